Source: an optimization exercise on an open RTL-to-GDS flow (aim: small area). Production flows keep margins and buffers that such runs may drop.
RTL that was checked went through simulation tests only; none was proved equivalent to the original.
Runs are listed by start time; runs that overlapped did not see each other's results, and the first one shown may already differ from the original design.
Some runs may be left out. An edit can pass the tests and still lose a function that they never use.
No functional check of the RTL was part of run 1.
No activity file was given, so power comes from the tool's default toggle rates.

[config.mk]
export PLATFORM = sky130hd
export DESIGN_NAME = c7bifu
export DESIGN_NICKNAME = c7bifu
export VERILOG_FILES = /design/flow/design.v
export SDC_FILE = /design/flow/constraint.sdc
export NUM_CORES = 4
export LEC_CHECK = 0
export CAP_MARGIN = 20
export CORE_MARGIN = 2
export CORE_UTILIZATION = 40
export SLEW_MARGIN = 20
[constraint.sdc]
create_clock -name core_clock -period 12.0 [get_ports {clk}]
set_input_delay 2.4000 -clock core_clock [delete_from_list [all_inputs] [get_ports {clk}]]
set_output_delay 2.4000 -clock core_clock [all_outputs]
set_load 0.01 [all_outputs]
[design.v]
module dffe_ns (din, en, clk, q);
   parameter SIZE = 1;
   input  [SIZE-1:0] din;
   input             en;
   input             clk;
   output [SIZE-1:0] q;
   reg    [SIZE-1:0] q;
   always @(posedge clk)
      q[SIZE-1:0] <= en ? din[SIZE-1:0] : q[SIZE-1:0];
endmodule
module dffrl_ns (din, clk, rst_l, q);
   parameter SIZE = 1;
   input  [SIZE-1:0] din;
   input             clk;
   input             rst_l;
   output [SIZE-1:0] q;
   reg    [SIZE-1:0] q;
   always @(posedge clk)
      q[SIZE-1:0] <= rst_l ? din[SIZE-1:0] : {SIZE{1'b0}};
endmodule
module dffrle_ns (din, rst_l, en, clk, q);
   parameter SIZE = 1;
   input  [SIZE-1:0] din;
   input             en;
   input             clk;
   input             rst_l;
   output [SIZE-1:0] q;
   reg    [SIZE-1:0] q;
   always @(posedge clk)
      q[SIZE-1:0] <= rst_l ? (en ? din[SIZE-1:0] : q[SIZE-1:0]) : {SIZE{1'b0}};
endmodule
module c7bifu_fcl (
   input              clk,
   input              resetn,
   output             ifu_icu_req_ic1,
   input              icu_ifu_ack_ic1,
   input              icu_ifu_data_valid_ic2,
   input              exu_ifu_except,
   input              exu_ifu_branch,
   input              exu_ifu_ertn,
   input              exu_ifu_stall,
   output             pf_addr_sel_init,
   output             pf_addr_sel_old,
   output             pf_addr_sel_inc,
   output             pf_addr_sel_brn,
   output             pf_addr_sel_isr,
   output             pf_addr_sel_ert,
   output             pf_addr_en,
   output             icu_data_vld,
   output             stall,
   output             flush,
   input              iq_full
);
   wire addr_stall;
   wire data_stall;
   wire stall_pf;
   wire stall_f;
   wire icu_req;
   wire icu_req_in;
   wire icu_req_q;
   wire d_stall_in;
   wire d_stall_q;
   wire except;
   wire branch;
   wire ertn;
   wire data_cancel_in;
   wire data_cancel_q;
   wire data_cancel_en;
   wire resetn_sync_q;
   assign flush = except | branch | ertn;
   assign addr_stall = icu_req_q; 
   assign stall_pf = addr_stall | stall_f | iq_full;
   assign stall_f = data_stall & ~flush;
   assign icu_req = (( ~icu_req_q & ~d_stall_q) | flush)
		    & ~iq_full
		    ;  
   assign icu_req_in = (~icu_ifu_ack_ic1) & (icu_req | icu_req_q);
   dffrl_ns #(1) icu_req_reg (
      .din (icu_req_in),
      .clk (clk),
      .rst_l (resetn),
      .q   (icu_req_q));
   assign ifu_icu_req_ic1 = icu_req_q;
   assign d_stall_in = (d_stall_q & ~icu_ifu_data_valid_ic2) | icu_ifu_ack_ic1;
   dffrl_ns #(1) d_stall_reg (
      .din (d_stall_in),
      .clk (clk),
      .rst_l (resetn),
      .q   (d_stall_q));
   assign data_stall = d_stall_q;
   assign except = exu_ifu_except;
   assign branch = exu_ifu_branch;
   assign ertn = exu_ifu_ertn;
   assign pf_addr_sel_init = ~resetn_sync_q;
   assign pf_addr_sel_old = stall_pf & ~pf_addr_sel_init & ~pf_addr_sel_brn & ~pf_addr_sel_isr & ~pf_addr_sel_ert;
   assign pf_addr_sel_inc = ~stall_pf & ~flush & ~pf_addr_sel_init;
   assign pf_addr_sel_brn = branch;
   assign pf_addr_sel_isr = except;
   assign pf_addr_sel_ert = ertn;
   assign pf_addr_en = ~stall_pf | flush;
   assign data_cancel_in = (data_stall & flush) & ~icu_ifu_data_valid_ic2;
   assign data_cancel_en = flush | icu_ifu_data_valid_ic2;
   assign icu_data_vld = icu_ifu_data_valid_ic2 & ~data_cancel_q;
   assign stall = exu_ifu_stall;
   dffrl_ns #(1) reset_sync_reg (
      .din (1'b1),
      .clk (clk),
      .rst_l (resetn),
      .q   (resetn_sync_q));
   dffrle_ns #(1) data_cancel_reg (
      .din (data_cancel_in),
      .clk (clk),
      .rst_l (resetn),
      .en (data_cancel_en),
      .q   (data_cancel_q));
endmodule
module c7bifu_iq (
    input              clk,
    input              resetn,
    input  [31:0]      data_addr,
    input  [63:0]      data,
    input              data_vld,
    input  [31:0]      start_addr,
    input              stall,
    input              flush,
    output             iq_full,
    output [31:0]      inst_addr,
    output [31:0]      inst,
    output             inst_vld
);
parameter DEPTH_BYTES = 128;
parameter DEPTH_WORDS = 4;
parameter WORD_BYTES = 4;
localparam PTR_WIDTH = 2;   
localparam COUNTER_WIDTH = PTR_WIDTH + 1;   
reg [31:0] queue_addr [0:DEPTH_WORDS-1];
reg [31:0] queue_data [0:DEPTH_WORDS-1];
reg [PTR_WIDTH:0] wr_ptr;      
reg [PTR_WIDTH:0] rd_ptr;      
reg [PTR_WIDTH:0] entry_count;
reg skip_first_half;
reg [31:0] expected_addr;
wire wr_en;
wire rd_en;
wire queue_full;
wire queue_empty;
wire [PTR_WIDTH-1:0] wr_ptr_idx;
wire [PTR_WIDTH-1:0] rd_ptr_idx;
always @(posedge clk or negedge resetn) begin
    if (!resetn) begin
        skip_first_half <= 1'b0;
        expected_addr <= 32'b0;
    end else if (flush) begin
        skip_first_half <= start_addr[2];
        expected_addr <= {start_addr[31:3], 3'b000};
    end else if (wr_en && skip_first_half && (data_addr == expected_addr)) begin
        skip_first_half <= 1'b0;
    end
end
wire [PTR_WIDTH:0] free_slots;
assign free_slots = DEPTH_WORDS - entry_count;
assign queue_full = (free_slots < 2);
assign queue_empty = (entry_count == 0);
assign iq_full = queue_full;
assign wr_en = data_vld && !queue_full;
assign rd_en = !stall && !queue_empty && !flush;
always @(posedge clk or negedge resetn) begin
    if (!resetn) begin
        entry_count <= {(PTR_WIDTH+1){1'b0}};
    end else if (flush) begin
        entry_count <= {(PTR_WIDTH+1){1'b0}};
    end else begin
        case ({wr_en, rd_en})
            2'b01:   entry_count <= entry_count - 1'b1;
            2'b10:   begin
                if (skip_first_half && (data_addr == expected_addr)) begin
                    entry_count <= entry_count + 1'b1;
                end else begin
                    entry_count <= entry_count + 2'b10;
                end
            end
            2'b11:   begin
                if (skip_first_half && (data_addr == expected_addr)) begin
                    entry_count <= entry_count;   
                end else begin
                    entry_count <= entry_count + 1'b1;   
                end
            end
            default: entry_count <= entry_count;
        endcase
    end
end
assign wr_ptr_idx = wr_ptr[PTR_WIDTH-1:0];
assign rd_ptr_idx = rd_ptr[PTR_WIDTH-1:0];
always @(posedge clk or negedge resetn) begin
    if (!resetn) begin
        wr_ptr <= {(PTR_WIDTH+1){1'b0}};
        rd_ptr <= {(PTR_WIDTH+1){1'b0}};
    end else if (flush) begin
        wr_ptr <= {(PTR_WIDTH+1){1'b0}};
        rd_ptr <= {(PTR_WIDTH+1){1'b0}};
    end else begin
        if (wr_en) begin
            if (skip_first_half && (data_addr == expected_addr)) begin
                wr_ptr <= wr_ptr + 1'b1;
            end else begin
                wr_ptr <= wr_ptr + 2'b10;   
            end
        end
        if (rd_en) begin
            rd_ptr <= rd_ptr + 1'b1;
        end
    end
end
integer i;
always @(posedge clk or negedge resetn) begin
    if (!resetn) begin
        for (i = 0; i < DEPTH_WORDS; i = i + 1) begin
            queue_addr[i] <= 32'b0;
            queue_data[i] <= 32'b0;
        end
    end else if (flush) begin
        for (i = 0; i < DEPTH_WORDS; i = i + 1) begin
            queue_addr[i] <= 32'b0;
            queue_data[i] <= 32'b0;
        end
    end else if (wr_en) begin
        if (skip_first_half && (data_addr == expected_addr)) begin
            queue_addr[wr_ptr_idx] <= expected_addr + 32'h4;
            queue_data[wr_ptr_idx] <= data[63:32];
        end else begin
            queue_addr[wr_ptr_idx] <= data_addr;
            queue_data[wr_ptr_idx] <= data[31:0];
            if (DEPTH_WORDS == 4) begin
                case (wr_ptr_idx)
                    2'b00: begin
                        queue_addr[2'b01] <= data_addr + 32'h4;
                        queue_data[2'b01] <= data[63:32];
                    end
                    2'b01: begin
                        queue_addr[2'b10] <= data_addr + 32'h4;
                        queue_data[2'b10] <= data[63:32];
                    end
                    2'b10: begin
                        queue_addr[2'b11] <= data_addr + 32'h4;
                        queue_data[2'b11] <= data[63:32];
                    end
                    2'b11: begin
                        queue_addr[2'b00] <= data_addr + 32'h4;
                        queue_data[2'b00] <= data[63:32];
                    end
                endcase
            end else begin
                queue_addr[(wr_ptr_idx + 1) % DEPTH_WORDS] <= data_addr + 32'h4;
                queue_data[(wr_ptr_idx + 1) % DEPTH_WORDS] <= data[63:32];
            end
        end
    end
end
reg [31:0] inst_addr_reg;
reg [31:0] inst_reg;
reg inst_vld_reg;
always @(posedge clk or negedge resetn) begin
    if (!resetn) begin
        inst_addr_reg <= 32'b0;
        inst_reg <= 32'b0;
        inst_vld_reg <= 1'b0;
    end else if (flush) begin
        inst_addr_reg <= 32'b0;
        inst_reg <= 32'b0;
        inst_vld_reg <= 1'b0;
    end else begin
        if (rd_en) begin
            inst_addr_reg <= queue_addr[rd_ptr_idx];
            inst_reg <= queue_data[rd_ptr_idx];
            inst_vld_reg <= 1'b1;
        end else begin
            inst_vld_reg <= 1'b0;
        end
    end
end
assign inst_addr = inst_addr_reg;
assign inst = inst_reg;
assign inst_vld = inst_vld_reg;
endmodule
module c7bifu_imd(
   input  [31:0]                        inst,
   input  [60-1:0]  op,
   output [31:0]                        imm_shifted,
   output [31:0]                  alu_c,
   output [31:0]                  br_offs
   );
   wire [ 4:0] port0_i5  = inst[14:10];
   wire [ 5:0] port0_i6  = inst[15:10];
   wire [11:0] port0_i12 = inst[21:10];
   wire [13:0] port0_i14 = inst[23:10];
   wire [15:0] port0_i16 = inst[25:10];
   wire [19:0] port0_i20 = inst[24: 5];
   wire [31:0] port0_i5_u  = {27'b0,port0_i5};
   wire [31:0] port0_i6_u  = {26'b0,port0_i6};
   wire [31:0] port0_i12_u = {20'b0,port0_i12};
   wire [31:0] port0_i12_s = {{20{port0_i12[11]}},port0_i12};
   wire [31:0] port0_i14_s = {{18{port0_i14[13]}},port0_i14};
   wire [31:0] port0_i16_s = {{16{port0_i16[15]}},port0_i16};
   wire [31:0] port0_i20_s = {{12{port0_i20[19]}},port0_i20};
   wire [31:0] port0_i5_i = op[6] ? port0_i6_u : port0_i5_u;
   wire [31:0] port0_i12_i = op[12] ? port0_i12_u : port0_i12_s;
   wire [31:0] port0_imm = op[8 ] ? port0_i5_i  :
	       op[9] ? port0_i12_i :
	       op[39] ? port0_i14_s :
	       op[10] ? port0_i16_s :
	       op[11] ? port0_i20_s :
	       32'b0;
   assign imm_shifted = op[38:36] == 3'b001  ? {port0_imm[29:0], 2'b0} :
				  op[38:36] == 3'b010 ? {port0_imm[19:0],12'b0} :
				  op[38:36] == 3'b011 ? {port0_imm[15:0],16'b0} :
				  op[38:36] == 3'b100 ? {port0_imm[13:0],18'b0} :
				  port0_imm; 
   assign alu_c = (op[33:28] == 6'd6 || op[33:28] == 6'd7) ? {31'd0,!op[12]} :
			(op[22] || op[33:28] == 6'd1) ? {29'd0,inst[17:15]} :
			(op[33:28] == 6'd9 || op[33:28] == 6'd10) ? {20'd0,inst[21:10]} :
			(op[33:28] == 6'd21) ? port0_imm :
			port0_imm;
   wire [15:0] port0_offset16 = inst[25:10];
   wire [20:0] port0_offset21 = {inst[4:0],inst[25:10]};
   wire [25:0] port0_offset26 = {inst[9:0],inst[25:10]};
   wire [31:0] port0_offset = op[20    ] ? {{14{port0_offset16[15]}},port0_offset16,2'b0} :
	                      op[7] ? {{ 4{port0_offset26[25]}},port0_offset26,2'b0} :
	                                                          {{ 9{port0_offset21[20]}},port0_offset21,2'b0} ;
   assign br_offs = port0_offset;
endmodule  
module decoder (
    input  [31:0] inst,
    output [60-1:0] res
);
wire [5:0] op_func = inst[31:26];
wire [4:0] op_rd   = inst[ 4: 0];
wire [4:0] op_rj   = inst[ 9: 5];
wire [4:0] op_rk   = inst[14:10];
wire [4:0] op_sa   = inst[19:15];
wire [5:0] op_def  = inst[25:20];
wire op_clo_w      = op_func == 6'b000000 && op_def == 6'b000000 && op_sa == 5'b00000 && op_rk == 5'b00100;
wire op_clz_w      = op_func == 6'b000000 && op_def == 6'b000000 && op_sa == 5'b00000 && op_rk == 5'b00101;
wire op_cto_w      = op_func == 6'b000000 && op_def == 6'b000000 && op_sa == 5'b00000 && op_rk == 5'b00110;
wire op_ctz_w      = op_func == 6'b000000 && op_def == 6'b000000 && op_sa == 5'b00000 && op_rk == 5'b00111;
wire op_clo_d      = op_func == 6'b000000 && op_def == 6'b000000 && op_sa == 5'b00000 && op_rk == 5'b01000;
wire op_clz_d      = op_func == 6'b000000 && op_def == 6'b000000 && op_sa == 5'b00000 && op_rk == 5'b01001;
wire op_cto_d      = op_func == 6'b000000 && op_def == 6'b000000 && op_sa == 5'b00000 && op_rk == 5'b01010;
wire op_ctz_d      = op_func == 6'b000000 && op_def == 6'b000000 && op_sa == 5'b00000 && op_rk == 5'b01011;
wire op_revb_2h    = op_func == 6'b000000 && op_def == 6'b000000 && op_sa == 5'b00000 && op_rk == 5'b01100;
wire op_revb_4h    = op_func == 6'b000000 && op_def == 6'b000000 && op_sa == 5'b00000 && op_rk == 5'b01101;
wire op_revb_2w    = op_func == 6'b000000 && op_def == 6'b000000 && op_sa == 5'b00000 && op_rk == 5'b01110;
wire op_revb_d     = op_func == 6'b000000 && op_def == 6'b000000 && op_sa == 5'b00000 && op_rk == 5'b01111;
wire op_revh_2w    = op_func == 6'b000000 && op_def == 6'b000000 && op_sa == 5'b00000 && op_rk == 5'b10000;
wire op_revh_d     = op_func == 6'b000000 && op_def == 6'b000000 && op_sa == 5'b00000 && op_rk == 5'b10001;
wire op_bitrev_4b  = op_func == 6'b000000 && op_def == 6'b000000 && op_sa == 5'b00000 && op_rk == 5'b10010;
wire op_bitrev_8b  = op_func == 6'b000000 && op_def == 6'b000000 && op_sa == 5'b00000 && op_rk == 5'b10011;
wire op_bitrev_w   = op_func == 6'b000000 && op_def == 6'b000000 && op_sa == 5'b00000 && op_rk == 5'b10100;
wire op_bitrev_d   = op_func == 6'b000000 && op_def == 6'b000000 && op_sa == 5'b00000 && op_rk == 5'b10101;
wire op_ext_w_h    = op_func == 6'b000000 && op_def == 6'b000000 && op_sa == 5'b00000 && op_rk == 5'b10110;
wire op_ext_w_b    = op_func == 6'b000000 && op_def == 6'b000000 && op_sa == 5'b00000 && op_rk == 5'b10111;
wire op_rdtimel_w  = op_func == 6'b000000 && op_def == 6'b000000 && op_sa == 5'b00000 && op_rk == 5'b11000;
wire op_rdtimeh_w  = op_func == 6'b000000 && op_def == 6'b000000 && op_sa == 5'b00000 && op_rk == 5'b11001;
wire op_rdtime_d   = op_func == 6'b000000 && op_def == 6'b000000 && op_sa == 5'b00000 && op_rk == 5'b11010;
wire op_cpucfg     = op_func == 6'b000000 && op_def == 6'b000000 && op_sa == 5'b00000 && op_rk == 5'b11011;
wire op_asrtle_d   = op_func == 6'b000000 && op_def == 6'b000000 && op_sa == 5'b00010                       && op_rd == 5'b00000;
wire op_asrtgt_d   = op_func == 6'b000000 && op_def == 6'b000000 && op_sa == 5'b00011                       && op_rd == 5'b00000;
wire op_alsl_w     = op_func == 6'b000000 && op_def == 6'b000000 && op_sa[4:2] == 3'b010;
wire op_alsl_wu    = op_func == 6'b000000 && op_def == 6'b000000 && op_sa[4:2] == 3'b011;
wire op_bytepick_w = op_func == 6'b000000 && op_def == 6'b000000 && op_sa[4:2] == 3'b100;
wire op_bytepick_d = op_func == 6'b000000 && op_def == 6'b000000 && op_sa[4:3] == 2'b11;
wire op_add_w      = op_func == 6'b000000 && op_def == 6'b000001 && op_sa == 5'b00000;
wire op_add_d      = op_func == 6'b000000 && op_def == 6'b000001 && op_sa == 5'b00001;
wire op_sub_w      = op_func == 6'b000000 && op_def == 6'b000001 && op_sa == 5'b00010;
wire op_sub_d      = op_func == 6'b000000 && op_def == 6'b000001 && op_sa == 5'b00011;
wire op_slt        = op_func == 6'b000000 && op_def == 6'b000001 && op_sa == 5'b00100;
wire op_sltu       = op_func == 6'b000000 && op_def == 6'b000001 && op_sa == 5'b00101;
wire op_maskeqz    = op_func == 6'b000000 && op_def == 6'b000001 && op_sa == 5'b00110;
wire op_masknez    = op_func == 6'b000000 && op_def == 6'b000001 && op_sa == 5'b00111;
wire op_nor        = op_func == 6'b000000 && op_def == 6'b000001 && op_sa == 5'b01000;
wire op_and        = op_func == 6'b000000 && op_def == 6'b000001 && op_sa == 5'b01001;
wire op_or         = op_func == 6'b000000 && op_def == 6'b000001 && op_sa == 5'b01010;
wire op_xor        = op_func == 6'b000000 && op_def == 6'b000001 && op_sa == 5'b01011;
wire op_orn        = op_func == 6'b000000 && op_def == 6'b000001 && op_sa == 5'b01100;
wire op_andn       = op_func == 6'b000000 && op_def == 6'b000001 && op_sa == 5'b01101;
wire op_sll_w      = op_func == 6'b000000 && op_def == 6'b000001 && op_sa == 5'b01110;
wire op_srl_w      = op_func == 6'b000000 && op_def == 6'b000001 && op_sa == 5'b01111;
wire op_sra_w      = op_func == 6'b000000 && op_def == 6'b000001 && op_sa == 5'b10000;
wire op_sll_d      = op_func == 6'b000000 && op_def == 6'b000001 && op_sa == 5'b10001;
wire op_srl_d      = op_func == 6'b000000 && op_def == 6'b000001 && op_sa == 5'b10010;
wire op_sra_d      = op_func == 6'b000000 && op_def == 6'b000001 && op_sa == 5'b10011;
wire op_rotr_w     = op_func == 6'b000000 && op_def == 6'b000001 && op_sa == 5'b10110;
wire op_rotr_d     = op_func == 6'b000000 && op_def == 6'b000001 && op_sa == 5'b10111;
wire op_mul_w      = op_func == 6'b000000 && op_def == 6'b000001 && op_sa == 5'b11000;
wire op_mulh_w     = op_func == 6'b000000 && op_def == 6'b000001 && op_sa == 5'b11001;
wire op_mulh_wu    = op_func == 6'b000000 && op_def == 6'b000001 && op_sa == 5'b11010;
wire op_mul_d      = op_func == 6'b000000 && op_def == 6'b000001 && op_sa == 5'b11011;
wire op_mulh_d     = op_func == 6'b000000 && op_def == 6'b000001 && op_sa == 5'b11100;
wire op_mulh_du    = op_func == 6'b000000 && op_def == 6'b000001 && op_sa == 5'b11101;
wire op_mulw_d_w   = op_func == 6'b000000 && op_def == 6'b000001 && op_sa == 5'b11110;
wire op_mulw_d_wu  = op_func == 6'b000000 && op_def == 6'b000001 && op_sa == 5'b11111;
wire op_div_w      = op_func == 6'b000000 && op_def == 6'b000010 && op_sa == 5'b00000;
wire op_mod_w      = op_func == 6'b000000 && op_def == 6'b000010 && op_sa == 5'b00001;
wire op_div_wu     = op_func == 6'b000000 && op_def == 6'b000010 && op_sa == 5'b00010;
wire op_mod_wu     = op_func == 6'b000000 && op_def == 6'b000010 && op_sa == 5'b00011;
wire op_div_d      = op_func == 6'b000000 && op_def == 6'b000010 && op_sa == 5'b00100;
wire op_mod_d      = op_func == 6'b000000 && op_def == 6'b000010 && op_sa == 5'b00101;
wire op_div_du     = op_func == 6'b000000 && op_def == 6'b000010 && op_sa == 5'b00110;
wire op_mod_du     = op_func == 6'b000000 && op_def == 6'b000010 && op_sa == 5'b00111;
wire op_crc_w_b_w  = op_func == 6'b000000 && op_def == 6'b000010 && op_sa == 5'b01000;
wire op_crc_w_h_w  = op_func == 6'b000000 && op_def == 6'b000010 && op_sa == 5'b01001;
wire op_crc_w_w_w  = op_func == 6'b000000 && op_def == 6'b000010 && op_sa == 5'b01010;
wire op_crc_w_d_w  = op_func == 6'b000000 && op_def == 6'b000010 && op_sa == 5'b01011;
wire op_crcc_w_b_w = op_func == 6'b000000 && op_def == 6'b000010 && op_sa == 5'b01100;
wire op_crcc_w_h_w = op_func == 6'b000000 && op_def == 6'b000010 && op_sa == 5'b01101;
wire op_crcc_w_w_w = op_func == 6'b000000 && op_def == 6'b000010 && op_sa == 5'b01110;
wire op_crcc_w_d_w = op_func == 6'b000000 && op_def == 6'b000010 && op_sa == 5'b01111;
wire op_break      = op_func == 6'b000000 && op_def == 6'b000010 && op_sa == 5'b10100;
wire op_syscall    = op_func == 6'b000000 && op_def == 6'b000010 && op_sa == 5'b10110;
wire op_alsl_d     = op_func == 6'b000000 && op_def == 6'b000010 && op_sa[4:2] == 3'b110;
wire op_slli_w     = op_func == 6'b000000 && op_def == 6'b000100 && op_sa == 5'b00001;
wire op_slli_d     = op_func == 6'b000000 && op_def == 6'b000100 && op_sa[4:1] == 4'b0001;
wire op_srli_w     = op_func == 6'b000000 && op_def == 6'b000100 && op_sa == 5'b01001;
wire op_srli_d     = op_func == 6'b000000 && op_def == 6'b000100 && op_sa[4:1] == 4'b0101;
wire op_srai_w     = op_func == 6'b000000 && op_def == 6'b000100 && op_sa == 5'b10001;
wire op_srai_d     = op_func == 6'b000000 && op_def == 6'b000100 && op_sa[4:1] == 4'b1001;
wire op_rotri_w    = op_func == 6'b000000 && op_def == 6'b000100 && op_sa == 5'b11001;
wire op_rotri_d    = op_func == 6'b000000 && op_def == 6'b000100 && op_sa[4:1] == 4'b1101;
wire op_bstrins_w  = op_func == 6'b000000 && op_def[5:1] == 5'b00011 && op_sa[0] == 1'b0;
wire op_bstrpick_w = op_func == 6'b000000 && op_def[5:1] == 5'b00011 && op_sa[0] == 1'b1;
wire op_bstrins_d  = op_func == 6'b000000 && op_def[5:2] == 4'b0010;
wire op_bstrpick_d = op_func == 6'b000000 && op_def[5:2] == 4'b0011;
wire op_slti       = op_func == 6'b000000 && op_def[5:2] == 4'b1000;
wire op_sltui      = op_func == 6'b000000 && op_def[5:2] == 4'b1001;
wire op_addi_w     = op_func == 6'b000000 && op_def[5:2] == 4'b1010;
wire op_addi_d     = op_func == 6'b000000 && op_def[5:2] == 4'b1011;
wire op_lu52i_d    = op_func == 6'b000000 && op_def[5:2] == 4'b1100;
wire op_andi       = op_func == 6'b000000 && op_def[5:2] == 4'b1101;
wire op_ori        = op_func == 6'b000000 && op_def[5:2] == 4'b1110;
wire op_xori       = op_func == 6'b000000 && op_def[5:2] == 4'b1111;
wire op_addu16i_d  = op_func == 6'b000100;
wire op_lu12i_w    = op_func == 6'b000101 && op_def[5] == 1'b0;
wire op_lu32i_d    = op_func == 6'b000101 && op_def[5] == 1'b1;
wire op_pcaddi     = op_func == 6'b000110 && op_def[5] == 1'b0;
wire op_pcalau12i  = op_func == 6'b000110 && op_def[5] == 1'b1;
wire op_pcaddu12i  = op_func == 6'b000111 && op_def[5] == 1'b0;
wire op_pcaddu18i  = op_func == 6'b000111 && op_def[5] == 1'b1;
wire op_csrrd      = op_func == 6'b000001 && op_def[5:4] == 2'b00                                           && op_rj == 5'b00000;
wire op_csrwr      = op_func == 6'b000001 && op_def[5:4] == 2'b00                                           && op_rj == 5'b00001;
wire op_csrxchg    = op_func == 6'b000001 && op_def[5:4] == 2'b00                                           && (op_rj != 5'b00001 && op_rj != 5'b00000);
wire op_cache      = op_func == 6'b000001 && op_def[5:2] == 4'b1000;
wire op_iocsrrd_b  = op_func == 6'b000001 && op_def == 6'b100100 && op_sa == 5'b10000 && op_rk == 5'b00000;
wire op_iocsrrd_h  = op_func == 6'b000001 && op_def == 6'b100100 && op_sa == 5'b10000 && op_rk == 5'b00001;
wire op_iocsrrd_w  = op_func == 6'b000001 && op_def == 6'b100100 && op_sa == 5'b10000 && op_rk == 5'b00010;
wire op_iocsrrd_d  = op_func == 6'b000001 && op_def == 6'b100100 && op_sa == 5'b10000 && op_rk == 5'b00011;
wire op_iocsrwr_b  = op_func == 6'b000001 && op_def == 6'b100100 && op_sa == 5'b10000 && op_rk == 5'b00100;
wire op_iocsrwr_h  = op_func == 6'b000001 && op_def == 6'b100100 && op_sa == 5'b10000 && op_rk == 5'b00101;
wire op_iocsrwr_w  = op_func == 6'b000001 && op_def == 6'b100100 && op_sa == 5'b10000 && op_rk == 5'b00110;
wire op_iocsrwr_d  = op_func == 6'b000001 && op_def == 6'b100100 && op_sa == 5'b10000 && op_rk == 5'b00111;
wire op_tlbinv     = op_func == 6'b000001 && op_def == 6'b100100 && op_sa == 5'b10000 && op_rk == 5'b01000 && op_rj == 5'b00000 && op_rd == 5'b00000;
wire op_gtlbinv    = op_func == 6'b000001 && op_def == 6'b100100 && op_sa == 5'b10000 && op_rk == 5'b01000 && op_rj == 5'b00000 && op_rd == 5'b00001;
wire op_tlbflush   = op_func == 6'b000001 && op_def == 6'b100100 && op_sa == 5'b10000 && op_rk == 5'b01001 && op_rj == 5'b00000 && op_rd == 5'b00000;
wire op_gtlbflush  = op_func == 6'b000001 && op_def == 6'b100100 && op_sa == 5'b10000 && op_rk == 5'b01001 && op_rj == 5'b00000 && op_rd == 5'b00001;
wire op_tlbp       = op_func == 6'b000001 && op_def == 6'b100100 && op_sa == 5'b10000 && op_rk == 5'b01010 && op_rj == 5'b00000 && op_rd == 5'b00000;
wire op_gtlbp      = op_func == 6'b000001 && op_def == 6'b100100 && op_sa == 5'b10000 && op_rk == 5'b01010 && op_rj == 5'b00000 && op_rd == 5'b00001;
wire op_tlbr       = op_func == 6'b000001 && op_def == 6'b100100 && op_sa == 5'b10000 && op_rk == 5'b01011 && op_rj == 5'b00000 && op_rd == 5'b00000;
wire op_gtlbr      = op_func == 6'b000001 && op_def == 6'b100100 && op_sa == 5'b10000 && op_rk == 5'b01011 && op_rj == 5'b00000 && op_rd == 5'b00001;
wire op_tlbwi      = op_func == 6'b000001 && op_def == 6'b100100 && op_sa == 5'b10000 && op_rk == 5'b01100 && op_rj == 5'b00000 && op_rd == 5'b00000;
wire op_gtlbwi     = op_func == 6'b000001 && op_def == 6'b100100 && op_sa == 5'b10000 && op_rk == 5'b01100 && op_rj == 5'b00000 && op_rd == 5'b00001;
wire op_tlbwr      = op_func == 6'b000001 && op_def == 6'b100100 && op_sa == 5'b10000 && op_rk == 5'b01101 && op_rj == 5'b00000 && op_rd == 5'b00000;
wire op_gtlbwr     = op_func == 6'b000001 && op_def == 6'b100100 && op_sa == 5'b10000 && op_rk == 5'b01101 && op_rj == 5'b00000 && op_rd == 5'b00001;
wire op_eret       = op_func == 6'b000001 && op_def == 6'b100100 && op_sa == 5'b10000 && op_rk == 5'b01110 && op_rj == 5'b00000 && op_rd == 5'b00000;
wire op_wait       = op_func == 6'b000001 && op_def == 6'b100100 && op_sa == 5'b10001;
wire op_invtlb     = op_func == 6'b000001 && op_def == 6'b100100 && op_sa == 5'b10011;
wire op_ll_w        = op_func == 6'b001000 && op_def[5:4] == 2'b00;
wire op_sc_w        = op_func == 6'b001000 && op_def[5:4] == 2'b01;
wire op_ll_d        = op_func == 6'b001000 && op_def[5:4] == 2'b10;
wire op_sc_d        = op_func == 6'b001000 && op_def[5:4] == 2'b11;
wire op_ldptr_w     = op_func == 6'b001001 && op_def[5:4] == 2'b00;
wire op_stptr_w     = op_func == 6'b001001 && op_def[5:4] == 2'b01;
wire op_ldptr_d     = op_func == 6'b001001 && op_def[5:4] == 2'b10;
wire op_stptr_d     = op_func == 6'b001001 && op_def[5:4] == 2'b11;
wire op_ld_b        = op_func == 6'b001010 && op_def[5:2] == 4'b0000;
wire op_ld_h        = op_func == 6'b001010 && op_def[5:2] == 4'b0001;
wire op_ld_w        = op_func == 6'b001010 && op_def[5:2] == 4'b0010;
wire op_ld_d        = op_func == 6'b001010 && op_def[5:2] == 4'b0011;
wire op_st_b        = op_func == 6'b001010 && op_def[5:2] == 4'b0100;
wire op_st_h        = op_func == 6'b001010 && op_def[5:2] == 4'b0101;
wire op_st_w        = op_func == 6'b001010 && op_def[5:2] == 4'b0110;
wire op_st_d        = op_func == 6'b001010 && op_def[5:2] == 4'b0111;
wire op_ld_bu       = op_func == 6'b001010 && op_def[5:2] == 4'b1000;
wire op_ld_hu       = op_func == 6'b001010 && op_def[5:2] == 4'b1001;
wire op_ld_wu       = op_func == 6'b001010 && op_def[5:2] == 4'b1010;
wire op_preld       = op_func == 6'b001010 && op_def[5:2] == 4'b1011;
wire op_ldx_b       = op_func == 6'b001110 && op_def == 6'b000000 && op_sa == 5'b00000;
wire op_ldx_h       = op_func == 6'b001110 && op_def == 6'b000000 && op_sa == 5'b01000;
wire op_ldx_w       = op_func == 6'b001110 && op_def == 6'b000000 && op_sa == 5'b10000;
wire op_ldx_d       = op_func == 6'b001110 && op_def == 6'b000000 && op_sa == 5'b11000;
wire op_stx_b       = op_func == 6'b001110 && op_def == 6'b000001 && op_sa == 5'b00000;
wire op_stx_h       = op_func == 6'b001110 && op_def == 6'b000001 && op_sa == 5'b01000;
wire op_stx_w       = op_func == 6'b001110 && op_def == 6'b000001 && op_sa == 5'b10000;
wire op_stx_d       = op_func == 6'b001110 && op_def == 6'b000001 && op_sa == 5'b11000;
wire op_ldx_bu      = op_func == 6'b001110 && op_def == 6'b000010 && op_sa == 5'b00000;
wire op_ldx_hu      = op_func == 6'b001110 && op_def == 6'b000010 && op_sa == 5'b01000;
wire op_ldx_wu      = op_func == 6'b001110 && op_def == 6'b000010 && op_sa == 5'b10000;
wire op_preldx      = op_func == 6'b001110 && op_def == 6'b000010 && op_sa == 5'b11000;
wire op_amswap_w    = op_func == 6'b001110 && op_def == 6'b000110 && op_sa == 5'b00000;
wire op_amswap_d    = op_func == 6'b001110 && op_def == 6'b000110 && op_sa == 5'b00001;
wire op_amadd_w     = op_func == 6'b001110 && op_def == 6'b000110 && op_sa == 5'b00010;
wire op_amadd_d     = op_func == 6'b001110 && op_def == 6'b000110 && op_sa == 5'b00011;
wire op_amand_w     = op_func == 6'b001110 && op_def == 6'b000110 && op_sa == 5'b00100;
wire op_amand_d     = op_func == 6'b001110 && op_def == 6'b000110 && op_sa == 5'b00101;
wire op_amor_w      = op_func == 6'b001110 && op_def == 6'b000110 && op_sa == 5'b00110;
wire op_amor_d      = op_func == 6'b001110 && op_def == 6'b000110 && op_sa == 5'b00111;
wire op_amxor_w     = op_func == 6'b001110 && op_def == 6'b000110 && op_sa == 5'b01000;
wire op_amxor_d     = op_func == 6'b001110 && op_def == 6'b000110 && op_sa == 5'b01001;
wire op_ammax_w     = op_func == 6'b001110 && op_def == 6'b000110 && op_sa == 5'b01010;
wire op_ammax_d     = op_func == 6'b001110 && op_def == 6'b000110 && op_sa == 5'b01011;
wire op_ammin_w     = op_func == 6'b001110 && op_def == 6'b000110 && op_sa == 5'b01100;
wire op_ammin_d     = op_func == 6'b001110 && op_def == 6'b000110 && op_sa == 5'b01101;
wire op_ammax_wu    = op_func == 6'b001110 && op_def == 6'b000110 && op_sa == 5'b01110;
wire op_ammax_du    = op_func == 6'b001110 && op_def == 6'b000110 && op_sa == 5'b01111;
wire op_ammin_wu    = op_func == 6'b001110 && op_def == 6'b000110 && op_sa == 5'b10000;
wire op_ammin_du    = op_func == 6'b001110 && op_def == 6'b000110 && op_sa == 5'b10001;
wire op_amswap_db_w = op_func == 6'b001110 && op_def == 6'b000110 && op_sa == 5'b10010;
wire op_amswap_db_d = op_func == 6'b001110 && op_def == 6'b000110 && op_sa == 5'b10011;
wire op_amadd_db_w  = op_func == 6'b001110 && op_def == 6'b000110 && op_sa == 5'b10100;
wire op_amadd_db_d  = op_func == 6'b001110 && op_def == 6'b000110 && op_sa == 5'b10101;
wire op_amand_db_w  = op_func == 6'b001110 && op_def == 6'b000110 && op_sa == 5'b10110;
wire op_amand_db_d  = op_func == 6'b001110 && op_def == 6'b000110 && op_sa == 5'b10111;
wire op_amor_db_w   = op_func == 6'b001110 && op_def == 6'b000110 && op_sa == 5'b11000;
wire op_amor_db_d   = op_func == 6'b001110 && op_def == 6'b000110 && op_sa == 5'b11001;
wire op_amxor_db_w  = op_func == 6'b001110 && op_def == 6'b000110 && op_sa == 5'b11010;
wire op_amxor_db_d  = op_func == 6'b001110 && op_def == 6'b000110 && op_sa == 5'b11011;
wire op_ammax_db_w  = op_func == 6'b001110 && op_def == 6'b000110 && op_sa == 5'b11100;
wire op_ammax_db_d  = op_func == 6'b001110 && op_def == 6'b000110 && op_sa == 5'b11101;
wire op_ammin_db_w  = op_func == 6'b001110 && op_def == 6'b000110 && op_sa == 5'b11110;
wire op_ammin_db_d  = op_func == 6'b001110 && op_def == 6'b000110 && op_sa == 5'b11111;
wire op_ammax_db_wu = op_func == 6'b001110 && op_def == 6'b000111 && op_sa == 5'b00000;
wire op_ammax_db_du = op_func == 6'b001110 && op_def == 6'b000111 && op_sa == 5'b00001;
wire op_ammin_db_wu = op_func == 6'b001110 && op_def == 6'b000111 && op_sa == 5'b00010;
wire op_ammin_db_du = op_func == 6'b001110 && op_def == 6'b000111 && op_sa == 5'b00011;
wire op_dbar        = op_func == 6'b001110 && op_def == 6'b000111 && op_sa == 5'b00100;
wire op_ibar        = op_func == 6'b001110 && op_def == 6'b000111 && op_sa == 5'b00101;
wire op_ldgt_b      = op_func == 6'b001110 && op_def == 6'b000111 && op_sa == 5'b10000;
wire op_ldgt_h      = op_func == 6'b001110 && op_def == 6'b000111 && op_sa == 5'b10001;
wire op_ldgt_w      = op_func == 6'b001110 && op_def == 6'b000111 && op_sa == 5'b10010;
wire op_ldgt_d      = op_func == 6'b001110 && op_def == 6'b000111 && op_sa == 5'b10011;
wire op_ldle_b      = op_func == 6'b001110 && op_def == 6'b000111 && op_sa == 5'b10100;
wire op_ldle_h      = op_func == 6'b001110 && op_def == 6'b000111 && op_sa == 5'b10101;
wire op_ldle_w      = op_func == 6'b001110 && op_def == 6'b000111 && op_sa == 5'b10110;
wire op_ldle_d      = op_func == 6'b001110 && op_def == 6'b000111 && op_sa == 5'b10111;
wire op_stgt_b      = op_func == 6'b001110 && op_def == 6'b000111 && op_sa == 5'b11000;
wire op_stgt_h      = op_func == 6'b001110 && op_def == 6'b000111 && op_sa == 5'b11001;
wire op_stgt_w      = op_func == 6'b001110 && op_def == 6'b000111 && op_sa == 5'b11010;
wire op_stgt_d      = op_func == 6'b001110 && op_def == 6'b000111 && op_sa == 5'b11011;
wire op_stle_b      = op_func == 6'b001110 && op_def == 6'b000111 && op_sa == 5'b11100;
wire op_stle_h      = op_func == 6'b001110 && op_def == 6'b000111 && op_sa == 5'b11101;
wire op_stle_w      = op_func == 6'b001110 && op_def == 6'b000111 && op_sa == 5'b11110;
wire op_stle_d      = op_func == 6'b001110 && op_def == 6'b000111 && op_sa == 5'b11111;
wire op_beqz       = op_func == 6'b010000;
wire op_bnez       = op_func == 6'b010001;
wire op_bceqz      = op_func == 6'b010010 && op_rj[4:3] == 2'b00;
wire op_bcnez      = op_func == 6'b010010 && op_rj[4:3] == 2'b01;
wire op_jiscr0     = op_func == 6'b010010 && op_rj == 5'b10000;
wire op_jiscr1     = op_func == 6'b010010 && op_rj == 5'b11000;
wire op_jirl       = op_func == 6'b010011;
wire op_b          = op_func == 6'b010100;
wire op_bl         = op_func == 6'b010101;
wire op_beq        = op_func == 6'b010110;
wire op_bne        = op_func == 6'b010111;
wire op_blt        = op_func == 6'b011000;
wire op_bge        = op_func == 6'b011001;
wire op_bltu       = op_func == 6'b011010;
wire op_bgeu       = op_func == 6'b011011;
wire op_fld_s      = op_func == 6'b001010 && op_def[5:2] == 4'b1100;
wire op_fst_s      = op_func == 6'b001010 && op_def[5:2] == 4'b1101;
wire op_fld_d      = op_func == 6'b001010 && op_def[5:2] == 4'b1110;
wire op_fst_d      = op_func == 6'b001010 && op_def[5:2] == 4'b1111;
wire op_fadd_s       = op_func == 6'b000000 && op_def == 6'b010000 && op_sa == 5'b00001;
wire op_fadd_d       = op_func == 6'b000000 && op_def == 6'b010000 && op_sa == 5'b00010;
wire op_fsub_s       = op_func == 6'b000000 && op_def == 6'b010000 && op_sa == 5'b00101;
wire op_fsub_d       = op_func == 6'b000000 && op_def == 6'b010000 && op_sa == 5'b00110;
wire op_fmul_s       = op_func == 6'b000000 && op_def == 6'b010000 && op_sa == 5'b01001;
wire op_fmul_d       = op_func == 6'b000000 && op_def == 6'b010000 && op_sa == 5'b01010;
wire op_fdiv_s       = op_func == 6'b000000 && op_def == 6'b010000 && op_sa == 5'b01101;
wire op_fdiv_d       = op_func == 6'b000000 && op_def == 6'b010000 && op_sa == 5'b01110;
wire op_fmax_s       = op_func == 6'b000000 && op_def == 6'b010000 && op_sa == 5'b10001;
wire op_fmax_d       = op_func == 6'b000000 && op_def == 6'b010000 && op_sa == 5'b10010;
wire op_fmin_s       = op_func == 6'b000000 && op_def == 6'b010000 && op_sa == 5'b10101;
wire op_fmin_d       = op_func == 6'b000000 && op_def == 6'b010000 && op_sa == 5'b10110;
wire op_fmaxa_s      = op_func == 6'b000000 && op_def == 6'b010000 && op_sa == 5'b11001;
wire op_fmaxa_d      = op_func == 6'b000000 && op_def == 6'b010000 && op_sa == 5'b11010;
wire op_fmina_s      = op_func == 6'b000000 && op_def == 6'b010000 && op_sa == 5'b11101;
wire op_fmina_d      = op_func == 6'b000000 && op_def == 6'b010000 && op_sa == 5'b11110;
wire op_fscaleb_s    = op_func == 6'b000000 && op_def == 6'b010001 && op_sa == 5'b00001;
wire op_fscaleb_d    = op_func == 6'b000000 && op_def == 6'b010001 && op_sa == 5'b00010;
wire op_fcopysign_s  = op_func == 6'b000000 && op_def == 6'b010001 && op_sa == 5'b00101;
wire op_fcopysign_d  = op_func == 6'b000000 && op_def == 6'b010001 && op_sa == 5'b00110;
wire op_fabs_s       = op_func == 6'b000000 && op_def == 6'b010001 && op_sa == 5'b01000 && op_rk == 5'b00001;
wire op_fabs_d       = op_func == 6'b000000 && op_def == 6'b010001 && op_sa == 5'b01000 && op_rk == 5'b00010;
wire op_neg_s        = op_func == 6'b000000 && op_def == 6'b010001 && op_sa == 5'b01000 && op_rk == 5'b00101;
wire op_neg_d        = op_func == 6'b000000 && op_def == 6'b010001 && op_sa == 5'b01000 && op_rk == 5'b00110;
wire op_flogb_s      = op_func == 6'b000000 && op_def == 6'b010001 && op_sa == 5'b01000 && op_rk == 5'b01001;
wire op_flogb_d      = op_func == 6'b000000 && op_def == 6'b010001 && op_sa == 5'b01000 && op_rk == 5'b01010;
wire op_fclass_s     = op_func == 6'b000000 && op_def == 6'b010001 && op_sa == 5'b01000 && op_rk == 5'b01101;
wire op_fclass_d     = op_func == 6'b000000 && op_def == 6'b010001 && op_sa == 5'b01000 && op_rk == 5'b01110;
wire op_fsqrt_s      = op_func == 6'b000000 && op_def == 6'b010001 && op_sa == 5'b01000 && op_rk == 5'b10001;
wire op_fsqrt_d      = op_func == 6'b000000 && op_def == 6'b010001 && op_sa == 5'b01000 && op_rk == 5'b10010;
wire op_frecip_s     = op_func == 6'b000000 && op_def == 6'b010001 && op_sa == 5'b01000 && op_rk == 5'b10101;
wire op_frecip_d     = op_func == 6'b000000 && op_def == 6'b010001 && op_sa == 5'b01000 && op_rk == 5'b10110;
wire op_frsqrt_s     = op_func == 6'b000000 && op_def == 6'b010001 && op_sa == 5'b01000 && op_rk == 5'b11001;
wire op_frsqrt_d     = op_func == 6'b000000 && op_def == 6'b010001 && op_sa == 5'b01000 && op_rk == 5'b11010;
wire op_fmov_s       = op_func == 6'b000000 && op_def == 6'b010001 && op_sa == 5'b01001 && op_rk == 5'b00101;
wire op_fmov_d       = op_func == 6'b000000 && op_def == 6'b010001 && op_sa == 5'b01001 && op_rk == 5'b00110;
wire op_movgr2fr_w   = op_func == 6'b000000 && op_def == 6'b010001 && op_sa == 5'b01001 && op_rk == 5'b01001;
wire op_movgr2fr_d   = op_func == 6'b000000 && op_def == 6'b010001 && op_sa == 5'b01001 && op_rk == 5'b01010;
wire op_movgr2frh_w  = op_func == 6'b000000 && op_def == 6'b010001 && op_sa == 5'b01001 && op_rk == 5'b01011;
wire op_movfr2gr_s   = op_func == 6'b000000 && op_def == 6'b010001 && op_sa == 5'b01001 && op_rk == 5'b01101;
wire op_movfr2gr_d   = op_func == 6'b000000 && op_def == 6'b010001 && op_sa == 5'b01001 && op_rk == 5'b01110;
wire op_movfrh2gr_s  = op_func == 6'b000000 && op_def == 6'b010001 && op_sa == 5'b01001 && op_rk == 5'b01111;
wire op_movgr2fcsr   = op_func == 6'b000000 && op_def == 6'b010001 && op_sa == 5'b01001 && op_rk == 5'b10000;
wire op_movfcsr2gr   = op_func == 6'b000000 && op_def == 6'b010001 && op_sa == 5'b01001 && op_rk == 5'b10010;
wire op_movfr2cf     = op_func == 6'b000000 && op_def == 6'b010001 && op_sa == 5'b01001 && op_rk == 5'b10100 && op_rd[4:3] == 2'b0;
wire op_movcf2fr     = op_func == 6'b000000 && op_def == 6'b010001 && op_sa == 5'b01001 && op_rk == 5'b10101 && op_rj[4:3] == 2'b0;
wire op_movgr2cf     = op_func == 6'b000000 && op_def == 6'b010001 && op_sa == 5'b01001 && op_rk == 5'b10110 && op_rd[4:3] == 2'b0;
wire op_movcf2gr     = op_func == 6'b000000 && op_def == 6'b010001 && op_sa == 5'b01001 && op_rk == 5'b10111 && op_rj[4:3] == 2'b0;
wire op_fcvt_s_d     = op_func == 6'b000000 && op_def == 6'b010001 && op_sa == 5'b10010 && op_rk == 5'b00110;
wire op_fcvt_d_s     = op_func == 6'b000000 && op_def == 6'b010001 && op_sa == 5'b10010 && op_rk == 5'b01001;
wire op_ftintrm_w_s  = op_func == 6'b000000 && op_def == 6'b010001 && op_sa == 5'b10100 && op_rk == 5'b00001;
wire op_ftintrm_w_d  = op_func == 6'b000000 && op_def == 6'b010001 && op_sa == 5'b10100 && op_rk == 5'b00010;
wire op_ftintrp_w_s  = op_func == 6'b000000 && op_def == 6'b010001 && op_sa == 5'b10100 && op_rk == 5'b10001;
wire op_ftintrp_w_d  = op_func == 6'b000000 && op_def == 6'b010001 && op_sa == 5'b10100 && op_rk == 5'b10010;
wire op_ftintrz_w_s  = op_func == 6'b000000 && op_def == 6'b010001 && op_sa == 5'b10101 && op_rk == 5'b00001;
wire op_ftintrz_w_d  = op_func == 6'b000000 && op_def == 6'b010001 && op_sa == 5'b10101 && op_rk == 5'b00010;
wire op_ftintrne_w_s = op_func == 6'b000000 && op_def == 6'b010001 && op_sa == 5'b10101 && op_rk == 5'b10001;
wire op_ftintrne_w_d = op_func == 6'b000000 && op_def == 6'b010001 && op_sa == 5'b10101 && op_rk == 5'b10010;
wire op_ftint_w_s    = op_func == 6'b000000 && op_def == 6'b010001 && op_sa == 5'b10110 && op_rk == 5'b00001;
wire op_ftint_w_d    = op_func == 6'b000000 && op_def == 6'b010001 && op_sa == 5'b10110 && op_rk == 5'b00010;
wire op_ffint_s_w    = op_func == 6'b000000 && op_def == 6'b010001 && op_sa == 5'b11010 && op_rk == 5'b00100;
wire op_ffint_d_w    = op_func == 6'b000000 && op_def == 6'b010001 && op_sa == 5'b11010 && op_rk == 5'b01000;
wire op_frint_s      = op_func == 6'b000000 && op_def == 6'b010001 && op_sa == 5'b11100 && op_rk == 5'b10001;
wire op_frint_d      = op_func == 6'b000000 && op_def == 6'b010001 && op_sa == 5'b11100 && op_rk == 5'b10010;
wire op_fmadd_s     = op_func == 6'b000010 && op_def == 6'b000001;
wire op_fmadd_d     = op_func == 6'b000010 && op_def == 6'b000010;
wire op_fmsub_s     = op_func == 6'b000010 && op_def == 6'b000101;
wire op_fmsub_d     = op_func == 6'b000010 && op_def == 6'b000110;
wire op_fnmadd_s    = op_func == 6'b000010 && op_def == 6'b001001;
wire op_fnmadd_d    = op_func == 6'b000010 && op_def == 6'b001010;
wire op_fnmsub_s    = op_func == 6'b000010 && op_def == 6'b001101;
wire op_fnmsub_d    = op_func == 6'b000010 && op_def == 6'b001110;
wire op_fcmp_cond_s = op_func == 6'b000011 && op_def == 6'b000001 && op_rd[4:3] == 2'b00;
wire op_fcmp_cond_d = op_func == 6'b000011 && op_def == 6'b000010 && op_rd[4:3] == 2'b00;
wire op_fsel        = op_func == 6'b000011 && op_def == 6'b010000 && op_sa[4:3] == 2'b00;
wire rd2rj = op_lu32i_d;
wire gr_wen = op_clo_w || op_clz_w || op_cto_w || op_ctz_w  || op_clo_d  || op_clz_d || op_cto_d || op_ctz_d || op_revb_2h || op_revb_4h || op_revb_2w || op_revb_d || 
              op_revh_2w || op_revh_d || op_bitrev_4b || op_bitrev_8b || op_bitrev_w || op_bitrev_d || op_ext_w_h || op_ext_w_b || op_rdtimel_w || op_rdtimeh_w || 
              op_rdtime_d || op_cpucfg || op_asrtle_d || op_asrtgt_d || op_alsl_w || op_alsl_wu || op_bytepick_w || op_bytepick_d || op_add_w || op_add_d || op_sub_w || 
              op_sub_d || op_slt || op_sltu || op_maskeqz || op_masknez  || op_nor || op_and || op_or || op_xor || op_orn || op_andn || op_sll_w || op_srl_w || op_sra_w || 
              op_sll_d || op_srl_d || op_sra_d || op_rotr_w || op_rotr_d || op_mul_w || op_mulh_w  || op_mulh_wu || op_mul_d || op_mulh_d || op_mulh_du || op_mulw_d_w || 
              op_mulw_d_wu || op_div_w || op_mod_w || op_div_wu || op_mod_wu || op_div_d || op_mod_d || op_div_du || op_mod_du || op_crc_w_b_w || op_crc_w_h_w || 
              op_crc_w_w_w || op_crc_w_d_w || op_crcc_w_b_w || op_crcc_w_h_w || op_crcc_w_w_w || op_crcc_w_d_w || op_crcc_w_d_w || 
              op_alsl_d || op_slli_w || op_slli_d || op_srli_w || op_srli_d || op_srai_w || op_srai_d || op_rotri_w || op_rotri_d || op_bstrins_w || op_bstrpick_w || 
              op_bstrins_d || op_bstrpick_d ||  
              op_slti || op_sltui || op_addi_w || op_addi_d || op_lu52i_d || op_andi || op_ori || op_xori ||  
              op_addu16i_d || op_lu12i_w || op_lu32i_d || op_pcaddi || op_pcalau12i || op_pcaddu12i || op_pcaddu18i ||  
              op_csrrd || op_csrxchg || op_csrwr || 
              op_ll_w || op_ll_d || op_ldptr_d || op_ldptr_w || op_ld_b || op_ld_h || op_ld_w || op_ld_d || op_ld_bu || op_ld_hu || op_ld_wu || op_ldx_b || op_ldx_h || 
              op_ldx_w || op_ldx_d || op_ldx_bu || op_ldx_hu || op_ldx_wu || op_sc_w || op_sc_d || 
              op_ldgt_b || op_ldgt_h || op_ldgt_w || op_ldgt_d || op_ldle_b || op_ldle_h || op_ldle_w || op_ldle_d ||  
              op_iocsrrd_b || op_iocsrrd_h || op_iocsrrd_w || op_iocsrrd_d ||  
              op_jirl || op_bl ||  
              op_movfr2gr_s || op_movfr2gr_d || op_movfrh2gr_s || op_movfcsr2gr || op_movcf2gr;  
wire rj_read = op_clo_w || op_clz_w || op_cto_w || op_ctz_w  || op_clo_d  || op_clz_d || op_cto_d || op_ctz_d || op_revb_2h || op_revb_4h || op_revb_2w || op_revb_d || 
              op_revh_2w || op_revh_d || op_bitrev_4b || op_bitrev_8b || op_bitrev_w || op_bitrev_d || op_ext_w_h || op_ext_w_b || op_rdtimel_w || op_rdtimeh_w || 
              op_rdtime_d || op_cpucfg || op_asrtle_d || op_asrtgt_d || op_alsl_w || op_alsl_wu || op_bytepick_w || op_bytepick_d || op_add_w || op_add_d || op_sub_w || 
              op_sub_d || op_slt || op_sltu || op_maskeqz || op_masknez  || op_nor || op_and || op_or || op_xor || op_orn || op_andn || op_sll_w || op_srl_w || op_sra_w || 
              op_sll_d || op_srl_d || op_sra_d || op_rotr_w || op_rotr_d || op_mul_w || op_mulh_w  || op_mulh_wu || op_mul_d || op_mulh_d || op_mulh_du || op_mulw_d_w || 
              op_mulw_d_wu || op_div_w || op_mod_w || op_div_wu || op_mod_wu || op_div_d || op_mod_d || op_div_du || op_mod_du || op_crc_w_b_w || op_crc_w_h_w || 
              op_crc_w_w_w || op_crc_w_d_w || op_crcc_w_b_w || op_crcc_w_h_w || op_crcc_w_w_w || op_crcc_w_d_w || op_crcc_w_d_w ||
              op_alsl_d || op_slli_w || op_slli_d || op_srli_w || op_srli_d || op_srai_w || op_srai_d || op_rotri_w || op_rotri_d || op_bstrins_w || op_bstrpick_w || 
              op_bstrins_d || op_bstrpick_d ||  
              op_slti || op_sltui || op_addi_w || op_addi_d || op_lu52i_d || op_andi || op_ori || op_xori ||  
              op_addu16i_d ||  
              rd2rj ||
              op_csrxchg ||
              op_invtlb || op_cache ||
              op_ll_w || op_sc_w || op_ll_d || op_sc_d || op_ldptr_w || op_stptr_w || op_ldptr_d || op_stptr_d || op_ld_b || op_ld_h || op_ld_w || op_ld_d || op_st_b || 
              op_st_h || op_st_w || op_st_d || op_ld_bu || op_ld_hu || op_ld_wu || op_preld || op_ldx_b || op_ldx_h || op_ldx_w || op_ldx_d || op_stx_b || op_stx_h || op_stx_w || op_stx_d || 
              op_ldx_bu || op_ldx_hu || op_ldx_wu || op_preldx || op_amswap_w || op_amswap_d || op_amadd_w || op_amadd_d || op_amand_w || op_amand_d || op_amor_w ||
              op_amor_d || op_amxor_w || op_amxor_d || op_ammax_w || op_ammax_d || op_ammin_w || op_ammin_d || op_ammax_wu || op_ammax_du || op_ammin_wu || op_ammin_du || 
              op_amswap_db_w || op_amswap_db_d || op_amadd_db_w || op_amadd_db_d || op_amand_db_w || op_amand_db_d || op_amor_db_w || op_amor_db_d || op_amxor_db_w || 
              op_amxor_db_d || op_ammax_db_w || op_ammax_db_d || op_ammin_db_w || op_ammin_db_d || op_ammax_db_wu || op_ammax_db_du || op_ammin_db_wu || op_ammin_db_du || 
              op_ldgt_b || op_ldgt_h || op_ldgt_w || op_ldgt_d || op_ldle_b || op_ldle_h || op_ldle_w || op_ldle_d || op_stgt_b || op_stgt_h || 
              op_stgt_w || op_stgt_d || op_stle_b || op_stle_h || op_stle_w || op_stle_d ||  
              op_iocsrrd_b || op_iocsrrd_h || op_iocsrrd_w || op_iocsrrd_w || op_iocsrwr_b || op_iocsrwr_h || op_iocsrwr_w || op_iocsrwr_d ||  
              op_beqz || op_bnez || op_jirl || op_beq || op_bne || op_blt || op_bge || op_bltu || op_bgeu ||  
              op_movgr2fr_w || op_movgr2fr_d || op_movgr2frh_w || op_movgr2fcsr || op_movgr2cf;
wire rk_read = op_asrtle_d || op_asrtgt_d || op_alsl_w || op_alsl_wu || op_bytepick_w || op_bytepick_d || op_add_w || op_add_d || op_sub_w || 
              op_sub_d || op_slt || op_sltu || op_maskeqz || op_masknez  || op_nor || op_and || op_or || op_xor || op_orn || op_andn || op_sll_w || op_srl_w || op_sra_w || 
              op_sll_d || op_srl_d || op_sra_d || op_rotr_w || op_rotr_d || op_mul_w || op_mulh_w  || op_mulh_wu || op_mul_d || op_mulh_d || op_mulh_du || op_mulw_d_w || 
              op_mulw_d_wu || op_div_w || op_mod_w || op_div_wu || op_mod_wu || op_div_d || op_mod_d || op_div_du || op_mod_du || op_crc_w_b_w || op_crc_w_h_w || 
              op_crc_w_w_w || op_crc_w_d_w || op_crcc_w_b_w || op_crcc_w_h_w || op_crcc_w_w_w || op_crcc_w_d_w || op_crcc_w_d_w || op_alsl_d || 
              op_ldx_b || op_ldx_h || op_ldx_w || op_ldx_d || op_ldx_bu || op_ldx_hu || op_ldx_wu || op_stx_b || op_stx_h || op_stx_w || op_stx_d ||
              op_ldgt_b || op_ldgt_h || op_ldgt_w || op_ldgt_d || op_ldle_b || op_ldle_h || op_ldle_w || op_ldle_d || 
              op_stgt_b || op_stgt_h || op_stgt_w || op_stgt_d || op_stle_b || op_stle_h || op_stle_w || op_stle_d ||
              op_preldx || op_invtlb ||
              op_amswap_w || op_amswap_d || op_amadd_w || op_amadd_d || op_amand_w || op_amand_d || op_amor_w || op_amor_d || 
              op_amxor_w || op_amxor_d || op_ammax_w || op_ammax_d || op_ammin_w || op_ammin_d || op_ammax_wu || op_ammax_du || 
              op_ammin_wu || op_ammin_du || op_amswap_db_w || op_amswap_db_d || op_amadd_db_w || op_amadd_db_d || op_amand_db_w || 
              op_amand_db_d || op_amor_db_w || op_amor_db_d || op_amxor_db_w || op_amxor_db_d || op_ammax_db_w || op_ammax_db_d || 
              op_ammin_db_w || op_ammin_db_d || op_ammax_db_wu || op_ammax_db_du || op_ammin_db_wu || op_ammin_db_du; 
wire rd_write = op_clo_w || op_clz_w || op_cto_w || op_ctz_w  || op_clo_d  || op_clz_d || op_cto_d || op_ctz_d || op_revb_2h || op_revb_4h || op_revb_2w || op_revb_d || 
              op_revh_2w || op_revh_d || op_bitrev_4b || op_bitrev_8b || op_bitrev_w || op_bitrev_d || op_ext_w_h || op_ext_w_b || op_rdtimel_w || op_rdtimeh_w || 
              op_rdtime_d || op_cpucfg || op_alsl_w || op_alsl_wu || op_bytepick_w || op_bytepick_d || op_add_w || op_add_d || op_sub_w || 
              op_sub_d || op_slt || op_sltu || op_maskeqz || op_masknez  || op_nor || op_and || op_or || op_xor || op_orn || op_andn || op_sll_w || op_srl_w || op_sra_w || 
              op_sll_d || op_srl_d || op_sra_d || op_rotr_w || op_rotr_d || op_mul_w || op_mulh_w  || op_mulh_wu || op_mul_d || op_mulh_d || op_mulh_du || op_mulw_d_w || 
              op_mulw_d_wu || op_div_w || op_mod_w || op_div_wu || op_mod_wu || op_div_d || op_mod_d || op_div_du || op_mod_du || op_crc_w_b_w || op_crc_w_h_w || 
              op_crc_w_w_w || op_crc_w_d_w || op_crcc_w_b_w || op_crcc_w_h_w || op_crcc_w_w_w || op_crcc_w_d_w || op_crcc_w_d_w ||
              op_alsl_d || op_slli_w || op_slli_d || op_srli_w || op_srli_d || op_srai_w || op_srai_d || op_rotri_w || op_rotri_d || op_bstrins_w || op_bstrpick_w || 
              op_bstrins_d || op_bstrpick_d ||  
              op_csrxchg || op_csrwr ||
              op_slti || op_sltui || op_addi_w || op_addi_d || op_lu52i_d || op_andi || op_ori || op_xori ||  
              op_addu16i_d || op_lu12i_w || op_lu32i_d || op_pcaddi || op_pcalau12i || op_pcaddu12i || op_pcaddu18i ||  
              op_ll_w || op_sc_w || op_ll_d || op_sc_d || op_ldptr_w || op_stptr_w || op_ldptr_d || op_stptr_d || op_ld_b || op_ld_h || op_ld_w || op_ld_d || 
              op_ld_bu || op_ld_hu || op_ld_wu || op_ldx_b || op_ldx_h || op_ldx_w || op_ldx_d ||
              op_ldx_bu || op_ldx_hu || op_ldx_wu || op_amswap_w || op_amswap_d || op_amadd_w || op_amadd_d || op_amand_w || op_amand_d || op_amor_w ||
              op_amor_d || op_amxor_w || op_amxor_d || op_ammax_w || op_ammax_d || op_ammin_w || op_ammin_d || op_ammax_wu || op_ammax_du || op_ammin_wu || op_ammin_du || 
              op_amswap_db_w || op_amswap_db_d || op_amadd_db_w || op_amadd_db_d || op_amand_db_w || op_amand_db_d || op_amor_db_w || op_amor_db_d || op_amxor_db_w || 
              op_amxor_db_d || op_ammax_db_w || op_ammax_db_d || op_ammin_db_w || op_ammin_db_d || op_ammax_db_wu || op_ammax_db_du || op_ammin_db_wu || op_ammin_db_du || 
              op_ldgt_b || op_ldgt_h || op_ldgt_w || op_ldgt_d || op_ldle_b || op_ldle_h || op_ldle_w || op_ldle_d || op_stgt_b || op_stgt_h || 
              op_stgt_w || op_stgt_d || op_stle_b || op_stle_h || op_stle_w || op_stle_d ||  
              op_iocsrrd_b || op_iocsrrd_h || op_iocsrrd_w || op_iocsrrd_w ||  
              op_movfr2gr_s || op_movfr2gr_d || op_movfrh2gr_s || op_movfcsr2gr || op_movcf2gr;  
  wire mul_related = op_mul_d || op_mul_w || op_mulh_d || op_mulh_du || op_mulh_w || op_mulh_wu || op_mulw_d_w || op_mulw_d_w || op_mulw_d_wu;
  wire div_related = op_div_d || op_div_du || op_div_w || op_div_wu || op_mod_d || op_mod_du || op_mod_w || op_mod_wu;
  wire high_target = op_mulh_d || op_mulh_du || op_mulh_w || op_mulh_wu || op_div_d || op_div_du || op_div_w || op_div_wu ||  
                     op_b || op_bl ||  
                     op_cto_d || op_cto_w || op_ctz_d || op_ctz_w ||  
                     op_rdtimeh_w;
  wire double_word =  op_clo_d || op_clz_d || op_cto_d || op_ctz_d || op_revb_d || op_revh_d || op_bitrev_d || op_rdtime_d || 
                      op_asrtle_d || op_asrtgt_d || op_bytepick_d ||op_add_d || op_sub_d || op_sll_d || op_srl_d || op_sra_d || 
                      op_rotr_d || op_mul_d || op_mulh_d || op_mulh_du || op_mulw_d_w || op_mulw_d_wu || op_div_d || op_div_du || 
                      op_mod_d || op_mod_du || op_alsl_d || op_slli_d || op_srli_d || op_srai_d || op_rotri_d || op_bstrins_d ||
                      op_bstrpick_d || op_revb_4h || op_bitrev_8b ||  
                      op_addi_d || op_lu52i_d ||  
                      op_addu16i_d || op_lu32i_d || op_pcaddu18i || op_pcalau12i || op_pcaddu12i || op_pcaddi ||  
                      op_ll_d || op_sc_d || op_ldptr_d || op_stptr_d || op_ld_d || op_st_d || op_ldx_d || op_stx_d || op_amswap_d || 
                      op_iocsrrd_d || op_iocsrwr_d ||
                      op_rdtime_d; 
  wire rd_read = op_jirl || op_beq || op_bne || op_blt || op_bge || op_bltu || op_bgeu ||
                op_bstrins_d || op_bstrins_w ||
                op_csrxchg || op_csrwr ||
                op_sc_w || op_sc_d || op_stptr_w || op_stptr_d || op_st_b || op_st_h || op_st_w || op_st_d || op_stx_b || op_stx_h || op_stx_w || op_stx_d || 
                op_amswap_w || op_amswap_d || op_amadd_w || op_amadd_d || op_amand_w || op_amand_d || op_amor_w ||
                op_amor_d || op_amxor_w || op_amxor_d || op_ammax_w || op_ammax_d || op_ammin_w || op_ammin_d || op_ammax_wu || op_ammax_du || op_ammin_wu || op_ammin_du || 
                op_amswap_db_w || op_amswap_db_d || op_amadd_db_w || op_amadd_db_d || op_amand_db_w || op_amand_db_d || op_amor_db_w || op_amor_db_d || op_amxor_db_w || 
                op_amxor_db_d || op_ammax_db_w || op_ammax_db_d || op_ammin_db_w || op_ammin_db_d || op_ammax_db_wu || op_ammax_db_du || op_ammin_db_wu || op_ammin_db_du || 
                op_ldgt_b || op_ldgt_h || op_ldgt_w || op_ldgt_d || op_ldle_b || op_ldle_h || op_ldle_w || op_ldle_d || op_stgt_b || op_stgt_h || 
                op_stgt_w || op_stgt_d || op_stle_b || op_stle_h || op_stle_w || op_stle_d ||  
                op_iocsrwr_b || op_iocsrwr_h || op_iocsrwr_w || op_iocsrwr_d;
  wire i5 = op_slli_w || op_srli_w || op_srai_w || op_rotri_w || op_slli_d || op_srli_d || op_srai_d || op_rotri_d;
  wire i12 = op_slti || op_sltui || op_addi_w || op_addi_d || op_lu52i_d || op_andi || op_ori || op_xori ||  
             op_ld_b || op_ld_h || op_ld_w || op_ld_d || op_st_b || op_st_h || op_st_w || op_st_d || op_ld_bu || op_ld_hu || 
             op_ld_wu || op_preld || op_cache ||  
             op_fld_d || op_fst_d ;
  wire i14 = op_ll_w || op_sc_w || op_ll_d || op_sc_d || op_ldptr_w || op_stptr_w || op_ldptr_d || op_stptr_d;
  wire i16 = op_addu16i_d;
  wire i20 = op_lu12i_w || op_lu32i_d || op_pcaddi || op_pcalau12i || op_pcaddu12i || op_pcaddu18i;
  wire lui = op_lu12i_w; 
  wire unsign = op_mulh_du || op_mulh_wu || op_mulw_d_wu || op_div_du || op_div_wu || op_mod_du || op_mod_wu || 
                op_slli_w || op_slli_d || op_srli_w || op_srli_d || op_srai_w || op_srai_d || op_rotri_w || op_rotri_d ||  
                op_andi || op_ori || op_xori || op_clz_d || op_clz_w || op_ctz_d || op_ctz_w || 
                op_bltu || op_bgeu;  
  wire lsu_related =op_ll_w || op_sc_w || op_ll_d || op_sc_d || op_ldptr_w || op_stptr_w || op_ldptr_d || op_stptr_d || op_ld_b || op_ld_h || op_ld_w || op_ld_d || op_st_b || 
                    op_st_h || op_st_w || op_st_d || op_ld_bu || op_ld_hu || op_ld_wu || op_preld || op_ldx_h || op_ldx_w || op_ldx_d || op_ldx_b || op_stx_b || op_stx_h || op_stx_w || op_stx_d || 
                    op_ldx_bu || op_ldx_hu || op_ldx_wu || op_preldx || op_amswap_w || op_amswap_d || op_amadd_w || op_amadd_d || op_amand_w || op_amand_d || op_amor_w ||
                    op_amor_d || op_amxor_w || op_amxor_d || op_ammax_w || op_ammax_d || op_ammin_w || op_ammin_d || op_ammax_wu || op_ammax_du || op_ammin_wu || op_ammin_du || 
                    op_amswap_db_w || op_amswap_db_d || op_amadd_db_w || op_amadd_db_d || op_amand_db_w || op_amand_db_d || op_amor_db_w || op_amor_db_d || op_amxor_db_w || 
                    op_amxor_db_d || op_ammax_db_w || op_ammax_db_d || op_ammin_db_w || op_ammin_db_d || op_ammax_db_wu || op_ammax_db_du || op_ammin_db_wu || op_ammin_db_du || 
                    op_dbar || op_ibar || op_ldgt_b || op_ldgt_h || op_ldgt_w || op_ldgt_d || op_ldle_b || op_ldle_h || op_ldle_w || op_ldle_d || op_stgt_b || op_stgt_h || 
                    op_stgt_w || op_stgt_d || op_stle_b || op_stle_h || op_stle_w || op_stle_d ||  
                    op_iocsrrd_b || op_iocsrrd_h || op_iocsrrd_w || op_iocsrrd_w || op_iocsrwr_b || op_iocsrwr_h || op_iocsrwr_w || op_iocsrwr_d ||  
                    op_fld_d || op_fst_d || 
                    op_invtlb ||  
                    op_cache ;  
  wire bru_related = op_beqz || op_bnez || op_bceqz || op_bcnez || op_jiscr0 || op_jiscr1 || op_jirl || op_b || op_bl || op_beq || op_bne || op_blt || op_bge ||
                     op_bltu || op_bgeu;
  wire csr_related = op_csrrd || op_csrwr || op_csrxchg || op_cpucfg || op_rdtime_d || op_rdtimeh_w || op_rdtimel_w;
  wire csr_write = op_csrwr || op_csrxchg;
  wire csr_read = op_csrrd || csr_write;
  wire csr_xchg = op_csrxchg;
  wire cache_related = op_cache;
  wire tlb_related = op_tlbflush  || op_tlbinv  || op_tlbp  || op_tlbr  || op_tlbwi  || op_tlbwr ||
                     op_gtlbflush || op_gtlbinv || op_gtlbp || op_gtlbr || op_gtlbwi || op_gtlbwr||
                     op_invtlb;
  wire pc_related = op_pcaddi || op_pcaddu12i || op_pcaddu18i || op_pcalau12i;
  wire lsu_st = op_sc_w || op_sc_d || op_stptr_w || op_stptr_d || op_st_b || op_st_h || op_st_w || op_st_d || op_stx_b || op_stx_h || op_stx_w || op_stx_d || 
                op_stgt_b || op_stgt_h || op_stgt_w || op_stgt_d || op_stle_b || op_stle_h || op_stle_w || op_stle_d || 
                op_iocsrwr_b || op_iocsrwr_h || op_iocsrwr_w || op_iocsrwr_d || 
                op_amswap_w || op_amswap_d || op_amadd_w || op_amadd_d || op_amand_w || op_amand_d || op_amor_w || op_amor_d || 
                op_amxor_w || op_amxor_d || op_ammax_w || op_ammax_d || op_ammin_w || op_ammin_d || op_ammax_wu || op_ammax_du || 
                op_ammin_wu || op_ammin_du || op_amswap_db_w || op_amswap_db_d || op_amadd_db_w || op_amadd_db_d || op_amand_db_w || 
                op_amand_db_d || op_amor_db_w || op_amor_db_d || op_amxor_db_w || op_amxor_db_d || op_ammax_db_w || op_ammax_db_d || 
                op_ammin_db_w || op_ammin_db_d || op_ammax_db_wu || op_ammax_db_du || op_ammin_db_wu || op_ammin_db_du;
  wire [7-1:0] lsu_code = op_ld_b                 ? 7'd24      :
                                       op_ld_h                 ? 7'd27      :
                                       (op_ld_w || op_ldptr_w) ? 7'd29      :
                                       (op_ld_d || op_ldptr_d) ? 7'd26      :
                                       op_st_b                 ? 7'd49      :
                                       op_st_h                 ? 7'd51      :
                                       (op_st_w || op_stptr_w) ? 7'd52      :
                                       (op_st_d || op_stptr_d) ? 7'd50      :
                                       op_stx_b                ? 7'd45     :
                                       op_stx_h                ? 7'd47     :
                                       op_stx_w                ? 7'd48     :
                                       op_stx_d                ? 7'd46     :
                                       op_ld_bu                ? 7'd25     :
                                       op_ld_hu                ? 7'd28     :
                                       op_ld_wu                ? 7'd30     :
                                       op_ldx_bu               ? 7'd18    :
                                       op_ldx_hu               ? 7'd21    :
                                       op_ldx_wu               ? 7'd23    :
                                       op_ldx_b                ? 7'd17     :
                                       op_ldx_h                ? 7'd20     :
                                       op_ldx_w                ? 7'd22     :
                                       op_ldx_d                ? 7'd19     :
                                       op_ldgt_b               ? 7'd9    :
                                       op_ldgt_h               ? 7'd11    :
                                       op_ldgt_w               ? 7'd12    :
                                       op_ldgt_d               ? 7'd10    :
                                       op_ldle_b               ? 7'd13    :
                                       op_ldle_h               ? 7'd15    :
                                       op_ldle_w               ? 7'd16    :
                                       op_ldle_d               ? 7'd14    :
                                       op_stgt_b               ? 7'd37    :
                                       op_stgt_h               ? 7'd39    :
                                       op_stgt_w               ? 7'd40    :
                                       op_stgt_d               ? 7'd38    :
                                       op_stle_b               ? 7'd41    :
                                       op_stle_h               ? 7'd43    :
                                       op_stle_w               ? 7'd44    :
                                       op_stle_d               ? 7'd42    :
                                       op_preld                ? 7'd33     :
                                       op_preldx               ? 7'd34    :
                                       op_iocsrrd_b            ? 7'd1 :
                                       op_iocsrrd_h            ? 7'd3 :
                                       op_iocsrrd_w            ? 7'd4 :
                                       op_iocsrrd_w            ? 7'd2 :
                                       op_iocsrwr_b            ? 7'd5 :
                                       op_iocsrwr_h            ? 7'd7 :
                                       op_iocsrwr_w            ? 7'd8 :
                                       op_iocsrwr_d            ? 7'd6 :
                                       op_ll_w                 ? 7'd32      :
                                       op_ll_d                 ? 7'd31      :
                                       op_sc_w                 ? 7'd36      :
                                       op_sc_d                 ? 7'd35      :
                                                                 7'd0      ;
  wire [4-1:0] mdu_code = op_mul_w     ? 4'b0000     :
                                             op_mulh_w    ? 4'b0001    :
                                             op_mulh_wu   ? 4'b0010   :
                                             op_mul_d     ? 4'b0011     :
                                             op_mulh_d    ? 4'b0100    :
                                             op_mulh_du   ? 4'b0101   :
                                             op_mulw_d_w  ? 4'b0110  :
                                             op_mulw_d_wu ? 4'b0111 :
                                             op_div_w     ? 4'b1000     :
                                             op_mod_w     ? 4'b1001     :
                                             op_div_wu    ? 4'b1010    :
                                             op_mod_wu    ? 4'b1011    :
                                             op_div_d     ? 4'b1100     :
                                             op_mod_d     ? 4'b1101     :
                                             op_div_du    ? 4'b1110    :
                                                            4'b1111    ;
  wire [6-1:0] alu_code = (op_add_w || op_add_d || op_addi_w || op_addi_d || op_addu16i_d || op_pcaddi || 
                                            op_pcaddu12i || op_pcaddu18i) ? 6'd0 :
                                            op_pcalau12i ? 6'd19 :
                                            (op_sub_w || op_sub_d) ? 6'd31 :
                                            (op_and || op_andi) ? 6'd2 :
                                            (op_andn) ? 6'd3 :
                                            (op_orn) ? 6'd18 :
                                            (op_or || op_ori) ? 6'd17 :
                                            (op_xor || op_xori) ? 6'd33 :
                                            (op_nor) ? 6'd16 :
                                            (op_slt || op_slti) ? 6'd27 :
                                            (op_sltu || op_sltui) ? 6'd28 :
                                            (op_sll_w || op_sll_d || op_slli_d || op_slli_w) ? 6'd26 :
                                            (op_srl_w || op_srl_d || op_srli_d || op_srli_w) ? 6'd30 :
                                            (op_sra_w || op_sra_d || op_srai_d || op_srai_w) ? 6'd29 :
                                            (op_rotr_w || op_rotr_d || op_rotri_w || op_rotri_d) ? 6'd21 :
                                            (op_clo_w || op_clz_w ||op_clo_d || op_clz_d) ? 6'd6 :
                                            (op_bitrev_4b || op_bitrev_8b) ? 6'd5 :
                                            (op_bitrev_w || op_bitrev_d) ? 6'd4 :
                                            (op_bstrpick_w || op_bstrpick_d) ? 6'd9 :
                                            (op_bstrins_w || op_bstrins_d) ? 6'd10 :
                                            op_ext_w_b ? 6'd22 :
                                            op_ext_w_h ? 6'd23 :
                                            (op_revb_2h || op_revb_4h) ? 6'd32 :
                                            (op_revb_2w || op_revb_d) ? 6'd20 :
                                            (op_maskeqz) ? 6'd25 :
                                            (op_masknez) ? 6'd24 :
                                            (op_alsl_w || op_alsl_d) ? 6'd11 :
                                            (op_alsl_wu) ? 6'd12 :
                                            (op_bytepick_w || op_bytepick_d) ? 6'd1 :
                                            (op_cto_w || op_ctz_w || op_cto_d || op_ctz_d) ? 6'd7 :
                                            (op_revh_d || op_revh_2w) ? 6'd8 :
                                            op_lu52i_d ? 6'd15 :
                                            op_lu12i_w ? 6'd13 :
                                            6'd14;  
wire [4-1:0] bru_code = (op_beqz || op_bceqz) ? 4'd3 :
                                           (op_bnez || op_bcnez) ? 4'd10 :
                                           (op_blt) ? 4'd7 :
                                           (op_bge) ? 4'd4 :
                                           (op_jirl || op_jiscr0 || op_jiscr1) ? 4'd6 :
                                           (op_beq) ? 4'd2 :
                                           (op_bne) ? 4'd9 :
                                           (op_bltu)? 4'd8:
                                           (op_bgeu)? 4'd5:
                                           (op_bl  )? 4'd1 :
                                           4'd0;
wire [4-1:0] tlb_code = op_tlbflush  ? 4'b0000  :
                                           op_tlbinv    ? 4'b0001    :
                                           op_tlbp      ? 4'b0010      :
                                           op_tlbr      ? 4'b0011      :
                                           op_tlbwi     ? 4'b0100     :
                                           op_tlbwr     ? 4'b0101     :
                                           op_gtlbflush ? 4'b0110 :
                                           op_gtlbinv   ? 4'b0111   :
                                           op_gtlbp     ? 4'b1000     :
                                           op_gtlbr     ? 4'b1001     :
                                           op_gtlbwi    ? 4'b1010    :
                                           op_gtlbwr    ? 4'b1011    :
                                           op_invtlb    ? 4'b1100    :
                                                          4'b0;
wire sa = op_alsl_d || op_bytepick_d || op_bytepick_w || op_alsl_w || op_alsl_wu;
wire msbd = op_bstrins_w || op_bstrpick_d || op_bstrins_d || op_bstrpick_w;
wire cpucfg = op_cpucfg;
wire syscall = op_syscall;
wire eret = op_eret;
wire rdtime = op_rdtimel_w || op_rdtimeh_w || op_rdtime_d;
wire [2:0] imm_shift =  (op_pcaddi || op_ll_d || op_ll_w || op_sc_d || op_sc_w || op_ldptr_d || 
                         op_ldptr_w || op_stptr_d || op_stptr_w || bru_related) ? 3'b001 :
                        (op_lu12i_w || op_pcaddu12i || op_pcalau12i) ? 3'b010 :
                        (op_addu16i_d) ? 3'b011 :
                        (op_pcaddu18i) ? 3'b100 :
                        (op_lu32i_d)   ? 3'b101 :
                        (op_lu52i_d)   ? 3'b110 :
                                         3'b000  ;
wire triple_read = op_stx_b || op_stx_d || op_stx_h || op_stx_w || op_stgt_b || op_stgt_h || op_stgt_w || op_stgt_d || op_stle_b || op_stle_h || op_stle_w || op_stle_d;
wire double_read = op_preldx || op_ldx_b || op_ldx_h || op_ldx_w || op_ldx_d || op_ldx_bu || op_ldx_hu || op_ldx_wu || op_ldgt_b || op_ldgt_h || op_ldgt_w || op_ldgt_d || op_ldle_b || op_ldle_h || op_ldle_w || op_ldle_d ||
                   op_amswap_w || op_amswap_d || op_amadd_w || op_amadd_d || op_amand_w || op_amand_d || op_amor_w ||
                   op_amor_d || op_amxor_w || op_amxor_d || op_ammax_w || op_ammax_d || op_ammin_w || op_ammin_d || op_ammax_wu || op_ammax_du || op_ammin_wu || op_ammin_du || 
                   op_amswap_db_w || op_amswap_db_d || op_amadd_db_w || op_amadd_db_d || op_amand_db_w || op_amand_db_d || op_amor_db_w || op_amor_db_d || op_amxor_db_w || 
                   op_amxor_db_d || op_ammax_db_w || op_ammax_db_d || op_ammin_db_w || op_ammin_db_d || op_ammax_db_wu || op_ammax_db_du || op_ammin_db_wu || op_ammin_db_du;
wire float    = op_fmadd_s || op_fmadd_d || op_fmsub_s || op_fld_d || op_fst_d || 
                op_fadd_s || op_fadd_d || op_fsub_s || 
                op_movgr2fr_w || op_movgr2fr_d || op_movgr2frh_w || op_movfr2gr_s || op_movfr2gr_d || op_movfrh2gr_s || op_movgr2fcsr || op_movfcsr2gr ||
                op_movfr2cf || op_movcf2fr || op_movgr2cf ||  
                op_bceqz || op_bcnez; 
wire fr_wen   = op_fmadd_s || op_fmadd_d || op_fmsub_s || op_fld_d ||
                op_fadd_s || op_fadd_d || op_fsub_s ||  
                op_movgr2fr_w || op_movgr2fr_d || op_movgr2frh_w || op_movcf2fr;
wire fk_read  = op_fadd_s || op_fadd_d || op_fsub_s;
wire fj_read  = op_fadd_s || op_fadd_d || op_fsub_s || op_movfr2gr_s || op_movfr2gr_d || op_movfrh2gr_s || op_movfr2cf;
wire fd_write = op_fadd_s || op_fadd_d || op_fsub_s || op_movgr2fr_w || op_movgr2fr_d || op_movgr2frh_w || op_movcf2fr;
wire ff_exchange = op_movgr2fr_w || op_movgr2fr_d || op_movgr2frh_w || op_movfr2gr_s || op_movfr2gr_d || op_movfrh2gr_s;
wire valid = op_rdtimel_w || op_rdtimeh_w || op_add_w     || op_sub_w   || op_slt    || op_sltu    || op_nor    || op_and     || op_or      || op_xor     || 
             op_sll_w     || op_srl_w     || op_sra_w     || op_mul_w   || op_mulh_w || op_mulh_wu || op_div_w  || op_mod_w   || op_div_wu  || op_mod_wu  ||
             op_break     || op_syscall   || op_slli_w    || op_srli_w  || op_srai_w || 
             op_fadd_s       || op_fadd_d       || op_fsub_s     || op_fsub_d      || op_fmul_s      || op_fmul_d      || op_fdiv_s      || op_fdiv_d      || op_fmax_s      || 
             op_fmax_d       || op_fmin_s       || op_fmin_d     || op_fmaxa_s     || op_fmaxa_d     || op_fmina_s     || op_fmina_d     || op_fscaleb_s   || op_fscaleb_d   || 
             op_fcopysign_s  || op_fcopysign_d  || op_fabs_s     || op_fabs_d      || op_neg_s       || op_neg_d       || op_flogb_s     || op_flogb_d     || op_fclass_s    ||
             op_fclass_d     || op_fsqrt_s      || op_fsqrt_d    || op_frecip_s    || op_frecip_d    || op_frsqrt_s    || op_frsqrt_d    || op_fmov_s      || op_fmov_d      ||
             op_movgr2fr_w   || op_movgr2frh_w  || op_movfr2gr_s || op_movfrh2gr_s || op_movgr2fcsr  || op_movfcsr2gr  || op_movfr2cf    || op_movcf2fr    || op_movgr2cf    ||
             op_movcf2gr     || op_fcvt_s_d     || op_fcvt_d_s   || op_ftintrm_w_s || op_ftintrm_w_d || op_ftintrp_w_s || op_ftintrp_w_d || op_ftintrz_w_s || op_ftintrz_w_d ||
             op_ftintrne_w_s || op_ftintrne_w_d || op_ftint_w_s  || op_ftint_w_d   || op_ffint_s_w   || op_ffint_d_w   || op_frint_s     || op_frint_d     || 
             op_slti || op_sltui || op_addi_w || op_andi  || op_ori  || op_xori || op_csrrd  || op_csrwr   || op_csrxchg || op_cache   || 
             op_tlbp || op_tlbr  || op_tlbwi  || op_tlbwr || op_eret || op_wait || op_tlbinv || op_invtlb  ||
             op_fmadd_s     || op_fmadd_d     || op_fmsub_s || op_fmsub_d || op_fnmadd_s || op_fnmadd_d || op_fnmsub_s || op_fnmsub_d ||
             op_fcmp_cond_s || op_fcmp_cond_d || op_fsel    ||
             op_lu12i_w || op_pcaddu12i || op_ll_w  || op_sc_w  || op_ld_b  || op_ld_h  || op_ld_w  || op_st_b  || op_st_h  ||
             op_st_w    || op_ld_bu     || op_ld_wu || op_ld_hu || op_preld || op_fld_s || op_fst_s || op_fld_d || op_fst_d ||
             op_dbar    || op_ibar      || op_bceqz || op_bcnez || op_jirl  || op_b     || op_bl    || op_beq   || op_bne   ||
             op_blt     || op_bge       || op_bltu  || op_bgeu  || op_bnez  || op_beqz ;
assign res[0        ] = gr_wen;
assign res[1       ] = rj_read;
assign res[2       ] = rk_read;
assign res[3      ] = rd_write || fd_write;
assign res[4   ] = mul_related;
assign res[5   ] = div_related;
assign res[6   ] = double_word;
assign res[7   ] = high_target;
assign res[8            ] = i5;
assign res[9           ] = i12;
assign res[39           ] = i14;
assign res[10           ] = i16;
assign res[11           ] = i20;
assign res[12        ] = unsign;
assign res[13   ] = lsu_related;
assign res[14   ] = bru_related;
assign res[15   ] = csr_related;
assign res[16     ] = csr_write;
assign res[17 ] = cache_related;
assign res[18   ] = tlb_related;
assign res[19    ] = pc_related;
assign res[20       ] = rd_read;
assign res[21        ] = lsu_st;
assign res[22            ] = sa;
assign res[23          ] = msbd;
assign res[25         ] = op_break;
assign res[24        ] = cpucfg;
assign res[26       ] = syscall;
assign res[27          ] = eret;
assign res[34:28       ] = (mul_related || div_related) ? {3'b0,mdu_code} :
                                     (lsu_related && !op_invtlb ) ?       lsu_code  :
                                     bru_related                  ? {3'b0,bru_code} :
                                     tlb_related                  ? {3'b0,tlb_code} :
                                                                    {1'b0,alu_code} ;
assign res[35           ] = lui;
assign res[38:36     ] = imm_shift;
assign res[56         ] = rd2rj;
assign res[40      ] = csr_read;
assign res[41      ] = csr_xchg;
assign res[42   ] = triple_read;
assign res[43   ] = double_read;
assign res[54          ] = op_dbar ||
                                     op_amswap_db_w || op_amswap_db_d || op_amadd_db_w || op_amadd_db_d || op_amand_db_w || op_amand_db_d || op_amor_db_w || op_amor_db_d || op_amxor_db_w || 
                                     op_amxor_db_d || op_ammax_db_w || op_ammax_db_d || op_ammin_db_w || op_ammin_db_d || op_ammax_db_wu || op_ammax_db_du || op_ammin_db_wu || op_ammin_db_du;
assign res[55          ] = op_ibar;
assign res[44         ] = float;
assign res[45        ] = fr_wen;
assign res[46       ] = fj_read;
assign res[47       ] = fk_read;
assign res[48       ] = 1'b0; 
assign res[50:49   ] = {1'b0,ff_exchange};
assign res[53:51     ] = 3'b0;  
assign res[57           ] = !valid || (op_invtlb && ((op_rd != 5'h0) && (op_rd != 5'h1) && (op_rd != 5'h2) && (op_rd != 5'h3) && (op_rd != 5'h4) && (op_rd != 5'h5) && (op_rd != 5'h6)));
assign res[58        ] = rdtime;
assign res[59          ] = op_wait;
endmodule
module c7bifu_dec (
   input              clk,
   input              resetn,
   input              stall,
   input              flush,
   input              inst_vld_f,
   input  [31:0]      inst_addr_f,
   input  [31:0]      inst_f,
   output             ifu_exu_vld_d,
   output [31:0]      ifu_exu_pc_d,
   output [4:0]       ifu_exu_rs1_d,
   output [4:0]       ifu_exu_rs2_d,
   output [4:0]       ifu_exu_rd_d,
   output             ifu_exu_wen_d,
   output [31:0]      ifu_exu_imm_shifted_d,
   output             ifu_exu_alu_vld_d,
   output [5:0]       ifu_exu_alu_op_d,
   output             ifu_exu_alu_a_pc_d,
   output [31:0]      ifu_exu_alu_c_d,
   output             ifu_exu_alu_double_word_d,
   output             ifu_exu_alu_b_imm_d,
   output             ifu_exu_lsu_vld_d,
   output [6:0]       ifu_exu_lsu_op_d,
   output             ifu_exu_lsu_double_read_d,
   output             ifu_exu_bru_vld_d,
   output [3:0]       ifu_exu_bru_op_d,
   output [31:0]      ifu_exu_bru_offset_d,
   output             ifu_exu_mul_vld_d,
   output             ifu_exu_mul_signed_d,
   output             ifu_exu_mul_double_d,
   output             ifu_exu_mul_hi_d,
   output             ifu_exu_mul_short_d,
   output             ifu_exu_csr_vld_d,
   output [13:0]      ifu_exu_csr_raddr_d,
   output             ifu_exu_csr_xchg_d,
   output             ifu_exu_csr_wen_d,
   output [13:0]      ifu_exu_csr_waddr_d,
   output             ifu_exu_ertn_vld_d,
   output             dec_exc_vld_d,
   output [5:0]       dec_exc_code_d
);
   wire [31:0] inst_d;
   wire        inst_vld_d;
   wire [60-1:0] op_d;
   wire [31:0] alu_c_d;
   wire [31:0] imm_shifted_d;
   wire [31:0] br_offs_d;
   decoder u_decoder(
      .inst                            (inst_d),
      .res                             (op_d)
   );
   c7bifu_imd u_imd(
      .inst                            (inst_d),
      .op                              (op_d),
      .imm_shifted                     (imm_shifted_d),
      .alu_c                           (alu_c_d),
      .br_offs                         (br_offs_d)
      );
   assign dec_exc_vld_d = (op_d[26] | op_d[25 ] | op_d[57]) & ifu_exu_vld_d;  
   assign dec_exc_code_d =  
                           op_d[26] ? 6'h0b :
                           op_d[25  ] ? 6'h0c :
                           op_d[57    ] ? 6'h0d :
                                              6'd0;
   wire alu_dispatch_d = ~op_d[13] && ~op_d[14] && ~op_d[4] && ~op_d[5] && ~op_d[15]
                         && ~op_d[27] && ~op_d[26] && ~op_d[25] && ~op_d[57];
   wire lsu_dispatch_d = op_d[13];
   wire bru_dispatch_d = op_d[14];
   wire mul_dispatch_d = op_d[4];
   wire none_dispatch_d = (op_d[15] || op_d[18] || op_d[17]);
   wire ertn_dispatch_d = op_d[27];
   assign ifu_exu_rs1_d = op_d[56  ] ? inst_d[ 4: 0] : inst_d[ 9: 5];
   assign ifu_exu_rs2_d = op_d[20] ? inst_d[ 4: 0] : inst_d[14:10];
   assign ifu_exu_wen_d = op_d[0];
   assign ifu_exu_rd_d = (op_d[14] && (op_d[31:28] == 4'd1)) ? 5'd1 : inst_d[ 4: 0];
   assign ifu_exu_imm_shifted_d = imm_shifted_d;
   assign ifu_exu_alu_vld_d = alu_dispatch_d & ifu_exu_vld_d;
   assign ifu_exu_alu_op_d = op_d[33:28];  
   assign ifu_exu_alu_a_pc_d = op_d[19];
   assign ifu_exu_alu_c_d = alu_c_d;
   assign ifu_exu_alu_double_word_d = op_d[6];
   assign ifu_exu_alu_b_imm_d = (op_d[8] || op_d[9] || op_d[10] || op_d[11]) & alu_dispatch_d;
   assign ifu_exu_lsu_vld_d = lsu_dispatch_d & ifu_exu_vld_d; 
   assign ifu_exu_lsu_op_d = op_d[34:28];
   assign ifu_exu_lsu_double_read_d = op_d[43] & lsu_dispatch_d;
   assign ifu_exu_bru_vld_d = bru_dispatch_d & ifu_exu_vld_d;
   assign ifu_exu_bru_op_d = op_d[31:28];
   assign ifu_exu_bru_offset_d = br_offs_d;
   assign ifu_exu_mul_vld_d = mul_dispatch_d & ifu_exu_vld_d;
   wire [4-1:0] mul_op_d = op_d[31:28];
   assign ifu_exu_mul_signed_d = mul_op_d == 4'b0000    ||
                                 mul_op_d == 4'b0001   ||
                                 mul_op_d == 4'b0011    ||
                                 mul_op_d == 4'b0100   ||
                                 mul_op_d == 4'b0110 ;
   assign ifu_exu_mul_double_d = mul_op_d == 4'b0011    ||
                                 mul_op_d == 4'b0100   ||
                                 mul_op_d == 4'b0101  ;
   assign ifu_exu_mul_hi_d     = mul_op_d == 4'b0001   ||
                                 mul_op_d == 4'b0010  ||
                                 mul_op_d == 4'b0100   ||
                                 mul_op_d == 4'b0101  ;
   assign ifu_exu_mul_short_d  = mul_op_d == 4'b0000    ||
                                 mul_op_d == 4'b0001   ||
                                 mul_op_d == 4'b0010  ;
   assign ifu_exu_csr_vld_d = none_dispatch_d & ifu_exu_vld_d;
   assign ifu_exu_csr_raddr_d = inst_d[23:10];
   assign ifu_exu_csr_xchg_d = op_d[41];
   assign ifu_exu_csr_wen_d = (op_d[41] | op_d[16]) & ifu_exu_csr_vld_d;
   assign ifu_exu_csr_waddr_d = inst_d[23:10];
   assign ifu_exu_ertn_vld_d = ertn_dispatch_d & ifu_exu_vld_d;
   wire reg_en = ~stall | flush;
   dffe_ns #(32) ifu_exu_pc_reg (
      .din   (inst_addr_f & {32{~flush}}),
      .en    (reg_en),
      .clk   (clk),
      .q     (ifu_exu_pc_d)
   );
   dffe_ns #(32) inst_reg (
      .din   (inst_f & {32{~flush}}),
      .en    (reg_en),
      .clk   (clk),
      .q     (inst_d)
   );
   dffrle_ns #(1) inst_vld_reg (
      .din   (inst_vld_f & ~flush),
      .rst_l (resetn),
      .en    (reg_en),
      .clk   (clk),
      .q     (inst_vld_d)
   );
   assign ifu_exu_vld_d = inst_vld_d && ~stall;
endmodule
module c7bifu (
   input              clk,
   input              resetn,
   output [31:0]      ifu_icu_addr_ic1,
   output             ifu_icu_req_ic1,
   input              icu_ifu_ack_ic1,
   input              icu_ifu_data_valid_ic2,
   input  [63:0]      icu_ifu_data_ic2,
   input              exu_ifu_except,
   input  [31:0]      exu_ifu_isr_addr,
   input              exu_ifu_branch,
   input  [31:0]      exu_ifu_brn_addr,
   input              exu_ifu_ertn,
   input  [31:0]      exu_ifu_ert_addr,
   input              exu_ifu_stall,
   output             ifu_exu_vld_d,
   output [31:0]      ifu_exu_pc_d,
   output [4:0]       ifu_exu_rs1_d,
   output [4:0]       ifu_exu_rs2_d,
   output [4:0]       ifu_exu_rd_d,
   output             ifu_exu_wen_d,
   output [31:0]      ifu_exu_imm_shifted_d,
   output             ifu_exu_alu_vld_d,
   output [5:0]       ifu_exu_alu_op_d,  
   output             ifu_exu_alu_a_pc_d, 
   output [31:0]      ifu_exu_alu_c_d,
   output             ifu_exu_alu_double_word_d,
   output             ifu_exu_alu_b_imm_d,
   output             ifu_exu_lsu_vld_d,
   output [6:0]       ifu_exu_lsu_op_d,  
   output             ifu_exu_lsu_double_read_d,
   output             ifu_exu_bru_vld_d,
   output [3:0]       ifu_exu_bru_op_d,  
   output [31:0]      ifu_exu_bru_offset_d,
   output             ifu_exu_mul_vld_d,
   output             ifu_exu_mul_signed_d,
   output             ifu_exu_mul_double_d,
   output             ifu_exu_mul_hi_d,
   output             ifu_exu_mul_short_d,
   output             ifu_exu_csr_vld_d,
   output [13:0]      ifu_exu_csr_raddr_d,  
   output             ifu_exu_csr_xchg_d,
   output             ifu_exu_csr_wen_d,
   output [13:0]      ifu_exu_csr_waddr_d,  
   output             ifu_exu_ertn_vld_d,
   output             ifu_exu_exc_vld_d,
   output [5:0]       ifu_exu_exc_code_d
);
   wire [31:0] pf_addr_in;
   wire [31:0] pf_addr_q;
   wire [31:0] pf_addr_inc;
   wire pf_addr_sel_init;
   wire pf_addr_sel_old;
   wire pf_addr_sel_inc;
   wire pf_addr_sel_brn;
   wire pf_addr_sel_isr;
   wire pf_addr_sel_ert;
   wire pf_addr_en;
   wire icu_data_vld;
   wire [31:0] inst_addr_f;
   wire [31:0] inst_f;
   wire        inst_vld_f;
   wire stall;
   wire stall_iq;
   wire stall_dec;
   wire flush;
   wire iq_full;
   wire dec_exc_vld_d;
   wire [5:0] dec_exc_code_d;
   assign stall_dec = stall;
   assign stall_iq = stall | ifu_exu_csr_vld_d | ifu_exu_lsu_vld_d; 
   c7bifu_fcl u_fcl (
      .clk                             (clk),
      .resetn                          (resetn),
      .ifu_icu_req_ic1                 (ifu_icu_req_ic1),
      .icu_ifu_ack_ic1                 (icu_ifu_ack_ic1),
      .icu_ifu_data_valid_ic2          (icu_ifu_data_valid_ic2),
      .exu_ifu_except                  (exu_ifu_except),
      .exu_ifu_branch                  (exu_ifu_branch),
      .exu_ifu_ertn                    (exu_ifu_ertn),
      .exu_ifu_stall                   (exu_ifu_stall),
      .pf_addr_sel_init                (pf_addr_sel_init),
      .pf_addr_sel_old                 (pf_addr_sel_old),
      .pf_addr_sel_inc                 (pf_addr_sel_inc),
      .pf_addr_sel_brn                 (pf_addr_sel_brn),
      .pf_addr_sel_isr                 (pf_addr_sel_isr),
      .pf_addr_sel_ert                 (pf_addr_sel_ert),
      .pf_addr_en                      (pf_addr_en),
      .icu_data_vld                    (icu_data_vld),
      .stall                           (stall),
      .flush                           (flush),
      .iq_full                         (iq_full)
   );
   assign pf_addr_inc = pf_addr_q + 4'h8;
   assign pf_addr_in = {32{pf_addr_sel_init}} & 32'h1c000000     |
                       {32{pf_addr_sel_old}}  & pf_addr_q        |
                       {32{pf_addr_sel_inc}}  & pf_addr_inc      |      
                       {32{pf_addr_sel_brn}}  & exu_ifu_brn_addr |
                       {32{pf_addr_sel_isr}}  & exu_ifu_isr_addr |
                       {32{pf_addr_sel_ert}}  & exu_ifu_ert_addr;		      
   assign ifu_icu_addr_ic1 = pf_addr_in;
   c7bifu_iq u_iq (
      .clk                             (clk),
      .resetn                          (resetn),
      .data_addr                       ({ifu_icu_addr_ic1[31:3], 3'b0}),
      .data                            (icu_ifu_data_ic2),
      .data_vld                        (icu_data_vld),
      .start_addr                      (ifu_icu_addr_ic1),
      .stall                           (stall_iq),
      .flush                           (flush),
      .iq_full                         (iq_full),
      .inst_addr                       (inst_addr_f),
      .inst                            (inst_f),
      .inst_vld                        (inst_vld_f)
   );
   c7bifu_dec u_dec (
      .clk                             (clk),
      .resetn                          (resetn),
      .stall                           (stall_dec),
      .flush                           (flush),
      .inst_vld_f                      (inst_vld_f),
      .inst_addr_f                     (inst_addr_f),
      .inst_f                          (inst_f),
      .ifu_exu_vld_d                   (ifu_exu_vld_d),
      .ifu_exu_pc_d                    (ifu_exu_pc_d),
      .ifu_exu_rs1_d                   (ifu_exu_rs1_d),
      .ifu_exu_rs2_d                   (ifu_exu_rs2_d),
      .ifu_exu_rd_d                    (ifu_exu_rd_d),
      .ifu_exu_wen_d                   (ifu_exu_wen_d),
      .ifu_exu_imm_shifted_d           (ifu_exu_imm_shifted_d),
      .ifu_exu_alu_vld_d               (ifu_exu_alu_vld_d),
      .ifu_exu_alu_op_d                (ifu_exu_alu_op_d),
      .ifu_exu_alu_a_pc_d              (ifu_exu_alu_a_pc_d),
      .ifu_exu_alu_c_d                 (ifu_exu_alu_c_d),
      .ifu_exu_alu_double_word_d       (ifu_exu_alu_double_word_d),
      .ifu_exu_alu_b_imm_d             (ifu_exu_alu_b_imm_d),
      .ifu_exu_lsu_vld_d               (ifu_exu_lsu_vld_d),
      .ifu_exu_lsu_op_d                (ifu_exu_lsu_op_d),
      .ifu_exu_lsu_double_read_d       (ifu_exu_lsu_double_read_d),
      .ifu_exu_bru_vld_d               (ifu_exu_bru_vld_d),
      .ifu_exu_bru_op_d                (ifu_exu_bru_op_d),
      .ifu_exu_bru_offset_d            (ifu_exu_bru_offset_d),
      .ifu_exu_mul_vld_d               (ifu_exu_mul_vld_d),
      .ifu_exu_mul_signed_d            (ifu_exu_mul_signed_d),
      .ifu_exu_mul_double_d            (ifu_exu_mul_double_d),
      .ifu_exu_mul_hi_d                (ifu_exu_mul_hi_d),
      .ifu_exu_mul_short_d             (ifu_exu_mul_short_d),
      .ifu_exu_csr_vld_d               (ifu_exu_csr_vld_d),
      .ifu_exu_csr_raddr_d             (ifu_exu_csr_raddr_d),
      .ifu_exu_csr_xchg_d              (ifu_exu_csr_xchg_d),
      .ifu_exu_csr_wen_d               (ifu_exu_csr_wen_d),
      .ifu_exu_csr_waddr_d             (ifu_exu_csr_waddr_d),
      .ifu_exu_ertn_vld_d              (ifu_exu_ertn_vld_d),
      .dec_exc_vld_d                   (dec_exc_vld_d),
      .dec_exc_code_d                  (dec_exc_code_d)
   );
   assign ifu_exu_exc_vld_d = dec_exc_vld_d;  
   assign ifu_exu_exc_code_d = dec_exc_code_d;
   dffe_ns #(32) pf_addr_reg (
      .din (pf_addr_in),
      .en  (pf_addr_en),
      .clk (clk),
      .q   (pf_addr_q));
endmodule
[run.sh]
#!/bin/bash
# synth_recipe.tcl (not shown) runs the flow's synth.tcl, then flattens the netlist and writes it again
# the make line also repeats each setting of config.mk as NAME=value (left out here)
make -C /OpenROAD-flow-scripts/flow DESIGN_CONFIG=/design/flow/config.mk WORK_HOME=/design/flow/orfs CLKGATE_MAP_FILE= SYNTH_SCRIPT=/design/flow/synth_recipe.tcl finish
==> impl_metrics.prom, run 1 <==
# TYPE chip_impl_metric gauge
chip_impl_info{name="outcome",value="timing/DRC/antenna clean"} 1
chip_impl_info{name="rr_endpoint",value="u_iq.queue_data[3][24]"} 1
chip_impl_metric{name="cts_made_buffers",unit=""} 50
chip_impl_metric{name="critPathRequiredTime",unit="ns"} 9.60
chip_impl_metric{name="worst_clock_skew",unit="ns"} 0.0279
chip_impl_metric{name="r2r_setup_slack",unit="ns"} 5.26
chip_impl_info{name="setup.worst_path.class",value="reg -> out"} 1
chip_impl_info{name="most_numerous_cell_in_the_yosys_netlist",value="sky130_fd_sc_hd__nand2_1"} 1
chip_impl_info{name="root_buffer",value="sky130_fd_sc_hd__clkbuf_16"} 1
chip_impl_metric{name="worst-path-max-fanout",unit=""} 42
chip_impl_info{name="registers.top_by_ff_count",value="u_iq.queue_data"} 1
chip_impl_info{name="largest_registers",value="u_iq.queue_data: 128 flops, u_iq.queue_addr: 120 flops"} 1
chip_impl_metric{name="placeableCoreArea",unit="um2"} 67400
chip_impl_metric{name="syn_inst",unit=""} 3121
chip_impl_metric{name="clkTransAtPathRegs",unit="ns"} 0.06
chip_impl_metric{name="seq_power_share",unit=""} 0.433
chip_impl_metric{name="total_global_route_track_usage",unit=""} 0.330
chip_impl_metric{name="die_x",unit="um"} 265
chip_impl_metric{name="dpl.hpwl",unit="um"} 82500
chip_impl_metric{name="drt_iter0_markers",unit=""} 3018
chip_impl_metric{name="final-max-slew-violation-count",unit=""} 0
chip_impl_metric{name="grt-ovfl-total",unit=""} 0
chip_impl_metric{name="setup_tns",unit="ns"} 0
chip_impl_metric{name="grt_antenna_before_repair",unit=""} 3
chip_impl_metric{name="power_per_cell_area",unit="nW/um2"} 113
chip_impl_metric{name="regArea",unit="um2"} 11600
chip_impl_metric{name="yosysWarningCount",unit=""} 6
chip_impl_metric{name="die_area",unit="um2"} 70500
chip_impl_info{name="worst_hold_path.endpoint",value="u_iq.queue_addr[3][21]"} 1
chip_impl_metric{name="netlist_area",unit="um2"} 27300
chip_impl_metric{name="average_wire_length_per_cell_after_detail_routing",unit="um"} 28.2
chip_impl_metric{name="detail_route.drc_violations",unit=""} 0
chip_impl_metric{name="areaGrowthSynthToFinish",unit="%"} 21.8
chip_impl_metric{name="hold_buffers",unit=""} 0
chip_impl_metric{name="global_placement_routability_congestion",unit=""} 1.05
chip_impl_metric{name="route.final.wire_length",unit="um"} 119000
chip_impl_metric{name="number_of_synthesized_flops_with_an_enable_pin",unit=""} 94
chip_impl_metric{name="final-setup-viol-count",unit=""} 0
chip_impl_metric{name="layout-drive-gt1-share",unit=""} 0.0682
chip_impl_metric{name="row_count",unit=""} 95
chip_impl_metric{name="max-cap-violations",unit=""} 0
chip_impl_metric{name="drt_first_pass_iters",unit=""} 9
chip_impl_metric{name="filler_cell_count",unit=""} 6333
chip_impl_metric{name="largest_reg_flops",unit=""} 128
chip_impl_metric{name="port-buffer-count",unit=""} 406
chip_impl_metric{name="mean_syn_cell_area",unit="um2"} 8.76
chip_impl_metric{name="worst_skew_pair.late_latency",unit="ns"} 0.61
chip_impl_info{name="timing.hold.worst.class",value="reg -> reg"} 1
chip_impl_metric{name="synth-seq-area-share",unit=""} 0.425
chip_impl_metric{name="initial_utilization",unit=""} 0.406
chip_impl_metric{name="clock_sink_count",unit=""} 447
chip_impl_metric{name="ys_seq_elements",unit=""} 447
chip_impl_metric{name="vias",unit=""} 26900
chip_impl_metric{name="avgViaCountPerCell",unit=""} 6.37
chip_impl_metric{name="first_global_vias",unit=""} 26100
chip_impl_metric{name="min_delay_path_depth",unit=""} 1
chip_impl_metric{name="finalCriticalPeriod",unit="ns"} 8.81
chip_impl_metric{name="timing.final.crit_share",unit=""} 0.734
chip_impl_metric{name="post_layout_nets",unit=""} 3497
chip_impl_metric{name="internal-power",unit="mW"} 2.72
chip_impl_info{name="synth_top_area_cell",value="sky130_fd_sc_hd__dfrtp_1"} 1
chip_impl_metric{name="switchingPower",unit="mW"} 1.04
chip_impl_info{name="hold_path_startpoint",value="u_iq.queue_addr[3][21]"} 1
chip_impl_metric{name="netlist-cell-type-count",unit=""} 96
chip_impl_metric{name="grt_start_max_net_pins",unit=""} 194
chip_impl_info{name="crit-reg2reg-launch",value="u_iq.entry_count[1]"} 1
chip_impl_metric{name="grt_first_pass_wirelength",unit="um"} 176000
chip_impl_info{name="end_kind",value="output port"} 1
chip_impl_metric{name="die-height",unit="um"} 265
chip_impl_metric{name="power.share.clock",unit=""} 0.415
chip_impl_info{name="ys.flop_type",value="sky130_fd_sc_hd__dfrtp_1"} 1
chip_impl_metric{name="timing_worst_slew_pin_value",unit="ns"} 1.11
chip_impl_metric{name="portion_of_synthesized_cell_area_occupied_by_the_leading_cell_type",unit=""} 0.319
chip_impl_metric{name="io_pins",unit=""} 414
chip_impl_metric{name="ant_nets",unit=""} 0
chip_impl_metric{name="post-cts-setup-buffer-count",unit=""} 0
chip_impl_info{name="setup.worst_path.start_class",value="flip-flop"} 1
chip_impl_metric{name="p_leak",unit="nW"} 13.5
chip_impl_metric{name="synthArstFlopShare",unit=""} 0.779
chip_impl_metric{name="total_power",unit="mW"} 3.76
chip_impl_metric{name="crit_arrival",unit="ns"} 6.41
chip_impl_metric{name="power.combinational.fraction",unit=""} 0.152
chip_impl_metric{name="cts_htree_levels",unit=""} 2
chip_impl_metric{name="clock_path_buffers",unit=""} 3
chip_impl_metric{name="timing.fmax",unit="MHz"} 114
chip_impl_metric{name="post_cts_resized",unit=""} 0
chip_impl_metric{name="ff2ff_path_depth",unit=""} 15
chip_impl_metric{name="swShare",unit=""} 0.276
chip_impl_info{name="cts_tree",value="yes"} 1
chip_impl_info{name="synth.top_cells.by_count",value="436 x sky130_fd_sc_hd__nand2_1, 348 x sky130_fd_sc_hd__dfrtp_1, 263 x sky130_fd_sc_hd__o21ai_0"} 1
chip_impl_metric{name="vdd_ir_drop_max",unit="mV"} 0.0920
chip_impl_metric{name="max-slew-margin-rel",unit=""} 0.256
chip_impl_metric{name="final_hold_violation_count",unit=""} 0
chip_impl_metric{name="combined_area_of_the_multi_input_logic_cells",unit="um2"} 14100
chip_impl_info{name="netlist_top_cells_area",value="sky130_fd_sc_hd__dfrtp_1 32%, sky130_fd_sc_hd__edfxtp_1 10%, sky130_fd_sc_hd__nand2_1 6.0%"} 1
chip_impl_info{name="unrepaired_setup_endpoints_after_global_routing",value="false"} 1
chip_impl_metric{name="antenna_cells",unit=""} 0
## power by group through the flow
stage | registers (mW) | logic (mW) | clock network (mW)
final | 1.63 | 0.572 | 1.56
after global routing | 1.63 | 0.612 | 1.65
after CTS | 1.63 | 0.567 | 1.59
after detailed placement | 1.66 | 0.564 | 0
after global placement | 1.65 | 0.561 | 0
after floorplan | 1.64 | 0.281 | 0
## critical path, stage by stage (launching register included)
cell and delay (ns):
sky130_fd_sc_hd__edfxtp_1 0.34, sky130_fd_sc_hd__buf_4 0.42, sky130_fd_sc_hd__nor4bb_1 0.88, sky130_fd_sc_hd__nand4_1 0.33, sky130_fd_sc_hd__nor4_1 0.39, sky130_fd_sc_hd__buf_4 0.23, sky130_fd_sc_hd__nand2_1 0.15, sky130_fd_sc_hd__a211o_1 0.31
sky130_fd_sc_hd__o21ai_0 0.31, sky130_fd_sc_hd__nor4_1 0.18, sky130_fd_sc_hd__a21oi_1 0.29, sky130_fd_sc_hd__o21ai_0 0.38, sky130_fd_sc_hd__a2111oi_0 0.90, sky130_fd_sc_hd__clkdlybuf4s50_1 0.69
## final cells by class
type | instances | share of cell area
timing repair buffer | 477 | 0.139
multi-input combinational | 2297 | 0.424
tap | 873 | 0.0328
clock inverter | 22 | 0.00714
sequential | 447 | 0.349
inverter | 42 | 0.00474
clock buffer | 71 | 0.0430
## layout by cell type (no fill, tap or decap), types with 40 or more instances in the layout
cell type,count
sky130_fd_sc_hd__buf_4,68
sky130_fd_sc_hd__and2_1,149
sky130_fd_sc_hd__o21ai_0,263
sky130_fd_sc_hd__nand4_1,40
sky130_fd_sc_hd__nor3_1,62
sky130_fd_sc_hd__dfrtp_1,348
sky130_fd_sc_hd__a222oi_1,84
sky130_fd_sc_hd__a22o_1,54
sky130_fd_sc_hd__a221o_1,69
sky130_fd_sc_hd__clkdlybuf4s50_1,405
sky130_fd_sc_hd__clkbuf_16,51
sky130_fd_sc_hd__nand2_1,435
sky130_fd_sc_hd__edfxtp_1,94
sky130_fd_sc_hd__a21oi_1,230
sky130_fd_sc_hd__inv_1,41
sky130_fd_sc_hd__nor2_1,171
sky130_fd_sc_hd__nand3_1,98
sky130_fd_sc_hd__mux2i_1,73
## through the flow
stage	hold slack, ns	utilization	worst slack (ns)	std cells	cell area [um2]
after detailed placement	0.473	0.469	3.58	4135	31600
after CTS	0.494	0.494	3.15	4228	33300
after global placement	0.468	0.469	3.61	4135	31600
after global routing	0.501	0.494	3.06	4229	33300
after floorplan	0.455	-	4.89	3127	27400
final	0.493	0.494	3.19	4229	33300
## layer usage
| layer | vias up | routed length [um] | track usage | share of wire |
|---|---|---|---|---|
| li1 | 11900 | - | - | - |
| met1 | 13400 | 51400 | 0.463 | 0.43 |
| met2 | 1498 | 53900 | 0.517 | 0.45 |
| met3 | 198 | 9940 | 0.0571 | 0.083 |
| met4 | 6 | 3840 | 0.106 | 0.032 |
| met5 | - | 46 | 0 | 0.00039 |
## how the worst max path moves through the flow
stage / start / to / slack, ns
detailed placement: exu_ifu_except / u_iq.queue_data[3][0] / 3.58
CTS: u_dec.inst_reg.q[19] / ifu_exu_imm_shifted_d[30] / 3.15
global placement: exu_ifu_branch / u_iq.queue_data[3][22] / 3.61
finish: u_dec.inst_reg.q[25] / ifu_exu_alu_b_imm_d / 3.19
global route: u_dec.inst_reg.q[25] / ifu_exu_alu_b_imm_d / 3.06
floorplan: u_iq.entry_count[1] / ifu_icu_addr_ic1[28] / 4.89
## logic make-up (layout without fill, tap and decap cells)
family,after synthesis,in the layout,synth area share
AOI/OAI and AO/OA,952,952,0.237
xor gates and xnor gates,45,45,0.0144
buffers and inverters,383,612,0.0665
and+or+nand+nor,1184,1184,0.214
muxes,94,94,0.0354
DFF,447,447,0.425
adders and majority gates,15,15,0.00677
other,1,7,0.000137
==> inputs of run 2 (changes only) <==
--- a/design.v
+++ b/design.v
@@ -1,288 +1,3 @@
-module dffe_ns (din, en, clk, q);
-   parameter SIZE = 1;
-   input  [SIZE-1:0] din;
-   input             en;
-   input             clk;
-   output [SIZE-1:0] q;
-   reg    [SIZE-1:0] q;
-   always @(posedge clk)
-      q[SIZE-1:0] <= en ? din[SIZE-1:0] : q[SIZE-1:0];
-endmodule
-module dffrl_ns (din, clk, rst_l, q);
-   parameter SIZE = 1;
-   input  [SIZE-1:0] din;
-   input             clk;
-   input             rst_l;
-   output [SIZE-1:0] q;
-   reg    [SIZE-1:0] q;
-   always @(posedge clk)
-      q[SIZE-1:0] <= rst_l ? din[SIZE-1:0] : {SIZE{1'b0}};
-endmodule
-module dffrle_ns (din, rst_l, en, clk, q);
-   parameter SIZE = 1;
-   input  [SIZE-1:0] din;
-   input             en;
-   input             clk;
-   input             rst_l;
-   output [SIZE-1:0] q;
-   reg    [SIZE-1:0] q;
-   always @(posedge clk)
-      q[SIZE-1:0] <= rst_l ? (en ? din[SIZE-1:0] : q[SIZE-1:0]) : {SIZE{1'b0}};
-endmodule
-module c7bifu_fcl (
-   input              clk,
-   input              resetn,
-   output             ifu_icu_req_ic1,
-   input              icu_ifu_ack_ic1,
-   input              icu_ifu_data_valid_ic2,
-   input              exu_ifu_except,
-   input              exu_ifu_branch,
-   input              exu_ifu_ertn,
-   input              exu_ifu_stall,
-   output             pf_addr_sel_init,
-   output             pf_addr_sel_old,
-   output             pf_addr_sel_inc,
-   output             pf_addr_sel_brn,
-   output             pf_addr_sel_isr,
-   output             pf_addr_sel_ert,
-   output             pf_addr_en,
-   output             icu_data_vld,
-   output             stall,
-   output             flush,
-   input              iq_full
-);
-   wire addr_stall;
-   wire data_stall;
-   wire stall_pf;
-   wire stall_f;
-   wire icu_req;
-   wire icu_req_in;
-   wire icu_req_q;
-   wire d_stall_in;
-   wire d_stall_q;
-   wire except;
-   wire branch;
-   wire ertn;
-   wire data_cancel_in;
-   wire data_cancel_q;
-   wire data_cancel_en;
-   wire resetn_sync_q;
-   assign flush = except | branch | ertn;
-   assign addr_stall = icu_req_q; 
-   assign stall_pf = addr_stall | stall_f | iq_full;
-   assign stall_f = data_stall & ~flush;
-   assign icu_req = (( ~icu_req_q & ~d_stall_q) | flush)
-		    & ~iq_full
-		    ;  
-   assign icu_req_in = (~icu_ifu_ack_ic1) & (icu_req | icu_req_q);
-   dffrl_ns #(1) icu_req_reg (
-      .din (icu_req_in),
-      .clk (clk),
-      .rst_l (resetn),
-      .q   (icu_req_q));
-   assign ifu_icu_req_ic1 = icu_req_q;
-   assign d_stall_in = (d_stall_q & ~icu_ifu_data_valid_ic2) | icu_ifu_ack_ic1;
-   dffrl_ns #(1) d_stall_reg (
-      .din (d_stall_in),
-      .clk (clk),
-      .rst_l (resetn),
-      .q   (d_stall_q));
-   assign data_stall = d_stall_q;
-   assign except = exu_ifu_except;
-   assign branch = exu_ifu_branch;
-   assign ertn = exu_ifu_ertn;
-   assign pf_addr_sel_init = ~resetn_sync_q;
-   assign pf_addr_sel_old = stall_pf & ~pf_addr_sel_init & ~pf_addr_sel_brn & ~pf_addr_sel_isr & ~pf_addr_sel_ert;
-   assign pf_addr_sel_inc = ~stall_pf & ~flush & ~pf_addr_sel_init;
-   assign pf_addr_sel_brn = branch;
-   assign pf_addr_sel_isr = except;
-   assign pf_addr_sel_ert = ertn;
-   assign pf_addr_en = ~stall_pf | flush;
-   assign data_cancel_in = (data_stall & flush) & ~icu_ifu_data_valid_ic2;
-   assign data_cancel_en = flush | icu_ifu_data_valid_ic2;
-   assign icu_data_vld = icu_ifu_data_valid_ic2 & ~data_cancel_q;
-   assign stall = exu_ifu_stall;
-   dffrl_ns #(1) reset_sync_reg (
-      .din (1'b1),
-      .clk (clk),
-      .rst_l (resetn),
-      .q   (resetn_sync_q));
-   dffrle_ns #(1) data_cancel_reg (
-      .din (data_cancel_in),
-      .clk (clk),
-      .rst_l (resetn),
-      .en (data_cancel_en),
-      .q   (data_cancel_q));
-endmodule
-module c7bifu_iq (
-    input              clk,
-    input              resetn,
-    input  [31:0]      data_addr,
-    input  [63:0]      data,
-    input              data_vld,
-    input  [31:0]      start_addr,
-    input              stall,
-    input              flush,
-    output             iq_full,
-    output [31:0]      inst_addr,
-    output [31:0]      inst,
-    output             inst_vld
-);
-parameter DEPTH_BYTES = 128;
-parameter DEPTH_WORDS = 4;
-parameter WORD_BYTES = 4;
-localparam PTR_WIDTH = 2;   
-localparam COUNTER_WIDTH = PTR_WIDTH + 1;   
-reg [31:0] queue_addr [0:DEPTH_WORDS-1];
-reg [31:0] queue_data [0:DEPTH_WORDS-1];
-reg [PTR_WIDTH:0] wr_ptr;      
-reg [PTR_WIDTH:0] rd_ptr;      
-reg [PTR_WIDTH:0] entry_count;
-reg skip_first_half;
-reg [31:0] expected_addr;
-wire wr_en;
-wire rd_en;
-wire queue_full;
-wire queue_empty;
-wire [PTR_WIDTH-1:0] wr_ptr_idx;
-wire [PTR_WIDTH-1:0] rd_ptr_idx;
-always @(posedge clk or negedge resetn) begin
-    if (!resetn) begin
-        skip_first_half <= 1'b0;
-        expected_addr <= 32'b0;
-    end else if (flush) begin
-        skip_first_half <= start_addr[2];
-        expected_addr <= {start_addr[31:3], 3'b000};
-    end else if (wr_en && skip_first_half && (data_addr == expected_addr)) begin
-        skip_first_half <= 1'b0;
-    end
-end
-wire [PTR_WIDTH:0] free_slots;
-assign free_slots = DEPTH_WORDS - entry_count;
-assign queue_full = (free_slots < 2);
-assign queue_empty = (entry_count == 0);
-assign iq_full = queue_full;
-assign wr_en = data_vld && !queue_full;
-assign rd_en = !stall && !queue_empty && !flush;
-always @(posedge clk or negedge resetn) begin
-    if (!resetn) begin
-        entry_count <= {(PTR_WIDTH+1){1'b0}};
-    end else if (flush) begin
-        entry_count <= {(PTR_WIDTH+1){1'b0}};
-    end else begin
-        case ({wr_en, rd_en})
-            2'b01:   entry_count <= entry_count - 1'b1;
-            2'b10:   begin
-                if (skip_first_half && (data_addr == expected_addr)) begin
-                    entry_count <= entry_count + 1'b1;
-                end else begin
-                    entry_count <= entry_count + 2'b10;
-                end
-            end
-            2'b11:   begin
-                if (skip_first_half && (data_addr == expected_addr)) begin
-                    entry_count <= entry_count;   
-                end else begin
-                    entry_count <= entry_count + 1'b1;   
-                end
-            end
-            default: entry_count <= entry_count;
-        endcase
-    end
-end
-assign wr_ptr_idx = wr_ptr[PTR_WIDTH-1:0];
-assign rd_ptr_idx = rd_ptr[PTR_WIDTH-1:0];
-always @(posedge clk or negedge resetn) begin
-    if (!resetn) begin
-        wr_ptr <= {(PTR_WIDTH+1){1'b0}};
-        rd_ptr <= {(PTR_WIDTH+1){1'b0}};
-    end else if (flush) begin
-        wr_ptr <= {(PTR_WIDTH+1){1'b0}};
-        rd_ptr <= {(PTR_WIDTH+1){1'b0}};
-    end else begin
-        if (wr_en) begin
-            if (skip_first_half && (data_addr == expected_addr)) begin
-                wr_ptr <= wr_ptr + 1'b1;
-            end else begin
-                wr_ptr <= wr_ptr + 2'b10;   
-            end
-        end
-        if (rd_en) begin
-            rd_ptr <= rd_ptr + 1'b1;
-        end
-    end
-end
-integer i;
-always @(posedge clk or negedge resetn) begin
-    if (!resetn) begin
-        for (i = 0; i < DEPTH_WORDS; i = i + 1) begin
-            queue_addr[i] <= 32'b0;
-            queue_data[i] <= 32'b0;
-        end
-    end else if (flush) begin
-        for (i = 0; i < DEPTH_WORDS; i = i + 1) begin
-            queue_addr[i] <= 32'b0;
-            queue_data[i] <= 32'b0;
-        end
-    end else if (wr_en) begin
-        if (skip_first_half && (data_addr == expected_addr)) begin
-            queue_addr[wr_ptr_idx] <= expected_addr + 32'h4;
-            queue_data[wr_ptr_idx] <= data[63:32];
-        end else begin
-            queue_addr[wr_ptr_idx] <= data_addr;
-            queue_data[wr_ptr_idx] <= data[31:0];
-            if (DEPTH_WORDS == 4) begin
-                case (wr_ptr_idx)
-                    2'b00: begin
-                        queue_addr[2'b01] <= data_addr + 32'h4;
-                        queue_data[2'b01] <= data[63:32];
-                    end
-                    2'b01: begin
-                        queue_addr[2'b10] <= data_addr + 32'h4;
-                        queue_data[2'b10] <= data[63:32];
-                    end
-                    2'b10: begin
-                        queue_addr[2'b11] <= data_addr + 32'h4;
-                        queue_data[2'b11] <= data[63:32];
-                    end
-                    2'b11: begin
-                        queue_addr[2'b00] <= data_addr + 32'h4;
-                        queue_data[2'b00] <= data[63:32];
-                    end
-                endcase
-            end else begin
-                queue_addr[(wr_ptr_idx + 1) % DEPTH_WORDS] <= data_addr + 32'h4;
-                queue_data[(wr_ptr_idx + 1) % DEPTH_WORDS] <= data[63:32];
-            end
-        end
-    end
-end
-reg [31:0] inst_addr_reg;
-reg [31:0] inst_reg;
-reg inst_vld_reg;
-always @(posedge clk or negedge resetn) begin
-    if (!resetn) begin
-        inst_addr_reg <= 32'b0;
-        inst_reg <= 32'b0;
-        inst_vld_reg <= 1'b0;
-    end else if (flush) begin
-        inst_addr_reg <= 32'b0;
-        inst_reg <= 32'b0;
-        inst_vld_reg <= 1'b0;
-    end else begin
-        if (rd_en) begin
-            inst_addr_reg <= queue_addr[rd_ptr_idx];
-            inst_reg <= queue_data[rd_ptr_idx];
-            inst_vld_reg <= 1'b1;
-        end else begin
-            inst_vld_reg <= 1'b0;
-        end
-    end
-end
-assign inst_addr = inst_addr_reg;
-assign inst = inst_reg;
-assign inst_vld = inst_vld_reg;
-endmodule
 module c7bifu_imd(
    input  [31:0]                        inst,
    input  [60-1:0]  op,
@@ -1039,15 +754,10 @@
 assign res[59          ] = op_wait;
 endmodule
 module c7bifu_dec (
-   input              clk,
-   input              resetn,
    input              stall,
-   input              flush,
-   input              inst_vld_f,
-   input  [31:0]      inst_addr_f,
-   input  [31:0]      inst_f,
+   input              inst_vld_d,
+   input  [31:0]      inst_d,
    output             ifu_exu_vld_d,
-   output [31:0]      ifu_exu_pc_d,
    output [4:0]       ifu_exu_rs1_d,
    output [4:0]       ifu_exu_rs2_d,
    output [4:0]       ifu_exu_rd_d,
@@ -1079,8 +789,6 @@
    output             dec_exc_vld_d,
    output [5:0]       dec_exc_code_d
 );
-   wire [31:0] inst_d;
-   wire        inst_vld_d;
    wire [60-1:0] op_d;
    wire [31:0] alu_c_d;
    wire [31:0] imm_shifted_d;
@@ -1149,26 +857,6 @@
    assign ifu_exu_csr_wen_d = (op_d[41] | op_d[16]) & ifu_exu_csr_vld_d;
    assign ifu_exu_csr_waddr_d = inst_d[23:10];
    assign ifu_exu_ertn_vld_d = ertn_dispatch_d & ifu_exu_vld_d;
-   wire reg_en = ~stall | flush;
-   dffe_ns #(32) ifu_exu_pc_reg (
-      .din   (inst_addr_f & {32{~flush}}),
-      .en    (reg_en),
-      .clk   (clk),
-      .q     (ifu_exu_pc_d)
-   );
-   dffe_ns #(32) inst_reg (
-      .din   (inst_f & {32{~flush}}),
-      .en    (reg_en),
-      .clk   (clk),
-      .q     (inst_d)
-   );
-   dffrle_ns #(1) inst_vld_reg (
-      .din   (inst_vld_f & ~flush),
-      .rst_l (resetn),
-      .en    (reg_en),
-      .clk   (clk),
-      .q     (inst_vld_d)
-   );
    assign ifu_exu_vld_d = inst_vld_d && ~stall;
 endmodule
 module c7bifu (
@@ -1219,83 +907,119 @@
    output             ifu_exu_exc_vld_d,
    output [5:0]       ifu_exu_exc_code_d
 );
-   wire [31:0] pf_addr_in;
-   wire [31:0] pf_addr_q;
-   wire [31:0] pf_addr_inc;
-   wire pf_addr_sel_init;
-   wire pf_addr_sel_old;
-   wire pf_addr_sel_inc;
-   wire pf_addr_sel_brn;
-   wire pf_addr_sel_isr;
-   wire pf_addr_sel_ert;
-   wire pf_addr_en;
-   wire icu_data_vld;
-   wire [31:0] inst_addr_f;
-   wire [31:0] inst_f;
-   wire        inst_vld_f;
-   wire stall;
-   wire stall_iq;
-   wire stall_dec;
-   wire flush;
+   wire flush = exu_ifu_except | exu_ifu_branch | exu_ifu_ertn;
+   wire stall = exu_ifu_stall;
+   reg  req_q;          
+   reg  d_stall_q;      
+   reg  cancel_q;       
+   reg  rsync_q;        
    wire iq_full;
-   wire dec_exc_vld_d;
+   wire init     = ~rsync_q;
+   wire stall_pf = req_q | (d_stall_q & ~flush) | iq_full;
+   wire pf_inc   = ~stall_pf & ~flush & ~init;
+   wire icu_req  = ((~req_q & ~d_stall_q) | flush) & ~iq_full;
+   always @(posedge clk) begin
+      if (!resetn) begin
+         req_q     <= 1'b0;
+         d_stall_q <= 1'b0;
+         cancel_q  <= 1'b0;
+         rsync_q   <= 1'b0;
+      end else begin
+         req_q     <= ~icu_ifu_ack_ic1 & (icu_req | req_q);
+         d_stall_q <= (d_stall_q & ~icu_ifu_data_valid_ic2) | icu_ifu_ack_ic1;
+         if (icu_ifu_data_valid_ic2)
+            cancel_q <= 1'b0;
+         else if (flush)
+            cancel_q <= d_stall_q;
+         rsync_q   <= 1'b1;
+      end
+   end
+   assign ifu_icu_req_ic1 = req_q;
+   reg  [31:2] pf_q;
+   wire [31:2] tgt = {30{exu_ifu_branch}} & exu_ifu_brn_addr[31:2] |
+                     {30{exu_ifu_except}} & exu_ifu_isr_addr[31:2] |
+                     {30{exu_ifu_ertn}}   & exu_ifu_ert_addr[31:2];
+   wire [31:3] pf_q_inc = pf_q[31:3] + 29'd1;
+   wire [31:2] pf_in = init     ? (30'h07000000 | tgt) :
+                       flush    ? tgt :
+                       stall_pf ? pf_q : {pf_q_inc, pf_q[2]};
+   always @(posedge clk)
+      pf_q <= pf_in;
+   assign ifu_icu_addr_ic1 = {pf_in, 2'b00};
+   wire data_vld = icu_ifu_data_valid_ic2 & ~cancel_q;
+   reg  [1:0]  wr_q;        
+   reg  [2:0]  rd_q;        
+   reg         skip_q;      
+   reg         fv_q;        
+   reg  [63:0] blk0, blk1;
+   reg  [1:0]  age0, age1;
+   wire [2:0] count = {wr_q, 1'b0} - rd_q;
+   assign iq_full   = (count > 3'd2);
+   wire iq_empty    = (count == 3'd0);
+   wire stall_iq;
+   wire wr_en   = data_vld & ~iq_full;
+   wire rd_en   = ~stall_iq & ~iq_empty & ~flush;
+   wire skip_wr = wr_en & skip_q & stall_pf;
+   always @(posedge clk or negedge resetn) begin
+      if (!resetn) begin
+         wr_q   <= 2'b0;
+         rd_q   <= 3'b0;
+         skip_q <= 1'b0;
+         fv_q   <= 1'b0;
+      end else if (flush) begin
+         wr_q   <= 2'b0;
+         rd_q   <= 3'b0;
+         skip_q <= pf_in[2];
+         fv_q   <= 1'b0;
+      end else begin
+         if (wr_en)
+            wr_q <= wr_q + 2'd1;
+         if (rd_en | skip_wr)
+            rd_q <= rd_q + 3'd1;
+         if (~stall_pf | wr_en)
+            skip_q <= 1'b0;
+         fv_q <= rd_en;
+      end
+   end
+   always @(posedge clk) begin
+      if (wr_en & ~wr_q[0]) blk0 <= icu_ifu_data_ic2;
+      if (wr_en &  wr_q[0]) blk1 <= icu_ifu_data_ic2;
+      age0 <= (wr_en & ~wr_q[0]) ? 2'd0 : age0 + {1'b0, pf_inc};
+      age1 <= (wr_en &  wr_q[0]) ? 2'd0 : age1 + {1'b0, pf_inc};
+   end
+   wire [1:0]  fp     = rd_q[1:0] - 2'd1;
+   wire [63:0] f_blk  = fp[1] ? blk1 : blk0;
+   wire [31:0] f_inst = fp[0] ? f_blk[63:32] : f_blk[31:0];
+   wire [1:0]  f_age  = fp[1] ? age1 : age0;
+   reg  [31:0] inst_d;
+   reg         half_d;
+   reg  [1:0]  age_d;
+   reg         vld_d;
+   wire        reg_en = ~stall | flush;
+   always @(posedge clk) begin
+      if (!resetn)
+         vld_d <= 1'b0;
+      else if (reg_en)
+         vld_d <= fv_q & ~flush;
+   end
+   always @(posedge clk) begin
+      if (reg_en) begin
+         inst_d <= f_inst;
+         half_d <= fp[0];
+         age_d  <= f_age + {1'b0, pf_inc};
+      end else begin
+         age_d  <= age_d + {1'b0, pf_inc};
+      end
+   end
+   assign ifu_exu_pc_d = {pf_q[31:3] - {27'd0, age_d}, half_d, 2'b00};
+   assign stall_iq = stall | ifu_exu_csr_vld_d | ifu_exu_lsu_vld_d;
+   wire       dec_exc_vld_d;
    wire [5:0] dec_exc_code_d;
-   assign stall_dec = stall;
-   assign stall_iq = stall | ifu_exu_csr_vld_d | ifu_exu_lsu_vld_d; 
-   c7bifu_fcl u_fcl (
-      .clk                             (clk),
-      .resetn                          (resetn),
-      .ifu_icu_req_ic1                 (ifu_icu_req_ic1),
-      .icu_ifu_ack_ic1                 (icu_ifu_ack_ic1),
-      .icu_ifu_data_valid_ic2          (icu_ifu_data_valid_ic2),
-      .exu_ifu_except                  (exu_ifu_except),
-      .exu_ifu_branch                  (exu_ifu_branch),
-      .exu_ifu_ertn                    (exu_ifu_ertn),
-      .exu_ifu_stall                   (exu_ifu_stall),
-      .pf_addr_sel_init                (pf_addr_sel_init),
-      .pf_addr_sel_old                 (pf_addr_sel_old),
-      .pf_addr_sel_inc                 (pf_addr_sel_inc),
-      .pf_addr_sel_brn                 (pf_addr_sel_brn),
-      .pf_addr_sel_isr                 (pf_addr_sel_isr),
-      .pf_addr_sel_ert                 (pf_addr_sel_ert),
-      .pf_addr_en                      (pf_addr_en),
-      .icu_data_vld                    (icu_data_vld),
-      .stall                           (stall),
-      .flush                           (flush),
-      .iq_full                         (iq_full)
-   );
-   assign pf_addr_inc = pf_addr_q + 4'h8;
-   assign pf_addr_in = {32{pf_addr_sel_init}} & 32'h1c000000     |
-                       {32{pf_addr_sel_old}}  & pf_addr_q        |
-                       {32{pf_addr_sel_inc}}  & pf_addr_inc      |      
-                       {32{pf_addr_sel_brn}}  & exu_ifu_brn_addr |
-                       {32{pf_addr_sel_isr}}  & exu_ifu_isr_addr |
-                       {32{pf_addr_sel_ert}}  & exu_ifu_ert_addr;		      
-   assign ifu_icu_addr_ic1 = pf_addr_in;
-   c7bifu_iq u_iq (
-      .clk                             (clk),
-      .resetn                          (resetn),
-      .data_addr                       ({ifu_icu_addr_ic1[31:3], 3'b0}),
-      .data                            (icu_ifu_data_ic2),
-      .data_vld                        (icu_data_vld),
-      .start_addr                      (ifu_icu_addr_ic1),
-      .stall                           (stall_iq),
-      .flush                           (flush),
-      .iq_full                         (iq_full),
-      .inst_addr                       (inst_addr_f),
-      .inst                            (inst_f),
-      .inst_vld                        (inst_vld_f)
-   );
    c7bifu_dec u_dec (
-      .clk                             (clk),
-      .resetn                          (resetn),
-      .stall                           (stall_dec),
-      .flush                           (flush),
-      .inst_vld_f                      (inst_vld_f),
-      .inst_addr_f                     (inst_addr_f),
-      .inst_f                          (inst_f),
+      .stall                           (stall),
+      .inst_vld_d                      (vld_d),
+      .inst_d                          (inst_d),
       .ifu_exu_vld_d                   (ifu_exu_vld_d),
-      .ifu_exu_pc_d                    (ifu_exu_pc_d),
       .ifu_exu_rs1_d                   (ifu_exu_rs1_d),
       .ifu_exu_rs2_d                   (ifu_exu_rs2_d),
       .ifu_exu_rd_d                    (ifu_exu_rd_d),
@@ -1327,11 +1051,6 @@
       .dec_exc_vld_d                   (dec_exc_vld_d),
       .dec_exc_code_d                  (dec_exc_code_d)
    );
-   assign ifu_exu_exc_vld_d = dec_exc_vld_d;  
+   assign ifu_exu_exc_vld_d = dec_exc_vld_d;
    assign ifu_exu_exc_code_d = dec_exc_code_d;
-   dffe_ns #(32) pf_addr_reg (
-      .din (pf_addr_in),
-      .en  (pf_addr_en),
-      .clk (clk),
-      .q   (pf_addr_q));
 endmodule
==> impl_metrics.prom, run 2 <==
# TYPE chip_impl_metric gauge
chip_impl_metric{name="drt_iter0_markers",unit=""} 1861
chip_impl_info{name="ys.flop_type",value="sky130_fd_sc_hd__edfxtp_1"} 1
chip_impl_metric{name="avgViaCountPerCell",unit=""} 6.30
chip_impl_metric{name="syn_inst",unit=""} 1579
chip_impl_metric{name="post_cts_resized",unit=""} 0
chip_impl_metric{name="filler_cell_count",unit=""} 3332
chip_impl_metric{name="worst-path-max-fanout",unit=""} 33
chip_impl_metric{name="global_route.usage.met1",unit=""} 0.440
chip_impl_metric{name="final_core_utilization",unit=""} 0.537
chip_impl_metric{name="die_area",unit="um2"} 38000
chip_impl_metric{name="detail_route.drc_violations",unit=""} 0
chip_impl_metric{name="max-cap-violations",unit=""} 0
chip_impl_metric{name="crit_arrival",unit="ns"} 6.69
chip_impl_info{name="outcome",value="timing/DRC/antenna clean"} 1
chip_impl_metric{name="worst_clock_skew",unit="ns"} 0.0277
chip_impl_metric{name="die-height",unit="um"} 195
chip_impl_metric{name="dpl.hpwl",unit="um"} 46600
chip_impl_metric{name="route.final.wire_length",unit="um"} 62800
chip_impl_metric{name="seq_power_share",unit=""} 0.433
chip_impl_metric{name="grt_util_met3",unit=""} 0.0724
chip_impl_metric{name="io_pins",unit=""} 414
chip_impl_metric{name="timing.final.crit_share",unit=""} 0.757
chip_impl_metric{name="p_leak",unit="nW"} 6.63
chip_impl_metric{name="portion_of_synthesized_cell_area_occupied_by_the_leading_cell_type",unit=""} 0.331
chip_impl_metric{name="final-max-slew-violation-count",unit=""} 0
chip_impl_metric{name="cts_htree_levels",unit=""} 1
chip_impl_metric{name="power.combinational.fraction",unit=""} 0.206
chip_impl_metric{name="yosysWarningCount",unit=""} 1
chip_impl_metric{name="placeableCoreArea",unit="um2"} 35700
chip_impl_info{name="synth.top_cells.by_count",value="161 x sky130_fd_sc_hd__edfxtp_1, 144 x sky130_fd_sc_hd__nor2_1, 110 x sky130_fd_sc_hd__nand2_1"} 1
chip_impl_metric{name="total_power",unit="mW"} 1.99
chip_impl_metric{name="areaGrowthSynthToFinish",unit="%"} 31.5
chip_impl_metric{name="grt_first_pass_wirelength",unit="um"} 92500
chip_impl_info{name="most_numerous_cell_in_the_yosys_netlist",value="sky130_fd_sc_hd__edfxtp_1"} 1
chip_impl_metric{name="first_global_vias",unit=""} 14100
chip_impl_info{name="end_kind",value="output port"} 1
chip_impl_metric{name="clock_path_buffers",unit=""} 3
chip_impl_metric{name="switchingPower",unit="mW"} 0.531
chip_impl_metric{name="drt_first_pass_iters",unit=""} 10
chip_impl_metric{name="vias",unit=""} 14600
chip_impl_metric{name="mean_syn_cell_area",unit="um2"} 9.24
chip_impl_info{name="synth_top_area_cell",value="sky130_fd_sc_hd__edfxtp_1"} 1
chip_impl_metric{name="netlist-cell-type-count",unit=""} 93
chip_impl_info{name="layout.cells.most_common_list",value="398 x sky130_fd_sc_hd__clkdlybuf4s50_1, 161 x sky130_fd_sc_hd__edfxtp_1, 143 x sky130_fd_sc_hd__nor2_1"} 1
chip_impl_info{name="setup.worst_path.class",value="in -> out"} 1
chip_impl_metric{name="global_placement_routability_congestion",unit=""} 1.06
chip_impl_metric{name="power_per_cell_area",unit="nW/um2"} 104
chip_impl_metric{name="setup_tns",unit="ns"} 0
chip_impl_metric{name="post-cts-setup-buffer-count",unit=""} 0
chip_impl_metric{name="ff2ff_path_depth",unit=""} 11
chip_impl_metric{name="final_area",unit="um2"} 19200
chip_impl_metric{name="initial_utilization",unit=""} 0.408
chip_impl_info{name="root_buffer",value="sky130_fd_sc_hd__clkbuf_16"} 1
chip_impl_info{name="unrepaired_setup_endpoints_after_global_routing",value="false"} 1
chip_impl_metric{name="clkTransAtPathRegs",unit="ns"} 0.06
chip_impl_metric{name="synth-seq-area-share",unit=""} 0.400
chip_impl_metric{name="grt_start_max_net_pins",unit=""} 67
chip_impl_metric{name="final-setup-viol-count",unit=""} 0
chip_impl_metric{name="vdd_ir_drop_max",unit="mV"} 0.119
chip_impl_info{name="largest_registers",value="blk0: 64 flops, blk1: 64 flops, inst_d: 32 flops"} 1
chip_impl_metric{name="number_of_synthesized_flops_with_an_enable_pin",unit=""} 161
chip_impl_metric{name="layout-drive-gt1-share",unit=""} 0.0831
chip_impl_info{name="layout.cells.most_common",value="sky130_fd_sc_hd__clkdlybuf4s50_1"} 1
chip_impl_metric{name="power.share.clock",unit=""} 0.361
chip_impl_metric{name="netlist_area",unit="um2"} 14600
chip_impl_metric{name="die_x",unit="um"} 195
chip_impl_info{name="cts_tree",value="yes"} 1
chip_impl_metric{name="total_global_route_track_usage",unit=""} 0.319
chip_impl_metric{name="internal-power",unit="mW"} 1.46
chip_impl_metric{name="critPathRequiredTime",unit="ns"} 9.60
chip_impl_metric{name="grt_antenna_before_repair",unit=""} 2
chip_impl_metric{name="antenna_cells",unit=""} 0
chip_impl_metric{name="cts_made_buffers",unit=""} 23
chip_impl_metric{name="timing_worst_slew_pin_value",unit="ns"} 1.17
chip_impl_metric{name="max-slew-margin-rel",unit=""} 0.220
chip_impl_info{name="setup.worst_path.start_class",value="input port"} 1
chip_impl_metric{name="ys_seq_elements",unit=""} 209
chip_impl_metric{name="ant_nets",unit=""} 0
chip_impl_metric{name="post_layout_nets",unit=""} 2018
chip_impl_metric{name="swShare",unit=""} 0.266
chip_impl_metric{name="hold_buffers",unit=""} 0
chip_impl_metric{name="average_wire_length_per_cell_after_detail_routing",unit="um"} 27.1
chip_impl_info{name="rr_endpoint",value="rd_q[2]"} 1
chip_impl_metric{name="r2r_setup_slack",unit="ns"} 7.16
chip_impl_info{name="endpoint",value="ifu_icu_addr_ic1[26]"} 1
chip_impl_metric{name="final_hold_violation_count",unit=""} 0
chip_impl_info{name="gr_busiest_metal",value="met2"} 1
chip_impl_metric{name="port-buffer-count",unit=""} 398
chip_impl_metric{name="synthArstFlopShare",unit=""} 0.0335
chip_impl_metric{name="worst_skew_pair.late_latency",unit="ns"} 0.52
chip_impl_info{name="crit-reg2reg-launch",value="inst_d[24]"} 1
chip_impl_metric{name="grt-ovfl-total",unit=""} 0
chip_impl_info{name="timing.hold.worst.class",value="reg -> reg"} 1
chip_impl_metric{name="finalCriticalPeriod",unit="ns"} 9.09
chip_impl_metric{name="clock_sink_count",unit=""} 209
chip_impl_info{name="crit_start",value="exu_ifu_except"} 1
chip_impl_metric{name="grt_util_met2",unit=""} 0.484
chip_impl_metric{name="timing.fmax",unit="MHz"} 110
chip_impl_metric{name="row_count",unit=""} 69
chip_impl_metric{name="placement.cell_area",unit="um2"} 18400
chip_impl_info{name="netlist_top_cells_area",value="sky130_fd_sc_hd__edfxtp_1 33%, sky130_fd_sc_hd__dfxtp_1 5.6%, sky130_fd_sc_hd__mux4_2 4.9%"} 1
[run 2: routing by layer]
layer  up-vias  routed length, um
li1       6432                  -
met1      7049              25900
met2       910              27500
met3       184               6360
met4         4               3070
met5         -                 23
[run 2: cell type report]
type / count / area (um2) / area share
clock buffer: 27 / 591 / 0.0308
inverter: 42 / 158 / 0.00822
sequential: 209 / 5830 / 0.304
multi-input combinational: 1125 / 7570 / 0.395
tap: 461 / 577 / 0.0301
timing repair buffer: 437 / 4280 / 0.223
clock inverter: 14 / 179 / 0.00933
[run 2: cell families after synthesis]
| logic type | share of synthesized area |
|---|---|
| AND/OR/NAND/NOR | 0.203 |
| AO/OA/AOI/OAI | 0.197 |
| buffers and inverters | 0.0867 |
| flip-flops | 0.400 |
| XOR/XNOR | 0.0411 |
| multiplexers | 0.0595 |
| adder cells (fa/ha/maj) | 0.0127 |
| other | 0.000257 |
[run 2: metrics by stage]
step	hold WS, ns	instances	setup WS [ns]
after detailed placement	0.466	2274	2.99
after global placement	0.465	2274	3.04
after floorplan	0.475	1587	4.72
after global routing	0.526	2315	2.53
final	0.494	2315	2.91
after CTS	0.489	2315	2.97
[run 2: critical path, stage by stage]
cell	delay, ns
sky130_fd_sc_hd__clkdlybuf4s50_1	0.45
sky130_fd_sc_hd__buf_4	0.35
sky130_fd_sc_hd__nor4b_1	0.15
sky130_fd_sc_hd__or4b_1	0.64
sky130_fd_sc_hd__nor2_1	0.24
sky130_fd_sc_hd__nand4_1	0.27
sky130_fd_sc_hd__nor3_1	0.52
sky130_fd_sc_hd__nand4_1	0.17
sky130_fd_sc_hd__nor2_1	0.32
sky130_fd_sc_hd__nand3_1	0.14
sky130_fd_sc_hd__xor2_1	0.16
sky130_fd_sc_hd__o2111ai_1	0.25
sky130_fd_sc_hd__clkdlybuf4s50_1	0.60
[run 2: worst min path at each step]
| stage | start | to | cells past startpoint |
|---|---|---|---|
| 2_1_floorplan | age0[1] | age0[1] | 2 |
| 3_3_place_gp | rsync_q | pf_q[27] | 1 |
| 3_5_place_dp | rsync_q | pf_q[27] | 1 |
| 4_1_cts | rsync_q | pf_q[27] | 1 |
| 5_1_grt | rsync_q | pf_q[26] | 1 |
| 6_report | rsync_q | pf_q[27] | 1 |
[run 2: power by group through the flow]
stage	Sequential, mW	Combinational (mW)	Clock [mW]
after CTS	0.862	0.407	0.733
after detailed placement	0.877	0.405	0
final	0.863	0.410	0.720
after global routing	0.869	0.436	0.764
after floorplan	0.859	0.208	0
after global placement	0.874	0.403	0
## Run 3: large edit since run 2, in outline
design.v: 1056 -> 4449 lines; modules unchanged: 3
  c7bifu_dec: edited, 106 -> 3499 lines, shown in part
==> module c7bifu_dec as of run 3, first 42 of 3499 lines <==
module c7bifu_dec(stall, inst_vld_d, inst_d, ifu_exu_vld_d, ifu_exu_rs1_d, ifu_exu_rs2_d, ifu_exu_rd_d, ifu_exu_wen_d, ifu_exu_imm_shifted_d, ifu_exu_alu_vld_d, ifu_exu_alu_op_d, ifu_exu_alu_a_pc_d, ifu_exu_alu_c_d, ifu_exu_alu_double_word_d, ifu_exu_alu_b_imm_d, ifu_exu_lsu_vld_d, ifu_exu_lsu_op_d, ifu_exu_lsu_double_read_d, ifu_exu_bru_vld_d, ifu_exu_bru_op_d, ifu_exu_bru_offset_d
, ifu_exu_mul_vld_d, ifu_exu_mul_signed_d, ifu_exu_mul_double_d, ifu_exu_mul_hi_d, ifu_exu_mul_short_d, ifu_exu_csr_vld_d, ifu_exu_csr_raddr_d, ifu_exu_csr_xchg_d, ifu_exu_csr_wen_d, ifu_exu_csr_waddr_d, ifu_exu_ertn_vld_d, dec_exc_vld_d, dec_exc_code_d);
  input stall;
  wire stall;
  input inst_vld_d;
  wire inst_vld_d;
  input [31:0] inst_d;
  wire [31:0] inst_d;
  output ifu_exu_vld_d;
  wire ifu_exu_vld_d;
  output [4:0] ifu_exu_rs1_d;
  wire [4:0] ifu_exu_rs1_d;
  output [4:0] ifu_exu_rs2_d;
  wire [4:0] ifu_exu_rs2_d;
  output [4:0] ifu_exu_rd_d;
  wire [4:0] ifu_exu_rd_d;
  output ifu_exu_wen_d;
  wire ifu_exu_wen_d;
  output [31:0] ifu_exu_imm_shifted_d;
  wire [31:0] ifu_exu_imm_shifted_d;
  output ifu_exu_alu_vld_d;
  wire ifu_exu_alu_vld_d;
  output [5:0] ifu_exu_alu_op_d;
  wire [5:0] ifu_exu_alu_op_d;
  output ifu_exu_alu_a_pc_d;
  wire ifu_exu_alu_a_pc_d;
  output [31:0] ifu_exu_alu_c_d;
  wire [31:0] ifu_exu_alu_c_d;
  output ifu_exu_alu_double_word_d;
  wire ifu_exu_alu_double_word_d;
  output ifu_exu_alu_b_imm_d;
  wire ifu_exu_alu_b_imm_d;
  output ifu_exu_lsu_vld_d;
  wire ifu_exu_lsu_vld_d;
  output [6:0] ifu_exu_lsu_op_d;
  wire [6:0] ifu_exu_lsu_op_d;
  output ifu_exu_lsu_double_read_d;
  wire ifu_exu_lsu_double_read_d;
  output ifu_exu_bru_vld_d;
  wire ifu_exu_bru_vld_d;
  output [3:0] ifu_exu_bru_op_d;
  wire [3:0] ifu_exu_bru_op_d;
==> impl_metrics.prom, run 3 <==
# TYPE chip_impl_metric gauge
chip_impl_info{name="outcome",value="timing/DRC/antenna clean"} 1
chip_impl_metric{name="vdd_ir_drop_max",unit="mV"} 0.139
chip_impl_metric{name="ff2ff_path_depth",unit=""} 11
chip_impl_metric{name="timing.fmax",unit="MHz"} 106
chip_impl_metric{name="setup_tns",unit="ns"} 0
chip_impl_metric{name="average_wire_length_per_cell_after_detail_routing",unit="um"} 26.2
chip_impl_metric{name="worst_clock_skew",unit="ns"} 0.00658
chip_impl_metric{name="final-setup-viol-count",unit=""} 0
chip_impl_metric{name="synth_fa_ha_area_frac",unit=""} 0.0341
chip_impl_metric{name="cts_made_buffers",unit=""} 23
chip_impl_info{name="worstPathCellList",value="inv_1 -> ha_1 -> buf_4 -> and4b_1 -> nand4_1 -> o21ai_0 -> nor4_1 -> a31oi_1 -> o21ai_0 -> o21ai_0 -> inv_1 -> ha_1 -> nor3_1 -> nor4b_4 -> or2_2 -> a22o_1 -> clkdlybuf4s50_1"} 1
chip_impl_info{name="hold_path_startpoint",value="pf_q[2]"} 1
chip_impl_metric{name="dpl.hpwl",unit="um"} 41400
chip_impl_metric{name="number_of_synthesized_flops_with_an_enable_pin",unit=""} 161
chip_impl_metric{name="critPathRequiredTime",unit="ns"} 9.60
chip_impl_metric{name="avgViaCountPerCell",unit=""} 6.04
chip_impl_metric{name="proportion_of_synthesized_area_in_mux_cells",unit=""} 0.0677
chip_impl_metric{name="ant_nets",unit=""} 0
chip_impl_info{name="netlist_top_cells_area",value="sky130_fd_sc_hd__edfxtp_1 35%, sky130_fd_sc_hd__dfxtp_1 6.0%, sky130_fd_sc_hd__mux4_2 5.3%"} 1
chip_impl_metric{name="route.layer.met1.wl",unit="um"} 23800
chip_impl_metric{name="grt_first_pass_wirelength",unit="um"} 81700
chip_impl_metric{name="vias",unit=""} 12900
chip_impl_info{name="cpMaxStageDelayCell",value="sky130_fd_sc_hd__edfxtp_1"} 1
chip_impl_metric{name="areaGrowthSynthToFinish",unit="%"} 34.0
chip_impl_metric{name="layout-drive-gt1-share",unit=""} 0.0843
chip_impl_info{name="unrepaired_setup_endpoints_after_global_routing",value="false"} 1
chip_impl_info{name="timing.critical_path.mode_cell",value="sky130_fd_sc_hd__o21ai_0"} 1
chip_impl_metric{name="final_hold_violation_count",unit=""} 0
chip_impl_metric{name="synth-compound-area-share",unit=""} 0.174
chip_impl_metric{name="ys_seq_elements",unit=""} 209
chip_impl_info{name="combinational_family_with_the_most_area_after_synthesis",value="compound AO/OA/AOI/OAI gates"} 1
chip_impl_info{name="end_kind",value="output port"} 1
chip_impl_info{name="layout.cells.most_common",value="sky130_fd_sc_hd__clkdlybuf4s50_1"} 1
chip_impl_metric{name="power_per_cell_area",unit="nW/um2"} 105
chip_impl_metric{name="clkTransAtPathRegs",unit="ns"} 0.06
chip_impl_info{name="worst_hold_path.endpoint",value="pf_q[2]"} 1
chip_impl_metric{name="synth_xor_xnor_area_share",unit=""} 0.0421
chip_impl_metric{name="yosysWarningCount",unit=""} 1
chip_impl_metric{name="mean_syn_cell_area",unit="um2"} 9.98
chip_impl_metric{name="global_placement_routability_congestion",unit=""} 1.00
chip_impl_info{name="cts_tree",value="yes"} 1
chip_impl_metric{name="syn_inst",unit=""} 1369
chip_impl_info{name="most_numerous_cell_in_the_yosys_netlist",value="sky130_fd_sc_hd__edfxtp_1"} 1
chip_impl_info{name="setup.worst_path.class",value="reg -> out"} 1
chip_impl_metric{name="max_stage_delay",unit="ns"} 0.85
chip_impl_info{name="crit-reg2reg-launch",value="rd_q[0]"} 1
chip_impl_metric{name="filler_cell_count",unit=""} 3039
chip_impl_metric{name="grt_start_max_net_pins",unit=""} 67
chip_impl_metric{name="drt_first_pass_iters",unit=""} 6
chip_impl_metric{name="first_global_vias",unit=""} 12300
chip_impl_metric{name="finalCriticalPeriod",unit="ns"} 9.41
chip_impl_info{name="synth_top_area_cell",value="sky130_fd_sc_hd__edfxtp_1"} 1
chip_impl_metric{name="netlist-cell-type-count",unit=""} 87
chip_impl_metric{name="crit_arrival",unit="ns"} 7.01
chip_impl_metric{name="max-slew-margin-rel",unit=""} 0.322
chip_impl_info{name="largest_registers",value="blk0: 64 flops, blk1: 64 flops, inst_d: 32 flops"} 1
chip_impl_info{name="setup.worst_path.start_class",value="flip-flop"} 1
chip_impl_metric{name="placeableCoreArea",unit="um2"} 33600
chip_impl_metric{name="cts_htree_levels",unit=""} 1
chip_impl_metric{name="hold_buffers",unit=""} 0
chip_impl_metric{name="io_pins",unit=""} 414
chip_impl_metric{name="portion_of_synthesized_cell_area_occupied_by_the_leading_cell_type",unit=""} 0.354
chip_impl_info{name="layout.cells.most_common_list",value="398 x sky130_fd_sc_hd__clkdlybuf4s50_1, 161 x sky130_fd_sc_hd__edfxtp_1, 106 x sky130_fd_sc_hd__nand2_1"} 1
chip_impl_metric{name="die_x",unit="um"} 189
chip_impl_metric{name="routed-wl-met2",unit="um"} 24800
chip_impl_metric{name="post-cts-setup-buffer-count",unit=""} 0
chip_impl_metric{name="total_global_route_track_usage",unit=""} 0.302
chip_impl_info{name="rr_endpoint",value="pf_q[31]"} 1
chip_impl_metric{name="clock_sink_count",unit=""} 209
chip_impl_metric{name="total_power",unit="mW"} 1.93
chip_impl_metric{name="netlist_area",unit="um2"} 13700
chip_impl_metric{name="worst-path-max-fanout",unit=""} 22
chip_impl_metric{name="detail_route.drc_violations",unit=""} 0
chip_impl_metric{name="die-height",unit="um"} 189
chip_impl_metric{name="antenna_cells",unit=""} 0
chip_impl_metric{name="grt_antenna_before_repair",unit=""} 0
chip_impl_metric{name="synth-seq-area-share",unit=""} 0.427
chip_impl_info{name="timing.hold.worst.class",value="reg -> reg"} 1
chip_impl_metric{name="combined_area_of_the_multi_input_logic_cells",unit="um2"} 6750
chip_impl_metric{name="post_layout_nets",unit=""} 1873
chip_impl_info{name="ys.flop_type",value="sky130_fd_sc_hd__edfxtp_1"} 1
chip_impl_metric{name="grt-ovfl-total",unit=""} 0
chip_impl_metric{name="initial_utilization",unit=""} 0.406
chip_impl_metric{name="min_delay_path_depth",unit=""} 2
chip_impl_metric{name="timing_worst_slew_pin_value",unit="ns"} 1.01
chip_impl_metric{name="row_count",unit=""} 67
chip_impl_info{name="synth.top_cells.by_count",value="161 x sky130_fd_sc_hd__edfxtp_1, 108 x sky130_fd_sc_hd__nand2_1, 102 x sky130_fd_sc_hd__nor2_1"} 1
chip_impl_metric{name="timing.final.crit_share",unit=""} 0.784
chip_impl_metric{name="r2r_setup_slack",unit="ns"} 7.50
chip_impl_metric{name="met3RoutedLength",unit="um"} 5190
chip_impl_metric{name="clock_path_buffers",unit=""} 3
chip_impl_info{name="cpLargestDelayFamily",value="simple AND/OR/NAND/NOR gates"} 1
chip_impl_metric{name="port-buffer-count",unit=""} 398
chip_impl_info{name="highest-signal-layer",value="met4"} 1
chip_impl_info{name="root_buffer",value="sky130_fd_sc_hd__clkbuf_16"} 1
chip_impl_metric{name="p_leak",unit="nW"} 6.55
chip_impl_metric{name="final-max-slew-violation-count",unit=""} 0
chip_impl_metric{name="drt_iter0_markers",unit=""} 1755
chip_impl_metric{name="route.final.wire_length",unit="um"} 56000
chip_impl_metric{name="worst_skew_pair.late_latency",unit="ns"} 0.50
chip_impl_metric{name="regArea",unit="um2"} 5830
chip_impl_metric{name="critical_path_buf_inv_count",unit=""} 4
chip_impl_metric{name="post_cts_resized",unit=""} 0
chip_impl_metric{name="synthArstFlopShare",unit=""} 0.0335
chip_impl_metric{name="simple_gate_share_of_the_synthesized_area",unit=""} 0.172
chip_impl_metric{name="die_area",unit="um2"} 35700
chip_impl_metric{name="max-cap-violations",unit=""} 0
run 3: changes by cell type in the layout (fill, tap and decap cells not counted), sizes merged, moves of 11 or more:
cell / change
a21oi: -22
ha: +24
nand3: -13
nor2: -43
nor2b: -14
nor4: -11
o21ai: -36
run 3: kinds of logic (layout without fill, tap and decap cells):
group / after synthesis / count (layout)
other: 1 / 9
DFF: 209 / 209
adders and majority gates: 36 / 36
and+or+nand+nor: 458 / 458
buffers and inverters: 217 / 525
muxes: 51 / 51
AOI/OAI and AO/OA: 333 / 333
xor gates and xnor gates: 64 / 64
run 3: area by class of cell:
class,instances,share of cell area
well taps,448,0.0306
clock buffers,28,0.0325
multi-input cells,951,0.369
inverters,47,0.00963
clock inverters,13,0.00663
repair buffers,437,0.234
flip-flops and latches,209,0.318
run 3: per-stage QoR:
stage	std cells	utilization	hold slack (ns)	instance area, um2	setup WS [ns]
after global routing	2133	0.545	0.548	18300	2.31
final	2133	0.545	0.490	18300	2.59
after detailed placement	2092	0.523	0.488	17600	2.76
after CTS	2133	0.544	0.496	18300	2.71
after global placement	2092	0.523	0.473	17600	2.79
after floorplan	1377	-	0.483	13700	4.61
run 3: metal layers:
| metal | vias up | global-route usage |
|---|---|---|
| li1 | 5748 | - |
| met1 | 6250 | 0.424 |
| met2 | 728 | 0.466 |
| met3 | 149 | 0.0626 |
| met4 | 0 | 0.0995 |
| met5 | - | 0 |
run 3: report_power, final:
group          total [mW]  switching (mW)  internal, mW
logic               0.398           0.199         0.198
registers           0.862          0.0367         0.825
clock network       0.671           0.275         0.395
run 3: how the worst max path moves through the flow:
stage / startpoint / to / slack, ns / depth (start not counted)
after floorplan: exu_ifu_branch / ifu_icu_addr_ic1[31] / 4.61 / 9
after global placement: exu_ifu_branch / ifu_icu_addr_ic1[31] / 2.79 / 14
after detailed placement: exu_ifu_branch / ifu_icu_addr_ic1[31] / 2.76 / 14
after CTS: exu_ifu_branch / ifu_icu_addr_ic1[31] / 2.71 / 14
after global routing: inst_d[22] / ifu_exu_alu_c_d[8] / 2.31 / 17
final: inst_d[22] / ifu_exu_alu_c_d[8] / 2.59 / 17
run 3: tightest hold or removal path, stage by stage (launching register included):
cell	delay (ns)
sky130_fd_sc_hd__dfxtp_1	0.29
sky130_fd_sc_hd__nor2_1	0.09
sky130_fd_sc_hd__a21oi_1	0.06
==> inputs of run 4 (changes only) <==
==> flow/run.sh (new file) <==
#!/bin/bash
# Standard layout, except that the port buffers use the smallest buffer cell.
set -euo pipefail
export BUFFER_PORTS_ARGS="-buffer_cell sky130_fd_sc_hd__buf_1"
bash standard.sh > standard.log 2>&1
==> standard.sh (new file) <==
#!/bin/bash
# synth_recipe.tcl (not shown) runs the flow's synth.tcl, then flattens the netlist and writes it again
# the make line also repeats each setting of config.mk as NAME=value (left out here)
make -C /OpenROAD-flow-scripts/flow DESIGN_CONFIG=/design/flow/config.mk WORK_HOME=/design/flow/orfs CLKGATE_MAP_FILE= SYNTH_SCRIPT=/design/flow/synth_recipe.tcl "${@:-finish}"
removed: run.sh
==> impl_metrics.prom, run 4 <==
# TYPE chip_impl_metric gauge
chip_impl_info{name="outcome",value="timing/DRC/antenna clean"} 1
chip_impl_metric{name="route.final.wire_length",unit="um"} 53200
chip_impl_metric{name="synth_xor_xnor_area_share",unit=""} 0.0421
chip_impl_metric{name="die_x",unit="um"} 189
chip_impl_metric{name="grt_first_pass_wirelength",unit="um"} 78100
chip_impl_metric{name="ff2ff_path_depth",unit=""} 11
chip_impl_metric{name="placeableCoreArea",unit="um2"} 33600
chip_impl_metric{name="worst-path-max-fanout",unit=""} 22
chip_impl_metric{name="worst_clock_skew",unit="ns"} 0.0149
chip_impl_metric{name="number_of_synthesized_flops_with_an_enable_pin",unit=""} 161
chip_impl_metric{name="netlist_area",unit="um2"} 13700
chip_impl_metric{name="worst_skew_pair.late_latency",unit="ns"} 0.51
chip_impl_metric{name="areaGrowthSynthToFinish",unit="%"} 15.7
chip_impl_metric{name="syn_inst",unit=""} 1369
chip_impl_metric{name="finalCriticalPeriod",unit="ns"} 8.55
chip_impl_info{name="timing.critical_path.mode_cell",value="sky130_fd_sc_hd__o21ai_0"} 1
chip_impl_metric{name="io_pins",unit=""} 414
chip_impl_metric{name="max-cap-violations",unit=""} 0
chip_impl_metric{name="cts_htree_levels",unit=""} 1
chip_impl_metric{name="max-slew-margin-rel",unit=""} 0.325
chip_impl_metric{name="portion_of_synthesized_cell_area_occupied_by_the_leading_cell_type",unit=""} 0.354
chip_impl_info{name="setup.worst_path.start_class",value="flip-flop"} 1
chip_impl_metric{name="post_cts_resized",unit=""} 0
chip_impl_metric{name="timing.fmax",unit="MHz"} 117
chip_impl_metric{name="post_layout_nets",unit=""} 1875
chip_impl_metric{name="yosysWarningCount",unit=""} 1
chip_impl_info{name="worstPathCellList",value="buf_4 -> inv_1 -> ha_1 -> buf_4 -> and4b_1 -> nand4_1 -> o21ai_0 -> nor4_1 -> a31oi_1 -> o21ai_0 -> o21ai_0 -> inv_1 -> ha_1 -> nor3_1 -> nor4b_4 -> or2_2 -> a22o_1 -> buf_1"} 1
chip_impl_metric{name="ant_nets",unit=""} 0
chip_impl_metric{name="clock_sink_count",unit=""} 209
chip_impl_metric{name="detail_route.drc_violations",unit=""} 0
chip_impl_metric{name="grt_antenna_before_repair",unit=""} 0
chip_impl_metric{name="grt_start_max_net_pins",unit=""} 67
chip_impl_metric{name="final.hold.worst_slack",unit="ns"} 0.493
chip_impl_metric{name="setup_tns",unit="ns"} 0
chip_impl_info{name="synth.top_cells.by_count",value="161 x sky130_fd_sc_hd__edfxtp_1, 108 x sky130_fd_sc_hd__nand2_1, 102 x sky130_fd_sc_hd__nor2_1"} 1
chip_impl_metric{name="avgViaCountPerCell",unit=""} 6.08
chip_impl_metric{name="initial_utilization",unit=""} 0.406
chip_impl_metric{name="total_global_route_track_usage",unit=""} 0.288
chip_impl_metric{name="final_hold_violation_count",unit=""} 0
chip_impl_metric{name="synth_fa_ha_area_frac",unit=""} 0.0341
chip_impl_metric{name="clkTransAtPathRegs",unit="ns"} 0.06
chip_impl_metric{name="p_leak",unit="nW"} 5.50
chip_impl_metric{name="vdd_ir_drop_max",unit="mV"} 0.131
chip_impl_metric{name="post-cts-setup-buffer-count",unit=""} 0
chip_impl_metric{name="synth-compound-area-share",unit=""} 0.174
chip_impl_metric{name="synth-seq-area-share",unit=""} 0.427
chip_impl_metric{name="clock_path_buffers",unit=""} 3
chip_impl_metric{name="vias",unit=""} 13000
chip_impl_metric{name="proportion_of_synthesized_area_in_mux_cells",unit=""} 0.0677
chip_impl_metric{name="drt_iter0_markers",unit=""} 1864
chip_impl_info{name="synth_top_area_cell",value="sky130_fd_sc_hd__edfxtp_1"} 1
chip_impl_metric{name="grt-ovfl-total",unit=""} 0
chip_impl_metric{name="critPathRequiredTime",unit="ns"} 9.60
chip_impl_metric{name="simple_gate_share_of_the_synthesized_area",unit=""} 0.172
chip_impl_metric{name="cts_made_buffers",unit=""} 23
chip_impl_metric{name="final-max-slew-violation-count",unit=""} 0
chip_impl_metric{name="port-buffer-count",unit=""} 398
chip_impl_metric{name="timing.final.crit_share",unit=""} 0.713
chip_impl_metric{name="first_global_vias",unit=""} 12000
chip_impl_info{name="cpMaxStageDelayCell",value="sky130_fd_sc_hd__nor4_1"} 1
chip_impl_info{name="end_kind",value="output port"} 1
chip_impl_metric{name="numPlacedInstances",unit=""} 2093
chip_impl_info{name="unrepaired_setup_endpoints_after_global_routing",value="false"} 1
chip_impl_info{name="setup.worst_path.class",value="reg -> out"} 1
chip_impl_metric{name="timing_worst_slew_pin_value",unit="ns"} 1.01
chip_impl_metric{name="synthArstFlopShare",unit=""} 0.0335
chip_impl_metric{name="max_stage_delay",unit="ns"} 0.79
chip_impl_metric{name="netlist-cell-type-count",unit=""} 87
chip_impl_metric{name="die_area",unit="um2"} 35700
chip_impl_metric{name="dpl.hpwl",unit="um"} 39300
chip_impl_metric{name="final-instance-count-excl-fill",unit=""} 2134
chip_impl_metric{name="average_wire_length_per_cell_after_detail_routing",unit="um"} 24.9
chip_impl_info{name="netlist_top_cells_area",value="sky130_fd_sc_hd__edfxtp_1 35%, sky130_fd_sc_hd__dfxtp_1 6.0%, sky130_fd_sc_hd__mux4_2 5.3%"} 1
chip_impl_info{name="layout.cells.most_common",value="sky130_fd_sc_hd__buf_1"} 1
chip_impl_info{name="ys.flop_type",value="sky130_fd_sc_hd__edfxtp_1"} 1
chip_impl_metric{name="crit_arrival",unit="ns"} 6.15
chip_impl_metric{name="drt_first_pass_iters",unit=""} 8
chip_impl_metric{name="mean_syn_cell_area",unit="um2"} 9.98
chip_impl_metric{name="die-height",unit="um"} 189
chip_impl_info{name="combinational_family_with_the_most_area_after_synthesis",value="compound AO/OA/AOI/OAI gates"} 1
chip_impl_metric{name="total_power",unit="mW"} 1.83
chip_impl_metric{name="hold_buffers",unit=""} 0
chip_impl_metric{name="min_delay_path_depth",unit=""} 2
chip_impl_info{name="timing.hold.worst.class",value="reg -> reg"} 1
chip_impl_metric{name="final-setup-viol-count",unit=""} 0
chip_impl_info{name="root_buffer",value="sky130_fd_sc_hd__clkbuf_16"} 1
chip_impl_info{name="most_numerous_cell_in_the_yosys_netlist",value="sky130_fd_sc_hd__edfxtp_1"} 1
chip_impl_metric{name="antenna_cells",unit=""} 0
chip_impl_metric{name="row_count",unit=""} 67
chip_impl_metric{name="global_placement_routability_congestion",unit=""} 0.985
chip_impl_metric{name="power_per_cell_area",unit="nW/um2"} 116
chip_impl_info{name="largest_registers",value="blk0: 64 flops, blk1: 64 flops, inst_d: 32 flops"} 1
chip_impl_info{name="layout.cells.most_common_list",value="398 x sky130_fd_sc_hd__buf_1, 161 x sky130_fd_sc_hd__edfxtp_1, 106 x sky130_fd_sc_hd__nand2_1"} 1
chip_impl_metric{name="layout-drive-gt1-share",unit=""} 0.0819
chip_impl_info{name="cts_tree",value="yes"} 1
chip_impl_metric{name="ys_seq_elements",unit=""} 209
-- run 4: area by class of cell --
| cell class | count | area, um2 |
|---|---|---|
| Sequential cell | 209 | 5830 |
| Clock inverter | 14 | 124 |
| Tap cell | 448 | 561 |
| Fill cell | 3291 | 17800 |
| Multi-Input combinational cell | 951 | 6730 |
| Inverter | 47 | 176 |
| Clock buffer | 26 | 587 |
| Timing Repair Buffer | 439 | 1800 |
-- run 4: final timing paths --
| kind | startpoint | to | slack, ns |
|---|---|---|---|
| max | inst_d[22] | ifu_exu_alu_c_d[7] | 3.45 |
| min | pf_q[2] | pf_q[2] | 0.49 |
| max reg2reg | rd_q[0] | pf_q[31] | 7.56 |
| min reg2reg | pf_q[2] | pf_q[2] | 0.49 |
| max in group asynchronous | resetn | rd_q[0] | 9.71 |
| min in group asynchronous | resetn | skip_q | 1.87 |
-- run 4: cells by family (layout without fill, tap and decap cells) --
group,count (synthesis),in the layout
muxes,51,51
adders and majority gates,36,36
buffers and inverters,217,526
xor gates and xnor gates,64,64
AOI/OAI and AO/OA,333,333
DFF,209,209
other,1,9
and+or+nand+nor,458,458
-- run 4: metal layers --
metal	wire length, um	GRT usage	vias to the layer above
met5	0	0	-
li1	-	-	5728
met3	5630	0.0581	147
met1	22400	0.417	6249
met2	23400	0.432	859
met4	1840	0.0931	0
-- run 4: worst max-delay path, delay by kind of cell, from the launching register on --
family | cells | cell delay (ns)
AO/OA/AOI/OAI | 5 | 1.11
AND/OR/NAND/NOR | 6 | 2.61
buffers and inverters | 5 | 1.05
flip-flops | 1 | 0.33
adder cells (fa/ha/maj) | 2 | 0.52
-- run 4: metrics by stage --
stage / setup slack, ns / cell area [um2] / util
after floorplan: 4.61 / 13700 / -
after global placement: 3.63 / 15100 / 0.449
after detailed placement: 3.64 / 15100 / 0.449
after CTS: 3.54 / 15800 / 0.470
after global routing: 3.13 / 15800 / 0.470
final: 3.45 / 15800 / 0.470
-- run 4: power breakdown --
group | leakage, nW | internal [mW] | total [mW] | switching [mW]
clock | 0.341 | 0.393 | 0.670 | 0.276
sequential | 1.97 | 0.825 | 0.861 | 0.0362
combinational | 3.19 | 0.104 | 0.299 | 0.195
==> inputs of run 5 (changes only) <==
==> flow/run.sh (replaced) <==
#!/bin/bash
# Standard layout, except: port buffers use the smallest buffer cell, and the
# clock tree uses small clock buffers and no dummy loads.
set -euo pipefail
export BUFFER_PORTS_ARGS="-buffer_cell sky130_fd_sc_hd__buf_1"
export CTS_ARGS="-sink_clustering_enable -repair_clock_nets -buf_list {sky130_fd_sc_hd__clkbuf_4 sky130_fd_sc_hd__clkbuf_8} -dont_use_dummy_load"
bash standard.sh > standard.log 2>&1
==> impl_metrics.prom, run 5 <==
# TYPE chip_impl_metric gauge
chip_impl_metric{name="netlist-cell-type-count",unit=""} 87
chip_impl_info{name="layout.cells.most_common",value="sky130_fd_sc_hd__buf_1"} 1
chip_impl_metric{name="post-cts-setup-buffer-count",unit=""} 0
chip_impl_metric{name="critPathRequiredTime",unit="ns"} 9.60
chip_impl_metric{name="grt-ovfl-total",unit=""} 0
chip_impl_info{name="setup.worst_path.class",value="reg -> out"} 1
chip_impl_metric{name="final_area",unit="um2"} 15600
chip_impl_metric{name="port-buffer-count",unit=""} 398
chip_impl_info{name="cts_tree",value="yes"} 1
chip_impl_metric{name="placeableCoreArea",unit="um2"} 33600
chip_impl_info{name="setup.worst_path.start_class",value="flip-flop"} 1
chip_impl_metric{name="met3RoutedLength",unit="um"} 5770
chip_impl_metric{name="first_global_vias",unit=""} 12000
chip_impl_info{name="netlist_top_cells_area",value="sky130_fd_sc_hd__edfxtp_1 35%, sky130_fd_sc_hd__dfxtp_1 6.0%, sky130_fd_sc_hd__mux4_2 5.3%"} 1
chip_impl_metric{name="ff2ff_path_depth",unit=""} 11
chip_impl_metric{name="power_per_cell_area",unit="nW/um2"} 108
chip_impl_metric{name="numPlacedInstances",unit=""} 2093
chip_impl_metric{name="final-max-slew-violation-count",unit=""} 0
chip_impl_metric{name="synthArstFlopShare",unit=""} 0.0335
chip_impl_info{name="hold_path_startpoint",value="pf_q[2]"} 1
chip_impl_metric{name="avgViaCountPerCell",unit=""} 6.12
chip_impl_info{name="end_kind",value="output port"} 1
chip_impl_metric{name="number_of_synthesized_flops_with_an_enable_pin",unit=""} 161
chip_impl_metric{name="worst_clock_skew",unit="ns"} 0.0728
chip_impl_info{name="endpoint",value="ifu_exu_alu_c_d[7]"} 1
chip_impl_metric{name="min_delay_path_depth",unit=""} 2
chip_impl_metric{name="initial_utilization",unit=""} 0.406
chip_impl_metric{name="post_cts_resized",unit=""} 0
chip_impl_metric{name="drt_iter0_markers",unit=""} 1869
chip_impl_metric{name="timing.final.crit_share",unit=""} 0.712
chip_impl_metric{name="cts_htree_levels",unit=""} 2
chip_impl_metric{name="ys_seq_elements",unit=""} 209
chip_impl_metric{name="setup_tns",unit="ns"} 0
chip_impl_info{name="synth.top_cells.by_count",value="161 x sky130_fd_sc_hd__edfxtp_1, 108 x sky130_fd_sc_hd__nand2_1, 102 x sky130_fd_sc_hd__nor2_1"} 1
chip_impl_metric{name="layout-drive-gt1-share",unit=""} 0.0862
chip_impl_metric{name="synth-seq-area-share",unit=""} 0.427
chip_impl_metric{name="antenna_cells",unit=""} 0
chip_impl_metric{name="yosysWarningCount",unit=""} 1
chip_impl_metric{name="mean_syn_cell_area",unit="um2"} 9.98
chip_impl_metric{name="r2r_setup_slack",unit="ns"} 7.57
chip_impl_metric{name="post_layout_nets",unit=""} 1889
chip_impl_metric{name="route.layer.met1.wl",unit="um"} 22400
chip_impl_metric{name="final.hold.worst_slack",unit="ns"} 0.493
chip_impl_metric{name="timing_worst_slew_pin_value",unit="ns"} 1.00
chip_impl_metric{name="hold_buffers",unit=""} 0
chip_impl_info{name="ys.flop_type",value="sky130_fd_sc_hd__edfxtp_1"} 1
chip_impl_metric{name="final_hold_violation_count",unit=""} 0
chip_impl_metric{name="clkTransAtPathRegs",unit="ns"} 0.05
chip_impl_metric{name="placement.cell_area",unit="um2"} 15100
chip_impl_metric{name="crit_arrival",unit="ns"} 6.14
chip_impl_metric{name="dpl.hpwl",unit="um"} 39300
chip_impl_info{name="timing.hold.worst.class",value="reg -> reg"} 1
chip_impl_metric{name="final_core_utilization",unit=""} 0.464
chip_impl_metric{name="areaGrowthSynthToFinish",unit="%"} 14.2
chip_impl_info{name="root_buffer",value="sky130_fd_sc_hd__clkbuf_8"} 1
chip_impl_metric{name="clock_path_buffers",unit=""} 3
chip_impl_metric{name="portion_of_synthesized_cell_area_occupied_by_the_leading_cell_type",unit=""} 0.354
chip_impl_info{name="most_numerous_cell_in_the_yosys_netlist",value="sky130_fd_sc_hd__edfxtp_1"} 1
chip_impl_metric{name="netlist_area",unit="um2"} 13700
chip_impl_metric{name="die-height",unit="um"} 189
chip_impl_metric{name="route.final.wire_length",unit="um"} 53300
chip_impl_metric{name="syn_inst",unit=""} 1369
chip_impl_metric{name="max-slew-margin-rel",unit=""} 0.330
chip_impl_metric{name="grt_start_max_net_pins",unit=""} 67
chip_impl_metric{name="vias",unit=""} 13000
chip_impl_metric{name="global_placement_routability_congestion",unit=""} 0.985
chip_impl_metric{name="worst-path-max-fanout",unit=""} 22
chip_impl_metric{name="grt_first_pass_wirelength",unit="um"} 78200
chip_impl_info{name="crit-reg2reg-launch",value="rd_q[0]"} 1
chip_impl_metric{name="grt_antenna_before_repair",unit=""} 0
chip_impl_metric{name="total_global_route_track_usage",unit=""} 0.290
chip_impl_metric{name="average_wire_length_per_cell_after_detail_routing",unit="um"} 25.0
chip_impl_metric{name="timing.fmax",unit="MHz"} 117
chip_impl_info{name="largest_registers",value="blk0: 64 flops, blk1: 64 flops, inst_d: 32 flops"} 1
chip_impl_metric{name="filler_cell_count",unit=""} 3307
chip_impl_info{name="rr_endpoint",value="pf_q[31]"} 1
chip_impl_metric{name="drt_first_pass_iters",unit=""} 7
chip_impl_metric{name="row_count",unit=""} 67
chip_impl_metric{name="final-instance-count-excl-fill",unit=""} 2131
chip_impl_metric{name="cts_made_buffers",unit=""} 37
chip_impl_metric{name="die_area",unit="um2"} 35700
chip_impl_metric{name="p_leak",unit="nW"} 5.43
chip_impl_metric{name="finalCriticalPeriod",unit="ns"} 8.54
chip_impl_metric{name="io_pins",unit=""} 414
chip_impl_metric{name="die_x",unit="um"} 189
chip_impl_metric{name="detail_route.drc_violations",unit=""} 0
chip_impl_metric{name="ant_nets",unit=""} 0
chip_impl_metric{name="clock_sink_count",unit=""} 209
chip_impl_metric{name="worst_skew_pair.late_latency",unit="ns"} 0.54
chip_impl_info{name="unrepaired_setup_endpoints_after_global_routing",value="false"} 1
chip_impl_metric{name="max-cap-violations",unit=""} 0
chip_impl_info{name="highest-signal-layer",value="met4"} 1
chip_impl_metric{name="routed-wl-met2",unit="um"} 23400
chip_impl_info{name="synth_top_area_cell",value="sky130_fd_sc_hd__edfxtp_1"} 1
chip_impl_info{name="crit_start",value="inst_d[22]"} 1
chip_impl_metric{name="final-setup-viol-count",unit=""} 0
chip_impl_info{name="outcome",value="timing/DRC/antenna clean"} 1
chip_impl_info{name="layout.cells.most_common_list",value="398 x sky130_fd_sc_hd__buf_1, 161 x sky130_fd_sc_hd__edfxtp_1, 106 x sky130_fd_sc_hd__nand2_1"} 1
chip_impl_metric{name="vdd_ir_drop_max",unit="mV"} 0.0908
[run 5: cell counts after synthesis]
Identical to the previous run, type by type.
[run 5: logic make-up after synthesis]
| kind of cell | count (synthesis) | synth area share |
|---|---|---|
| mux | 51 | 0.0677 |
| flops | 209 | 0.427 |
| xor+xnor | 64 | 0.0421 |
| compound gates | 333 | 0.174 |
| buf+inv | 217 | 0.0834 |
| simple gates | 458 | 0.172 |
| fa+ha+maj | 36 | 0.0341 |
| other cells | 1 | 0.000274 |
[run 5: power breakdown]
part	switching (mW)	total (mW)	internal [mW]
sequential	0.0359	0.862	0.826
clock	0.249	0.521	0.271
combinational	0.195	0.298	0.104
total	0.480	1.68	1.20
[run 5: worst min path at each step]
stage                   end  slack (ns)
floorplan           age1[1]        0.48
global route        pf_q[2]        0.50
detailed placement  pf_q[2]        0.48
finish              pf_q[2]        0.49
global placement    pf_q[2]        0.47
CTS                 pf_q[2]        0.49
[run 5: area by class of cell]
cell class              instances  area (um2)  share of cell area
multi-input cells             951        6730               0.431
clock buffers                  37         509              0.0326
repair buffers                439        1800               0.115
well taps                     448         561              0.0359
flip-flops and latches        209        5830               0.374
inverters                      47         176              0.0113
[run 5: metal layers]
| layer | GRT usage | vias to the layer above |
|---|---|---|
| met3 | 0.0628 | 133 |
| met1 | 0.415 | 6252 |
| met2 | 0.432 | 914 |
| li1 | - | 5747 |
| met4 | 0.103 | 0 |
| met5 | 0 | - |
[run 5: critical path: stages (launching register included)]
cell,delay [ns]
sky130_fd_sc_hd__edfxtp_1,0.33
sky130_fd_sc_hd__buf_4,0.26
sky130_fd_sc_hd__inv_1,0.26
sky130_fd_sc_hd__ha_1,0.27
sky130_fd_sc_hd__buf_4,0.22
sky130_fd_sc_hd__and4b_1,0.27
sky130_fd_sc_hd__nand4_1,0.38
sky130_fd_sc_hd__o21ai_0,0.21
sky130_fd_sc_hd__nor4_1,0.79
sky130_fd_sc_hd__a31oi_1,0.17
sky130_fd_sc_hd__o21ai_0,0.34
sky130_fd_sc_hd__o21ai_0,0.27
sky130_fd_sc_hd__inv_1,0.18
sky130_fd_sc_hd__ha_1,0.26
sky130_fd_sc_hd__nor3_1,0.44
sky130_fd_sc_hd__nor4b_4,0.49
sky130_fd_sc_hd__or2_2,0.24
sky130_fd_sc_hd__a22o_1,0.13
sky130_fd_sc_hd__buf_1,0.15
[run 5: stage by stage]
| step | total power, mW | setup slack, ns |
|---|---|---|
| after floorplan | 1.05 | 4.61 |
| after global placement | 1.17 | 3.63 |
| after detailed placement | 1.17 | 3.64 |
| after CTS | 1.70 | 3.51 |
| after global routing | 1.76 | 3.16 |
| final | 1.68 | 3.46 |
==> inputs of run 6 (changes only) <==
==> flow/run.sh (replaced) <==
#!/bin/bash
# Layout flow: the standard synthesis, then an area-oriented re-mapping of
# the combinational logic (registers untouched), then the standard layout with
# the smallest buffer cell on the ports and a clock tree of small buffers.
set -euo pipefail
RES=orfs/results/sky130hd/c7bifu/base
LIB=$FLOW_HOME/platforms/sky130hd/lib/sky130_fd_sc_hd__tt_025C_1v80.lib

bash standard.sh synth > synth.log 2>&1

cp $RES/1_2_yosys.v $RES/1_2_yosys.std.v
DONT_USE=$(grep -oE 'cell \("sky130_fd_sc_hd__(lpflow|probe)[a-z0-9_]*' $LIB | sed 's/cell ("/-dont_use /' | tr '\n' ' ')
sed -e "s#@LIB@#$LIB#g" -e "s#@DONT_USE@#$DONT_USE#g" -e "s#@IN@#$RES/1_2_yosys.std.v#g" \
    -e "s#@OUT@#$RES/1_2_yosys.v#g" -e "s#@ABC@#flow/remap.abc#g" flow/remap.ys.in > remap.ys
yosys -l remap.log -q remap.ys > /dev/null

export BUFFER_PORTS_ARGS="-buffer_cell sky130_fd_sc_hd__buf_1"
export CTS_ARGS="-sink_clustering_enable -repair_clock_nets -buf_list {sky130_fd_sc_hd__clkbuf_8} -sink_clustering_size 18 -sink_clustering_max_diameter 80 -dont_use_dummy_load"
bash standard.sh > layout.log 2>&1
==> flow/remap.abc (new file) <==
strash
&get -n
&deepsyn -T 120
&put
&get -n
&st
&dch
&nf -R 1000
&put
==> flow/remap.ys.in (new file) <==
# Re-map the combinational cells of the standard synthesis for area.
# Registers (and the tie cell) stay as they are, with their names.
read_liberty -ignore_miss_func -overwrite @LIB@
read_verilog @IN@
hierarchy -top c7bifu
blackbox sky130_fd_sc_hd__dfrtp_1 sky130_fd_sc_hd__dfxtp_1 sky130_fd_sc_hd__edfxtp_1 sky130_fd_sc_hd__conb_1
flatten
opt_clean
abc -liberty @LIB@ @DONT_USE@ -script @ABC@
opt_clean -purge
hilomap -singleton -hicell sky130_fd_sc_hd__conb_1 HI -locell sky130_fd_sc_hd__conb_1 LO
insbuf -buf sky130_fd_sc_hd__buf_4 A X
splitnets
opt_clean -purge
stat -liberty @LIB@
write_verilog -noattr -nohex -nodec @OUT@
--- a/config.mk
+++ b/config.mk
@@ -8,4 +8,5 @@
 export CAP_MARGIN = 20
 export CORE_MARGIN = 2
 export CORE_UTILIZATION = 40
+export GPL_TIMING_DRIVEN = 0
 export SLEW_MARGIN = 20
==> impl_metrics.prom, run 6 <==
# TYPE chip_impl_metric gauge
chip_impl_metric{name="ff2ff_path_depth",unit=""} 24
chip_impl_metric{name="antenna_cells",unit=""} 0
chip_impl_metric{name="final-setup-viol-count",unit=""} 0
chip_impl_info{name="cpMaxStageDelayCell",value="sky130_fd_sc_hd__nor3_2"} 1
chip_impl_metric{name="max-slew-margin-rel",unit=""} 0.224
chip_impl_metric{name="vias",unit=""} 12500
chip_impl_metric{name="route.final.wire_length",unit="um"} 47200
chip_impl_metric{name="placeableCoreArea",unit="um2"} 29600
chip_impl_info{name="root_buffer",value="sky130_fd_sc_hd__clkbuf_8"} 1
chip_impl_metric{name="post-cts-setup-buffer-count",unit=""} 0
chip_impl_metric{name="final_hold_violation_count",unit=""} 0
chip_impl_info{name="timing.hold.worst.class",value="reg -> reg"} 1
chip_impl_metric{name="cts_htree_levels",unit=""} 1
chip_impl_info{name="cpLargestDelayFamily",value="simple AND/OR/NAND/NOR gates"} 1
chip_impl_metric{name="worst_clock_skew",unit="ns"} 0.0319
chip_impl_metric{name="max-cap-violations",unit=""} 0
chip_impl_metric{name="filler_cell_count",unit=""} 2911
chip_impl_metric{name="grt_antenna_before_repair",unit=""} 0
chip_impl_metric{name="io_pins",unit=""} 414
chip_impl_info{name="unrepaired_setup_endpoints_after_global_routing",value="false"} 1
chip_impl_info{name="outcome",value="timing/DRC/antenna clean"} 1
chip_impl_metric{name="crit_arrival",unit="ns"} 7.09
chip_impl_metric{name="avgViaCountPerCell",unit=""} 5.97
chip_impl_info{name="setup.worst_path.start_class",value="flip-flop"} 1
chip_impl_metric{name="grt-ovfl-total",unit=""} 0
chip_impl_metric{name="dpl.hpwl",unit="um"} 35300
chip_impl_metric{name="drt_first_pass_iters",unit=""} 8
chip_impl_metric{name="ant_nets",unit=""} 0
chip_impl_info{name="hold_path_startpoint",value="pf_q[2]"} 1
chip_impl_info{name="largest_registers",value="blk0: 64 flops, blk1: 64 flops, inst_d: 32 flops"} 1
chip_impl_metric{name="netlist_area",unit="um2"} 12000
chip_impl_metric{name="drt_iter0_markers",unit=""} 1559
chip_impl_metric{name="timing.final.crit_share",unit=""} 0.790
chip_impl_metric{name="timing_worst_slew_pin_value",unit="ns"} 1.16
chip_impl_metric{name="worst_skew_pair.late_latency",unit="ns"} 0.52
chip_impl_metric{name="timing.fmax",unit="MHz"} 105
chip_impl_metric{name="setup_tns",unit="ns"} 0
chip_impl_metric{name="layout-drive-gt1-share",unit=""} 0.0764
chip_impl_metric{name="max_stage_delay",unit="ns"} 0.54
chip_impl_metric{name="average_wire_length_per_cell_after_detail_routing",unit="um"} 22.5
chip_impl_metric{name="cts_made_buffers",unit=""} 15
chip_impl_metric{name="first_global_vias",unit=""} 11100
chip_impl_info{name="crit-reg2reg-launch",value="rd_q[1]"} 1
chip_impl_metric{name="hold_buffers",unit=""} 0
chip_impl_metric{name="vdd_ir_drop_max",unit="mV"} 0.0823
chip_impl_metric{name="die-height",unit="um"} 177
chip_impl_metric{name="numPlacedInstances",unit=""} 2076
chip_impl_metric{name="worst-path-max-fanout",unit=""} 11
chip_impl_metric{name="final-instance-count-excl-fill",unit=""} 2092
chip_impl_metric{name="total_global_route_track_usage",unit=""} 0.282
chip_impl_metric{name="final-max-slew-violation-count",unit=""} 0
chip_impl_info{name="rr_endpoint",value="pf_q[31]"} 1
chip_impl_metric{name="grt_start_max_net_pins",unit=""} 42
chip_impl_metric{name="r2r_setup_slack",unit="ns"} 5.50
chip_impl_info{name="end_kind",value="output port"} 1
chip_impl_info{name="layout.cells.most_common_list",value="395 x sky130_fd_sc_hd__buf_1, 190 x sky130_fd_sc_hd__nand2_1, 161 x sky130_fd_sc_hd__edfxtp_1"} 1
chip_impl_metric{name="post_layout_nets",unit=""} 1872
chip_impl_metric{name="post_cts_resized",unit=""} 0
chip_impl_metric{name="p_leak",unit="nW"} 5.05
chip_impl_info{name="worst_hold_path.endpoint",value="pf_q[2]"} 1
chip_impl_metric{name="detail_route.drc_violations",unit=""} 0
chip_impl_info{name="layout.cells.most_common",value="sky130_fd_sc_hd__buf_1"} 1
chip_impl_metric{name="row_count",unit=""} 63
chip_impl_metric{name="clock_path_buffers",unit=""} 3
chip_impl_metric{name="die_area",unit="um2"} 31400
chip_impl_info{name="timing.critical_path.mode_cell",value="sky130_fd_sc_hd__and3_1"} 1
chip_impl_metric{name="yosysWarningCount",unit=""} 1
chip_impl_metric{name="initial_utilization",unit=""} 0.406
chip_impl_metric{name="clkTransAtPathRegs",unit="ns"} 0.12
chip_impl_metric{name="finalCriticalPeriod",unit="ns"} 9.49
chip_impl_metric{name="areaGrowthSynthToFinish",unit="%"} 21.7
chip_impl_metric{name="grt_first_pass_wirelength",unit="um"} 67400
chip_impl_metric{name="critPathRequiredTime",unit="ns"} 9.60
chip_impl_metric{name="power_per_cell_area",unit="nW/um2"} 95.8
chip_impl_metric{name="port-buffer-count",unit=""} 398
chip_impl_info{name="setup.worst_path.class",value="reg -> out"} 1
chip_impl_metric{name="die_x",unit="um"} 177
chip_impl_metric{name="critical_path_buf_inv_count",unit=""} 1
chip_impl_metric{name="min_delay_path_depth",unit=""} 2
chip_impl_metric{name="clock_sink_count",unit=""} 209
chip_impl_metric{name="syn_inst",unit=""} 1264
chip_impl_info{name="cts_tree",value="yes"} 1
chip_impl_metric{name="mean_syn_cell_area",unit="um2"} 9.49
chip_impl_metric{name="global_placement_routability_congestion",unit=""} 0.964
run 6: how the worst max path moves through the flow:
stage | slack (ns) | from | depth (start not counted) | to
after CTS | 2.25 | rd_q[1] | 25 | ifu_icu_addr_ic1[31]
after global placement | 3.00 | rd_q[1] | 25 | ifu_icu_addr_ic1[31]
after detailed placement | 2.84 | rd_q[1] | 25 | ifu_icu_addr_ic1[31]
final | 2.51 | rd_q[1] | 25 | ifu_icu_addr_ic1[31]
after floorplan | 4.02 | rd_q[1] | 24 | ifu_icu_addr_ic1[31]
after global routing | 1.69 | rd_q[1] | 25 | ifu_icu_addr_ic1[31]
run 6: layout make-up:
class	count	area, um2	area share
flip-flops and latches	209	5830	0.399
multi-input cells	953	5560	0.381
repair buffers	415	1800	0.124
plain buffers	80	601	0.0411
well taps	390	488	0.0334
clock buffers	15	206	0.0141
inverters	30	113	0.00771
run 6: power breakdown:
| part | internal (mW) | switching (mW) |
|---|---|---|
| logic | 0.0843 | 0.133 |
| clock network | 0.114 | 0.215 |
| registers | 0.817 | 0.0349 |
run 6: metal layers:
| layer | GRT usage | wire, um | up-vias |
|---|---|---|---|
| met5 | 0 | 0 | - |
| met2 | 0.430 | 20900 | 781 |
| li1 | - | - | 5722 |
| met4 | 0.113 | 1820 | 0 |
| met3 | 0.0509 | 4660 | 95 |
| met1 | 0.395 | 19800 | 5886 |
run 6: worst min-delay path, cell delays in order, from the launching register on:
cell	delay, ns
sky130_fd_sc_hd__dfxtp_1	0.32
sky130_fd_sc_hd__nand2_1	0.05
sky130_fd_sc_hd__nand2_1	0.06
run 6: per-stage QoR:
stage | power (mW) | setup WS, ns | area [um2] | hold WS, ns | utilization
global placement | 1.08 | 3.00 | 14000 | 0.435 | 0.474
global route | 1.46 | 1.69 | 14600 | 0.496 | 0.494
detailed placement | 1.08 | 2.84 | 14400 | 0.448 | 0.486
floorplan | 0.978 | 4.02 | 12000 | 0.453 | -
finish | 1.40 | 2.51 | 14600 | 0.466 | 0.494
CTS | 1.41 | 2.25 | 14600 | 0.471 | 0.493
==> inputs of run 7 (changes only) <==
==> config.mk (replaced) <==
export PLATFORM = sky130hd
export DESIGN_NAME = c7bifu
export DESIGN_NICKNAME = c7bifu
export VERILOG_FILES = /design/flow/design.v
export SDC_FILE = /design/flow/constraint.sdc
export NUM_CORES = 4
export LEC_CHECK = 0
export CAP_MARGIN = 5
export CORE_MARGIN = 2
export CORE_UTILIZATION = 40
export SLEW_MARGIN = 5
==> impl_metrics.prom, run 7 <==
# TYPE chip_impl_metric gauge
chip_impl_info{name="outcome",value="timing/DRC/antenna clean"} 1
chip_impl_info{name="worst_hold_path.endpoint",value="pf_q[2]"} 1
chip_impl_metric{name="grt_antenna_before_repair",unit=""} 0
chip_impl_info{name="end_kind",value="output port"} 1
chip_impl_metric{name="layout-drive-gt1-share",unit=""} 0.0336
chip_impl_metric{name="max_stage_delay",unit="ns"} 0.46
chip_impl_metric{name="p_leak",unit="nW"} 4.66
chip_impl_metric{name="antenna_cells",unit=""} 0
chip_impl_metric{name="timing_worst_slew_pin_value",unit="ns"} 1.18
chip_impl_metric{name="clkTransAtPathRegs",unit="ns"} 0.11
chip_impl_info{name="layout.cells.most_common",value="sky130_fd_sc_hd__buf_1"} 1
chip_impl_metric{name="port-buffer-count",unit=""} 398
chip_impl_metric{name="first_global_vias",unit=""} 10900
chip_impl_metric{name="hold_buffers",unit=""} 0
chip_impl_info{name="largest_registers",value="blk0: 64 flops, blk1: 64 flops, inst_d: 32 flops"} 1
chip_impl_metric{name="seq_power_share",unit=""} 0.610
chip_impl_metric{name="final-setup-viol-count",unit=""} 0
chip_impl_metric{name="cts_made_buffers",unit=""} 16
chip_impl_metric{name="initial_utilization",unit=""} 0.406
chip_impl_metric{name="areaGrowthSynthToFinish",unit="%"} 15.8
chip_impl_metric{name="avgViaCountPerCell",unit=""} 6.00
chip_impl_info{name="gr_busiest_metal",value="met2"} 1
chip_impl_metric{name="final-max-slew-violation-count",unit=""} 0
chip_impl_metric{name="filler_cell_count",unit=""} 2955
chip_impl_metric{name="final_hold_violation_count",unit=""} 0
chip_impl_metric{name="syn_inst",unit=""} 1264
chip_impl_metric{name="power.combinational.fraction",unit=""} 0.151
chip_impl_metric{name="die_x",unit="um"} 177
chip_impl_info{name="rr_endpoint",value="pf_q[31]"} 1
chip_impl_metric{name="row_count",unit=""} 63
chip_impl_info{name="hold_path_startpoint",value="pf_q[2]"} 1
chip_impl_metric{name="mean_syn_cell_area",unit="um2"} 9.49
chip_impl_metric{name="numPlacedInstances",unit=""} 2012
chip_impl_metric{name="netlist_area",unit="um2"} 12000
chip_impl_metric{name="drt_first_pass_iters",unit=""} 7
chip_impl_metric{name="io_pins",unit=""} 414
chip_impl_metric{name="critical_path_buf_inv_count",unit=""} 2
chip_impl_info{name="layout.cells.most_common_list",value="398 x sky130_fd_sc_hd__buf_1, 190 x sky130_fd_sc_hd__nand2_1, 161 x sky130_fd_sc_hd__edfxtp_1"} 1
chip_impl_metric{name="internal-power",unit="mW"} 1.01
chip_impl_metric{name="detail_route.drc_violations",unit=""} 0
chip_impl_metric{name="post_cts_resized",unit=""} 0
chip_impl_info{name="unrepaired_setup_endpoints_after_global_routing",value="false"} 1
chip_impl_metric{name="cts_htree_levels",unit=""} 1
chip_impl_metric{name="grt_start_max_net_pins",unit=""} 70
chip_impl_info{name="setup.worst_path.class",value="reg -> out"} 1
chip_impl_metric{name="total_global_route_track_usage",unit=""} 0.278
chip_impl_metric{name="ff2ff_path_depth",unit=""} 25
chip_impl_metric{name="post-cts-setup-buffer-count",unit=""} 0
chip_impl_info{name="timing.hold.worst.class",value="reg -> reg"} 1
chip_impl_metric{name="grt-ovfl-total",unit=""} 0
chip_impl_metric{name="critPathRequiredTime",unit="ns"} 9.60
chip_impl_metric{name="crit_arrival",unit="ns"} 6.83
chip_impl_info{name="root_buffer",value="sky130_fd_sc_hd__clkbuf_8"} 1
chip_impl_metric{name="worst_skew_pair.late_latency",unit="ns"} 0.52
chip_impl_info{name="cpLargestDelayFamily",value="simple AND/OR/NAND/NOR gates"} 1
chip_impl_metric{name="clock_path_buffers",unit=""} 3
chip_impl_metric{name="worst_clock_skew",unit="ns"} 0.0437
chip_impl_metric{name="swShare",unit=""} 0.270
chip_impl_metric{name="final-instance-count-excl-fill",unit=""} 2028
chip_impl_info{name="setup.worst_path.start_class",value="flip-flop"} 1
chip_impl_info{name="cts_tree",value="yes"} 1
chip_impl_metric{name="max-slew-margin-rel",unit=""} 0.206
chip_impl_info{name="crit-reg2reg-launch",value="rd_q[1]"} 1
chip_impl_metric{name="setup_tns",unit="ns"} 0
chip_impl_metric{name="route.final.wire_length",unit="um"} 45600
chip_impl_metric{name="placeableCoreArea",unit="um2"} 29600
chip_impl_metric{name="die_area",unit="um2"} 31400
chip_impl_info{name="cpMaxStageDelayCell",value="sky130_fd_sc_hd__dfrtp_1"} 1
chip_impl_metric{name="dpl.hpwl",unit="um"} 33100
chip_impl_info{name="timing.critical_path.mode_cell",value="sky130_fd_sc_hd__and3_1"} 1
chip_impl_metric{name="timing.final.crit_share",unit=""} 0.769
chip_impl_metric{name="min_delay_path_depth",unit=""} 2
chip_impl_metric{name="average_wire_length_per_cell_after_detail_routing",unit="um"} 22.5
chip_impl_metric{name="yosysWarningCount",unit=""} 1
chip_impl_metric{name="vdd_ir_drop_max",unit="mV"} 0.109
chip_impl_metric{name="global_placement_routability_congestion",unit=""} 0.983
chip_impl_metric{name="ant_nets",unit=""} 0
chip_impl_metric{name="r2r_setup_slack",unit="ns"} 5.74
chip_impl_metric{name="power_per_cell_area",unit="nW/um2"} 99.7
chip_impl_metric{name="clock_sink_count",unit=""} 209
chip_impl_metric{name="worst-path-max-fanout",unit=""} 11
chip_impl_metric{name="grt_util_met2",unit=""} 0.430
chip_impl_metric{name="max-cap-violations",unit=""} 0
chip_impl_metric{name="grt_first_pass_wirelength",unit="um"} 66800
chip_impl_metric{name="grt_util_met3",unit=""} 0.0395
chip_impl_metric{name="global_route.usage.met1",unit=""} 0.399
chip_impl_metric{name="finalCriticalPeriod",unit="ns"} 9.23
chip_impl_metric{name="drt_iter0_markers",unit=""} 1407
chip_impl_metric{name="die-height",unit="um"} 177
chip_impl_metric{name="vias",unit=""} 12200
chip_impl_metric{name="power.share.clock",unit=""} 0.239
chip_impl_metric{name="switchingPower",unit="mW"} 0.374
chip_impl_metric{name="post_layout_nets",unit=""} 1808
chip_impl_metric{name="timing.fmax",unit="MHz"} 108
-- run 7: final cells by class --
class | instances | area (um2) | share of cell area
multi-input combinational | 953 | 5500 | 0.396
tap | 390 | 488 | 0.0351
inverter | 30 | 113 | 0.00811
timing repair buffer | 430 | 1730 | 0.125
sequential | 209 | 5830 | 0.420
clock buffer | 16 | 220 | 0.0159
-- run 7: worst max path at each step --
stage                                end  slack, ns     from  depth (start not counted)
finish              ifu_icu_addr_ic1[31]       2.77  rd_q[1]                         26
global route        ifu_icu_addr_ic1[31]       2.15  rd_q[1]                         26
CTS                 ifu_icu_addr_ic1[31]       2.88  rd_q[1]                         26
detailed placement  ifu_icu_addr_ic1[31]       3.47  rd_q[1]                         26
global placement    ifu_icu_addr_ic1[31]       3.63  rd_q[1]                         26
floorplan           ifu_icu_addr_ic1[31]       4.02  rd_q[1]                         24
-- run 7: power groups by stage --
stage	Clock, mW	Sequential [mW]	Combinational [mW]
2_1_floorplan	0	0.859	0.119
3_3_place_gp	0	0.859	0.207
3_5_place_dp	0	0.861	0.207
4_1_cts	0.345	0.844	0.208
5_1_grt	0.372	0.850	0.229
6_report	0.330	0.844	0.209
-- run 7: routing by layer --
layer,up-vias,wire length (um)
met5,-,0
met4,0,1390
met3,80,4190
met2,715,20400
met1,5787,19600
li1,5594,-
-- run 7: per-stage QoR --
| stage | utilization | setup WS [ns] | hold slack [ns] | instance area, um2 | power [mW] |
|---|---|---|---|---|---|
| floorplan | - | 4.02 | 0.453 | 12000 | 0.978 |
| finish | 0.470 | 2.77 | 0.468 | 13900 | 1.38 |
| CTS | 0.470 | 2.88 | 0.466 | 13900 | 1.40 |
| global placement | 0.462 | 3.63 | 0.433 | 13700 | 1.07 |
| detailed placement | 0.462 | 3.47 | 0.446 | 13700 | 1.07 |
| global route | 0.470 | 2.15 | 0.494 | 13900 | 1.45 |
-- run 7: worst register-to-register path, cell delays in order, from the launching register on --
cell and delay [ns]:
sky130_fd_sc_hd__dfrtp_1 0.46, sky130_fd_sc_hd__nand2b_1 0.20, sky130_fd_sc_hd__a211oi_1 0.30, sky130_fd_sc_hd__a21oi_1 0.13, sky130_fd_sc_hd__nor3_1 0.16, sky130_fd_sc_hd__buf_4 0.20, sky130_fd_sc_hd__and3_1 0.22, sky130_fd_sc_hd__and2_0 0.26
sky130_fd_sc_hd__and3_1 0.25, sky130_fd_sc_hd__and2_0 0.26, sky130_fd_sc_hd__and3_1 0.24, sky130_fd_sc_hd__and2_0 0.25, sky130_fd_sc_hd__and3_1 0.23, sky130_fd_sc_hd__and2_0 0.24, sky130_fd_sc_hd__and3_1 0.23, sky130_fd_sc_hd__and2_0 0.27
sky130_fd_sc_hd__and3_1 0.24, sky130_fd_sc_hd__and2_0 0.27, sky130_fd_sc_hd__and3_1 0.24, sky130_fd_sc_hd__and2_0 0.27, sky130_fd_sc_hd__and3_1 0.26, sky130_fd_sc_hd__and3_1 0.28, sky130_fd_sc_hd__and3_1 0.25, sky130_fd_sc_hd__nand2_1 0.08
sky130_fd_sc_hd__xor2_1 0.14, sky130_fd_sc_hd__o21ai_0 0.22
==> inputs of run 8 (changes only) <==
==> config.mk (replaced) <==
export PLATFORM = sky130hd
export DESIGN_NAME = c7bifu
export DESIGN_NICKNAME = c7bifu
export VERILOG_FILES = /design/flow/design.v
export SDC_FILE = /design/flow/constraint.sdc
export NUM_CORES = 4
export LEC_CHECK = 0
export CAP_MARGIN = 20
export CORE_MARGIN = 2
export CORE_UTILIZATION = 60
export SLEW_MARGIN = 20
==> impl_metrics.prom, run 8 <==
# TYPE chip_impl_metric gauge
chip_impl_info{name="outcome",value="timing/DRC/antenna clean"} 1
chip_impl_metric{name="preCtsSetupSlack",unit="ns"} 3.55
chip_impl_metric{name="crit_arrival",unit="ns"} 6.84
chip_impl_info{name="layout.cells.most_common",value="sky130_fd_sc_hd__buf_1"} 1
chip_impl_metric{name="grt-ovfl-total",unit=""} 0
chip_impl_metric{name="max-slew-margin-rel",unit=""} 0.296
chip_impl_metric{name="post_layout_nets",unit=""} 1777
chip_impl_metric{name="final_area",unit="um2"} 13700
chip_impl_metric{name="avgViaCountPerCell",unit=""} 6.68
chip_impl_metric{name="first_global_vias",unit=""} 11600
chip_impl_metric{name="cts_htree_levels",unit=""} 1
chip_impl_info{name="setup.worst_path.class",value="reg -> out"} 1
chip_impl_metric{name="hold_buffers",unit=""} 0
chip_impl_metric{name="combined_area_of_the_multi_input_logic_cells",unit="um2"} 5480
chip_impl_info{name="end_kind",value="output port"} 1
chip_impl_metric{name="critPathRequiredTime",unit="ns"} 9.60
chip_impl_metric{name="switchingPower",unit="mW"} 0.404
chip_impl_metric{name="die_x",unit="um"} 145
chip_impl_metric{name="antenna_cells",unit=""} 0
chip_impl_metric{name="drt_iter0_markers",unit=""} 1881
chip_impl_metric{name="final-instance-count-excl-fill",unit=""} 1872
chip_impl_metric{name="clock_path_buffers",unit=""} 3
chip_impl_metric{name="swShare",unit=""} 0.283
chip_impl_metric{name="dpl.hpwl",unit="um"} 30400
chip_impl_metric{name="worst-path-max-fanout",unit=""} 11
chip_impl_metric{name="final_hold_violation_count",unit=""} 0
chip_impl_metric{name="power.share.clock",unit=""} 0.224
chip_impl_metric{name="numPlacedInstances",unit=""} 1857
chip_impl_metric{name="grt_antenna_before_repair",unit=""} 0
chip_impl_metric{name="total_global_route_track_usage",unit=""} 0.391
chip_impl_metric{name="post_cts_resized",unit=""} 0
chip_impl_metric{name="average_wire_length_per_cell_after_detail_routing",unit="um"} 23.1
chip_impl_info{name="layout.cells.most_common_list",value="398 x sky130_fd_sc_hd__buf_1, 175 x sky130_fd_sc_hd__nand2_1, 161 x sky130_fd_sc_hd__edfxtp_1"} 1
chip_impl_metric{name="timing_worst_slew_pin_value",unit="ns"} 1.06
chip_impl_metric{name="vdd_ir_drop_max",unit="mV"} 0.128
chip_impl_info{name="timing.hold.worst.class",value="reg -> reg"} 1
chip_impl_info{name="cts_tree",value="yes"} 1
chip_impl_info{name="largest_registers",value="blk0: 64 flops, blk1: 64 flops, inst_d: 32 flops"} 1
chip_impl_metric{name="seq_power_share",unit=""} 0.599
chip_impl_metric{name="clkTransAtPathRegs",unit="ns"} 0.11
chip_impl_metric{name="drt_first_pass_iters",unit=""} 10
chip_impl_metric{name="global_placement_routability_congestion",unit=""} 0.970
chip_impl_metric{name="areaGrowthSynthToFinish",unit="%"} 14.3
chip_impl_metric{name="vias",unit=""} 12500
chip_impl_metric{name="final-max-slew-violation-count",unit=""} 0
chip_impl_metric{name="layout-drive-gt1-share",unit=""} 0.0324
chip_impl_metric{name="die_area",unit="um2"} 21000
chip_impl_info{name="root_buffer",value="sky130_fd_sc_hd__clkbuf_8"} 1
chip_impl_metric{name="worst_skew_pair.late_latency",unit="ns"} 0.49
chip_impl_info{name="unrepaired_setup_endpoints_after_global_routing",value="false"} 1
chip_impl_metric{name="final_core_utilization",unit=""} 0.699
chip_impl_info{name="setup.worst_path.start_class",value="flip-flop"} 1
chip_impl_metric{name="ant_nets",unit=""} 0
chip_impl_metric{name="internal-power",unit="mW"} 1.02
chip_impl_metric{name="die-height",unit="um"} 145
chip_impl_metric{name="power_per_cell_area",unit="nW/um2"} 105
chip_impl_metric{name="max-cap-violations",unit=""} 0
chip_impl_metric{name="worst_clock_skew",unit="ns"} 0.0144
chip_impl_metric{name="yosysWarningCount",unit=""} 1
chip_impl_metric{name="timing.fmax",unit="MHz"} 108
chip_impl_metric{name="syn_inst",unit=""} 1235
chip_impl_metric{name="placement.cell_area",unit="um2"} 13400
chip_impl_metric{name="io_pins",unit=""} 414
chip_impl_metric{name="finalCriticalPeriod",unit="ns"} 9.24
chip_impl_metric{name="row_count",unit=""} 51
chip_impl_metric{name="p_leak",unit="nW"} 4.76
chip_impl_metric{name="initial_utilization",unit=""} 0.611
chip_impl_metric{name="final-setup-viol-count",unit=""} 0
chip_impl_metric{name="route.final.wire_length",unit="um"} 43200
chip_impl_metric{name="grt_start_max_net_pins",unit=""} 68
chip_impl_metric{name="clock_sink_count",unit=""} 209
chip_impl_metric{name="cts_made_buffers",unit=""} 15
chip_impl_metric{name="port-buffer-count",unit=""} 398
chip_impl_metric{name="placeableCoreArea",unit="um2"} 19500
chip_impl_metric{name="power.combinational.fraction",unit=""} 0.176
chip_impl_metric{name="detail_route.drc_violations",unit=""} 0
chip_impl_metric{name="netlist_area",unit="um2"} 11900
chip_impl_metric{name="setup_tns",unit="ns"} 0
chip_impl_metric{name="finalWorstSetupSlack",unit="ns"} 2.76
chip_impl_metric{name="mean_syn_cell_area",unit="um2"} 9.67
chip_impl_metric{name="post-cts-setup-buffer-count",unit=""} 0
chip_impl_metric{name="filler_cell_count",unit=""} 1510
chip_impl_metric{name="timing.final.crit_share",unit=""} 0.770
chip_impl_metric{name="grt_first_pass_wirelength",unit="um"} 65500
chip_impl_metric{name="regArea",unit="um2"} 5830
[run 8: worst paths after layout]
check,slack [ns],end,startpoint,depth (start not counted)
max,2.76,ifu_exu_alu_c_d[10],inst_d[29],20
min,0.49,pf_q[2],pf_q[2],2
max reg2reg,5.89,pf_q[31],rd_q[1],24
min reg2reg,0.49,pf_q[2],pf_q[2],2
max in group asynchronous,9.74,wr_q[1],resetn,1
min in group asynchronous,1.87,skip_q,resetn,1
[run 8: cell type report]
cell class | instances | area share
timing repair buffer | 429 | 0.126
sequential | 209 | 0.427
inverter | 21 | 0.00577
clock buffer | 15 | 0.0151
tap | 265 | 0.0243
multi-input combinational | 933 | 0.401
[run 8: per-layer routing]
metal,share of wire,routed length [um],track usage,up-vias
li1,-,-,-,5473
met1,0.37,15800,0.508,5839
met2,0.48,20700,0.649,1013
met4,0.042,1820,0.153,0
met3,0.11,4970,0.0770,171
met5,0,0,0,-
[run 8: worst max-delay path, cell delays in order, from the launching register on]
cell and delay (ns):
sky130_fd_sc_hd__edfxtp_1 0.55, sky130_fd_sc_hd__nor4_1 0.78, sky130_fd_sc_hd__and2_0 0.69, sky130_fd_sc_hd__nand2_1 0.21, sky130_fd_sc_hd__or3_1 0.54, sky130_fd_sc_hd__nor4_1 0.33
sky130_fd_sc_hd__buf_4 0.23, sky130_fd_sc_hd__nand2_1 0.11, sky130_fd_sc_hd__or3_1 0.43, sky130_fd_sc_hd__nand4_1 0.12, sky130_fd_sc_hd__or3_1 0.10, sky130_fd_sc_hd__o21ai_0 0.07
sky130_fd_sc_hd__a221oi_1 0.29, sky130_fd_sc_hd__o21ai_0 0.11, sky130_fd_sc_hd__buf_4 0.18, sky130_fd_sc_hd__xnor2_1 0.23, sky130_fd_sc_hd__nand2_1 0.08, sky130_fd_sc_hd__nor3_1 0.58
sky130_fd_sc_hd__or2_0 0.35, sky130_fd_sc_hd__a22o_1 0.19, sky130_fd_sc_hd__buf_1 0.16
[run 8: power groups by stage]
stage                     sequential [mW]  combinational [mW]  clock [mW]
after floorplan                     0.867               0.149           0
after global placement              0.865               0.237           0
after detailed placement            0.870               0.244           0
after CTS                           0.854               0.247       0.322
after global routing                0.859               0.271       0.343
final                               0.855               0.252       0.320
[run 8: per-stage QoR]
| stage | total power [mW] | hold slack, ns |
|---|---|---|
| final | 1.43 | 0.489 |
| after detailed placement | 1.11 | 0.467 |
| after floorplan | 1.02 | 0.453 |
| after CTS | 1.42 | 0.491 |
| after global routing | 1.47 | 0.515 |
| after global placement | 1.10 | 0.455 |
==> inputs of run 9 (changes only) <==
--- a/design.v
+++ b/design.v
@@ -4345,7 +4345,7 @@
    reg         skip_q;      
    reg         fv_q;        
    reg  [63:0] blk0, blk1;
-   reg  [1:0]  age0, age1;
+   reg         age0, age1;    
    wire [2:0] count = {wr_q, 1'b0} - rd_q;
    assign iq_full   = (count > 3'd2);
    wire iq_empty    = (count == 3'd0);
@@ -4377,13 +4377,13 @@
    always @(posedge clk) begin
       if (wr_en & ~wr_q[0]) blk0 <= icu_ifu_data_ic2;
       if (wr_en &  wr_q[0]) blk1 <= icu_ifu_data_ic2;
-      age0 <= (wr_en & ~wr_q[0]) ? 2'd0 : age0 + {1'b0, pf_inc};
-      age1 <= (wr_en &  wr_q[0]) ? 2'd0 : age1 + {1'b0, pf_inc};
+      age0 <= ~(wr_en & ~wr_q[0]) & (age0 | pf_inc);
+      age1 <= ~(wr_en &  wr_q[0]) & (age1 | pf_inc);
    end
    wire [1:0]  fp     = rd_q[1:0] - 2'd1;
    wire [63:0] f_blk  = fp[1] ? blk1 : blk0;
    wire [31:0] f_inst = fp[0] ? f_blk[63:32] : f_blk[31:0];
-   wire [1:0]  f_age  = fp[1] ? age1 : age0;
+   wire        f_age  = fp[1] ? age1 : age0;
    reg  [31:0] inst_d;
    reg         half_d;
    reg  [1:0]  age_d;
@@ -4399,7 +4399,7 @@
       if (reg_en) begin
          inst_d <= f_inst;
          half_d <= fp[0];
-         age_d  <= f_age + {1'b0, pf_inc};
+         age_d  <= {1'b0, f_age} + {1'b0, pf_inc};
       end else begin
          age_d  <= age_d + {1'b0, pf_inc};
       end
--- a/config.mk
+++ b/config.mk
@@ -5,7 +5,7 @@
 export SDC_FILE = /design/flow/constraint.sdc
 export NUM_CORES = 4
 export LEC_CHECK = 0
-export CAP_MARGIN = 20
+export CAP_MARGIN = 5
 export CORE_MARGIN = 2
 export CORE_UTILIZATION = 60
-export SLEW_MARGIN = 20
+export SLEW_MARGIN = 5
==> impl_metrics.prom, run 9 <==
# TYPE chip_impl_metric gauge
chip_impl_info{name="layout.cells.most_common_list",value="398 x sky130_fd_sc_hd__buf_1, 181 x sky130_fd_sc_hd__nand2_1, 161 x sky130_fd_sc_hd__edfxtp_1"} 1
chip_impl_metric{name="ff2ff_path_depth",unit=""} 23
chip_impl_metric{name="p_leak",unit="nW"} 4.76
chip_impl_info{name="setup.worst_path.start_class",value="flip-flop"} 1
chip_impl_metric{name="die-height",unit="um"} 145
chip_impl_info{name="largest_registers",value="blk0: 64 flops, blk1: 64 flops, inst_d: 32 flops"} 1
chip_impl_metric{name="grt_first_pass_wirelength",unit="um"} 65400
chip_impl_metric{name="total_global_route_track_usage",unit=""} 0.418
chip_impl_metric{name="cts_made_buffers",unit=""} 16
chip_impl_metric{name="io_pins",unit=""} 414
chip_impl_info{name="timing.critical_path.mode_cell",value="sky130_fd_sc_hd__and3_1"} 1
chip_impl_metric{name="grt-ovfl-total",unit=""} 0
chip_impl_info{name="unrepaired_setup_endpoints_after_global_routing",value="false"} 1
chip_impl_metric{name="initial_utilization",unit=""} 0.611
chip_impl_metric{name="timing.final.crit_share",unit=""} 0.784
chip_impl_metric{name="filler_cell_count",unit=""} 1523
chip_impl_metric{name="max-cap-violations",unit=""} 0
chip_impl_info{name="timing.hold.worst.class",value="reg -> reg"} 1
chip_impl_metric{name="clkTransAtPathRegs",unit="ns"} 0.11
chip_impl_info{name="worst_hold_path.endpoint",value="age0"} 1
chip_impl_metric{name="critPathRequiredTime",unit="ns"} 9.60
chip_impl_metric{name="combined_area_of_the_multi_input_logic_cells",unit="um2"} 5430
chip_impl_metric{name="total_power",unit="mW"} 1.40
chip_impl_info{name="layout.cells.most_common",value="sky130_fd_sc_hd__buf_1"} 1
chip_impl_metric{name="final-setup-viol-count",unit=""} 0
chip_impl_metric{name="netlist_area",unit="um2"} 11800
chip_impl_metric{name="final-max-slew-violation-count",unit=""} 0
chip_impl_info{name="cpLargestDelayFamily",value="simple AND/OR/NAND/NOR gates"} 1
chip_impl_metric{name="post-cts-setup-buffer-count",unit=""} 0
chip_impl_metric{name="avgViaCountPerCell",unit=""} 6.78
chip_impl_info{name="root_buffer",value="sky130_fd_sc_hd__clkbuf_8"} 1
chip_impl_metric{name="row_count",unit=""} 51
chip_impl_metric{name="final_hold_violation_count",unit=""} 0
chip_impl_metric{name="dpl.hpwl",unit="um"} 32400
chip_impl_metric{name="drt_iter0_markers",unit=""} 2155
chip_impl_info{name="cts_tree",value="yes"} 1
chip_impl_metric{name="critical_path_buf_inv_count",unit=""} 1
chip_impl_metric{name="areaGrowthSynthToFinish",unit="%"} 14.3
chip_impl_info{name="setup.worst_path.class",value="reg -> out"} 1
chip_impl_metric{name="clock_sink_count",unit=""} 207
chip_impl_info{name="end_kind",value="output port"} 1
chip_impl_metric{name="average_wire_length_per_cell_after_detail_routing",unit="um"} 24.2
chip_impl_metric{name="switchingPower",unit="mW"} 0.391
chip_impl_info{name="cpMaxStageDelayCell",value="sky130_fd_sc_hd__nor3_1"} 1
chip_impl_metric{name="die_x",unit="um"} 145
chip_impl_metric{name="r2r_setup_slack",unit="ns"} 5.59
chip_impl_metric{name="min_delay_path_depth",unit=""} 2
chip_impl_metric{name="finalCriticalPeriod",unit="ns"} 9.41
chip_impl_metric{name="ant_nets",unit=""} 0
chip_impl_metric{name="die_area",unit="um2"} 20900
chip_impl_metric{name="worst_clock_skew",unit="ns"} 0.0939
chip_impl_metric{name="seq_power_share",unit=""} 0.602
chip_impl_info{name="outcome",value="timing/DRC/antenna clean"} 1
chip_impl_metric{name="post_layout_nets",unit=""} 1763
chip_impl_metric{name="global_placement_routability_congestion",unit=""} 1.06
chip_impl_metric{name="grt_antenna_before_repair",unit=""} 1
chip_impl_metric{name="swShare",unit=""} 0.280
chip_impl_metric{name="port-buffer-count",unit=""} 398
chip_impl_info{name="rr_endpoint",value="pf_q[31]"} 1
chip_impl_metric{name="yosysWarningCount",unit=""} 1
chip_impl_metric{name="first_global_vias",unit=""} 11300
chip_impl_metric{name="power.share.clock",unit=""} 0.231
chip_impl_metric{name="placeableCoreArea",unit="um2"} 19400
chip_impl_metric{name="power.combinational.fraction",unit=""} 0.167
chip_impl_metric{name="preCtsSetupSlack",unit="ns"} 3.31
chip_impl_metric{name="syn_inst",unit=""} 1224
chip_impl_metric{name="regArea",unit="um2"} 5790
chip_impl_metric{name="cts_htree_levels",unit=""} 1
chip_impl_metric{name="hold_buffers",unit=""} 0
chip_impl_info{name="hold_path_startpoint",value="age0"} 1
chip_impl_metric{name="vdd_ir_drop_max",unit="mV"} 0.127
chip_impl_metric{name="post_cts_resized",unit=""} 0
chip_impl_metric{name="mean_syn_cell_area",unit="um2"} 9.68
chip_impl_metric{name="drt_first_pass_iters",unit=""} 14
chip_impl_metric{name="crit_arrival",unit="ns"} 7.01
chip_impl_metric{name="max_stage_delay",unit="ns"} 0.54
chip_impl_metric{name="finalWorstSetupSlack",unit="ns"} 2.59
chip_impl_metric{name="max-slew-margin-rel",unit=""} 0.238
chip_impl_metric{name="timing_worst_slew_pin_value",unit="ns"} 1.14
chip_impl_metric{name="power_per_cell_area",unit="nW/um2"} 103
chip_impl_info{name="worstPathCellList",value="nand2b_1 -> a211oi_1 -> a21oi_1 -> nor3_1 -> and4_1 -> and3_1 -> and2_0 -> and3_1 -> and2_0 -> and3_1 -> and2_0 -> and3_1 -> and2_0 -> and3_1 -> and2_0 -> and3_1 -> and2_0 -> and3_1 -> and3_1 -> and3_1 -> nand2_1 -> xor2_1 -> o21ai_0 -> buf_1"} 1
chip_impl_metric{name="grt_start_max_net_pins",unit=""} 50
chip_impl_metric{name="layout-drive-gt1-share",unit=""} 0.0308
chip_impl_metric{name="worst_skew_pair.late_latency",unit="ns"} 0.51
chip_impl_metric{name="vias",unit=""} 12600
chip_impl_metric{name="worst-path-max-fanout",unit=""} 8
chip_impl_metric{name="antenna_cells",unit=""} 0
chip_impl_metric{name="final_core_utilization",unit=""} 0.698
chip_impl_metric{name="clock_path_buffers",unit=""} 3
chip_impl_metric{name="timing.fmax",unit="MHz"} 106
chip_impl_metric{name="route.final.wire_length",unit="um"} 44900
chip_impl_metric{name="final.hold.worst_slack",unit="ns"} 0.450
chip_impl_metric{name="detail_route.drc_violations",unit=""} 0
chip_impl_metric{name="setup_tns",unit="ns"} 0
chip_impl_info{name="crit-reg2reg-launch",value="rd_q[1]"} 1
chip_impl_metric{name="internal-power",unit="mW"} 1.01
## run 9: power groups by stage
stage | logic [mW] | registers (mW) | clock network, mW
finish | 0.233 | 0.840 | 0.323
floorplan | 0.129 | 0.852 | 0
global route | 0.250 | 0.844 | 0.349
global placement | 0.220 | 0.851 | 0
detailed placement | 0.224 | 0.854 | 0
CTS | 0.225 | 0.839 | 0.325
## run 9: layout make-up
class / instances / area share
sequential: 207 / 0.428
multi-input combinational: 925 / 0.401
timing repair buffer: 425 / 0.125
tap: 265 / 0.0245
clock buffer: 16 / 0.0163
inverter: 20 / 0.00554
## run 9: stage by stage
stage	cell area [um2]	instances
floorplan	11900	1232
global placement	13300	1842
detailed placement	13300	1842
CTS	13500	1858
global route	13500	1858
finish	13500	1858
## run 9: how the worst max path moves through the flow
stage          slack, ns              endpoint  cells past startpoint     from
3_3_place_gp        3.64  ifu_icu_addr_ic1[31]                     24  rd_q[1]
3_5_place_dp        3.31  ifu_icu_addr_ic1[31]                     24  rd_q[1]
6_report            2.59  ifu_icu_addr_ic1[31]                     24  rd_q[1]
2_1_floorplan       4.36  ifu_icu_addr_ic1[31]                     23  rd_q[1]
4_1_cts             2.75  ifu_icu_addr_ic1[31]                     24  rd_q[1]
5_1_grt             2.03  ifu_icu_addr_ic1[31]                     24  rd_q[1]
## run 9: worst min-delay path: stages, from the launching register on
cell                       delay (ns)
sky130_fd_sc_hd__dfxtp_1         0.32
sky130_fd_sc_hd__clkinv_1        0.05
sky130_fd_sc_hd__a21oi_1         0.05
## run 9: layer usage
| metal | vias to the layer above | track usage | routed length, um |
|---|---|---|---|
| met5 | - | 0 | 9 |
| met4 | 2 | 0.144 | 1800 |
| met3 | 185 | 0.112 | 6490 |
| met2 | 1145 | 0.647 | 20100 |
| met1 | 5823 | 0.574 | 16500 |
| li1 | 5440 | - | - |
==> inputs of run 10 (changes only) <==
--- a/flow/run.sh
+++ b/flow/run.sh
@@ -15,5 +15,5 @@
 yosys -l remap.log -q remap.ys > /dev/null
 
 export BUFFER_PORTS_ARGS="-buffer_cell sky130_fd_sc_hd__buf_1"
-export CTS_ARGS="-sink_clustering_enable -repair_clock_nets -buf_list {sky130_fd_sc_hd__clkbuf_8} -sink_clustering_size 18 -sink_clustering_max_diameter 80 -dont_use_dummy_load"
+export CTS_ARGS="-sink_clustering_enable -repair_clock_nets -buf_list {sky130_fd_sc_hd__clkbuf_16} -sink_clustering_size 36 -sink_clustering_max_diameter 60 -dont_use_dummy_load"
 bash standard.sh > layout.log 2>&1
==> impl_metrics.prom, run 10 <==
# TYPE chip_impl_metric gauge
chip_impl_info{name="outcome",value="timing/DRC/antenna clean"} 1
chip_impl_metric{name="ant_nets",unit=""} 0
chip_impl_metric{name="finalCriticalPeriod",unit="ns"} 9.41
chip_impl_info{name="layout.cells.most_common_list",value="398 x sky130_fd_sc_hd__buf_1, 181 x sky130_fd_sc_hd__nand2_1, 161 x sky130_fd_sc_hd__edfxtp_1"} 1
chip_impl_metric{name="max-cap-violations",unit=""} 0
chip_impl_metric{name="drt_iter0_markers",unit=""} 2375
chip_impl_metric{name="die_area",unit="um2"} 20900
chip_impl_metric{name="vias",unit=""} 12700
chip_impl_info{name="cts_tree",value="yes"} 1
chip_impl_metric{name="max-slew-margin-rel",unit=""} 0.210
chip_impl_metric{name="power_per_cell_area",unit="nW/um2"} 111
chip_impl_metric{name="grt_start_max_net_pins",unit=""} 50
chip_impl_metric{name="post-cts-setup-buffer-count",unit=""} 0
chip_impl_metric{name="route.final.wire_length",unit="um"} 45200
chip_impl_metric{name="row_count",unit=""} 51
chip_impl_metric{name="netlist_area",unit="um2"} 11800
chip_impl_metric{name="cts_made_buffers",unit=""} 15
chip_impl_metric{name="grt-ovfl-total",unit=""} 0
chip_impl_metric{name="final_hold_violation_count",unit=""} 0
chip_impl_info{name="root_buffer",value="sky130_fd_sc_hd__clkbuf_16"} 1
chip_impl_metric{name="r2r_setup_slack",unit="ns"} 5.57
chip_impl_info{name="unrepaired_setup_endpoints_after_global_routing",value="false"} 1
chip_impl_metric{name="die_x",unit="um"} 145
chip_impl_info{name="crit-reg2reg-launch",value="rd_q[1]"} 1
chip_impl_metric{name="clock_sink_count",unit=""} 207
chip_impl_metric{name="grt_antenna_before_repair",unit=""} 1
chip_impl_info{name="hold_path_startpoint",value="age0"} 1
chip_impl_info{name="largest_registers",value="blk0: 64 flops, blk1: 64 flops, inst_d: 32 flops"} 1
chip_impl_info{name="crit_start",value="rd_q[1]"} 1
chip_impl_metric{name="timing.fmax",unit="MHz"} 106
chip_impl_metric{name="first_global_vias",unit=""} 11300
chip_impl_metric{name="avgViaCountPerCell",unit=""} 6.82
chip_impl_info{name="end_kind",value="output port"} 1
chip_impl_metric{name="yosysWarningCount",unit=""} 1
chip_impl_metric{name="drt_first_pass_iters",unit=""} 13
chip_impl_metric{name="average_wire_length_per_cell_after_detail_routing",unit="um"} 24.3
chip_impl_metric{name="final-max-slew-violation-count",unit=""} 0
chip_impl_metric{name="post_layout_nets",unit=""} 1762
chip_impl_metric{name="vdd_ir_drop_max",unit="mV"} 0.168
chip_impl_metric{name="timing_worst_slew_pin_value",unit="ns"} 1.18
chip_impl_info{name="timing.hold.worst.class",value="reg -> reg"} 1
chip_impl_info{name="layout.cells.most_common",value="sky130_fd_sc_hd__buf_1"} 1
chip_impl_metric{name="cts_htree_levels",unit=""} 1
chip_impl_metric{name="layout-drive-gt1-share",unit=""} 0.0302
chip_impl_metric{name="post_cts_resized",unit=""} 0
chip_impl_metric{name="clkTransAtPathRegs",unit="ns"} 0.10
chip_impl_metric{name="grt_first_pass_wirelength",unit="um"} 66000
chip_impl_metric{name="port-buffer-count",unit=""} 398
chip_impl_metric{name="filler_cell_count",unit=""} 1490
chip_impl_metric{name="worst-path-max-fanout",unit=""} 8
chip_impl_metric{name="critPathRequiredTime",unit="ns"} 9.60
chip_impl_metric{name="dpl.hpwl",unit="um"} 32400
chip_impl_metric{name="die-height",unit="um"} 145
chip_impl_metric{name="mean_syn_cell_area",unit="um2"} 9.68
chip_impl_metric{name="antenna_cells",unit=""} 0
chip_impl_metric{name="setup_tns",unit="ns"} 0
chip_impl_info{name="setup.worst_path.start_class",value="flip-flop"} 1
chip_impl_metric{name="final_core_utilization",unit=""} 0.706
chip_impl_metric{name="timing.final.crit_share",unit=""} 0.784
chip_impl_metric{name="initial_utilization",unit=""} 0.611
chip_impl_info{name="setup.worst_path.class",value="reg -> out"} 1
chip_impl_metric{name="syn_inst",unit=""} 1224
chip_impl_metric{name="crit_arrival",unit="ns"} 7.01
chip_impl_metric{name="areaGrowthSynthToFinish",unit="%"} 15.6
chip_impl_metric{name="hold_buffers",unit=""} 0
chip_impl_metric{name="final-setup-viol-count",unit=""} 0
chip_impl_metric{name="worst_clock_skew",unit="ns"} 0.0700
chip_impl_metric{name="worst_skew_pair.late_latency",unit="ns"} 0.50
chip_impl_metric{name="total_global_route_track_usage",unit=""} 0.422
chip_impl_metric{name="io_pins",unit=""} 414
chip_impl_metric{name="clock_path_buffers",unit=""} 3
chip_impl_metric{name="detail_route.drc_violations",unit=""} 0
chip_impl_metric{name="p_leak",unit="nW"} 4.83
chip_impl_metric{name="global_placement_routability_congestion",unit=""} 1.06
chip_impl_metric{name="placeableCoreArea",unit="um2"} 19400
-- run 10: worst paths after layout --
kind,endpoint,depth (start not counted)
worst max-delay path,ifu_icu_addr_ic1[31],24
worst min-delay path,age0,2
worst max register to register,pf_q[31],23
worst min register to register,age0,2
max in group asynchronous,skip_q,1
min in group asynchronous,wr_q[1],1
-- run 10: per-layer routing --
| layer | vias to the layer above | part of all wire | global-route usage |
|---|---|---|---|
| li1 | 5445 | - | - |
| met2 | 1247 | 0.44 | 0.651 |
| met4 | 0 | 0.044 | 0.143 |
| met5 | - | 0 | 0 |
| met1 | 5770 | 0.35 | 0.581 |
| met3 | 201 | 0.16 | 0.113 |
-- run 10: critical path, stage by stage (launching register included) --
cell	delay, ns
sky130_fd_sc_hd__dfrtp_1	0.47
sky130_fd_sc_hd__nand2b_1	0.20
sky130_fd_sc_hd__a211oi_1	0.30
sky130_fd_sc_hd__a21oi_1	0.14
sky130_fd_sc_hd__nor3_1	0.53
sky130_fd_sc_hd__and4_1	0.36
sky130_fd_sc_hd__and3_1	0.23
sky130_fd_sc_hd__and2_0	0.26
sky130_fd_sc_hd__and3_1	0.24
sky130_fd_sc_hd__and2_0	0.27
sky130_fd_sc_hd__and3_1	0.24
sky130_fd_sc_hd__and2_0	0.26
sky130_fd_sc_hd__and3_1	0.23
sky130_fd_sc_hd__and2_0	0.26
sky130_fd_sc_hd__and3_1	0.24
sky130_fd_sc_hd__and2_0	0.25
sky130_fd_sc_hd__and3_1	0.23
sky130_fd_sc_hd__and2_0	0.26
sky130_fd_sc_hd__and3_1	0.33
sky130_fd_sc_hd__and3_1	0.31
sky130_fd_sc_hd__and3_1	0.27
sky130_fd_sc_hd__nand2_1	0.09
sky130_fd_sc_hd__xor2_1	0.14
sky130_fd_sc_hd__o21ai_0	0.21
sky130_fd_sc_hd__buf_1	0.19
-- run 10: power breakdown --
part	switching, mW	leakage, nW	internal [mW]
logic	0.158	2.68	0.0750
registers	0.0304	1.96	0.810
clock network	0.223	0.185	0.222
total	0.410	4.83	1.11
-- run 10: per-stage QoR --
stage                     hold WS, ns  power (mW)  instance area, um2  instances  worst slack [ns]
after CTS                       0.444        1.51               13700       1857              2.74
after detailed placement        0.434        1.08               13300       1842              3.31
after global routing            0.467        1.56               13700       1857              2.06
after floorplan                 0.416       0.981               11900       1232              4.36
final                           0.444        1.52               13700       1857              2.59
after global placement          0.425        1.07               13300       1842              3.64
-- run 10: final cells by class --
| class | count | area (um2) | share of cell area |
|---|---|---|---|
| clock buffer | 15 | 375 | 0.0274 |
| inverter | 20 | 75.1 | 0.00548 |
| multi-input combinational | 925 | 5430 | 0.396 |
| sequential | 207 | 5790 | 0.423 |
| tap | 265 | 332 | 0.0242 |
| timing repair buffer | 425 | 1700 | 0.124 |
==> inputs of run 11 (changes only) <==
--- a/flow/run.sh
+++ b/flow/run.sh
@@ -15,5 +15,5 @@
 yosys -l remap.log -q remap.ys > /dev/null
 
 export BUFFER_PORTS_ARGS="-buffer_cell sky130_fd_sc_hd__buf_1"
-export CTS_ARGS="-sink_clustering_enable -repair_clock_nets -buf_list {sky130_fd_sc_hd__clkbuf_16} -sink_clustering_size 36 -sink_clustering_max_diameter 60 -dont_use_dummy_load"
+export CTS_ARGS="-sink_clustering_enable -repair_clock_nets -buf_list {sky130_fd_sc_hd__clkbuf_8} -sink_clustering_size 18 -sink_clustering_max_diameter 80 -dont_use_dummy_load"
 bash standard.sh > layout.log 2>&1
==> flow/remap.abc (replaced) <==
strash
&get -n
&deepsyn -T 240 -S 7
&put
&get -n
&st
&dch
&nf -R 1000
&put
==> impl_metrics.prom, run 11 <==
# TYPE chip_impl_metric gauge
chip_impl_metric{name="port-buffer-count",unit=""} 398
chip_impl_metric{name="initial_utilization",unit=""} 0.609
chip_impl_metric{name="grt_antenna_before_repair",unit=""} 3
chip_impl_info{name="rr_endpoint",value="pf_q[31]"} 1
chip_impl_metric{name="grt_start_max_net_pins",unit=""} 69
chip_impl_info{name="cts_tree",value="yes"} 1
chip_impl_info{name="layout.cells.most_common_list",value="398 x sky130_fd_sc_hd__buf_1, 161 x sky130_fd_sc_hd__edfxtp_1, 153 x sky130_fd_sc_hd__nor2_1"} 1
chip_impl_metric{name="average_wire_length_per_cell_after_detail_routing",unit="um"} 27.1
chip_impl_metric{name="post_layout_nets",unit=""} 1784
chip_impl_metric{name="crit_arrival",unit="ns"} 7.63
chip_impl_metric{name="cts_made_buffers",unit=""} 15
chip_impl_metric{name="final-setup-viol-count",unit=""} 0
chip_impl_metric{name="timing.final.crit_share",unit=""} 0.836
chip_impl_metric{name="hold_buffers",unit=""} 0
chip_impl_metric{name="max_stage_delay",unit="ns"} 0.48
chip_impl_info{name="outcome",value="timing/DRC/antenna clean"} 1
chip_impl_metric{name="route.final.wire_length",unit="um"} 51100
chip_impl_info{name="cpMaxStageDelayCell",value="sky130_fd_sc_hd__dfrtp_1"} 1
chip_impl_metric{name="p_leak",unit="nW"} 4.59
chip_impl_metric{name="post_cts_resized",unit=""} 0
chip_impl_metric{name="clock_path_buffers",unit=""} 3
chip_impl_info{name="worst_hold_path.endpoint",value="pf_q[2]"} 1
chip_impl_metric{name="grt_first_pass_wirelength",unit="um"} 72300
chip_impl_metric{name="netlist_area",unit="um2"} 11800
chip_impl_metric{name="max-slew-margin-rel",unit=""} 0.164
chip_impl_metric{name="final-max-slew-violation-count",unit=""} 0
chip_impl_metric{name="cts_htree_levels",unit=""} 1
chip_impl_info{name="unrepaired_setup_endpoints_after_global_routing",value="false"} 1
chip_impl_metric{name="dpl.hpwl",unit="um"} 36800
chip_impl_metric{name="critPathRequiredTime",unit="ns"} 9.60
chip_impl_metric{name="drt_first_pass_iters",unit=""} 11
chip_impl_info{name="largest_registers",value="blk0: 64 flops, blk1: 64 flops, inst_d: 32 flops"} 1
chip_impl_metric{name="drt_iter0_markers",unit=""} 2108
chip_impl_metric{name="final-instance-count-excl-fill",unit=""} 1882
chip_impl_metric{name="vdd_ir_drop_max",unit="mV"} 0.133
chip_impl_metric{name="die-height",unit="um"} 144
chip_impl_info{name="timing.hold.worst.class",value="reg -> reg"} 1
chip_impl_metric{name="layout-drive-gt1-share",unit=""} 0.0297
chip_impl_metric{name="syn_inst",unit=""} 1243
chip_impl_metric{name="vias",unit=""} 13100
chip_impl_metric{name="setup_tns",unit="ns"} 0
chip_impl_info{name="hold_path_startpoint",value="pf_q[2]"} 1
chip_impl_metric{name="r2r_setup_slack",unit="ns"} 5.21
chip_impl_metric{name="areaGrowthSynthToFinish",unit="%"} 14.5
chip_impl_metric{name="global_placement_routability_congestion",unit=""} 1.05
chip_impl_metric{name="worst-path-max-fanout",unit=""} 10
chip_impl_metric{name="clock_sink_count",unit=""} 207
chip_impl_metric{name="timing_worst_slew_pin_value",unit="ns"} 1.24
chip_impl_info{name="crit-reg2reg-launch",value="rd_q[1]"} 1
chip_impl_metric{name="power_per_cell_area",unit="nW/um2"} 102
chip_impl_metric{name="timing.fmax",unit="MHz"} 99.7
chip_impl_info{name="layout.cells.most_common",value="sky130_fd_sc_hd__buf_1"} 1
chip_impl_metric{name="placeableCoreArea",unit="um2"} 19300
chip_impl_info{name="timing.critical_path.mode_cell",value="sky130_fd_sc_hd__and3_1"} 1
chip_impl_metric{name="ff2ff_path_depth",unit=""} 24
chip_impl_info{name="end_kind",value="output port"} 1
chip_impl_metric{name="finalCriticalPeriod",unit="ns"} 10.03
chip_impl_metric{name="worst_clock_skew",unit="ns"} 0.0378
chip_impl_metric{name="row_count",unit=""} 51
chip_impl_metric{name="avgViaCountPerCell",unit=""} 6.98
chip_impl_info{name="setup.worst_path.start_class",value="flip-flop"} 1
chip_impl_metric{name="final_hold_violation_count",unit=""} 0
chip_impl_metric{name="post-cts-setup-buffer-count",unit=""} 0
chip_impl_metric{name="io_pins",unit=""} 414
chip_impl_metric{name="die_x",unit="um"} 144
chip_impl_metric{name="numPlacedInstances",unit=""} 1864
chip_impl_metric{name="die_area",unit="um2"} 20800
chip_impl_metric{name="yosysWarningCount",unit=""} 1
chip_impl_metric{name="detail_route.drc_violations",unit=""} 0
chip_impl_info{name="setup.worst_path.class",value="reg -> out"} 1
chip_impl_metric{name="max-cap-violations",unit=""} 0
chip_impl_metric{name="mean_syn_cell_area",unit="um2"} 9.48
chip_impl_metric{name="ant_nets",unit=""} 0
chip_impl_metric{name="worst_skew_pair.late_latency",unit="ns"} 0.52
chip_impl_metric{name="grt-ovfl-total",unit=""} 0
chip_impl_metric{name="first_global_vias",unit=""} 11800
chip_impl_metric{name="total_global_route_track_usage",unit=""} 0.474
chip_impl_info{name="root_buffer",value="sky130_fd_sc_hd__clkbuf_8"} 1
chip_impl_metric{name="min_delay_path_depth",unit=""} 2
chip_impl_metric{name="clkTransAtPathRegs",unit="ns"} 0.12
-- run 11: worst max path at each step --
stage | from | endpoint | slack (ns) | cells past startpoint
after global routing | rd_q[1] | ifu_icu_addr_ic1[31] | 1.54 | 25
after detailed placement | rd_q[1] | ifu_icu_addr_ic1[31] | 3.00 | 25
final | rd_q[1] | ifu_icu_addr_ic1[31] | 1.97 | 25
after global placement | rd_q[1] | ifu_icu_addr_ic1[31] | 3.53 | 25
after floorplan | rd_q[1] | ifu_icu_addr_ic1[31] | 4.33 | 24
after CTS | rd_q[1] | ifu_icu_addr_ic1[31] | 2.35 | 25
-- run 11: layer usage --
layer,share of wire,global-route usage,vias to the layer above
met1,0.33,0.583,6035
met2,0.44,0.728,1324
li1,-,-,5502
met5,0,0,-
met3,0.15,0.162,282
met4,0.075,0.280,0
-- run 11: cell type report --
cell class	instances	area (um2)
Antenna cell	3	7.51
Clock buffer	15	206
Fill cell	1450	5850
Inverter	17	63.8
Multi-Input combinational cell	947	5370
Sequential cell	207	5790
Tap cell	265	332
Timing Repair Buffer	428	1720
-- run 11: power by group --
part | total [mW] | switching, mW | internal (mW)
Sequential | 0.837 | 0.0297 | 0.807
Combinational | 0.207 | 0.143 | 0.0639
Clock | 0.330 | 0.216 | 0.114
-- run 11: through the flow --
step           instance area (um2)   util  hold WS (ns)  setup WS (ns)  power [mW]
2_1_floorplan                11800      -         0.433           4.33       0.952
3_3_place_gp                 13300  0.686         0.442           3.53        1.03
3_5_place_dp                 13300  0.686         0.472           3.00        1.04
4_1_cts                      13500  0.697         0.495           2.35        1.36
5_1_grt                      13500  0.698         0.513           1.54        1.40
6_report                     13500  0.698         0.497           1.97        1.37
-- run 11: worst max-delay path, delay by kind of cell (launching register included) --
family	cells	cell delay (ns)
and+or+nand+nor	20	5.38
AOI/OAI and AO/OA	3	0.68
DFF	1	0.48
buffers and inverters	1	0.43
xor gates and xnor gates	1	0.15
==> inputs of run 12 (changes only) <==
--- a/flow/run.sh
+++ b/flow/run.sh
@@ -15,5 +15,5 @@
 yosys -l remap.log -q remap.ys > /dev/null
 
 export BUFFER_PORTS_ARGS="-buffer_cell sky130_fd_sc_hd__buf_1"
-export CTS_ARGS="-sink_clustering_enable -repair_clock_nets -buf_list {sky130_fd_sc_hd__clkbuf_8} -sink_clustering_size 18 -sink_clustering_max_diameter 80 -dont_use_dummy_load"
+export CTS_ARGS="-sink_clustering_enable -repair_clock_nets -buf_list {sky130_fd_sc_hd__clkbuf_8} -sink_clustering_size 20 -sink_clustering_max_diameter 50 -dont_use_dummy_load"
 bash standard.sh > layout.log 2>&1
==> impl_metrics.prom, run 12 <==
# TYPE chip_impl_metric gauge
chip_impl_metric{name="dpl.hpwl",unit="um"} 30500
chip_impl_metric{name="clock_sink_count",unit=""} 207
chip_impl_info{name="timing.hold.worst.class",value="reg -> reg"} 1
chip_impl_metric{name="critPathRequiredTime",unit="ns"} 9.60
chip_impl_metric{name="max-cap-violations",unit=""} 0
chip_impl_metric{name="post_cts_resized",unit=""} 0
chip_impl_metric{name="mean_syn_cell_area",unit="um2"} 9.46
chip_impl_metric{name="port-buffer-count",unit=""} 398
chip_impl_metric{name="ant_nets",unit=""} 0
chip_impl_metric{name="filler_cell_count",unit=""} 1588
chip_impl_metric{name="io_pins",unit=""} 414
chip_impl_metric{name="layout-drive-gt1-share",unit=""} 0.0332
chip_impl_metric{name="cts_made_buffers",unit=""} 18
chip_impl_info{name="cpLargestDelayFamily",value="simple AND/OR/NAND/NOR gates"} 1
chip_impl_metric{name="die_area",unit="um2"} 20800
chip_impl_metric{name="post_layout_nets",unit=""} 1797
chip_impl_metric{name="clkTransAtPathRegs",unit="ns"} 0.07
chip_impl_metric{name="setup_tns",unit="ns"} 0
chip_impl_metric{name="timing_worst_slew_pin_value",unit="ns"} 1.05
chip_impl_info{name="crit_start",value="rd_q[1]"} 1
chip_impl_metric{name="yosysWarningCount",unit=""} 1
chip_impl_metric{name="global_placement_routability_congestion",unit=""} 1.08
chip_impl_metric{name="max_stage_delay",unit="ns"} 0.53
chip_impl_metric{name="max-slew-margin-rel",unit=""} 0.294
chip_impl_metric{name="total_power",unit="mW"} 1.42
chip_impl_metric{name="vias",unit=""} 12600
chip_impl_metric{name="worst_clock_skew",unit="ns"} 0.0815
chip_impl_metric{name="cts_htree_levels",unit=""} 1
chip_impl_metric{name="internal-power",unit="mW"} 1.02
chip_impl_metric{name="vdd_ir_drop_max",unit="mV"} 0.150
chip_impl_metric{name="route.final.wire_length",unit="um"} 42900
chip_impl_metric{name="final-max-slew-violation-count",unit=""} 0
chip_impl_metric{name="die_x",unit="um"} 144
chip_impl_metric{name="power_per_cell_area",unit="nW/um2"} 104
chip_impl_info{name="unrepaired_setup_endpoints_after_global_routing",value="false"} 1
chip_impl_metric{name="detail_route.drc_violations",unit=""} 0
chip_impl_metric{name="swShare",unit=""} 0.280
chip_impl_metric{name="r2r_setup_slack",unit="ns"} 5.74
chip_impl_info{name="hold_path_startpoint",value="age0"} 1
chip_impl_metric{name="final_hold_violation_count",unit=""} 0
chip_impl_metric{name="avgViaCountPerCell",unit=""} 6.63
chip_impl_info{name="crit-reg2reg-launch",value="rd_q[1]"} 1
chip_impl_metric{name="final-setup-viol-count",unit=""} 0
chip_impl_metric{name="first_global_vias",unit=""} 11300
chip_impl_metric{name="worst-path-max-fanout",unit=""} 10
chip_impl_metric{name="hold_buffers",unit=""} 0
chip_impl_metric{name="finalCriticalPeriod",unit="ns"} 9.20
chip_impl_info{name="setup.worst_path.class",value="reg -> out"} 1
chip_impl_metric{name="critical_path_buf_inv_count",unit=""} 1
chip_impl_info{name="end_kind",value="output port"} 1
chip_impl_metric{name="grt_antenna_before_repair",unit=""} 2
chip_impl_info{name="worstPathCellList",value="nand2b_1 -> a211oi_1 -> a21oi_1 -> nor3_1 -> and4_1 -> and3_1 -> and2_0 -> and3_1 -> and2_0 -> and3_1 -> and2_0 -> and3_1 -> and2_0 -> and3_1 -> and2_0 -> and3_1 -> and2_0 -> and3_1 -> and3_1 -> and3_1 -> nand2_1 -> xor2_1 -> o21ai_0 -> buf_1"} 1
chip_impl_metric{name="min_delay_path_depth",unit=""} 2
chip_impl_metric{name="timing.fmax",unit="MHz"} 109
chip_impl_metric{name="clock_path_buffers",unit=""} 3
chip_impl_info{name="largest_registers",value="blk0: 64 flops, blk1: 64 flops, inst_d: 32 flops"} 1
chip_impl_info{name="outcome",value="timing/DRC/antenna clean"} 1
chip_impl_metric{name="p_leak",unit="nW"} 4.65
chip_impl_metric{name="total_global_route_track_usage",unit=""} 0.393
chip_impl_info{name="setup.worst_path.start_class",value="flip-flop"} 1
chip_impl_metric{name="drt_first_pass_iters",unit=""} 9
chip_impl_info{name="timing.critical_path.mode_cell",value="sky130_fd_sc_hd__and3_1"} 1
chip_impl_metric{name="netlist_area",unit="um2"} 11800
chip_impl_metric{name="ff2ff_path_depth",unit=""} 23
chip_impl_metric{name="worst_skew_pair.late_latency",unit="ns"} 0.55
chip_impl_info{name="cpMaxStageDelayCell",value="sky130_fd_sc_hd__nor3_1"} 1
chip_impl_info{name="layout.cells.most_common_list",value="398 x sky130_fd_sc_hd__buf_1, 161 x sky130_fd_sc_hd__edfxtp_1, 140 x sky130_fd_sc_hd__nor2_1"} 1
chip_impl_metric{name="drt_iter0_markers",unit=""} 1675
chip_impl_info{name="layout.cells.most_common",value="sky130_fd_sc_hd__buf_1"} 1
chip_impl_metric{name="grt_start_max_net_pins",unit=""} 69
chip_impl_info{name="cts_tree",value="yes"} 1
chip_impl_metric{name="crit_arrival",unit="ns"} 6.80
chip_impl_metric{name="grt_first_pass_wirelength",unit="um"} 62400
chip_impl_metric{name="switchingPower",unit="mW"} 0.397
chip_impl_metric{name="power.share.clock",unit=""} 0.247
chip_impl_metric{name="seq_power_share",unit=""} 0.591
chip_impl_metric{name="syn_inst",unit=""} 1250
chip_impl_info{name="root_buffer",value="sky130_fd_sc_hd__clkbuf_8"} 1
chip_impl_metric{name="initial_utilization",unit=""} 0.610
chip_impl_metric{name="areaGrowthSynthToFinish",unit="%"} 14.9
chip_impl_metric{name="row_count",unit=""} 51
chip_impl_metric{name="worst-path-stages",unit=""} 24
chip_impl_metric{name="timing.final.crit_share",unit=""} 0.767
chip_impl_metric{name="grt-ovfl-total",unit=""} 0
chip_impl_metric{name="die-height",unit="um"} 144
chip_impl_metric{name="power.combinational.fraction",unit=""} 0.163
chip_impl_metric{name="average_wire_length_per_cell_after_detail_routing",unit="um"} 22.7
chip_impl_metric{name="placeableCoreArea",unit="um2"} 19400
chip_impl_metric{name="post-cts-setup-buffer-count",unit=""} 0
run 12: cell count changes in the layout (fill, tap and decap cells not counted), sizes merged, moves of 7 or more:
cell / change
nor2: -13
o21ai: +19
clkinv: +11
or3: -7
nand2: -17
nand3: +12
run 12: routing by layer:
metal / share of wire / GRT usage
met5: 0.00030 / 0
met4: 0.062 / 0.213
met3: 0.13 / 0.0868
met2: 0.45 / 0.625
met1: 0.36 / 0.506
run 12: power groups by stage:
stage | clock, mW | sequential [mW] | combinational (mW)
6_report | 0.349 | 0.837 | 0.231
3_3_place_gp | 0 | 0.849 | 0.220
2_1_floorplan | 0 | 0.852 | 0.130
5_1_grt | 0.373 | 0.841 | 0.250
3_5_place_dp | 0 | 0.852 | 0.223
4_1_cts | 0.349 | 0.836 | 0.225
run 12: layout make-up:
class	count	area, um2	share of cell area
multi-input cells	943	5370	0.395
flip-flops and latches	207	5790	0.426
clock buffers	18	248	0.0182
inverters	28	105	0.00773
well taps	265	332	0.0244
repair buffers	431	1740	0.128
diodes	1	2.50	0.000184
run 12: worst min-delay path: stages, from the launching register on:
cell	delay, ns
sky130_fd_sc_hd__dfxtp_1	0.32
sky130_fd_sc_hd__clkinv_1	0.04
sky130_fd_sc_hd__a21oi_1	0.05
run 12: final timing paths:
path,endpoint
hold reg to reg,age0
hold / removal,age0
setup / recovery,ifu_icu_addr_ic1[31]
max in group asynchronous,rd_q[0]
min in group asynchronous,skip_q
setup reg to reg,pf_q[31]
run 12: per-stage QoR:
| stage | instance area (um2) | cells | setup WS [ns] | hold WS, ns | util |
|---|---|---|---|---|---|
| after floorplan | 11900 | 1258 | 4.34 | 0.421 | - |
| after global placement | 13300 | 1874 | 3.76 | 0.427 | 0.688 |
| after detailed placement | 13300 | 1874 | 3.44 | 0.446 | 0.688 |
| after CTS | 13600 | 1892 | 2.89 | 0.456 | 0.700 |
| after global routing | 13600 | 1893 | 2.13 | 0.498 | 0.701 |
| final | 13600 | 1893 | 2.80 | 0.456 | 0.701 |
==> inputs of run 13 (changes only) <==
--- a/flow/run.sh
+++ b/flow/run.sh
@@ -15,5 +15,5 @@
 yosys -l remap.log -q remap.ys > /dev/null
 
 export BUFFER_PORTS_ARGS="-buffer_cell sky130_fd_sc_hd__buf_1"
-export CTS_ARGS="-sink_clustering_enable -repair_clock_nets -buf_list {sky130_fd_sc_hd__clkbuf_8} -sink_clustering_size 20 -sink_clustering_max_diameter 50 -dont_use_dummy_load"
+export CTS_ARGS="-sink_clustering_enable -repair_clock_nets -buf_list {sky130_fd_sc_hd__clkbuf_8} -sink_clustering_size 18 -sink_clustering_max_diameter 80 -dont_use_dummy_load"
 bash standard.sh > layout.log 2>&1
--- a/config.mk
+++ b/config.mk
@@ -7,5 +7,5 @@
 export LEC_CHECK = 0
 export CAP_MARGIN = 5
 export CORE_MARGIN = 2
-export CORE_UTILIZATION = 60
+export CORE_UTILIZATION = 66
 export SLEW_MARGIN = 5
==> impl_metrics.prom, run 13 <==
# TYPE chip_impl_metric gauge
chip_impl_info{name="outcome",value="timing/DRC/antenna clean"} 1
chip_impl_metric{name="areaGrowthSynthToFinish",unit="%"} 13.9
chip_impl_info{name="setup.worst_path.class",value="reg -> out"} 1
chip_impl_metric{name="port-buffer-count",unit=""} 398
chip_impl_metric{name="crit_arrival",unit="ns"} 7.50
chip_impl_metric{name="ant_nets",unit=""} 0
chip_impl_metric{name="cts_htree_levels",unit=""} 1
chip_impl_metric{name="timing.fmax",unit="MHz"} 101
chip_impl_metric{name="worst_clock_skew",unit="ns"} 0.0481
chip_impl_metric{name="post_layout_nets",unit=""} 1782
chip_impl_info{name="unrepaired_setup_endpoints_after_global_routing",value="false"} 1
chip_impl_info{name="highest-signal-layer",value="met4"} 1
chip_impl_metric{name="route.final.wire_length",unit="um"} 48600
chip_impl_metric{name="drt_iter0_markers",unit=""} 2358
chip_impl_metric{name="critPathRequiredTime",unit="ns"} 9.60
chip_impl_metric{name="timing.final.crit_share",unit=""} 0.825
chip_impl_metric{name="total_global_route_track_usage",unit=""} 0.506
chip_impl_metric{name="syn_inst",unit=""} 1243
chip_impl_metric{name="layout-drive-gt1-share",unit=""} 0.0285
chip_impl_metric{name="global_placement_routability_congestion",unit=""} 1.19
chip_impl_metric{name="mean_syn_cell_area",unit="um2"} 9.48
chip_impl_info{name="setup.worst_path.start_class",value="flip-flop"} 1
chip_impl_metric{name="post_cts_resized",unit=""} 0
chip_impl_metric{name="grt_start_max_net_pins",unit=""} 69
chip_impl_metric{name="dpl.hpwl",unit="um"} 34500
chip_impl_metric{name="die_area",unit="um2"} 18900
chip_impl_metric{name="setup_tns",unit="ns"} 0
chip_impl_metric{name="worst_skew_pair.late_latency",unit="ns"} 0.53
chip_impl_metric{name="vias",unit=""} 13200
chip_impl_metric{name="row_count",unit=""} 48
chip_impl_metric{name="initial_utilization",unit=""} 0.679
chip_impl_metric{name="final-setup-viol-count",unit=""} 0
chip_impl_metric{name="finalCriticalPeriod",unit="ns"} 9.90
chip_impl_metric{name="vdd_ir_drop_max",unit="mV"} 0.109
chip_impl_metric{name="clock_path_buffers",unit=""} 3
chip_impl_info{name="largest_registers",value="blk0: 64 flops, blk1: 64 flops, inst_d: 32 flops"} 1
chip_impl_info{name="layout.cells.most_common",value="sky130_fd_sc_hd__buf_1"} 1
chip_impl_metric{name="netlist_area",unit="um2"} 11800
chip_impl_metric{name="cts_made_buffers",unit=""} 15
chip_impl_metric{name="first_global_vias",unit=""} 11900
chip_impl_metric{name="die-height",unit="um"} 138
chip_impl_metric{name="drt_first_pass_iters",unit=""} 17
chip_impl_info{name="timing.hold.worst.class",value="reg -> reg"} 1
chip_impl_metric{name="avgViaCountPerCell",unit=""} 7.19
chip_impl_metric{name="io_pins",unit=""} 414
chip_impl_info{name="end_kind",value="output port"} 1
chip_impl_metric{name="die_x",unit="um"} 138
chip_impl_metric{name="power_per_cell_area",unit="nW/um2"} 102
chip_impl_metric{name="average_wire_length_per_cell_after_detail_routing",unit="um"} 26.4
chip_impl_metric{name="final-max-slew-violation-count",unit=""} 0
chip_impl_metric{name="grt_first_pass_wirelength",unit="um"} 70100
chip_impl_metric{name="hold_buffers",unit=""} 0
chip_impl_metric{name="yosysWarningCount",unit=""} 1
chip_impl_metric{name="clock_sink_count",unit=""} 207
chip_impl_metric{name="worst-path-max-fanout",unit=""} 10
chip_impl_metric{name="placeableCoreArea",unit="um2"} 17400
chip_impl_metric{name="final_hold_violation_count",unit=""} 0
chip_impl_metric{name="route.layer.met1.wl",unit="um"} 15000
chip_impl_metric{name="timing_worst_slew_pin_value",unit="ns"} 1.17
chip_impl_metric{name="max-slew-margin-rel",unit=""} 0.211
chip_impl_metric{name="grt_antenna_before_repair",unit=""} 3
chip_impl_metric{name="met3RoutedLength",unit="um"} 8310
chip_impl_metric{name="clkTransAtPathRegs",unit="ns"} 0.11
chip_impl_metric{name="max-cap-violations",unit=""} 0
chip_impl_info{name="cts_tree",value="yes"} 1
chip_impl_metric{name="grt-ovfl-total",unit=""} 0
chip_impl_info{name="layout.cells.most_common_list",value="398 x sky130_fd_sc_hd__buf_1, 161 x sky130_fd_sc_hd__edfxtp_1, 153 x sky130_fd_sc_hd__nor2_1"} 1
chip_impl_metric{name="detail_route.drc_violations",unit=""} 0
chip_impl_metric{name="p_leak",unit="nW"} 4.58
chip_impl_info{name="root_buffer",value="sky130_fd_sc_hd__clkbuf_8"} 1
chip_impl_metric{name="final.hold.worst_slack",unit="ns"} 0.486
chip_impl_metric{name="routed-wl-met2",unit="um"} 21000
chip_impl_metric{name="post-cts-setup-buffer-count",unit=""} 0
[run 13: layout make-up]
| class | count | area (um2) |
|---|---|---|
| timing repair buffer | 426 | 1700 |
| multi-input combinational | 947 | 5370 |
| tap | 225 | 282 |
| clock buffer | 15 | 206 |
| sequential | 207 | 5790 |
| inverter | 17 | 63.8 |
| antenna | 3 | 7.51 |
| fill | 1226 | 3940 |
[run 13: per-stage QoR]
stage          area (um2)  utilization  setup slack, ns  instances  power, mW
2_1_floorplan       11800            -             4.33       1251      0.952
3_3_place_gp        13200        0.761             3.57       1822       1.03
3_5_place_dp        13200        0.761             3.08       1822       1.04
4_1_cts             13400        0.773             2.48       1837       1.35
5_1_grt             13400        0.773             1.59       1839       1.40
6_report            13400        0.773             2.10       1840       1.37
[run 13: worst paths after layout]
| kind | from | to | depth (start not counted) | slack, ns |
|---|---|---|---|---|
| min reg2reg | age1 | age1 | 2 | 0.49 |
| min in group asynchronous | resetn | rd_q[0] | 1 | 1.87 |
| max | rd_q[1] | ifu_icu_addr_ic1[31] | 25 | 2.10 |
| max reg2reg | rd_q[1] | pf_q[31] | 24 | 5.31 |
| min | age1 | age1 | 2 | 0.49 |
| max in group asynchronous | resetn | wr_q[1] | 1 | 9.74 |
[run 13: worst max-delay path, stage by stage, from the launching register on]
cell	delay (ns)
sky130_fd_sc_hd__dfrtp_1	0.49
sky130_fd_sc_hd__nand2b_1	0.20
sky130_fd_sc_hd__a211oi_1	0.35
sky130_fd_sc_hd__a21oi_1	0.16
sky130_fd_sc_hd__nor3_1	0.37
sky130_fd_sc_hd__and3_1	0.27
sky130_fd_sc_hd__and2_0	0.28
sky130_fd_sc_hd__and3_1	0.29
sky130_fd_sc_hd__and2_0	0.31
sky130_fd_sc_hd__and3_1	0.26
sky130_fd_sc_hd__and2_0	0.29
sky130_fd_sc_hd__and3_1	0.27
sky130_fd_sc_hd__and2_0	0.28
sky130_fd_sc_hd__and3_1	0.23
sky130_fd_sc_hd__and2_0	0.27
sky130_fd_sc_hd__and3_1	0.25
sky130_fd_sc_hd__and2_0	0.28
sky130_fd_sc_hd__and3_1	0.25
sky130_fd_sc_hd__and2_0	0.28
sky130_fd_sc_hd__and3_1	0.25
sky130_fd_sc_hd__and3_1	0.25
sky130_fd_sc_hd__and3_1	0.23
sky130_fd_sc_hd__nand2_1	0.08
sky130_fd_sc_hd__xor2_1	0.14
sky130_fd_sc_hd__o21ai_0	0.23
sky130_fd_sc_hd__buf_1	0.44
[run 13: layer usage]
metal / vias up / global-route usage
li1: 5501 / -
met2: 1449 / 0.753
met1: 5960 / 0.612
met4: 0 / 0.327
met3: 320 / 0.199
met5: - / 0
[run 13: report_power, final]
group | switching (mW) | total [mW] | leakage [nW] | internal (mW)
combinational | 0.145 | 0.208 | 2.51 | 0.0638
clock | 0.209 | 0.323 | 0.108 | 0.114
sequential | 0.0289 | 0.836 | 1.96 | 0.807
total | 0.383 | 1.37 | 4.58 | 0.984

## re-timing with driven ports
The flow's constraints put no driver on any port. The routed layouts listed below were extracted and timed again, unchanged, in two steps.
Step 1 assumes that a clkbuf_16 drives the clock port and a buf_2 every other input.
Step 2 also shifts input and output timing later by t, the mid clock arrival at the registers, as if the neighbouring blocks saw the same clock.
a / b / c = ideal ports / drivers / drivers and shift; a / b = the first two.
| run | t, ns | setup WS [ns] | hold WS [ns] | worst setup path after step 2 | worst data-port slew with drivers (ns) |
|---|---|---|---|---|---|
| run 1 | 0.657 | 3.192 / 3.128 / 3.502 | 0.493 / 0.493 / 0.493 | input to register | 0.07 |
| run 2 | 0.559 | 2.914 / 2.883 / 2.883 | 0.494 / 0.494 / 0.494 | input to output | 0.07 |
| run 3 | 0.544 | 2.593 / 2.544 / 2.655 | 0.490 / 0.490 / 0.490 | input to output | 0.07 |
| run 4 | 0.546 | 3.447 / 3.399 / 3.499 | 0.493 / 0.493 / 0.493 | input to output | 0.09 |
| run 5 | 0.543 | 3.459 / 3.416 / 3.471 | 0.493 / 0.493 / 0.493 | input to output | 0.08 |
| run 6 | 0.551 | 2.514 / 2.465 / 3.016 | 0.466 / 0.466 / 0.466 | register to output | 0.06 |
| run 7 | 0.543 | 2.772 / 2.724 / 3.267 | 0.468 / 0.468 / 0.468 | register to output | 0.06 |
| run 8 | 0.529 | 2.755 / 2.713 / 3.242 | 0.489 / 0.489 / 0.489 | register to output | 0.07 |
| run 9 | 0.508 | 2.589 / 2.545 / 3.053 | 0.450 / 0.450 / 0.450 | register to output | 0.06 |
| run 10 | 0.517 | 2.594 / 2.545 / 3.062 | 0.444 / 0.444 / 0.444 | register to output | 0.06 |
| run 11 | 0.546 | 1.970 / 1.931 / 2.477 | 0.497 / 0.497 / 0.497 | register to output | 0.12 |
| run 12 | 0.535 | 2.796 / 2.763 / 3.298 | 0.456 / 0.456 / 0.456 | register to output | 0.06 |
| run 13 | 0.544 | 2.102 / 2.059 / 2.603 | 0.486 / 0.486 / 0.486 | register to output | 0.11 |
After both steps setup and hold are still met in every run listed. The setup slack of run 2, which loses most, moves by -0.031 ns with the drivers and by -0.031 ns with both steps.
